Context: an optimization exercise on an open-source flow, tuned for small area. The choices shown serve that exercise and are no tape-out recipe. RTL that was checked went through simulation tests only; none was proved equivalent to the original. Runs are listed by start time; runs that overlapped did not see each other's results, and the first one shown may already differ from the original design. Some runs may be left out. An edit can pass the tests and still lose a function that they never use. The RTL of run 12 was laid out without a check of its function. In runs 15 to 21 and 23 to 27 the design's own scripts or RTL, not TritonCTS, make the clock network. No driver is modelled on the clock port, so clock power and skew are understated where the tree is cut down; a real chip needs a root buffer or a tree.

**flow/design.v**
```verilog
`timescale 1ns / 1ps
module multiplicador(constante,multiplicador,salida);
input signed [8:0]constante,multiplicador;
output wire[17:0]salida;
assign salida=constante*multiplicador;
endmodule
`timescale 1ns / 1ps
module sumador16bits(entrada1,entrada2,salida);
input [17:0]entrada1,entrada2;
output wire [17:0]salida;
assign salida=entrada1+entrada2;
endmodule
`timescale 1ns / 1ps
module restador8bits(entrada1,entrada2,salida);
input[8:0]entrada1,entrada2;
output wire[8:0]salida;
assign salida=entrada1-entrada2;
endmodule
`timescale 1ns / 1ps
module restador16bits(entrada1,entrada2,salida);
input[17:0]entrada1,entrada2;
output wire[17:0]salida;
assign salida=entrada1-entrada2;
endmodule
`timescale 1ns / 1ps
module registro16bits(clk,rst,ena,dato,guardado);
input clk,ena,rst;
input [17:0]dato;
output reg [17:0]guardado;
always @(posedge clk)
	if(rst)
		guardado<=18'b0;
	else if(ena)
				guardado<=dato;
			else 
				guardado<=guardado;
endmodule
`timescale 1ns / 1ps
module registro8bits(clk,rst,ena,dato,guardado);
input clk,ena,rst;
input [8:0]dato;
output reg [8:0]guardado;
always @(posedge clk)
	if(rst)
		guardado<=8'b0;
	else if(ena)
				guardado<=dato;
			else 
				guardado<=guardado;
endmodule
`timescale 1ns / 1ps
module cuentatiempos(clk,rst1,ena1,salidaz1,salida2);
input clk,rst1,ena1;
output wire salidaz1;
output wire salida2;
reg [19:0] cuenta;
always @(posedge clk)
	if(rst1)
		cuenta<=20'b0;
	else if (ena1)
		cuenta<=cuenta+1'b1;
	else 
		cuenta<=cuenta;
assign salidaz1=(cuenta==20'd25000);
assign salida2=&cuenta[1:0];
endmodule
`timescale 1ns / 1ps
module controldelPID(clk,rst,tiempo,seg,ena1,ena2,ki,kd,kp,rst1,etapa2,etapa3,etapa4);
input clk,tiempo,rst,seg;
output reg ena1,ena2,rst1,etapa2,etapa3,etapa4;
output reg [8:0] ki,kp,kd;
reg [2:0] pres,futu;
	parameter 
	t0=3'b000,
	t1=3'b001,
	t2=3'b010,
	t3=3'b011,
	t4=3'b100,
	t5=3'b101,
	t6=3'b110,
	t7=3'b111;
always @(posedge clk)
	if (rst)
		pres<=0;
	else
		pres<=futu;
always @(pres or tiempo or seg)
	case(pres)
	t0: futu=t1;
	t1: if(seg)
			futu=t2;
		 else
			futu=t1;
	t2: if(seg)
			futu=t3;
		 else
			futu=t2;
	t3: if(seg)
			futu=t4;
		 else
			futu=t3;
	t4: if(seg)
			futu=t5;
		 else
			futu=t4;
	t5:futu=t6;
	t6: futu=t7;
	t7: if(tiempo)
			futu=t0;
		 else
			futu=t7;
	endcase
always @(pres)
	case(pres)
		t0:begin 
			ena1=0;
			ena2=0;
			rst1=1;
			ki=9'd504;
			kp=9'd493;
			kd=9'd436;
			etapa2=0;
			etapa3=0;
			etapa4=0;end
		t1:begin 
			ena1=1;
			ena2=0;
			rst1=0;
			ki=9'd7;
			kp=9'd18;
			kd=9'd150;
			etapa2=0;
			etapa3=0;
			etapa4=0;end
		t2:begin 
			ena1=1;
			ena2=0;
			rst1=0;
			ki=9'd7;
			kp=9'd18;
			kd=9'd150;
			etapa2=1;
			etapa3=0;
			etapa4=0;end
		t3:begin 
			ena1=1;
			ena2=0;
			rst1=0;
			ki=9'd7;
			kp=9'd18;
			kd=9'd150;
			etapa2=0;
			etapa3=1;
			etapa4=0;end
		t4:begin 
			ena1=1;
			ena2=0;
			rst1=0;
			ki=9'd7;
			kp=9'd18;
			kd=9'd150;
			etapa2=0;
			etapa3=0;
			etapa4=1;end
		t5:begin 
			ena1=1;
			ena2=0;
			rst1=0;
			ki=9'd7;
			kp=9'd18;
			kd=9'd150;
			etapa2=0;
			etapa3=0;
			etapa4=0;end
		t6:begin 
			ena1=1;
			ena2=0;
			rst1=0;
			ki=9'd7;
			kp=9'd18;
			kd=9'd150;
			etapa2=0;
			etapa3=0;
			etapa4=0;end
		t7:begin 
			ena1=1;
			ena2=1;
			rst1=0;
			ki=9'd7;
			kp=9'd18;
			kd=9'd150;
			etapa2=0;
			etapa3=0;
			etapa4=0;end
	endcase
endmodule
`timescale 1ns / 1ps
module P(clk,rst,etapa2,kp,yact,propo);
input clk,rst,etapa2;
input signed [8:0]yact,kp;
output wire [17:0]propo;
wire [17:0]salida,guardado;
multiplicador multipique(kp,yact,salida);
registro16bits guarde(clk,rst,etapa2,salida,guardado);
assign propo=guardado; 
endmodule
`timescale 1ns / 1ps
module I(clk,rst,etapa5,etapa2,yact,refe,ki,Isal);
input clk,rst,etapa5,etapa2;
input [8:0]yact,refe,ki;
output wire[17:0] Isal;
wire [8:0]dif;
wire [17:0]kiek,iant,salida,guardado;
restador8bits restador(refe,yact,dif);
multiplicador multip(ki,dif,kiek);
sumador16bits suma(iant,kiek,salida);
registro16bits ianterior(clk,rst,etapa5,guardado,iant);
registro16bits sigue(clk,rst,etapa2,salida,guardado);
assign Isal=guardado;
endmodule
`timescale 1ns / 1ps
module D(clk,rst,etapa5,etapa3,kd,yact,Dsal);
input clk,rst,etapa5,etapa3;
input [8:0]kd,yact;
output wire [17:0]Dsal;
wire [8:0]yant,ysub;
wire [17:0]kdysub,guardado;
registro16bits salidapd(clk,rst,etapa3,kdysub,guardado);
restador8bits ymenos(yact,yant,ysub);
multiplicador multi(kd,ysub,kdysub);
registro8bits anterior(clk,rst,etapa5,yact,yant);
assign Dsal=guardado;
endmodule
`timescale 1ns / 1ps
module PIDgeneral(clk,rst,etapa2,etapa3,etapa4,yactual,referencia,ki,kd,kp,PWMin);
input clk,rst,etapa2,etapa3,etapa4;
input[8:0] yactual,referencia,ki,kd,kp;
output wire [17:0]PWMin;
wire [17:0]Isal,propo,dato,Pids;
P proporcional(clk,rst,etapa2,kp,yactual,propo); 
I integral(clk,rst,etapa4,etapa2,yactual,referencia,ki,Isal); 
restador16bits restPI(Isal,propo,dato); 
registro16bits guardaresta(clk,rst,etapa3,dato,Pids); 
wire [17:0]Dsal,restatodo,fin;
D derivada(clk,rst,etapa4,etapa3,kd,yactual,Dsal); 
restador16bits restPID(Pids,Dsal,restatodo); 
registro16bits guardatodo(clk,rst,etapa4,restatodo,fin); 
assign PWMin=fin;
endmodule
`timescale 1ns / 1ps
module todoPID(clk,rst,yactual,referencia,ena2,PWMin);
input clk,rst;
input [8:0]yactual,referencia;
output wire ena2;
output wire [17:0]PWMin;
wire etapa2,etapa3,etapa4,ena1,seg,tiempo,rst1;
wire [8:0]ki,kp,kd;
PIDgeneral fisico(clk,rst,etapa2,etapa3,etapa4,yactual,referencia,ki,kd,kp,PWMin);
controldelPID FSM(clk,rst,tiempo,seg,ena1,ena2,ki,kd,kp,rst1,etapa2,etapa3,etapa4);
cuentatiempos periodo(clk,rst1,ena1,tiempo,seg); 
endmodule
```
**flow/run.sh**
```bash
#!/bin/bash
# synth_recipe.tcl (not shown) runs the flow's synth.tcl, then flattens the netlist and writes it again
# the make line also repeats each setting of config.mk as NAME=value (left out here)
make -C /OpenROAD-flow-scripts/flow DESIGN_CONFIG=/design/flow/config.mk WORK_HOME=/design/flow/orfs CLKGATE_MAP_FILE= SYNTH_SCRIPT=/design/flow/synth_recipe.tcl finish
```
**flow/config.mk**
```make
export PLATFORM = sky130hd
export DESIGN_NAME = todoPID
export DESIGN_NICKNAME = todoPID
export VERILOG_FILES = /design/flow/design.v
export SDC_FILE = /design/flow/constraint.sdc
export NUM_CORES = 4
export LEC_CHECK = 0
export CAP_MARGIN = 20
export CORE_MARGIN = 2
export CORE_UTILIZATION = 40
export SLEW_MARGIN = 20
```
**flow/constraint.sdc**
```tcl
create_clock -name core_clock -period 10.0 [get_ports {clk}]
set_input_delay 2.0000 -clock core_clock [delete_from_list [all_inputs] [get_ports {clk}]]
set_output_delay 2.0000 -clock core_clock [all_outputs]
set_load 0.01 [all_outputs]
```
==> flow_summary.yaml, run 1 <==
drt:
  drc: 0
  post_drt_wl_per_cell_um: 15.3
  num_vias: 10700
  viasPerCell: 5.02
  dr.first_iter.drc_count: 405
  first_pass_iters: 4
  ant_nets: 0
  drt_wl_total_um: 32800
synthesis:
  yosysMostFrequentCell: "inv_1"
  synth_area_sq_um: 14700
  yosys_warnings: 4
  synth_edf_count: 0
  synth_nets: 2000
  syn_area_per_cell_sq_um: 8.93
  seq_area_frac_synth: 0.198
  synthTopCellsByCount: "inv_1 (295), ha_1 (192), nor2_1 (151)"
  synth_top_flop_cell: "dfxtp_1"
  ys_seq_elements: 145
  syn_inst: 1640
  synth_area_leaders: "fa_1 (20%), dfxtp_1 (20%), ha_1 (16%), inv_1 (7.6%), mux2i_1 (5.2%)"
  synth.top_cell.area_share: 0.202
  async_flop_share: 0
  ys_types: 67
  synth_area_leader_cell: "fa_1"
timing:
  tns_ns: 0
  whs_ns: 0.460
  worstMarginPinSlew_ns: 0.919
  period_share: 0.847
  setup_violations: 0
  maxSlewViolCount: 0
  slew_headroom: 0.387
  finalHoldViolCount: 0
  max_freq_ghz: 0.118
  rsz0062_at_grt: "false"
  timing.final.crit_period_ns: 8.47
  worst_clock_skew_ns: 0.0142
global_route:
  grt_pass1_vias: 11000
  grt-ovfl-total: 0
  antenna_found_initial: 0
  grt_pass1_wl_um: 55100
  grt_usage: 0.180
  grt_max_degree: 82
min_path:
  min_path_type: "register to register"
floorplanning:
  io_pins: 39
  die_h_um: 195
  die_area_sq_um: 38200
  rows: 70
  coreArea_sq_um: 36300
  die_x_um: 195
  initial_utilization: 0.403
worst_setup_path:
  critPathMaxFanout: 5
  cp-start-kind: "input pin"
  crit_path_end_kind: "register"
  critPathKind: "input pin to register"
  arrival_ns: 8.85
  crit_required_ns: 10.38
clocking:
  cts.path.max_buffers: 2
  cts_buffers: 17
  h-tree-depth: 4
  cts_sinks: 145
  clk_latency_ns: 0.44
  cts_tree: "yes"
  clkTransAtPathRegs_ns: 0.07
  cts_setup_buffers: 0
  cts_root_buf: "clkbuf_16"
  cts_hold_buf: 0
  cts_resized: 0
final_layout:
  layout.nets: 2019
  area_growth_pct: 10.1
  drive_gt1_frac: 0.0353
  antenna_cells: 0
status:
  status: "complete, no violations"
placement:
  port_buffers: 38
  hpwl_um: 26700
  place_congestion: 0.828
run:
  drv_cap: 0
## sequential cells by signal (all words and copies together), names as in the netlist, 2 cells and up
register                             cells
fisico.proporcional.guarde.guardado     18
fisico.integral.sigue.guardado          18
fisico.integral.ianterior.guardado      18
fisico.derivada.salidapd.guardado       17
fisico.guardatodo.guardado              18
FSM.pres                                 3
periodo.cuenta                          20
fisico.guardaresta.guardado             18
fisico.derivada.multi.constante          2
fisico.derivada.anterior.guardado        9
## critical path: stages
cell and delay, ns:
clkdlybuf4s50_1 0.55, ha_1 0.30, fa_1 0.41, nor2b_1 0.13
o21ai_1 0.09, a21boi_1 0.21, o21ai_1 0.10, a21oi_1 0.16
xnor2_1 0.13, or2_1 0.26, fa_1 0.59, inv_1 0.07
fa_1 0.50, inv_1 0.09, fa_1 0.51, inv_1 0.06
fa_1 0.53, inv_1 0.06, fa_1 0.53, inv_1 0.04
ha_1 0.34, a21o_1 0.18, a21o_1 0.21, a31oi_2 0.18
nor2_1 0.09, or4_1 0.46, nand4_1 0.08
## cell type report
cell class | instances | area (sq um)
Clock buffer | 18 | 429
Sequential cell | 145 | 2910
Tap cell | 468 | 586
Clock inverter | 12 | 205
Multi-Input combinational cell | 1150 | 10400
Fill cell | 3500 | 20200
Timing Repair Buffer | 46 | 438
Inverter | 299 | 1120
## metal layers
metal | up-vias | track usage | share of wire | wire [um]
met4 | 0 | 0.0500 | 0.018 | 578
met2 | 102 | 0.314 | 0.48 | 15800
met5 | - | 0 | 0 | 0
met1 | 5182 | 0.234 | 0.48 | 15700
li1 | 5423 | - | - | -
met3 | 29 | 0.0238 | 0.019 | 626
## metrics by stage
stage / instance area [sq um] / util / instances / worst slack, ns
3_3_place_gp: 15500 / 0.426 / 2108 / 1.24
6_report: 16100 / 0.444 / 2138 / 1.53
4_1_cts: 16100 / 0.444 / 2138 / 1.55
3_5_place_dp: 15500 / 0.426 / 2108 / 1.09
2_1_floorplan: 14700 / - / 1640 / 2.08
5_1_grt: 16100 / 0.444 / 2138 / 1.18
## cell usage in the layout, fill, tap and decap left out, types with 9 or more instances in the layout
cell type / count
clkdlybuf4s50_1: 37
clkbuf_16: 17
xnor2_1: 58
or3_1: 10
nor3_1: 29
nand2b_1: 11
o21ai_1: 30
o21ai_0: 18
ha_1: 192
nor2b_1: 19
nor2_1: 151
a31oi_1: 11
dfxtp_1: 142
nand2_1: 76
a211oi_1: 17
buf_4: 9
nand4_1: 9
mux2i_1: 76
a21o_1: 21
and2_1: 30
nand3_1: 22
o21a_1: 13
fa_1: 148
xor2_1: 33
a21oi_1: 66
inv_1: 295
## cell families (layout without fill, tap and decap cells)
family,Yosys count,in the layout,share of synthesized area
muxes,76,76,0.0519
DFF,145,145,0.198
and+or+nand+nor,404,404,0.133
buffers and inverters,345,375,0.0886
adders and majority gates,340,340,0.366
AOI/OAI and AO/OA,239,239,0.107
xor gates and xnor gates,91,91,0.0544
## path summary, 6_finish.rpt
kind                                                                         from                                                  to  cells past startpoint  slack, ns
worst max-delay path                                                   yactual[0]     fisico.integral.sigue.guardado[15]$_SDFFE_PP0P_                     27       1.53
worst min-delay path                  fisico.guardatodo.guardado[15]$_SDFFE_PP0P_         fisico.guardatodo.guardado[15]$_SDFFE_PP0P_                      2       0.46
worst max register to register  fisico.derivada.anterior.guardado[0]$_SDFFE_PP0P_  fisico.derivada.salidapd.guardado[17]$_SDFFE_PP0P_                     22       3.74
worst min register to register        fisico.guardatodo.guardado[15]$_SDFFE_PP0P_         fisico.guardatodo.guardado[15]$_SDFFE_PP0P_                      2       0.46
Power of run 1 is not shown: the default activity estimate is doubtful for this run.
==> run 2, diff against run 1 <==
==> flow/design.v (replaced) <==
`timescale 1ns / 1ps
module rca #(parameter N = 8) (a, b, ci, s);
input [N-1:0] a, b;
input ci;
output [N-1:0] s;
wire [N:0] c;
assign c[0] = ci;
genvar i;
generate for (i = 0; i < N; i = i + 1) begin : fa
  assign s[i] = a[i] ^ b[i] ^ c[i];
  assign c[i+1] = (a[i] & b[i]) | (c[i] & (a[i] ^ b[i]));
end endgenerate
endmodule
`timescale 1ns / 1ps
module todoPID(clk,rst,yactual,referencia,ena2,PWMin);
input clk,rst;
input [8:0]yactual,referencia;
output wire ena2;
output reg [17:0]PWMin;
reg [14:0] k;       
reg [17:0] I;       
reg [8:0]  y8;      
reg [8:0]  yp;      
wire last = k[14] & k[13] & k[8] & k[7] & k[5] & k[3] & k[0];  
wire [14:0] kn;
rca #(15) inc(k, 15'd0, 1'b1, kn);
wire [8:0] e;
rca #(9) sub_e(referencia, ~yactual, 1'b1, e);
wire [11:0] e7;
rca #(12) mul7({e[8],e,3'b0}, ~{{3{e[8]}},e}, 1'b1, e7);
wire [17:0] ie;
rca #(18) add_i(I, {{6{e7[11]}},e7}, 1'b0, ie);
wire [8:0] d;
rca #(9) sub_d(yactual, ~yp, 1'b1, d);
wire [12:0] z;    
rca #(13) add_z({{4{y8[8]}},y8}, {yp[8],yp,3'b0}, 1'b0, z);
wire [16:0] z9;   
rca #(17) add_z9({{4{z[12]}},z}, {z[12],z,3'b0}, 1'b0, z9);
wire [10:0] d3;   
rca #(11) add_d3({{2{yp[8]}},yp}, {yp[8],yp,1'b0}, 1'b0, d3);
wire [16:0] s;
rca #(17) add_s(z9, {{6{d3[10]}},d3}, 1'b0, s);
wire [17:0] pw;
rca #(18) add_pw(I, ~{s,1'b0}, 1'b1, pw);
assign ena2 = (k >= 15'd19);
always @(posedge clk)
  if (rst) begin
    k <= 0; I <= 0; yp <= 0; PWMin <= 0;
  end else begin
    k <= last ? 15'd0 : kn;
    if (k == 15'd8) begin
      I <= ie;
      y8 <= yactual;
    end
    if (k == 15'd12) yp <= d;
    if (k == 15'd13) PWMin <= pw;
    if (k == 15'd16) yp <= yactual;
  end
endmodule
==> flow_summary.yaml, run 2 <==
final_layout:
  top_regs: "I: 18 flops, PWMin: 18 flops, k: 15 flops"
  fin_util: 0.482
  antenna_cells: 0
  layout.nets: 628
  area_growth_pct: 17.6
  fillers: 1195
  final_common_cell: "inv_1"
  drive_gt1_frac: 0.0850
  final_cell_mix: "inv_1 (92), fa_1 (90), dfxtp_1 (60)"
worst_setup_path:
  cp-start-kind: "input pin"
  crit_path_end_kind: "register"
  arrival_ns: 9.90
  crit_path_frequent_cell: "fa_1"
  path_buf_inv: 7
  crit_required_ns: 10.26
  cp_slowest_cell: "fa_1"
  critPathMaxFanout: 2
  critPathKind: "input pin to register"
  max_stage_delay_ns: 0.50
  path_delay_family: "adder cells"
clocking:
  cts_hold_buf: 0
  cts_setup_buffers: 0
  cts_sinks: 69
  cts.path.max_buffers: 2
  cts_root_buf: "clkbuf_16"
  clkTransAtPathRegs_ns: 0.06
  h-tree-depth: 3
  cts_tree: "yes"
  cts_buffers: 9
  clk_latency_ns: 0.34
synthesis:
  synth_area_leaders: "fa_1 (36%), dfxtp_1 (23%), inv_1 (6.7%), ha_1 (6.1%), edfxtp_1 (5.2%)"
  synth_top_flop_cell: "dfxtp_1"
  async_flop_share: 0
  yosys_warnings: 2
  yosysMostFrequentCell: "fa_1"
  syn_inst: 444
  ys_seq_elements: 69
  seq_area_frac_synth: 0.285
  synth_area_leader_cell: "fa_1"
  synth_area_sq_um: 5170
  synth_edf_count: 9
  synth.top_cell.area_share: 0.364
  synth_nets: 583
  ys_types: 42
  synthTopCellsByCount: "fa_1 (94), inv_1 (92), dfxtp_1 (60)"
  syn_area_per_cell_sq_um: 11.6
drt:
  wl_met2_um: 3840
  dr_wl_met3_um: 300
  routed.top_layer: "met4"
  post_drt_wl_per_cell_um: 13.1
  drc: 0
  ant_nets: 0
  drt_wl_total_um: 8690
  num_vias: 3059
  dr.first_iter.drc_count: 63
  drt-met1-wl_um: 4380
  first_pass_iters: 4
  viasPerCell: 4.59
floorplanning:
  initial_utilization: 0.409
  die_area_sq_um: 13800
  die_h_um: 118
  coreArea_sq_um: 12600
  die_x_um: 118
  io_pins: 39
  rows: 41
min_path:
  min_path_type: "register to register"
timing:
  max_freq_ghz: 0.104
  finalHoldViolCount: 0
  whs_ns: 0.457
  timing.final.crit_period_ns: 9.64
  tns_ns: 0
  period_share: 0.964
  setup_violations: 0
  rsz0062_at_grt: "false"
  setup_ws_ns: 0.357
  worstMarginPinSlew_ns: 0.998
  slew_headroom: 0.335
  maxSlewViolCount: 0
  worst_clock_skew_ns: 0.00716
placement:
  place_ws_ns: -0.155
  port_buffers: 38
  hpwl_um: 7130
  place_congestion: 0.761
global_route:
  grt_pass1_vias: 3390
  grt_usage: 0.144
  antenna_found_initial: 0
  grt_pass1_wl_um: 16000
  grt-ovfl-total: 0
  grt_max_degree: 52
run:
  drv_cap: 0
status:
  status: "complete, no violations"
[run 2: layout make-up]
type | instances | area [sq um] | area share
clock inverters | 4 | 51.3 | 0.00844
flip-flops and latches | 69 | 1470 | 0.242
repair buffers | 45 | 428 | 0.0704
multi-input cells | 272 | 3300 | 0.543
inverters | 92 | 345 | 0.0568
well taps | 172 | 215 | 0.0354
clock buffers | 12 | 268 | 0.0441
[run 2: worst paths after layout]
| path | startpoint | to | cells after the start | slack, ns |
|---|---|---|---|---|
| worst max register to register | yp[0]$_SDFFE_PP0P_ | PWMin[17]$_SDFFE_PP0N_ | 22 | 1.66 |
| worst max-delay path | yactual[0] | I[17]$_SDFFE_PP0N_ | 29 | 0.36 |
| worst min register to register | PWMin[1]$_SDFFE_PP0N_ | PWMin[1]$_SDFFE_PP0N_ | 2 | 0.46 |
| worst min-delay path | PWMin[1]$_SDFFE_PP0N_ | PWMin[1]$_SDFFE_PP0N_ | 2 | 0.46 |
[run 2: kinds of logic after synthesis]
group,Yosys count,synth area share
AOI/OAI and AO/OA,38,0.0538
adders and majority gates,119,0.425
buffers and inverters,103,0.0789
and+or+nand+nor,84,0.0969
DFF,69,0.285
muxes,24,0.0465
xor gates and xnor gates,7,0.0145
[run 2: through the flow]
step,std cells,area [sq um]
3_3_place_gp,650,5750
4_1_cts,666,6070
3_5_place_dp,650,5750
6_report,666,6080
5_1_grt,666,6080
2_1_floorplan,444,5170
[run 2: per-layer routing]
layer	global-route usage	vias up
li1	-	1490
met1	0.199	1508
met2	0.223	48
met3	0.0310	13
met4	0.0587	0
met5	0	-
[run 2: worst min-delay path, delay by kind of cell (launching register included)]
| family | cells | cell delay (ns) |
|---|---|---|
| DFF | 1 | 0.31 |
| and+or+nand+nor | 1 | 0.05 |
| AOI/OAI and AO/OA | 1 | 0.05 |
[run 2: what timing repair did]
item | CTS | global route
endpoints found under the setup margin | 0 | 1
endpoints found under the hold margin | 0 | 0
gates resized for setup | 0 | 4
Power of run 2 is not shown: the default activity estimate is doubtful for this run.
==> run 3, diff against run 2 <==
--- a/flow/config.mk
+++ b/flow/config.mk
@@ -9,3 +9,6 @@
 export CORE_MARGIN = 2
 export CORE_UTILIZATION = 40
+export CTS_BUF_LIST = sky130_fd_sc_hd__clkbuf_8
+export CTS_CLUSTER_DIAMETER = 500
+export CTS_CLUSTER_SIZE = 100
 export SLEW_MARGIN = 20
==> flow_summary.yaml, run 3 <==
synthesis:
  seq_area_frac_synth: 0.285
  ys_seq_elements: 69
  async_flop_share: 0
  yosys_warnings: 2
  syn_area_per_cell_sq_um: 11.6
  synth_area_sq_um: 5170
  synth_area_leader_cell: "fa_1"
  synth_top_flop_cell: "dfxtp_1"
  synthTopCellsByCount: "fa_1 (94), inv_1 (92), dfxtp_1 (60)"
  synth_area_leaders: "fa_1 (36%), dfxtp_1 (23%), inv_1 (6.7%), ha_1 (6.1%), edfxtp_1 (5.2%)"
  synth.top_cell.area_share: 0.364
  ys_types: 42
  synth_nets: 583
  yosysMostFrequentCell: "fa_1"
  synth_edf_count: 9
  syn_inst: 444
drt:
  first_pass_iters: 4
  num_vias: 3055
  drt_wl_total_um: 8640
  viasPerCell: 4.59
  drc: 0
  ant_nets: 0
  dr.first_iter.drc_count: 60
  post_drt_wl_per_cell_um: 13.0
timing:
  timing.final.crit_period_ns: 9.64
  rsz0062_at_grt: "false"
  max_freq_ghz: 0.104
  maxSlewViolCount: 0
  slew_headroom: 0.350
  worst_clock_skew_ns: 0.00919
  period_share: 0.964
  setup_violations: 0
  finalHoldViolCount: 0
  worstMarginPinSlew_ns: 0.975
  tns_ns: 0
final_layout:
  antenna_cells: 0
  final_common_cell: "inv_1"
  ff_latch_area_sq_um: 1470
  fin_area_sq_um: 5980
  final_cell_mix: "inv_1 (93), fa_1 (91), dfxtp_1 (60)"
  top_regs: "I: 18 flops, PWMin: 18 flops, k: 15 flops"
  multi_input_area_sq_um: 3300
  fin_util: 0.474
  drive_gt1_frac: 0.0830
  area_growth_pct: 15.7
  layout.nets: 628
  fillers: 1205
worst_setup_path:
  crit_path_end_kind: "register"
  critPathKind: "input pin to register"
  cp_slowest_cell: "fa_1"
  arrival_ns: 9.92
  cp-start-kind: "input pin"
  max_stage_delay_ns: 0.50
  critPathMaxFanout: 2
  crit_path_frequent_cell: "fa_1"
  cp-startpoint: "yactual[0]"
  crit_required_ns: 10.28
  timing.rr.start: "yp[1]$_SDFFE_PP0P_"
floorplanning:
  io_pins: 39
  die_area_sq_um: 13800
  die_x_um: 118
  rows: 41
  initial_utilization: 0.409
  die_h_um: 118
  coreArea_sq_um: 12600
run:
  drv_cap: 0
clocking:
  cts_tree: "yes"
  cts.path.max_buffers: 2
  cts_sinks: 69
  cts_hold_buf: 0
  h-tree-depth: 3
  clkTransAtPathRegs_ns: 0.08
  cts_buffers: 9
  cts_root_buf: "clkbuf_8"
  clk_latency_ns: 0.36
global_route:
  grt_pass1_vias: 3407
  grt_usage: 0.144
  grt_max_degree: 52
  grt_pass1_wl_um: 16000
  antenna_found_initial: 0
  grt-ovfl-total: 0
placement:
  post_dp_cell_area_sq_um: 5750
  port_buffers: 38
  hpwl_um: 7130
  place_congestion: 0.761
status:
  status: "complete, no violations"
min_path:
  hold_start: "I[1]$_SDFFE_PP0N_"
  min_path_type: "register to register"
## run 3: layout make-up
class / count / share of cell area
Clock inverter: 6 / 0.0142
Multi-Input combinational cell: 272 / 0.551
Clock buffer: 10 / 0.0230
Inverter: 92 / 0.0578
Timing Repair Buffer: 45 / 0.0716
Sequential cell: 69 / 0.246
Tap cell: 172 / 0.0360
## run 3: path summary, 6_finish.rpt
kind | depth (start not counted) | slack [ns] | end
worst max-delay path | 29 | 0.36 | I[17]$_SDFFE_PP0N_
worst min-delay path | 2 | 0.46 | I[1]$_SDFFE_PP0N_
worst max register to register | 22 | 1.67 | PWMin[17]$_SDFFE_PP0N_
worst min register to register | 2 | 0.46 | I[1]$_SDFFE_PP0N_
## run 3: critical path: cells and delay by family
family                   cells  cell delay (ns)
AO/OA/AOI/OAI                1             0.15
AND/OR/NAND/NOR              1             0.31
XOR/XNOR                     1             0.15
buffers and inverters        7             0.84
adder cells (fa/ha/maj)     19             6.46
## run 3: stage by stage
step	hold slack, ns	setup WS (ns)	cells
6_report	0.460	0.359	666
5_1_grt	0.494	0.0290	666
4_1_cts	0.463	0.236	666
3_5_place_dp	0.453	-0.155	650
3_3_place_gp	0.439	-0.0767	650
2_1_floorplan	0.432	0.587	444
## run 3: kinds of logic (layout without fill, tap and decap cells)
| group | Yosys count | after routing | share of synthesized area |
|---|---|---|---|
| AOI/OAI and AO/OA | 38 | 38 | 0.0538 |
| DFF | 69 | 69 | 0.285 |
| buffers and inverters | 103 | 153 | 0.0789 |
| adders and majority gates | 119 | 119 | 0.425 |
| and+or+nand+nor | 84 | 84 | 0.0969 |
| xor gates and xnor gates | 7 | 7 | 0.0145 |
| muxes | 24 | 24 | 0.0465 |
## run 3: layer usage
layer  GRT usage  vias to the layer above  wire length, um
met5           0                        -                0
met4      0.0565                        0              164
met3      0.0310                       15              289
met2       0.225                       43             3850
met1       0.198                     1507             4340
li1            -                     1490                -
## run 3: timing repair
item,4_1_cts,5_1_grt
setup endpoints to repair,0,1
buffers inserted,0,0
resized for setup,0,3
Power of run 3 is not shown: the default activity estimate is doubtful for this run.
==> run 4, diff against run 3 <==
--- a/flow/config.mk
+++ b/flow/config.mk
@@ -9,5 +9,5 @@
 export CORE_MARGIN = 2
 export CORE_UTILIZATION = 40
-export CTS_BUF_LIST = sky130_fd_sc_hd__clkbuf_8
+export CTS_BUF_LIST = sky130_fd_sc_hd__clkbuf_16
 export CTS_CLUSTER_DIAMETER = 500
 export CTS_CLUSTER_SIZE = 100
==> flow_summary.yaml, run 4 <==
clocking:
  clkTransAtPathRegs_ns: 0.06
  cts_hold_buf: 0
  cts_setup_buffers: 0
  cts.path.max_buffers: 2
  cts_resized: 0
  h-tree-depth: 3
  clk_latency_ns: 0.34
  cts_buffers: 9
  cts_tree: "yes"
  cts_sinks: 69
  cts_root_buf: "clkbuf_16"
timing:
  finalHoldViolCount: 0
  rsz0062_at_grt: "false"
  whs_ns: 0.457
  worstMarginPinSlew_ns: 0.993
  timing.final.crit_period_ns: 9.65
  worst_clock_skew_ns: 0.00789
  period_share: 0.965
  slew_headroom: 0.338
  setup_violations: 0
  maxSlewViolCount: 0
  max_freq_ghz: 0.104
worst_setup_path:
  crit_path_frequent_cell: "fa_1"
  crit_required_ns: 10.26
  critPathKind: "input pin to register"
  cp-start-kind: "input pin"
  crit_path_end_kind: "register"
  max_stage_delay_ns: 0.50
  critPathMaxFanout: 2
  arrival_ns: 9.91
  cp_slowest_cell: "fa_1"
final_layout:
  final_common_cell: "inv_1"
  area_growth_pct: 17.4
  final_cell_mix: "inv_1 (93), fa_1 (90), dfxtp_1 (60)"
  drive_gt1_frac: 0.0830
  fin_util: 0.481
  fillers: 1193
  top_regs: "I: 18 flops, PWMin: 18 flops, k: 15 flops"
  antenna_cells: 0
  layout.nets: 628
synthesis:
  async_flop_share: 0
  synth_nets: 583
  yosys_warnings: 2
  ys_types: 42
  yosysMostFrequentCell: "fa_1"
  synth_edf_count: 9
  synth_area_leader_cell: "fa_1"
  seq_area_frac_synth: 0.285
  syn_inst: 444
  syn_area_per_cell_sq_um: 11.6
  synth_area_sq_um: 5170
  ys_seq_elements: 69
  synthTopCellsByCount: "fa_1 (94), inv_1 (92), dfxtp_1 (60)"
  synth.top_cell.area_share: 0.364
  synth_top_flop_cell: "dfxtp_1"
  synth_area_leaders: "fa_1 (36%), dfxtp_1 (23%), inv_1 (6.7%), ha_1 (6.1%), edfxtp_1 (5.2%)"
drt:
  post_drt_wl_per_cell_um: 13.0
  ant_nets: 0
  viasPerCell: 4.57
  drt_wl_total_um: 8670
  num_vias: 3041
  dr.first_iter.drc_count: 53
  first_pass_iters: 4
  drc: 0
floorplanning:
  die_h_um: 118
  coreArea_sq_um: 12600
  die_area_sq_um: 13800
  die_x_um: 118
  io_pins: 39
  rows: 41
  initial_utilization: 0.409
global_route:
  grt_max_degree: 52
  grt_pass1_vias: 3408
  grt_usage: 0.145
  grt-ovfl-total: 0
  antenna_found_initial: 0
  grt_pass1_wl_um: 16000
placement:
  hpwl_um: 7130
  place_congestion: 0.761
  port_buffers: 38
run:
  drv_cap: 0
min_path:
  min_path_type: "register to register"
status:
  status: "complete, no violations"
==> run 4: metrics by stage <==
step                      area, sq um  std cells  setup WS (ns)  TNS, ns
after detailed placement         5750        650         -0.155   -0.155
final                            6070        666          0.353        0
after floorplan                  5170        444          0.587        0
after global placement           5750        650        -0.0767  -0.0767
after global routing             6070        666         0.0331        0
after CTS                        6060        666          0.202        0
==> run 4: area by class of cell <==
cell class	instances	area, sq um	share of cell area
repair buffers	45	428	0.0705
inverters	92	345	0.0569
clock inverters	6	58.8	0.00969
flip-flops and latches	69	1470	0.243
multi-input cells	272	3300	0.544
clock buffers	10	250	0.0412
well taps	172	215	0.0355
==> run 4: critical path, delay by kind of cell <==
kind	cells	cell delay [ns]
buf+inv	7	0.84
simple gates	1	0.31
compound gates	1	0.15
xor+xnor	1	0.15
fa+ha+maj	19	6.44
==> run 4: per-layer routing <==
layer,part of all wire,track usage
met4,0.019,0.0587
met1,0.51,0.198
met2,0.44,0.224
met5,0,0
met3,0.034,0.0325
==> run 4: cell families (layout without fill, tap and decap cells) <==
group	Yosys count	count (layout)	share of synthesized area
flops	69	69	0.285
fa+ha+maj	119	119	0.425
buf+inv	103	153	0.0789
mux	24	24	0.0465
simple gates	84	84	0.0969
compound gates	38	38	0.0538
xor+xnor	7	7	0.0145
==> run 4: final timing paths <==
path | from | endpoint | slack (ns) | cells past startpoint
setup / recovery | yactual[0] | I[17]$_SDFFE_PP0N_ | 0.35 | 29
hold / removal | I[1]$_SDFFE_PP0N_ | I[1]$_SDFFE_PP0N_ | 0.46 | 2
setup reg to reg | yp[1]$_SDFFE_PP0P_ | PWMin[17]$_SDFFE_PP0N_ | 1.67 | 22
hold reg to reg | I[1]$_SDFFE_PP0N_ | I[1]$_SDFFE_PP0N_ | 0.46 | 2
Power of run 4 is not shown: the default activity estimate is doubtful for this run.
==> run 5, diff against run 4 <==
==> flow/design.v (replaced) <==
`timescale 1ns / 1ps
module rca #(parameter N = 8) (a, b, ci, s);
input [N-1:0] a, b;
input ci;
output [N-1:0] s;
wire [N:0] c;
assign c[0] = ci;
genvar i;
generate for (i = 0; i < N; i = i + 1) begin : fa
  assign s[i] = a[i] ^ b[i] ^ c[i];
  assign c[i+1] = (a[i] & b[i]) | (c[i] & (a[i] ^ b[i]));
end endgenerate
endmodule
`timescale 1ns / 1ps
module todoPID(clk,rst,yactual,referencia,ena2,PWMin);
input clk,rst;
input [8:0]yactual,referencia;
output reg ena2;
output reg [17:0]PWMin;
reg [5:0]  L;
reg [8:0]  H;
reg [17:0] I;       
reg [8:0]  yp;      
wire w = ena2;
wire k8  = ~w & L[3] & ~L[2] & ~L[1] & ~L[0];
wire k12 = ~w & L[3] &  L[2] & ~L[1] & ~L[0];
wire k13 = ~w & L[3] &  L[2] & ~L[1] &  L[0];
wire k16 = ~w & L[4] & ~L[1] & ~L[0];
wire k18 = ~w & L[4] &  L[1];
wire last = w & H[8] & H[7] & H[2] & H[1] & L[5] & L[3] & L[0];  
wire [5:0] Ln;
rca #(6) incl(L, 6'd0, 1'b1, Ln);
wire [8:0] Hn;
rca #(9) inch(H, 9'd0, w & (&L), Hn);
wire [8:0] e;
rca #(9) sub_e(referencia, ~yactual, 1'b1, e);
wire [8:0] eg = e & {9{k8}};
wire [11:0] e7;
rca #(12) mul7({eg[8],eg,3'b0}, ~{{3{eg[8]}},eg}, 1'b1, e7);
wire [17:0] ie;
rca #(18) add_i(I, {{6{e7[11]}},e7}, 1'b0, ie);
wire [8:0] d;
rca #(9) sub_d(yactual, ~yp, 1'b1, d);
wire [12:0] z;    
rca #(13) add_z({{4{H[8]}},H}, {yp[8],yp,3'b0}, 1'b0, z);
wire [16:0] z9;   
rca #(17) add_z9({{4{z[12]}},z}, {z[12],z,3'b0}, 1'b0, z9);
wire [10:0] d3;   
rca #(11) add_d3({{2{yp[8]}},yp}, {yp[8],yp,1'b0}, 1'b0, d3);
wire [16:0] s;
rca #(17) add_s(z9, {{6{d3[10]}},d3}, 1'b0, s);
wire [17:0] pw;
rca #(18) add_pw(I, ~{s,1'b0}, 1'b1, pw);
always @(posedge clk) begin
  if (rst | last) begin
    L <= 0; ena2 <= 0;
  end else begin
    L <= Ln;
    if (k18) ena2 <= 1'b1;
  end
  if (k8) H <= yactual;
  else if (w) H <= Hn;
  else if (L[4]) H <= 0;
  if (rst) begin
    I <= 0; yp <= 0; PWMin <= 0;
  end else begin
    I <= ie;
    if (k12) yp <= d;
    if (k13) PWMin <= pw;
    if (k16) yp <= yactual;
  end
end
endmodule
--- a/flow/config.mk
+++ b/flow/config.mk
@@ -9,6 +9,3 @@
 export CORE_MARGIN = 2
 export CORE_UTILIZATION = 40
-export CTS_BUF_LIST = sky130_fd_sc_hd__clkbuf_16
-export CTS_CLUSTER_DIAMETER = 500
-export CTS_CLUSTER_SIZE = 100
 export SLEW_MARGIN = 20
==> flow_summary.yaml, run 5 <==
status:
  status: "complete, no violations"
synthesis:
  ys_types: 35
  synthTopCellsByCount: "fa_1 (94), inv_1 (84), nand2_1 (57)"
  synth_area_sq_um: 4770
  yosys_warnings: 2
  syn_inst: 444
  syn_area_per_cell_sq_um: 10.7
  yosysMostFrequentCell: "fa_1"
  synth_edf_count: 9
  synth_area_leader_cell: "fa_1"
  synth_top_flop_cell: "dfxtp_1"
  synth.top_cell.area_share: 0.395
  synth_area_leaders: "fa_1 (39%), dfxtp_1 (22%), inv_1 (6.6%), edfxtp_1 (5.7%), ha_1 (5.5%)"
  ys_seq_elements: 61
  async_flop_share: 0
  synth_nets: 579
  seq_area_frac_synth: 0.275
floorplanning:
  coreArea_sq_um: 11500
  initial_utilization: 0.414
  die_x_um: 113
  rows: 39
  die_area_sq_um: 12800
  io_pins: 39
  die_h_um: 113
timing:
  worstMarginPinSlew_ns: 0.945
  worst_clock_skew_ns: 0.00740
  timing.final.crit_period_ns: 9.65
  setup_ws_ns: 0.348
  setup_violations: 0
  slew_headroom: 0.370
  max_freq_ghz: 0.104
  finalHoldViolCount: 0
  period_share: 0.965
  maxSlewViolCount: 0
  rsz0062_at_grt: "false"
placement:
  place_ws_ns: -0.357
  dp.cells: 618
  post_dp_cell_area_sq_um: 5310
  place_congestion: 0.802
  port_buffers: 38
  hpwl_um: 7160
worst_setup_path:
  critPathMaxFanout: 2
  crit_path_frequent_cell: "fa_1"
  cp-startpoint: "yactual[0]"
  max_stage_delay_ns: 0.49
  r2r_cells: 22
  cp_slowest_cell: "clkdlybuf4s50_1"
  timing.rr.start: "yp[1]$_SDFFE_PP0P_"
  cp-start-kind: "input pin"
  arrival_ns: 9.84
  critPathKind: "input pin to register"
  crit_path_end_kind: "register"
  crit_required_ns: 10.19
clocking:
  cts_buffers: 9
  cts_tree: "yes"
  cts.path.max_buffers: 2
  clkTransAtPathRegs_ns: 0.05
  clk_latency_ns: 0.34
  cts_sinks: 61
  cts_root_buf: "clkbuf_16"
  h-tree-depth: 3
drt:
  drt_wl_total_um: 8930
  drc: 0
  ant_nets: 0
  post_drt_wl_per_cell_um: 14.1
  viasPerCell: 4.76
  num_vias: 3016
  dr.first_iter.drc_count: 131
  first_pass_iters: 15
global_route:
  grt_usage: 0.162
  grt_pass1_vias: 3392
  grt_pass1_wl_um: 15900
  grt_max_degree: 48
  antenna_found_initial: 0
  grt-ovfl-total: 0
final_layout:
  layout.nets: 621
  fin_area_sq_um: 5600
  fin_util: 0.486
  final_common_cell: "fa_1"
  area_growth_pct: 17.3
  antenna_cells: 0
  top_regs: "I: 18 flops, PWMin: 18 flops"
  instances_no_fill: 634
  drive_gt1_frac: 0.0733
  final_cell_mix: "fa_1 (88), inv_1 (84), nand2_1 (57)"
run:
  drv_cap: 0
min_path:
  hold_start: "PWMin[7]$_SDFFE_PP0P_"
  min_path_type: "register to register"
  holdPathStages: 2
==> run 5: cell types whose count changed after synthesis, moves of 5 or more <==
cell | previous run | this run
nand2_1 | 13 | 57
mux2i_1 | 24 | 0
a21oi_1 | 13 | 26
or2_0 | 11 | 0
nor2_1 | 28 | 19
nor2b_1 | 0 | 9
a22o_1 | 1 | 9
dfxtp_1 | 60 | 52
inv_1 | 92 | 84
o32ai_1 | 8 | 0
a31o_2 | 6 | 0
o211ai_1 | 0 | 6
and2_1 | 14 | 9
==> run 5: timing repair <==
| item | CTS | global route |
|---|---|---|
| hold buffers | 0 | 0 |
| setup buffers | 0 | 0 |
| resized for setup | 0 | 7 |
| endpoints found under the setup margin | 0 | 2 |
==> run 5: critical path, delay by kind of cell <==
| family | cells | cell delay (ns) |
|---|---|---|
| XOR/XNOR | 2 | 0.31 |
| adder cells (fa/ha/maj) | 19 | 6.63 |
| buffers and inverters | 6 | 0.78 |
| AND/OR/NAND/NOR | 2 | 0.13 |
==> run 5: cell families (layout without fill, tap and decap cells) <==
kind of cell	Yosys count	in the layout	share of synthesized area
AOI/OAI and AO/OA	50	50	0.0695
buffers and inverters	100	147	0.0824
xor gates and xnor gates	10	10	0.0212
and+or+nand+nor	108	108	0.102
adders and majority gates	115	115	0.450
DFF	61	61	0.275
==> run 5: through the flow <==
step           setup TNS (ns)  hold slack, ns
2_1_floorplan               0           0.436
6_report                    0           0.452
4_1_cts                     0           0.453
5_1_grt                     0           0.474
3_3_place_gp           -0.280           0.441
3_5_place_dp           -0.509           0.446
==> run 5: layer usage <==
| metal | part of all wire | GRT usage | vias up |
|---|---|---|---|
| met4 | 0.015 | 0.0626 | 0 |
| met2 | 0.49 | 0.269 | 46 |
| met5 | 0 | 0 | - |
| met1 | 0.45 | 0.207 | 1515 |
| li1 | - | - | 1446 |
| met3 | 0.046 | 0.0391 | 9 |
==> run 5: final cells by class <==
type	instances	area (sq um)
clock buffers	11	233
clock inverters	5	27.5
fillers	1047	5920
inverters	84	315
multi-input cells	283	3090
flip-flops and latches	61	1310
well taps	143	179
repair buffers	47	443
==> run 5: worst paths after layout <==
path / to / slack (ns)
worst max register to register: PWMin[17]$_SDFFE_PP0P_ / 1.97
worst min-delay path: PWMin[7]$_SDFFE_PP0P_ / 0.45
worst min register to register: PWMin[7]$_SDFFE_PP0P_ / 0.45
worst max-delay path: I[17]$_SDFF_PP0_ / 0.35
Power of run 5 is not shown: the default activity estimate is doubtful for this run.
==> run 6, diff against run 5 <==
==> flow/flow/run.sh (new file) <==
#!/bin/bash
# Own layout flow: the standard synthesis, then full adders used in the
# polarity that needs fewer inverters (flow/fixpol.py), then the standard
# layout steps with a smaller clock tree and smaller port buffers.
set -euo pipefail
R=orfs/results/$FLOW_PLATFORM/todoPID/base
export CTS_ARGS="-sink_clustering_enable -repair_clock_nets -dont_use_dummy_load -buf_list sky130_fd_sc_hd__clkbuf_8"
export BUFFER_PORTS_ARGS="-buffer_cell sky130_fd_sc_hd__buf_1"
bash standard.sh synth > synth.log 2>&1
cp $R/1_2_yosys.v yosys_before_fixpol.v
python3 flow/fixpol.py $R/1_2_yosys.v > fixpol.log 2>&1
rm -f $R/1_synth.odb
bash standard.sh finish > layout.log 2>&1
==> flow/flow/fixpol.py (new file) <==
#!/usr/bin/env python3
"""Push inverters through full-adder cells of a flat Yosys netlist.

A full adder is self-dual: FA(~a, ~b, ~c) = (~sum, ~cout). For each
sky130 fa cell, try using it in the other polarity (complementing its three
inputs and both outputs) and keep the change when the netlist ends up with
fewer inverter cells. The logic function of every net that existed before is
unchanged; only inverters are added or removed around the full adders.

usage: fixpol.py NETLIST.v  (rewrites the file in place)
"""
import copy, re, sys

INV = 'sky130_fd_sc_hd__inv_1'

def parse(text):
    cell_re = re.compile(r'^[ \t]*(sky130_fd_sc_hd__\w+)\s+(\S+)\s*\((.*?)\);[ \t]*\n', re.S | re.M)
    cells = {}
    order = []
    spans = []
    for m in cell_re.finditer(text):
        pins = {}
        for p, v in re.findall(r'\.(\w+)\(\s*(.*?)\s*\)', m.group(3), re.S):
            pins[p] = v.strip()
        cells[m.group(2)] = {'type': m.group(1), 'pins': pins}
        order.append(m.group(2))
        spans.append((m.start(), m.end()))
    return cells, order, spans

OUTS = ('X', 'Y', 'Q', 'Q_N', 'SUM', 'COUT', 'HI', 'LO')

def is_inv(c):
    return re.search(r'__(clk)?inv_\d+$', c['type']) is not None

class Net:
    def __init__(self, cells, fixed):
        self.cells = cells
        self.fixed = fixed
        self.n = 0
        self.rebuild()
    def rebuild(self):
        self.drv = {}
        self.lds = {}
        for name, c in self.cells.items():
            for p, v in c['pins'].items():
                if p in OUTS:
                    self.drv[v] = name
                else:
                    self.lds.setdefault(v, set()).add((name, p))
    def connect(self, cell, pin, net):
        old = self.cells[cell]['pins'].get(pin)
        if old is not None:
            if pin in OUTS:
                if self.drv.get(old) == cell:
                    del self.drv[old]
            else:
                self.lds.get(old, set()).discard((cell, pin))
        self.cells[cell]['pins'][pin] = net
        if pin in OUTS:
            self.drv[net] = cell
        else:
            self.lds.setdefault(net, set()).add((cell, pin))
    def remove(self, cell):
        for p, v in self.cells[cell]['pins'].items():
            if p in OUTS:
                if self.drv.get(v) == cell:
                    del self.drv[v]
            else:
                self.lds.get(v, set()).discard((cell, p))
        del self.cells[cell]
    def fresh(self, base):
        while True:
            self.n += 1
            name = '_fp%s%d_' % (base, self.n)
            if name not in self.drv and name not in self.lds:
                return name
    def new_inv(self, a):
        y = self.fresh('n')
        name = self.fresh('i')
        self.cells[name] = {'type': INV, 'pins': {}}
        self.connect(name, 'A', a)
        self.connect(name, 'Y', y)
        return y
    def inv_of(self, net):
        for (c, p) in self.lds.get(net, ()):
            if p == 'A' and is_inv(self.cells[c]):
                return self.cells[c]['pins']['Y']
        return None
    def move_loads(self, src, dst):
        for (c, p) in list(self.lds.get(src, ())):
            self.connect(c, p, dst)
    def flip(self, f):
        pins = self.cells[f]['pins']
        for p in ('A', 'B', 'CIN'):
            x = pins[p]
            d = self.drv.get(x)
            if d is not None and is_inv(self.cells[d]):
                self.connect(f, p, self.cells[d]['pins']['A'])
            else:
                y = self.inv_of(x) or self.new_inv(x)
                self.connect(f, p, y)
        for p in ('SUM', 'COUT'):
            o = pins[p]
            o2 = self.fresh('o')
            self.connect(f, p, o2)
            for (c, q) in list(self.lds.get(o, ())):
                if c in self.cells and q == 'A' and is_inv(self.cells[c]) \
                        and self.cells[c]['pins']['Y'] not in self.fixed:
                    t = self.cells[c]['pins']['Y']
                    self.remove(c)
                    self.move_loads(t, o2)
            if self.lds.get(o) or o in self.fixed:
                name = self.fresh('i')
                self.cells[name] = {'type': INV, 'pins': {}}
                self.connect(name, 'A', o2)
                self.connect(name, 'Y', o)
        self.cleanup()
    def cleanup(self):
        changed = True
        while changed:
            changed = False
            for name in list(self.cells):
                c = self.cells.get(name)
                if c is None or not is_inv(c):
                    continue
                y = c['pins']['Y']
                if not self.lds.get(y) and y not in self.fixed:
                    self.remove(name); changed = True; continue
                d = self.drv.get(c['pins']['A'])
                if d is not None and is_inv(self.cells[d]) and y not in self.fixed:
                    self.move_loads(y, self.cells[d]['pins']['A'])
                    self.remove(name); changed = True
    def ninv(self):
        return sum(1 for c in self.cells.values() if is_inv(c))

def main():
    path = sys.argv[1]
    text = open(path).read()
    cells, order, spans = parse(text)
    body = text[:spans[0][0]] + ''.join(
        text[spans[i][1]:spans[i + 1][0]] for i in range(len(spans) - 1)) + text[spans[-1][1]:]
    fixed = set()
    for m in re.finditer(r'^\s*(input|output|inout)\s+(\[[^\]]*\]\s*)?([^;]+);', body, re.M):
        for n in m.group(3).split(','):
            n = n.strip()
            if m.group(2):
                lo, hi = sorted(int(x) for x in re.findall(r'\d+', m.group(2)))
                fixed.update('%s[%d]' % (n, i) for i in range(lo, hi + 1))
            fixed.add(n)
    for m in re.finditer(r'^\s*assign\s+(.*?);', body, re.M | re.S):
        for tok in re.findall(r'\\\S+|[A-Za-z_][\w$]*(?:\s*\[\d+\])?', m.group(1)):
            fixed.add(re.sub(r'\s+', '', tok))
    net = Net(cells, fixed)
    before = net.ninv()
    fas = [n for n in order if re.search(r'__fa_\d+$', cells[n]['type'])]
    # carry chains: runs of full adders linked COUT -> CIN (through at most one inverter)
    def nxt(nt, f):
        o = nt.cells[f]['pins']['COUT']
        for (c, p) in nt.lds.get(o, ()):
            if p == 'CIN' and c in fas:
                return c
            if p == 'A' and is_inv(nt.cells[c]):
                for (c2, p2) in nt.lds.get(nt.cells[c]['pins']['Y'], ()):
                    if p2 == 'CIN' and c2 in fas:
                        return c2
        return None
    def chains(nt):
        succ = {f: nxt(nt, f) for f in fas}
        heads = set(fas) - set(v for v in succ.values() if v)
        out = []
        for h in heads:
            ch = [h]
            while succ[ch[-1]] and len(ch) < 64:
                ch.append(succ[ch[-1]])
            out.append(ch)
        return out
    for it in range(20):
        improved = False
        cands = [[f] for f in fas]
        for ch in chains(net):
            for i in range(len(ch)):
                for j in range(i + 2, len(ch) + 1):
                    cands.append(ch[i:j])
        for group in cands:
            if any(f not in net.cells for f in group):
                continue
            trial = copy.deepcopy(net)
            for f in group:
                trial.flip(f)
            if trial.ninv() < net.ninv():
                net = trial
                improved = True
        if not improved:
            break
    after = net.ninv()
    # write back: header/wires/assigns as they were, then every cell
    nets_new = sorted({v for c in net.cells.values() for v in c['pins'].values() if v.startswith('_fp')})
    head_end = body.index(';', body.index('module')) + 1
    decl = ''.join('  wire %s;\n' % n for n in nets_new)
    endm = body.rindex('endmodule')
    out = body[:head_end] + '\n' + decl + body[head_end:endm]
    for name, c in net.cells.items():
        pins = ',\n'.join('    .%s(%s )' % (p, v) for p, v in c['pins'].items())
        out += '  %s %s (\n%s\n  );\n' % (c['type'], name, pins)
    out += body[endm:]
    open(path, 'w').write(out)
    print('fixpol: %d full adders, inverters %d -> %d' % (len(fas), before, after))

main()
==> flow/standard.sh (new file) <==
#!/bin/bash
# synth_recipe.tcl (not shown) runs the flow's synth.tcl, then flattens the netlist and writes it again
# the make line also repeats each setting of config.mk as NAME=value (left out here)
make -C /OpenROAD-flow-scripts/flow DESIGN_CONFIG=/design/flow/config.mk WORK_HOME=/design/flow/orfs CLKGATE_MAP_FILE= SYNTH_SCRIPT=/design/flow/synth_recipe.tcl "${@:-finish}"
removed: flow/run.sh
==> flow_summary.yaml, run 6 <==
status:
  status: "complete, no violations"
final_layout:
  area_growth_pct: 9.36
  antenna_cells: 0
  final_cell_mix: "fa_1 (94), nand2_1 (57), inv_1 (56)"
  drive_gt1_frac: 0.0571
  top_regs: "I: 18 flops, PWMin: 18 flops"
  layout.nets: 592
  fin_util: 0.447
  final_common_cell: "fa_1"
  instances_no_fill: 598
timing:
  maxSlewViolCount: 0
  slew_headroom: 0.404
  rsz0062_at_grt: "false"
  period_share: 0.970
  worst_clock_skew_ns: 0.0181
  finalHoldViolCount: 0
  worstMarginPinSlew_ns: 0.892
  timing.final.crit_period_ns: 9.70
  setup_violations: 0
  max_freq_ghz: 0.103
clocking:
  h-tree-depth: 3
  cts_setup_buffers: 0
  cts_sinks: 61
  clk_latency_ns: 0.33
  cts_tree: "yes"
  cts.path.max_buffers: 2
  cts_root_buf: "clkbuf_8"
  clkTransAtPathRegs_ns: 0.06
  cts_buffers: 9
worst_setup_path:
  arrival_ns: 9.89
  max_stage_delay_ns: 0.51
  crit_required_ns: 10.19
  critPathMaxFanout: 2
  cp_slowest_cell: "fa_1"
  path_delay_family: "adder cells"
  cp-start-kind: "input pin"
  critPathKind: "input pin to register"
  path_buf_inv: 3
  crit_path_end_kind: "register"
  crit_path_frequent_cell: "fa_1"
run:
  drv_cap: 0
floorplanning:
  die_area_sq_um: 12500
  initial_utilization: 0.409
  die_h_um: 112
  rows: 39
  coreArea_sq_um: 11400
  io_pins: 39
  die_x_um: 112
placement:
  place_congestion: 0.769
  hpwl_um: 6770
  port_buffers: 38
  dp.cells: 589
drt:
  post_drt_wl_per_cell_um: 14.1
  drt_wl_total_um: 8410
  viasPerCell: 4.80
  first_pass_iters: 4
  ant_nets: 0
  dr.first_iter.drc_count: 117
  num_vias: 2872
  drc: 0
synthesis:
  synth_nets: 551
  synth_area_sq_um: 4660
  syn_inst: 416
  yosys_warnings: 2
  syn_area_per_cell_sq_um: 11.2
global_route:
  grt_max_degree: 48
  grt_usage: 0.151
  grt_pass1_vias: 3154
  antenna_found_initial: 0
  grt-ovfl-total: 0
  grt_pass1_wl_um: 14800
min_path:
  min_path_type: "register to register"
[run 6: repair_timing]
action	CTS	global route
setup endpoints to repair	0	1
resized for setup	0	1
hold buffers	0	0
[run 6: layout make-up]
cell class / count / area (sq um)
Tap cell: 143 / 179
Multi-Input combinational cell: 283 / 3070
Clock buffer: 9 / 124
Sequential cell: 61 / 1310
Timing Repair Buffer: 46 / 204
Fill cell: 1125 / 6320
Inverter: 56 / 210
[run 6: final timing paths]
check / from / to / cells past startpoint / slack [ns]
setup / recovery: yactual[0] / I[17]$_SDFF_PP0_ / 26 / 0.30
hold / removal: PWMin[8]$_SDFFE_PP0P_ / PWMin[8]$_SDFFE_PP0P_ / 2 / 0.45
setup reg to reg: yp[1]$_SDFFE_PP0P_ / PWMin[17]$_SDFFE_PP0P_ / 22 / 1.77
hold reg to reg: PWMin[8]$_SDFFE_PP0P_ / PWMin[8]$_SDFFE_PP0P_ / 2 / 0.45
[run 6: per-layer routing]
layer  vias up  wire (um)  GRT usage
li1       1375          -          -
met1      1452       3940      0.199
met2        38       4130      0.255
met3         7        237     0.0316
met4         0        105     0.0439
met5         -          0          0
[run 6: metrics by stage]
step	worst slack, ns	hold slack [ns]	cell area (sq um)	setup TNS (ns)
6_report	0.304	0.451	5100	0
5_1_grt	0.0218	0.470	5100	0
4_1_cts	0.260	0.455	5090	0
3_5_place_dp	-0.0844	0.447	4970	-0.0844
3_3_place_gp	-0.0296	0.441	4970	-0.0296
2_1_floorplan	0.327	0.436	4660	0
[run 6: worst min-delay path, cell delays in order, from the launching register on]
cell and delay [ns]:
dfxtp_1 0.30, nand2_1 0.05, a21oi_1 0.05
Power of run 6 is not shown: the default activity estimate is doubtful for this run.
==> run 7, diff against run 6 <==
==> flow/design.v (replaced) <==
`timescale 1ns / 1ps
module rca #(parameter N = 8) (a, b, ci, s);
input [N-1:0] a, b;
input ci;
output [N-1:0] s;
wire [N:0] c;
assign c[0] = ci;
genvar i;
generate for (i = 0; i < N; i = i + 1) begin : fa
  assign s[i] = a[i] ^ b[i] ^ c[i];
  assign c[i+1] = (a[i] & b[i]) | (c[i] & (a[i] ^ b[i]));
end endgenerate
endmodule
`timescale 1ns / 1ps
module todoPID(clk,rst,yactual,referencia,ena2,PWMin);
input clk,rst;
input [8:0]yactual,referencia;
output reg ena2;
output reg [17:0]PWMin;
reg [5:0]  L;
reg [8:0]  H;
reg [17:0] J;       
reg [8:0]  yp;      
wire w = ena2;
wire k8  = ~w & L[3] & ~L[2] & ~L[1] & ~L[0];
wire k12 = ~w & L[3] &  L[2] & ~L[1] & ~L[0];
wire k13 = ~w & L[3] &  L[2] & ~L[1] &  L[0];
wire k16 = ~w & L[4] & ~L[1] & ~L[0];
wire k18 = ~w & L[4] &  L[1];
wire last = w & H[8] & H[7] & H[2] & H[1] & L[5] & L[3] & L[0];  
wire [5:0] Ln;
rca #(6) incl(L, 6'd0, 1'b1, Ln);
wire [8:0] Hn;
rca #(9) inch(H, 9'd0, w & (&L), Hn);
wire [8:0] e;
rca #(9) sub_e(referencia & {9{k8}}, ~yactual & {9{k8}}, k8, e);
wire [11:0] e7;
rca #(12) mul7({e[8],e,3'b0}, ~{{3{e[8]}},e}, 1'b1, e7);
wire [17:0] je;
rca #(18) add_j(J, {{6{e7[11]}},e7}, 1'b0, je);
wire [8:0] nd;
rca #(9) sub_d(~yactual & {9{k12}}, yp, 1'b0, nd);
wire [16:0] Jh = J[17:1];
wire [16:0] pwh;
wire ts1 = Jh[6] ^ H[3];
wire tc2 = Jh[6] & H[3];
wire ts3 = Jh[7] ^ H[4] ^ H[7];
wire tc4 = (Jh[7] & H[4]) | (H[7] & (Jh[7] ^ H[4]));
wire ts5 = Jh[8] ^ H[5] ^ H[8];
wire tc6 = (Jh[8] & H[5]) | (H[8] & (Jh[8] ^ H[5]));
wire ts7 = Jh[3] ^ H[0] ^ H[3];
wire tc8 = (Jh[3] & H[0]) | (H[3] & (Jh[3] ^ H[0]));
wire ts9 = Jh[4] ^ H[1] ^ H[4];
wire tc10 = (Jh[4] & H[1]) | (H[4] & (Jh[4] ^ H[1]));
wire ts11 = yp[1] ^ yp[3];
wire tc12 = yp[1] & yp[3];
wire ts13 = Jh[5] ^ H[2] ^ H[5];
wire tc14 = (Jh[5] & H[2]) | (H[5] & (Jh[5] ^ H[2]));
wire ts15 = yp[2] ^ yp[4] ^ yp[5];
wire tc16 = (yp[2] & yp[4]) | (yp[5] & (yp[2] ^ yp[4]));
wire ts17 = ts1 ^ H[6] ^ yp[0];
wire tc18 = (ts1 & H[6]) | (yp[0] & (ts1 ^ H[6]));
wire ts19 = yp[3] ^ yp[5] ^ yp[6];
wire tc20 = (yp[3] & yp[5]) | (yp[6] & (yp[3] ^ yp[5]));
wire ts21 = ts3 ^ yp[1] ^ yp[4];
wire tc22 = (ts3 & yp[1]) | (yp[4] & (ts3 ^ yp[1]));
wire ts23 = yp[6] ^ yp[7] ^ tc2;
wire tc24 = (yp[6] & yp[7]) | (tc2 & (yp[6] ^ yp[7]));
wire ts25 = ts5 ^ yp[2] ^ yp[5];
wire tc26 = (ts5 & yp[2]) | (yp[5] & (ts5 ^ yp[2]));
wire ts27 = yp[7] ^ yp[8] ^ tc4;
wire tc28 = (yp[7] & yp[8]) | (tc4 & (yp[7] ^ yp[8]));
wire ts29 = Jh[9] ^ H[6] ^ yp[3];
wire tc30 = (Jh[9] & H[6]) | (yp[3] & (Jh[9] ^ H[6]));
wire ts31 = yp[6] ^ yp[8] ^ tc6;
wire tc32 = (yp[6] & yp[8]) | (tc6 & (yp[6] ^ yp[8]));
wire ts33 = Jh[10] ^ H[7] ^ yp[4];
wire tc34 = (Jh[10] & H[7]) | (yp[4] & (Jh[10] ^ H[7]));
wire ts35 = Jh[11] ^ H[8];
wire tc36 = Jh[11] & H[8];
wire ts37 = Jh[1] ^ H[1];
wire tc38 = Jh[1] & H[1];
wire ts39 = Jh[2] ^ H[2] ^ yp[1];
wire tc40 = (Jh[2] & H[2]) | (yp[1] & (Jh[2] ^ H[2]));
wire ts41 = ts7 ^ yp[0] ^ yp[2];
wire tc42 = (ts7 & yp[0]) | (yp[2] & (ts7 ^ yp[0]));
wire ts43 = ts9 ^ ts11 ^ yp[4];
wire tc44 = (ts9 & ts11) | (yp[4] & (ts9 ^ ts11));
wire ts45 = ts13 ^ ts15 ^ tc10;
wire tc46 = (ts13 & ts15) | (tc10 & (ts13 ^ ts15));
wire ts47 = ts17 ^ ts19 ^ tc14;
wire tc48 = (ts17 & ts19) | (tc14 & (ts17 ^ ts19));
wire ts49 = ts21 ^ ts23 ^ tc18;
wire tc50 = (ts21 & ts23) | (tc18 & (ts21 ^ ts23));
wire ts51 = ts25 ^ ts27 ^ tc22;
wire tc52 = (ts25 & ts27) | (tc22 & (ts25 ^ ts27));
wire ts53 = ts29 ^ ts31 ^ tc26;
wire tc54 = (ts29 & ts31) | (tc26 & (ts29 ^ ts31));
wire ts55 = ts33 ^ yp[7] ^ tc30;
wire tc56 = (ts33 & yp[7]) | (tc30 & (ts33 ^ yp[7]));
wire ts57 = ts35 ^ yp[5] ^ yp[8];
wire tc58 = (ts35 & yp[5]) | (yp[8] & (ts35 ^ yp[5]));
wire ts59 = Jh[12] ^ yp[6];
wire tc60 = Jh[12] & yp[6];
wire ts61 = Jh[0] ^ H[0];
wire tc62 = Jh[0] & H[0];
wire ts63 = ts37 ^ yp[0] ^ yp[1];
wire tc64 = (ts37 & yp[0]) | (yp[1] & (ts37 ^ yp[0]));
wire ts65 = ts39 ^ yp[2] ^ tc38;
wire tc66 = (ts39 & yp[2]) | (tc38 & (ts39 ^ yp[2]));
wire ts67 = ts41 ^ yp[3] ^ tc40;
wire tc68 = (ts41 & yp[3]) | (tc40 & (ts41 ^ yp[3]));
wire ts69 = ts43 ^ tc8 ^ tc42;
wire tc70 = (ts43 & tc8) | (tc42 & (ts43 ^ tc8));
wire ts71 = ts45 ^ tc12 ^ tc44;
wire tc72 = (ts45 & tc12) | (tc44 & (ts45 ^ tc12));
wire ts73 = ts47 ^ tc16 ^ tc46;
wire tc74 = (ts47 & tc16) | (tc46 & (ts47 ^ tc16));
wire ts75 = ts49 ^ tc20 ^ tc48;
wire tc76 = (ts49 & tc20) | (tc48 & (ts49 ^ tc20));
wire ts77 = ts51 ^ tc24 ^ tc50;
wire tc78 = (ts51 & tc24) | (tc50 & (ts51 ^ tc24));
wire ts79 = ts53 ^ tc28 ^ tc52;
wire tc80 = (ts53 & tc28) | (tc52 & (ts53 ^ tc28));
wire ts81 = ts55 ^ tc32 ^ tc54;
wire tc82 = (ts55 & tc32) | (tc54 & (ts55 ^ tc32));
wire ts83 = ts57 ^ tc34 ^ tc56;
wire tc84 = (ts57 & tc34) | (tc56 & (ts57 ^ tc34));
wire ts85 = ts59 ^ tc36 ^ tc58;
wire tc86 = (ts59 & tc36) | (tc58 & (ts59 ^ tc36));
wire ts87 = Jh[13] ^ yp[7] ^ tc60;
wire tc88 = (Jh[13] & yp[7]) | (tc60 & (Jh[13] ^ yp[7]));
wire ts89 = Jh[14] ^ yp[8];
wire tc90 = Jh[14] & yp[8];
wire ps0 = ts61 ^ yp[0];
wire pc0 = ts61 & yp[0];
wire ps1 = ts63 ^ tc62 ^ pc0;
wire pc1 = (ts63 & tc62) | (pc0 & (ts63 ^ tc62));
wire ps2 = ts65 ^ tc64 ^ pc1;
wire pc2 = (ts65 & tc64) | (pc1 & (ts65 ^ tc64));
wire ps3 = ts67 ^ tc66 ^ pc2;
wire pc3 = (ts67 & tc66) | (pc2 & (ts67 ^ tc66));
wire ps4 = ts69 ^ tc68 ^ pc3;
wire pc4 = (ts69 & tc68) | (pc3 & (ts69 ^ tc68));
wire ps5 = ts71 ^ tc70 ^ pc4;
wire pc5 = (ts71 & tc70) | (pc4 & (ts71 ^ tc70));
wire ps6 = ts73 ^ tc72 ^ pc5;
wire pc6 = (ts73 & tc72) | (pc5 & (ts73 ^ tc72));
wire ps7 = ts75 ^ tc74 ^ pc6;
wire pc7 = (ts75 & tc74) | (pc6 & (ts75 ^ tc74));
wire ps8 = ts77 ^ tc76 ^ pc7;
wire pc8 = (ts77 & tc76) | (pc7 & (ts77 ^ tc76));
wire ps9 = ts79 ^ tc78 ^ pc8;
wire pc9 = (ts79 & tc78) | (pc8 & (ts79 ^ tc78));
wire ps10 = ts81 ^ tc80 ^ pc9;
wire pc10 = (ts81 & tc80) | (pc9 & (ts81 ^ tc80));
wire ps11 = ts83 ^ tc82 ^ pc10;
wire pc11 = (ts83 & tc82) | (pc10 & (ts83 ^ tc82));
wire ps12 = ts85 ^ tc84 ^ pc11;
wire pc12 = (ts85 & tc84) | (pc11 & (ts85 ^ tc84));
wire ps13 = ts87 ^ tc86 ^ pc12;
wire pc13 = (ts87 & tc86) | (pc12 & (ts87 ^ tc86));
wire ps14 = ts89 ^ tc88 ^ pc13;
wire pc14 = (ts89 & tc88) | (pc13 & (ts89 ^ tc88));
wire ps15 = Jh[15] ^ tc90 ^ pc14;
wire pc15 = (Jh[15] & tc90) | (pc14 & (Jh[15] ^ tc90));
wire ps16 = Jh[16] ^ pc15;
wire pc16 = Jh[16] & pc15;
assign pwh = {ps16, ps15, ps14, ps13, ps12, ps11, ps10, ps9, ps8, ps7, ps6, ps5, ps4, ps3, ps2, ps1, ps0};
always @(posedge clk) begin
  if (rst | last) begin
    L <= 0; ena2 <= 0;
  end else begin
    L <= Ln;
    if (k18) ena2 <= 1'b1;
  end
  if (k8) H <= {yactual[8], ~yactual[7:0]};
  else if (w) H <= Hn;
  else if (L[4]) H <= 0;
  if (rst) begin
    J <= 18'd219304; yp <= 0; PWMin <= 0;
  end else begin
    J <= je;
    if (k12) yp <= {~nd[8], nd[7:0]};
    if (k13) PWMin <= {pwh, J[0]};
    if (k16) yp <= yactual;
  end
end
endmodule
--- a/flow/config.mk
+++ b/flow/config.mk
@@ -9,3 +9,4 @@
 export CORE_MARGIN = 2
 export CORE_UTILIZATION = 40
+export GPL_TIMING_DRIVEN = 0
 export SLEW_MARGIN = 20
==> flow_summary.yaml, run 7 <==
clocking:
  cts.path.max_buffers: 2
  cts_root_buf: "clkbuf_8"
  cts_sinks: 61
  cts_tree: "yes"
  cts_buffers: 9
  h-tree-depth: 3
  clk_latency_ns: 0.34
  clkTransAtPathRegs_ns: 0.06
placement:
  dp.cells: 590
  port_buffers: 38
  place_congestion: 0.836
  hpwl_um: 7760
floorplanning:
  coreArea_sq_um: 11300
  die_h_um: 111
  die_x_um: 111
  initial_utilization: 0.406
  rows: 39
  io_pins: 39
  die_area_sq_um: 12400
timing:
  setup_violations: 0
  max_freq_ghz: 0.104
  rsz0062_at_grt: "false"
  slew_headroom: 0.444
  worst_clock_skew_ns: 0.0142
  timing.final.crit_period_ns: 9.65
  tns_ns: 0
  worstMarginPinSlew_ns: 0.831
  period_share: 0.965
  finalHoldViolCount: 0
  maxSlewViolCount: 0
drt:
  drc: 0
  first_pass_iters: 4
  ant_nets: 0
  num_vias: 2998
  post_drt_wl_per_cell_um: 15.8
  drt_wl_total_um: 9460
  viasPerCell: 5.00
  dr.first_iter.drc_count: 110
worst_setup_path:
  critPathKind: "input pin to register"
  cp_slowest_cell: "fa_1"
  crit_path_frequent_cell: "fa_2"
  critPathMaxFanout: 3
  timing.rr.end: "J[17]$_SDFF_PP1_"
  r2r_cells: 34
  crit_path_end_kind: "register"
  arrival_ns: 9.85
  cp-start-kind: "input pin"
  max_stage_delay_ns: 0.59
  timing.rr.start: "L[0]$_SDFF_PP0_"
  rrSetupSlack_ns: 1.03
  crit_required_ns: 10.20
synthesis:
  syn_inst: 409
  synth_nets: 545
  syn_area_per_cell_sq_um: 11.2
  synth_area_sq_um: 4590
  yosys_warnings: 2
final_layout:
  drive_gt1_frac: 0.0832
  area_growth_pct: 10.6
  final_cell_mix: "fa_1 (77), nand2_1 (71), dfxtp_1 (52)"
  instances_no_fill: 600
  fillers: 1112
  layout.nets: 595
  antenna_cells: 0
  top_regs: "J: 18 flops, PWMin: 18 flops"
  final_common_cell: "fa_1"
global_route:
  grt_pass1_vias: 3259
  antenna_found_initial: 0
  grt-ovfl-total: 0
  grt_usage: 0.171
  grt_max_degree: 11
  grt_pass1_wl_um: 16300
run:
  drv_cap: 0
min_path:
  hold_start: "PWMin[9]$_SDFFE_PP0P_"
  min_path_type: "register to register"
  hold_end: "PWMin[9]$_SDFFE_PP0P_"
  holdPathStages: 2
status:
  status: "complete, no violations"
[run 7: worst max path at each step]
stage / from / end / slack [ns]
finish: yactual[0] / J[17]$_SDFF_PP1_ / 0.35
global route: yactual[0] / J[17]$_SDFF_PP1_ / 0.02
CTS: yactual[0] / J[17]$_SDFF_PP1_ / 0.02
detailed placement: yactual[0] / J[17]$_SDFF_PP1_ / -0.42
global placement: yactual[0] / J[17]$_SDFF_PP1_ / -0.37
floorplan: yactual[0] / J[17]$_SDFF_PP1_ / 0.11
[run 7: worst max-delay path: cells and delay by family]
| kind | cells | cell delay (ns) |
|---|---|---|
| AOI/OAI and AO/OA | 3 | 0.25 |
| xor gates and xnor gates | 3 | 0.46 |
| adders and majority gates | 19 | 6.37 |
| buffers and inverters | 4 | 0.30 |
| and+or+nand+nor | 2 | 0.46 |
[run 7: per-stage QoR]
| stage | hold slack, ns | cell area (sq um) | setup slack [ns] | utilization |
|---|---|---|---|---|
| final | 0.455 | 5080 | 0.349 | 0.449 |
| after global placement | 0.443 | 4910 | -0.374 | 0.434 |
| after global routing | 0.475 | 5080 | 0.0215 | 0.449 |
| after floorplan | 0.436 | 4590 | 0.112 | - |
| after detailed placement | 0.447 | 4910 | -0.417 | 0.434 |
| after CTS | 0.457 | 5060 | 0.0220 | 0.447 |
[run 7: what timing repair did]
action,CTS,global route
pin swaps,1,3
setup endpoints to repair,1,2
gates resized for setup,4,9
hold buffers,0,0
setup buffers,1,0
[run 7: layer usage]
layer,GRT usage,wire (um),up-vias
met4,0.0535,185,0
met1,0.210,4040,1525
met2,0.301,4820,51
li1,-,-,1406
met3,0.0372,414,16
met5,0,0,-
[run 7: area by class of cell]
class	count	area, sq um	area share
Clock buffer	9	124	0.0244
Timing Repair Buffer	39	150	0.0296
Tap cell	143	179	0.0352
Sequential cell	61	1310	0.258
Multi-Input combinational cell	303	3140	0.618
Buffer	16	66.3	0.0131
Inverter	29	109	0.0214
Power of run 7 is not shown: the default activity estimate is doubtful for this run.
==> run 8, diff against run 7 <==
--- a/flow/flow/run.sh
+++ b/flow/flow/run.sh
@@ -5,5 +5,5 @@
 set -euo pipefail
 R=orfs/results/$FLOW_PLATFORM/todoPID/base
-export CTS_ARGS="-sink_clustering_enable -repair_clock_nets -dont_use_dummy_load -buf_list sky130_fd_sc_hd__clkbuf_8"
+export CTS_ARGS="-sink_clustering_enable -repair_clock_nets -dont_use_dummy_load -root_buf sky130_fd_sc_hd__clkbuf_8 -buf_list sky130_fd_sc_hd__clkbuf_4"
 export BUFFER_PORTS_ARGS="-buffer_cell sky130_fd_sc_hd__buf_1"
 bash standard.sh synth > synth.log 2>&1
==> flow_summary.yaml, run 8 <==
status:
  status: "complete, no violations"
clocking:
  cts_hold_buf: 0
  cts_buffers: 9
  h-tree-depth: 3
  cts_sinks: 61
  cts.path.max_buffers: 2
  clkTransAtPathRegs_ns: 0.06
  cts_tree: "yes"
  cts_root_buf: "clkbuf_8"
  clk_latency_ns: 0.34
floorplanning:
  die_area_sq_um: 12400
  io_pins: 39
  coreArea_sq_um: 11300
  die_x_um: 111
  initial_utilization: 0.406
  rows: 39
  die_h_um: 111
timing:
  tns_ns: 0
  max_freq_ghz: 0.104
  whs_ns: 0.455
  worst_clock_skew_ns: 0.0142
  rsz0062_at_grt: "false"
  finalHoldViolCount: 0
  timing.final.crit_period_ns: 9.65
  period_share: 0.965
  maxSlewViolCount: 0
  setup_violations: 0
  slew_headroom: 0.444
  worstMarginPinSlew_ns: 0.831
drt:
  post_drt_wl_per_cell_um: 15.8
  num_vias: 2998
  first_pass_iters: 4
  viasPerCell: 5.00
  dr.first_iter.drc_count: 110
  drc: 0
  drt_wl_total_um: 9460
  ant_nets: 0
synthesis:
  yosys_warnings: 2
  syn_area_per_cell_sq_um: 11.2
  syn_inst: 409
  synth_nets: 545
  synth_area_sq_um: 4590
final_layout:
  layout.nets: 595
  fillers: 1112
  antenna_cells: 0
  instances_no_fill: 600
  area_growth_pct: 10.6
  top_regs: "J: 18 flops, PWMin: 18 flops"
  drive_gt1_frac: 0.0832
  fin_util: 0.449
  multi_input_area_sq_um: 3140
  final_cell_mix: "fa_1 (77), nand2_1 (71), dfxtp_1 (52)"
  ff_latch_area_sq_um: 1310
  final_common_cell: "fa_1"
placement:
  dp.cells: 590
  port_buffers: 38
  hpwl_um: 7760
  place_congestion: 0.836
worst_setup_path:
  crit_required_ns: 10.20
  arrival_ns: 9.85
  max_stage_delay_ns: 0.59
  cp_slowest_cell: "fa_1"
  crit_path_end_kind: "register"
  critPathKind: "input pin to register"
  crit_path_frequent_cell: "fa_2"
  critPathMaxFanout: 3
  cp-start-kind: "input pin"
  rrSetupSlack_ns: 1.03
global_route:
  grt_max_degree: 11
  grt_usage: 0.171
  antenna_found_initial: 0
  grt_pass1_wl_um: 16300
  grt_pass1_vias: 3259
  grt-ovfl-total: 0
min_path:
  min_path_type: "register to register"
run:
  drv_cap: 0
## run 8: cell counts in the layout (fill, tap and decap cells not counted)
Identical to the previous run, type by type.
## run 8: path summary, 6_finish.rpt
check / startpoint / to / depth (start not counted)
min: PWMin[9]$_SDFFE_PP0P_ / PWMin[9]$_SDFFE_PP0P_ / 2
max reg2reg: L[0]$_SDFF_PP0_ / J[17]$_SDFF_PP1_ / 34
min reg2reg: PWMin[9]$_SDFFE_PP0P_ / PWMin[9]$_SDFFE_PP0P_ / 2
max: yactual[0] / J[17]$_SDFF_PP1_ / 31
## run 8: stage by stage
step | setup WS (ns) | instance area, sq um
2_1_floorplan | 0.112 | 4590
3_3_place_gp | -0.374 | 4910
3_5_place_dp | -0.417 | 4910
4_1_cts | 0.0220 | 5060
5_1_grt | 0.0215 | 5080
6_report | 0.349 | 5080
## run 8: layer usage
layer,up-vias,track usage,share of wire
li1,1406,-,-
met4,0,0.0535,0.020
met5,-,0,0
met2,51,0.301,0.51
met3,16,0.0372,0.044
met1,1525,0.210,0.43
## run 8: critical path: cells and delay by family
kind            cells  cell delay [ns]
compound gates      3             0.25
xor+xnor            3             0.46
fa+ha+maj          19             6.37
buf+inv             4             0.30
simple gates        2             0.46
## run 8: final cells by class
type | instances | area share
clock buffer | 9 | 0.0244
sequential | 61 | 0.258
multi-input combinational | 303 | 0.618
tap | 143 | 0.0352
inverter | 29 | 0.0214
buffer | 16 | 0.0131
timing repair buffer | 39 | 0.0296
## run 8: timing repair
action,CTS,global route
pin swaps,1,3
buffers inserted,1,0
resized for setup,4,9
endpoints found under the setup margin,1,2
Power of run 8 is not shown: the default activity estimate is doubtful for this run.
==> run 9, diff against run 8 <==
--- a/flow/flow/run.sh
+++ b/flow/flow/run.sh
@@ -5,5 +5,5 @@
 set -euo pipefail
 R=orfs/results/$FLOW_PLATFORM/todoPID/base
-export CTS_ARGS="-sink_clustering_enable -repair_clock_nets -dont_use_dummy_load -root_buf sky130_fd_sc_hd__clkbuf_8 -buf_list sky130_fd_sc_hd__clkbuf_4"
+export CTS_ARGS="-sink_clustering_enable -repair_clock_nets -dont_use_dummy_load -buf_list sky130_fd_sc_hd__clkbuf_8"
 export BUFFER_PORTS_ARGS="-buffer_cell sky130_fd_sc_hd__buf_1"
 bash standard.sh synth > synth.log 2>&1
--- a/flow/config.mk
+++ b/flow/config.mk
@@ -9,4 +9,3 @@
 export CORE_MARGIN = 2
 export CORE_UTILIZATION = 40
-export GPL_TIMING_DRIVEN = 0
 export SLEW_MARGIN = 20
==> flow_summary.yaml, run 9 <==
worst_setup_path:
  crit_path_end_kind: "register"
  timing.rr.start: "L[0]$_SDFF_PP0_"
  crit_required_ns: 10.23
  r2r_cells: 32
  critPathMaxFanout: 2
  cp-startpoint: "yactual[0]"
  rrSetupSlack_ns: 0.69
  critPathKind: "input pin to register"
  endpoint: "J[17]$_SDFF_PP1_"
  max_stage_delay_ns: 0.58
  cp_slowest_cell: "fa_1"
  crit_path_frequent_cell: "fa_1"
  timing.rr.end: "J[17]$_SDFF_PP1_"
  cp-start-kind: "input pin"
  arrival_ns: 10.00
timing:
  setup_ws_ns: 0.233
  worstMarginPinSlew_ns: 0.595
  setup_violations: 0
  maxSlewViolCount: 0
  tns_ns: 0
  period_share: 0.977
  slew_headroom: 0.604
  finalHoldViolCount: 0
  worst_clock_skew_ns: 0.0263
  max_freq_ghz: 0.102
  whs_ns: 0.454
  timing.final.crit_period_ns: 9.77
final_layout:
  antenna_cells: 0
  final_cell_mix: "fa_1 (82), nand2_1 (71), dfxtp_1 (52)"
  drive_gt1_frac: 0.0822
  top_regs: "J: 18 flops, PWMin: 18 flops"
  fin_util: 0.448
  layout.nets: 588
  area_growth_pct: 10.4
  final_common_cell: "fa_1"
drt:
  wl_met2_um: 4900
  drc: 0
  num_vias: 2959
  drt-met1-wl_um: 3860
  ant_nets: 0
  routed.top_layer: "met4"
  dr_wl_met3_um: 363
  drt_wl_total_um: 9290
  viasPerCell: 4.99
  post_drt_wl_per_cell_um: 15.7
  first_pass_iters: 4
  dr.first_iter.drc_count: 121
global_route:
  antenna_found_initial: 0
  grt_max_degree: 39
  grt_pass1_vias: 3273
  grt_pass1_wl_um: 16300
  grt-ovfl-total: 0
  grt_usage: 0.169
synthesis:
  synth_area_sq_um: 4590
  synth_nets: 545
  syn_inst: 409
  syn_area_per_cell_sq_um: 11.2
  yosys_warnings: 2
clocking:
  clk_latency_ns: 0.35
  cts_hold_buf: 0
  cts_buffers: 9
  clkTransAtPathRegs_ns: 0.08
  cts_root_buf: "clkbuf_8"
  cts.path.max_buffers: 2
  h-tree-depth: 3
  cts_tree: "yes"
  cts_sinks: 61
floorplanning:
  die_x_um: 111
  coreArea_sq_um: 11300
  initial_utilization: 0.406
  io_pins: 39
  die_area_sq_um: 12400
  rows: 39
  die_h_um: 111
status:
  status: "complete, no violations"
placement:
  place_ws_ns: -0.312
  hpwl_um: 7550
  port_buffers: 38
  place_congestion: 0.820
min_path:
  min_path_type: "register to register"
run:
  drv_cap: 0
run 9: metal layers:
layer  GRT usage  up-vias
met5           0        -
met2       0.307       61
met4      0.0436        0
met3      0.0339       13
met1       0.205     1496
li1            -     1389
run 9: how the worst min path moves through the flow:
stage / startpoint / to / depth (start not counted)
after floorplan: J[0]$_SDFF_PP0_ / PWMin[0]$_SDFFE_PP0P_ / 2
after global placement: PWMin[3]$_SDFFE_PP0P_ / PWMin[3]$_SDFFE_PP0P_ / 2
after detailed placement: PWMin[3]$_SDFFE_PP0P_ / PWMin[3]$_SDFFE_PP0P_ / 2
after CTS: PWMin[3]$_SDFFE_PP0P_ / PWMin[3]$_SDFFE_PP0P_ / 2
after global routing: J[0]$_SDFF_PP0_ / PWMin[0]$_SDFFE_PP0P_ / 2
final: PWMin[3]$_SDFFE_PP0P_ / PWMin[3]$_SDFFE_PP0P_ / 2
run 9: repair_timing:
action,CTS,global route
setup buffers,0,0
gates resized for setup,0,8
setup endpoints to repair,0,2
run 9: worst max-delay path: cells and delay by family:
| family | cells | cell delay [ns] |
|---|---|---|
| simple gates | 2 | 0.44 |
| buf+inv | 5 | 0.36 |
| xor+xnor | 2 | 0.30 |
| fa+ha+maj | 19 | 6.66 |
| compound gates | 2 | 0.22 |
run 9: through the flow:
| step | area (sq um) | cells |
|---|---|---|
| 2_1_floorplan | 4590 | 409 |
| 3_3_place_gp | 4920 | 584 |
| 3_5_place_dp | 4920 | 584 |
| 4_1_cts | 5050 | 593 |
| 5_1_grt | 5070 | 593 |
| 6_report | 5070 | 593 |
run 9: area by class of cell:
cell class,instances,area [sq um]
Multi-Input combinational cell,303,3130
Tap cell,143,179
Timing Repair Buffer,48,218
Clock buffer,9,124
Inverter,29,109
Sequential cell,61,1310
Fill cell,1093,6250
Power of run 9 is not shown: the default activity estimate is doubtful for this run.
==> run 10, diff against run 9 <==
--- a/flow/config.mk
+++ b/flow/config.mk
@@ -8,4 +8,4 @@
 export CAP_MARGIN = 20
 export CORE_MARGIN = 2
-export CORE_UTILIZATION = 40
+export CORE_UTILIZATION = 75
 export SLEW_MARGIN = 20
==> flow_summary.yaml, run 10 <==
status:
  status: "complete, no violations"
timing:
  period_share: 0.983
  max_freq_ghz: 0.102
  worst_clock_skew_ns: 0.0155
  whs_ns: 0.451
  slew_headroom: 0.599
  worstMarginPinSlew_ns: 0.601
  finalHoldViolCount: 0
  timing.final.crit_period_ns: 9.83
  setup_violations: 0
  maxSlewViolCount: 0
drt:
  drt_wl_total_um: 9490
  drc: 0
  dr.first_iter.drc_count: 154
  ant_nets: 0
  viasPerCell: 5.87
  num_vias: 3075
  first_pass_iters: 5
  post_drt_wl_per_cell_um: 18.1
clocking:
  cts.path.max_buffers: 2
  cts_setup_buffers: 0
  clkTransAtPathRegs_ns: 0.06
  h-tree-depth: 3
  clk_latency_ns: 0.34
  cts_sinks: 61
  cts_tree: "yes"
  cts_root_buf: "clkbuf_8"
  cts_buffers: 9
  cts_hold_buf: 0
final_layout:
  top_regs: "J: 18 flops, PWMin: 18 flops"
  final_common_cell: "fa_1"
  final_cell_mix: "fa_1 (83), nand2_1 (71), dfxtp_1 (52)"
  area_growth_pct: 8.31
  antenna_cells: 0
  drive_gt1_frac: 0.0780
  layout.nets: 587
floorplanning:
  io_pins: 39
  initial_utilization: 0.776
  rows: 28
  die_area_sq_um: 6760
  die_x_um: 82.2
  coreArea_sq_um: 5920
  die_h_um: 82.2
worst_setup_path:
  cp_slowest_cell: "fa_1"
  crit_path_end_kind: "register"
  path_buf_inv: 5
  crit_path_frequent_cell: "fa_1"
  timing.rr.end: "J[17]$_SDFF_PP1_"
  timing.rr.start: "ena2$_SDFFE_PP0P_"
  cp-start-kind: "input pin"
  critPathMaxFanout: 2
  path_delay_family: "adder cells"
  rrSetupSlack_ns: 0.56
  arrival_ns: 10.04
  r2r_cells: 32
  cp-startpoint: "yactual[0]"
  worst-path-stages: 30
  max_stage_delay_ns: 0.51
  crit_required_ns: 10.21
  critPathKind: "input pin to register"
global_route:
  grt_pass1_wl_um: 15700
  antenna_found_initial: 0
  grt_util_met1: 0.398
  grt_max_degree: 39
  met3_usage: 0.0598
  grt-busiest-layer: "met2"
  grt_pass1_vias: 3316
  grt_usage: 0.328
  grt-ovfl-total: 0
  met2_usage: 0.568
synthesis:
  syn_area_per_cell_sq_um: 11.2
  synth_nets: 545
  syn_inst: 409
  yosys_warnings: 2
  synth_area_sq_um: 4590
placement:
  hpwl_um: 7470
  place_congestion: 0.915
  port_buffers: 38
min_path:
  min_path_type: "register to register"
  holdPathStages: 2
  hold_start: "PWMin[0]$_SDFFE_PP0P_"
  hold_end: "PWMin[0]$_SDFFE_PP0P_"
run:
  drv_cap: 0
[run 10: cell types whose count changed in the layout (fill, tap and decap cells not counted)]
| cell | previous run | this run |
|---|---|---|
| buf_4 | 10 | 9 |
| fa_1 | 82 | 83 |
| fa_2 | 7 | 6 |
[run 10: area by class of cell]
type | count | area (sq um)
flip-flops and latches | 61 | 1310
multi-input cells | 303 | 3130
fillers | 339 | 947
clock buffers | 9 | 124
inverters | 29 | 109
well taps | 75 | 93.8
repair buffers | 47 | 210
[run 10: stage by stage]
stage          utilization  TNS [ns]  instances  setup slack [ns]  area, sq um
2_1_floorplan            -         0        409             0.112         4590
3_3_place_gp         0.816    -0.136        515           -0.0994         4830
3_5_place_dp         0.816    -0.644        515            -0.369         4830
4_1_cts              0.837         0        524            0.0117         4960
5_1_grt              0.840   -0.0159        524           -0.0159         4970
6_report             0.840         0        524             0.173         4970
[run 10: per-layer routing]
layer,part of all wire,wire length [um]
met2,0.53,5070
met4,0.030,286
met1,0.39,3660
met3,0.049,466
met5,0,0
[run 10: worst max-delay path by stage]
| stage | endpoint | slack [ns] |
|---|---|---|
| 2_1_floorplan | J[17]$_SDFF_PP1_ | 0.11 |
| 3_3_place_gp | J[17]$_SDFF_PP1_ | -0.1 |
| 3_5_place_dp | J[17]$_SDFF_PP1_ | -0.37 |
| 4_1_cts | J[17]$_SDFF_PP1_ | 0.01 |
| 5_1_grt | J[17]$_SDFF_PP1_ | -0.02 |
| 6_report | J[17]$_SDFF_PP1_ | 0.17 |
[run 10: tightest hold or removal path, stage by stage (launching register included)]
cell	delay [ns]
dfxtp_1	0.30
nand2_1	0.05
a21oi_1	0.05
[run 10: repair_timing]
action / in CTS / in global routing
pin swaps: 0 / 2
resized for setup: 1 / 6
setup endpoints to repair: 1 / 2
Power of run 10 is not shown: the default activity estimate is doubtful for this run.
==> run 11, diff against run 10 <==
--- a/flow/config.mk
+++ b/flow/config.mk
@@ -8,4 +8,4 @@
 export CAP_MARGIN = 20
 export CORE_MARGIN = 2
-export CORE_UTILIZATION = 75
+export CORE_UTILIZATION = 60
 export SLEW_MARGIN = 20
==> flow_summary.yaml, run 11 <==
clocking:
  clkTransAtPathRegs_ns: 0.06
  cts_hold_buf: 0
  cts_buffers: 9
  h-tree-depth: 3
  cts_root_buf: "clkbuf_8"
  clk_latency_ns: 0.34
  cts.path.max_buffers: 2
  cts_tree: "yes"
  cts_sinks: 61
run:
  drv_cap: 0
timing:
  maxSlewViolCount: 0
  tns_ns: 0
  max_freq_ghz: 0.104
  finalHoldViolCount: 0
  setup_violations: 0
  slew_headroom: 0.616
  period_share: 0.964
  worst_clock_skew_ns: 0.0112
  timing.final.crit_period_ns: 9.64
  worstMarginPinSlew_ns: 0.576
  rsz0062_at_grt: "false"
placement:
  port_buffers: 38
  post_dp_cell_area_sq_um: 4870
  place_congestion: 0.856
  hpwl_um: 7060
floorplanning:
  die_area_sq_um: 8370
  io_pins: 39
  initial_utilization: 0.626
  die_x_um: 91.5
  die_h_um: 91.5
  rows: 31
  coreArea_sq_um: 7330
drt:
  first_pass_iters: 4
  drt_wl_total_um: 8790
  drc: 0
  dr.first_iter.drc_count: 74
  num_vias: 2922
  ant_nets: 0
  viasPerCell: 5.31
  post_drt_wl_per_cell_um: 16.0
synthesis:
  synth_area_sq_um: 4590
  syn_area_per_cell_sq_um: 11.2
  yosys_warnings: 2
  synth_nets: 545
  syn_inst: 409
final_layout:
  fin_area_sq_um: 5030
  fillers: 584
  top_regs: "J: 18 flops, PWMin: 18 flops"
  final_common_cell: "fa_1"
  layout.nets: 589
  drive_gt1_frac: 0.0843
  antenna_cells: 0
  final_cell_mix: "fa_1 (83), nand2_1 (71), dfxtp_1 (52)"
  area_growth_pct: 9.46
worst_setup_path:
  cp_slowest_cell: "fa_1"
  critPathKind: "input pin to register"
  rrSetupSlack_ns: 0.84
  cp-start-kind: "input pin"
  timing.rr.start: "L[0]$_SDFF_PP0_"
  max_stage_delay_ns: 0.55
  crit_path_frequent_cell: "fa_1"
  crit_required_ns: 10.21
  crit_path_end_kind: "register"
  arrival_ns: 9.85
  r2r_cells: 33
  critPathMaxFanout: 2
  path_buf_inv: 4
  timing.rr.end: "J[17]$_SDFF_PP1_"
  path_delay_family: "adder cells"
global_route:
  grt_usage: 0.244
  grt_max_degree: 39
  grt_pass1_wl_um: 15500
  grt_pass1_vias: 3156
  antenna_found_initial: 0
  grt-ovfl-total: 0
min_path:
  hold_end: "PWMin[14]$_SDFFE_PP0P_"
  holdPathStages: 2
  min_path_type: "register to register"
  hold_start: "PWMin[14]$_SDFFE_PP0P_"
status:
  status: "complete, no violations"
==> run 11: final cells by class <==
cell class,instances,area [sq um],area share
Tap cell,99,124,0.0246
Multi-Input combinational cell,303,3130,0.623
Timing Repair Buffer,49,225,0.0448
Clock buffer,9,124,0.0246
Inverter,29,109,0.0217
Sequential cell,61,1310,0.261
==> run 11: worst max path at each step <==
stage	from	to	slack [ns]	cells after the start
3_3_place_gp	yactual[0]	J[17]$_SDFF_PP1_	-0.12	30
4_1_cts	yactual[0]	J[17]$_SDFF_PP1_	0.04	31
5_1_grt	yactual[0]	J[17]$_SDFF_PP1_	0.03	30
6_report	yactual[0]	J[17]$_SDFF_PP1_	0.36	31
2_1_floorplan	yactual[0]	J[17]$_SDFF_PP1_	0.11	29
3_5_place_dp	yactual[0]	J[17]$_SDFF_PP1_	-0.27	31
==> run 11: routing by layer <==
layer	track usage	wire [um]	vias up
li1	-	-	1395
met1	0.309	3660	1449
met2	0.413	4520	63
met3	0.0456	404	15
met4	0.0972	198	0
met5	0	0	-
==> run 11: what timing repair did <==
action	CTS	global route
resized for setup	0	8
setup endpoints to repair	0	2
setup buffers	0	1
==> run 11: through the flow <==
step                      std cells  setup WS, ns  utilization  hold WS (ns)
after detailed placement        540        -0.272        0.664         0.446
final                           550         0.363        0.686         0.454
after CTS                       549        0.0366        0.681         0.456
after global placement          540        -0.124        0.664         0.442
after global routing            550        0.0305        0.686         0.468
after floorplan                 409         0.112            -         0.436
==> run 11: tightest hold or removal path, stage by stage, from the launching register on <==
cell and delay [ns]:
dfxtp_1 0.31, nand2_1 0.05, a21oi_1 0.05
Power of run 11 is not shown: the default activity estimate is doubtful for this run.
==> run 12, diff against run 11 <==
==> flow/design.v (replaced) <==
`timescale 1ns / 1ps
module rca #(parameter N = 8) (a, b, ci, s);
input [N-1:0] a, b;
input ci;
output [N-1:0] s;
wire [N:0] c;
assign c[0] = ci;
genvar i;
generate for (i = 0; i < N; i = i + 1) begin : fa
  assign s[i] = a[i] ^ b[i] ^ c[i];
  assign c[i+1] = (a[i] & b[i]) | (c[i] & (a[i] ^ b[i]));
end endgenerate
endmodule
`timescale 1ns / 1ps
module todoPID(clk,rst,yactual,referencia,ena2,PWMin);
input clk,rst;
input [8:0]yactual,referencia;
output reg ena2;
output reg [17:0]PWMin;
reg [5:0]  L;
reg [8:0]  H;
reg [17:0] J;       
reg [8:0]  yp;      
wire w = ena2;
wire k8  = ~w & L[3] & ~L[2] & ~L[1] & ~L[0];
wire k12 = ~w & L[3] &  L[2] & ~L[1] & ~L[0];
wire k13 = ~w & L[3] &  L[2] & ~L[1] &  L[0];
wire k16 = ~w & L[4] & ~L[1] & ~L[0];
wire k18 = ~w & L[4] &  L[1];
wire last = w & H[8] & H[7] & H[2] & H[1] & L[5] & L[3] & L[0];  
wire [5:0] Ln;
rca #(6) incl(L, 6'd0, 1'b1, Ln);
wire [8:0] Hn;
rca #(9) inch(H, 9'd0, w & (&L), Hn);
wire [8:0] e;
rca #(9) sub_e(referencia & {9{k8}}, ~yactual & {9{k8}}, k8, e);
wire [11:0] e7;
rca #(12) mul7({e[8],e,3'b0}, ~{{3{e[8]}},e}, 1'b1, e7);
wire [17:0] je;
rca #(18) add_j(J, {{6{e7[11]}},e7}, 1'b0, je);
wire [8:0] nd;
rca #(9) sub_d(~yactual & {9{k12}}, yp, 1'b0, nd);
wire [16:0] Jh = J[17:1];
wire [16:0] pwh;
wire rs1 = Jh[0] ^ H[0] ^ yp[0];
wire rc1 = (Jh[0] & H[0]) | (yp[0] & (Jh[0] ^ H[0]));
wire rs2 = Jh[1] ^ H[1] ^ yp[0];
wire rc2 = (Jh[1] & H[1]) | (yp[0] & (Jh[1] ^ H[1]));
wire rs3 = yp[1] ^ rc1 ^ rs2;
wire rc3 = (yp[1] & rc1) | (rs2 & (yp[1] ^ rc1));
wire rs4 = Jh[2] ^ H[2] ^ yp[1];
wire rc4 = (Jh[2] & H[2]) | (yp[1] & (Jh[2] ^ H[2]));
wire rs5 = yp[2] ^ rc2 ^ rc3;
wire rc5 = (yp[2] & rc2) | (rc3 & (yp[2] ^ rc2));
wire rs6 = rs4 ^ rs5;
wire rc6 = rs4 & rs5;
wire rs7 = Jh[3] ^ H[0] ^ H[3];
wire rc7 = (Jh[3] & H[0]) | (H[3] & (Jh[3] ^ H[0]));
wire rs8 = yp[0] ^ yp[2] ^ yp[3];
wire rc8 = (yp[0] & yp[2]) | (yp[3] & (yp[0] ^ yp[2]));
wire rs9 = rc4 ^ rc5 ^ rc6;
wire rc9 = (rc4 & rc5) | (rc6 & (rc4 ^ rc5));
wire rs10 = rs7 ^ rs8 ^ rs9;
wire rc10 = (rs7 & rs8) | (rs9 & (rs7 ^ rs8));
wire rs11 = Jh[4] ^ H[1] ^ H[4];
wire rc11 = (Jh[4] & H[1]) | (H[4] & (Jh[4] ^ H[1]));
wire rs12 = yp[1] ^ yp[3] ^ yp[4];
wire rc12 = (yp[1] & yp[3]) | (yp[4] & (yp[1] ^ yp[3]));
wire rs13 = rc7 ^ rc8 ^ rc9;
wire rc13 = (rc7 & rc8) | (rc9 & (rc7 ^ rc8));
wire rs14 = rc10 ^ rs11 ^ rs12;
wire rc14 = (rc10 & rs11) | (rs12 & (rc10 ^ rs11));
wire rs15 = rs13 ^ rs14;
wire rc15 = rs13 & rs14;
wire rs16 = Jh[5] ^ H[2] ^ H[5];
wire rc16 = (Jh[5] & H[2]) | (H[5] & (Jh[5] ^ H[2]));
wire rs17 = yp[2] ^ yp[4] ^ yp[5];
wire rc17 = (yp[2] & yp[4]) | (yp[5] & (yp[2] ^ yp[4]));
wire rs18 = rc11 ^ rc12 ^ rc13;
wire rc18 = (rc11 & rc12) | (rc13 & (rc11 ^ rc12));
wire rs19 = rc14 ^ rc15 ^ rs16;
wire rc19 = (rc14 & rc15) | (rs16 & (rc14 ^ rc15));
wire rs20 = rs17 ^ rs18 ^ rs19;
wire rc20 = (rs17 & rs18) | (rs19 & (rs17 ^ rs18));
wire rs21 = Jh[6] ^ H[3] ^ H[6];
wire rc21 = (Jh[6] & H[3]) | (H[6] & (Jh[6] ^ H[3]));
wire rs22 = yp[0] ^ yp[3] ^ yp[5];
wire rc22 = (yp[0] & yp[3]) | (yp[5] & (yp[0] ^ yp[3]));
wire rs23 = yp[6] ^ rc16 ^ rc17;
wire rc23 = (yp[6] & rc16) | (rc17 & (yp[6] ^ rc16));
wire rs24 = rc18 ^ rc19 ^ rc20;
wire rc24 = (rc18 & rc19) | (rc20 & (rc18 ^ rc19));
wire rs25 = rs21 ^ rs22 ^ rs23;
wire rc25 = (rs21 & rs22) | (rs23 & (rs21 ^ rs22));
wire rs26 = rs24 ^ rs25;
wire rc26 = rs24 & rs25;
wire rs27 = Jh[7] ^ H[4] ^ H[7];
wire rc27 = (Jh[7] & H[4]) | (H[7] & (Jh[7] ^ H[4]));
wire rs28 = yp[1] ^ yp[4] ^ yp[6];
wire rc28 = (yp[1] & yp[4]) | (yp[6] & (yp[1] ^ yp[4]));
wire rs29 = yp[7] ^ rc21 ^ rc22;
wire rc29 = (yp[7] & rc21) | (rc22 & (yp[7] ^ rc21));
wire rs30 = rc23 ^ rc24 ^ rc25;
wire rc30 = (rc23 & rc24) | (rc25 & (rc23 ^ rc24));
wire rs31 = rc26 ^ rs27 ^ rs28;
wire rc31 = (rc26 & rs27) | (rs28 & (rc26 ^ rs27));
wire rs32 = rs29 ^ rs30 ^ rs31;
wire rc32 = (rs29 & rs30) | (rs31 & (rs29 ^ rs30));
wire rs33 = Jh[8] ^ H[5] ^ H[8];
wire rc33 = (Jh[8] & H[5]) | (H[8] & (Jh[8] ^ H[5]));
wire rs34 = yp[2] ^ yp[5] ^ yp[7];
wire rc34 = (yp[2] & yp[5]) | (yp[7] & (yp[2] ^ yp[5]));
wire rs35 = yp[8] ^ rc27 ^ rc28;
wire rc35 = (yp[8] & rc27) | (rc28 & (yp[8] ^ rc27));
wire rs36 = rc29 ^ rc30 ^ rc31;
wire rc36 = (rc29 & rc30) | (rc31 & (rc29 ^ rc30));
wire rs37 = rc32 ^ rs33 ^ rs34;
wire rc37 = (rc32 & rs33) | (rs34 & (rc32 ^ rs33));
wire rs38 = rs35 ^ rs36 ^ rs37;
wire rc38 = (rs35 & rs36) | (rs37 & (rs35 ^ rs36));
wire rs39 = Jh[9] ^ H[6] ^ yp[3];
wire rc39 = (Jh[9] & H[6]) | (yp[3] & (Jh[9] ^ H[6]));
wire rs40 = yp[6] ^ yp[8] ^ rc33;
wire rc40 = (yp[6] & yp[8]) | (rc33 & (yp[6] ^ yp[8]));
wire rs41 = rc34 ^ rc35 ^ rc36;
wire rc41 = (rc34 & rc35) | (rc36 & (rc34 ^ rc35));
wire rs42 = rc37 ^ rc38 ^ rs39;
wire rc42 = (rc37 & rc38) | (rs39 & (rc37 ^ rc38));
wire rs43 = rs40 ^ rs41 ^ rs42;
wire rc43 = (rs40 & rs41) | (rs42 & (rs40 ^ rs41));
wire rs44 = Jh[10] ^ H[7] ^ yp[4];
wire rc44 = (Jh[10] & H[7]) | (yp[4] & (Jh[10] ^ H[7]));
wire rs45 = yp[7] ^ rc39 ^ rc40;
wire rc45 = (yp[7] & rc39) | (rc40 & (yp[7] ^ rc39));
wire rs46 = rc41 ^ rc42 ^ rc43;
wire rc46 = (rc41 & rc42) | (rc43 & (rc41 ^ rc42));
wire rs47 = rs44 ^ rs45 ^ rs46;
wire rc47 = (rs44 & rs45) | (rs46 & (rs44 ^ rs45));
wire rs48 = Jh[11] ^ H[8] ^ yp[5];
wire rc48 = (Jh[11] & H[8]) | (yp[5] & (Jh[11] ^ H[8]));
wire rs49 = yp[8] ^ rc44 ^ rc45;
wire rc49 = (yp[8] & rc44) | (rc45 & (yp[8] ^ rc44));
wire rs50 = rc46 ^ rc47 ^ rs48;
wire rc50 = (rc46 & rc47) | (rs48 & (rc46 ^ rc47));
wire rs51 = rs49 ^ rs50;
wire rc51 = rs49 & rs50;
wire rs52 = Jh[12] ^ yp[6] ^ rc48;
wire rc52 = (Jh[12] & yp[6]) | (rc48 & (Jh[12] ^ yp[6]));
wire rs53 = rc49 ^ rc50 ^ rc51;
wire rc53 = (rc49 & rc50) | (rc51 & (rc49 ^ rc50));
wire rs54 = rs52 ^ rs53;
wire rc54 = rs52 & rs53;
wire rs55 = Jh[13] ^ yp[7] ^ rc52;
wire rc55 = (Jh[13] & yp[7]) | (rc52 & (Jh[13] ^ yp[7]));
wire rs56 = rc53 ^ rc54 ^ rs55;
wire rc56 = (rc53 & rc54) | (rs55 & (rc53 ^ rc54));
wire rs57 = Jh[14] ^ yp[8] ^ rc55;
wire rc57 = (Jh[14] & yp[8]) | (rc55 & (Jh[14] ^ yp[8]));
wire rs58 = rc56 ^ rs57;
wire rc58 = rc56 & rs57;
wire rs59 = Jh[15] ^ rc57 ^ rc58;
wire rc59 = (Jh[15] & rc57) | (rc58 & (Jh[15] ^ rc57));
wire rs60 = Jh[16] ^ rc59;
wire rc60 = Jh[16] & rc59;
assign pwh = {rs60, rs59, rs58, rs56, rs54, rs51, rs47, rs43, rs38, rs32, rs26, rs20, rs15, rs10, rs6, rs3, rs1};
always @(posedge clk) begin
  if (rst | last) begin
    L <= 0; ena2 <= 0;
  end else begin
    L <= Ln;
    if (k18) ena2 <= 1'b1;
  end
  if (k8) H <= {yactual[8], ~yactual[7:0]};
  else if (w) H <= Hn;
  else if (L[4]) H <= 0;
  if (rst) begin
    J <= 18'd219304; yp <= 0; PWMin <= 0;
  end else begin
    J <= je;
    if (k12) yp <= {~nd[8], nd[7:0]};
    if (k13) PWMin <= {pwh, J[0]};
    if (k16) yp <= yactual;
  end
end
endmodule
==> flow/flow/run.sh (replaced) <==
#!/bin/bash
# Own layout flow: the standard synthesis; then the full adders are used in
# the polarity that needs fewer inverters (flow/fixpol.py) and the plain logic
# around them is re-mapped with ABC (flow/reabc.tcl), twice; then the standard flow's
# standard layout steps, with a clock tree without dummy loads and with buf_1
# port buffers.
set -euo pipefail
R=orfs/results/$FLOW_PLATFORM/todoPID/base
export CTS_ARGS="-sink_clustering_enable -repair_clock_nets -dont_use_dummy_load -buf_list sky130_fd_sc_hd__clkbuf_8"
export BUFFER_PORTS_ARGS="-buffer_cell sky130_fd_sc_hd__buf_1"
bash standard.sh synth > synth.log 2>&1
cp $R/1_2_yosys.v synth_standard.v
YOSYS=yosys
[ -x "$FLOW_HOME/../tools/install/yosys/bin/yosys" ] && YOSYS="$FLOW_HOME/../tools/install/yosys/bin/yosys"
export LIB="$FLOW_HOME/platforms/$FLOW_PLATFORM/lib/sky130_fd_sc_hd__tt_025C_1v80.lib"
export NETLIST="$PWD/$R/1_2_yosys.v"
export DELAY_PS=$(python3 -c "print(int(round(float('$FLOW_PERIOD_NS') * 1000)))")
export DONT_USE="$(make -s -C "$FLOW_HOME" DESIGN_CONFIG="$PWD/config.mk" WORK_HOME="$PWD/orfs" print-DONT_USE_CELLS 2>/dev/null | sed 's/^DONT_USE_CELLS[:=] *//' | tail -1)"
echo "DONT_USE: $DONT_USE" > reabc.log
for pass in 1 2; do
  python3 flow/fixpol.py "$NETLIST" >> fixpol.log 2>&1
  "$YOSYS" -c flow/reabc.tcl >> reabc.log 2>&1
done
cp $R/1_2_yosys.v synth_final.v
rm -f $R/1_synth.odb
bash standard.sh finish > layout.log 2>&1
==> flow/flow/reabc.tcl (new file) <==
# Re-map the plain logic of the synthesized netlist with ABC, keeping the
# full/half adders and the flip-flops (and so every register name) as they are.
yosys read_liberty -ignore_miss_func $::env(LIB)
yosys read_verilog $::env(NETLIST)
yosys hierarchy -top $::env(FLOW_TOP)
yosys setattr -mod -set blackbox 1 sky130_fd_sc_hd__fa_* sky130_fd_sc_hd__ha_* sky130_fd_sc_hd__df* sky130_fd_sc_hd__edf* sky130_fd_sc_hd__sdf* sky130_fd_sc_hd__conb_*
yosys flatten
yosys opt -purge
set du {}
foreach c $::env(DONT_USE) { lappend du -dont_use $c }
yosys abc -liberty $::env(LIB) {*}$du -D $::env(DELAY_PS)
yosys opt_clean -purge
yosys stat -liberty $::env(LIB)
yosys write_verilog -noattr -nohex -nodec $::env(NETLIST)
--- a/flow/config.mk
+++ b/flow/config.mk
@@ -8,4 +8,4 @@
 export CAP_MARGIN = 20
 export CORE_MARGIN = 2
-export CORE_UTILIZATION = 60
+export CORE_UTILIZATION = 40
 export SLEW_MARGIN = 20
==> flow_summary.yaml, run 12 <==
worst_setup_path:
  timing.rr.end: "PWMin[16]$_SDFFE_PP0P_"
  endpoint: "PWMin[16]$_SDFFE_PP0P_"
  cp-startpoint: "yp[0]$_SDFFE_PP0P_"
  cp-start-kind: "register"
  timing.rr.start: "yp[0]$_SDFFE_PP0P_"
  max_stage_delay_ns: 0.55
  crit_path_end_kind: "register"
  crit_path_frequent_cell: "fa_1"
  critPathMaxFanout: 2
  arrival_ns: 11.21
  crit_required_ns: 10.28
  r2r_cells: 35
  rrSetupSlack_ns: -0.93
  critPathKind: "register to register"
  cp_slowest_cell: "fa_1"
drt:
  drt_wl_total_um: 9060
  drc: 0
  ant_nets: 0
  post_drt_wl_per_cell_um: 14.9
  first_pass_iters: 4
  viasPerCell: 4.86
  num_vias: 2963
  dr.first_iter.drc_count: 85
final_layout:
  final_common_cell: "fa_1"
  area_growth_pct: 16.9
  drive_gt1_frac: 0.164
  final_cell_mix: "fa_1 (68), nand2_1 (58), dfxtp_1 (51)"
  layout.nets: 606
  fillers: 1025
  antenna_cells: 0
  top_regs: "J: 18 flops, PWMin: 18 flops"
timing:
  setup_violations: 4
  worstMarginPinSlew_ns: 0.833
  slew_headroom: 0.444
  worst_clock_skew_ns: 0.0248
  maxSlewViolCount: 0
  finalHoldViolCount: 0
  rsz0062_at_grt: "true"
  setup_ws_ns: -0.928
  period_share: 1.09
  whs_ns: 0.455
  timing.final.crit_period_ns: 10.93
  max_freq_ghz: 0.0915
global_route:
  grt_pass1_wl_um: 15900
  grt_max_degree: 42
  grt_pass1_vias: 3273
  antenna_found_initial: 0
  grt_usage: 0.181
  grt-ovfl-total: 0
status:
  status: "complete, but fails checks"
  so.violations: "negative setup slack"
synthesis:
  syn_area_per_cell_sq_um: 11.3
  synth_area_sq_um: 4480
  yosys_warnings: 2
  synth_nets: 531
  syn_inst: 397
clocking:
  clkTransAtPathRegs_ns: 0.07
  clk_latency_ns: 0.36
  cts_tree: "yes"
  cts_root_buf: "clkbuf_8"
  h-tree-depth: 3
  cts.path.max_buffers: 2
  cts_buffers: 9
  cts_sinks: 61
floorplanning:
  die_area_sq_um: 12100
  die_h_um: 110
  io_pins: 39
  coreArea_sq_um: 10900
  die_x_um: 110
  initial_utilization: 0.412
  rows: 38
placement:
  hpwl_um: 7550
  place_ws_ns: -1.14
  place_congestion: 0.813
  port_buffers: 38
min_path:
  min_path_type: "register to register"
  hold_start: "PWMin[8]$_SDFFE_PP0P_"
run:
  drv_cap: 0
-- run 12: changes by cell type in the layout (fill, tap and decap cells not counted), sizes merged, moves of 4 or more --
cell and delta:
buf +14, or3 -8, xnor2 -4, ha -5, or2 +7, o21ai +13, clkinv +42, a21oi -5
nand2 -13, inv -28, a31oi -7, nor2 +7
-- run 12: what timing repair did --
action / 4_1_cts / 5_1_grt
setup buffers: 1 / 0
gates resized for setup: 6 / 8
hold endpoints to repair: 0 / 0
hold buffers: 0 / 0
pin swaps: 10 / 10
setup endpoints to repair: 6 / 7
-- run 12: worst min path at each step --
stage	to	slack (ns)	cells after the start
finish	PWMin[8]$_SDFFE_PP0P_	0.45	2
global route	PWMin[3]$_SDFFE_PP0P_	0.48	2
CTS	PWMin[5]$_SDFFE_PP0P_	0.46	2
detailed placement	PWMin[8]$_SDFFE_PP0P_	0.45	2
global placement	PWMin[4]$_SDFFE_PP0P_	0.44	2
floorplan	PWMin[0]$_SDFFE_PP0P_	0.43	2
-- run 12: routing by layer --
metal,wire length (um),part of all wire,GRT usage
met1,3790,0.42,0.214
met2,4770,0.53,0.313
met3,351,0.039,0.0593
met4,153,0.017,0.0533
met5,0,0,0
-- run 12: critical path, delay by kind of cell (launching register included) --
family	cells	cell delay [ns]
buffers and inverters	6	0.33
adder cells (fa/ha/maj)	27	9.94
AO/OA/AOI/OAI	1	0.14
flip-flops	1	0.36
AND/OR/NAND/NOR	1	0.06
-- run 12: final cells by class --
cell class,instances,area [sq um],area share
Multi-Input combinational cell,293,3110,0.594
Sequential cell,61,1320,0.251
Timing Repair Buffer,64,339,0.0647
Tap cell,140,175,0.0334
Inverter,43,174,0.0332
Clock buffer,9,124,0.0236
-- run 12: through the flow --
step | setup TNS, ns | instance area (sq um) | instances | util
floorplan | -2.18 | 4560 | 397 | -
global placement | -3.30 | 5070 | 600 | 0.465
detailed placement | -4.36 | 5070 | 600 | 0.465
CTS | -3.37 | 5220 | 610 | 0.480
global route | -4.61 | 5240 | 610 | 0.481
finish | -2.69 | 5240 | 610 | 0.481
Power of run 12 is not shown: the default activity estimate is doubtful for this run.
==> run 13, diff against run 12 <==
==> flow/design.v: back to that of run 7 <==
==> flow_summary.yaml, run 13 <==
worst_setup_path:
  arrival_ns: 9.87
  r2r_cells: 29
  timing.rr.end: "J[16]$_SDFF_PP1_"
  max_stage_delay_ns: 0.57
  crit_required_ns: 10.23
  critPathMaxFanout: 3
  timing.rr.start: "ena2$_SDFFE_PP0P_"
  cp_slowest_cell: "fa_1"
  rrSetupSlack_ns: 0.79
  cp-start-kind: "input pin"
  crit_path_end_kind: "register"
  path_delay_family: "adder cells"
  path_buf_inv: 5
  crit_path_frequent_cell: "fa_1"
  critPathKind: "input pin to register"
final_layout:
  top_regs: "J: 18 flops, PWMin: 18 flops"
  final_cell_mix: "fa_1 (81), nand2_1 (63), dfxtp_1 (52)"
  drive_gt1_frac: 0.0626
  fillers: 1047
  area_growth_pct: 12.1
  fin_util: 0.460
  antenna_cells: 0
  layout.nets: 585
  final_common_cell: "fa_1"
global_route:
  grt-ovfl-total: 0
  grt_pass1_wl_um: 15800
  grt_max_degree: 42
  grt_pass1_vias: 3175
  antenna_found_initial: 0
  grt_usage: 0.179
timing:
  rsz0062_at_grt: "false"
  finalHoldViolCount: 0
  maxSlewViolCount: 0
  worstMarginPinSlew_ns: 0.675
  slew_headroom: 0.550
  setup_violations: 0
  timing.final.crit_period_ns: 9.64
  max_freq_ghz: 0.104
  worst_clock_skew_ns: 0.0164
  period_share: 0.964
floorplanning:
  die_x_um: 110
  initial_utilization: 0.411
  die_area_sq_um: 12000
  coreArea_sq_um: 10900
  die_h_um: 110
  io_pins: 39
  rows: 38
clocking:
  h-tree-depth: 3
  cts_tree: "yes"
  cts_root_buf: "clkbuf_8"
  cts_buffers: 9
  clk_latency_ns: 0.35
  cts_sinks: 61
  cts_hold_buf: 0
  cts.path.max_buffers: 2
  clkTransAtPathRegs_ns: 0.06
min_path:
  hold_start: "PWMin[9]$_SDFFE_PP0P_"
  min_path_type: "register to register"
  holdPathStages: 2
  hold_end: "PWMin[9]$_SDFFE_PP0P_"
drt:
  num_vias: 2934
  first_pass_iters: 4
  drt_wl_total_um: 9020
  dr.first_iter.drc_count: 121
  viasPerCell: 5.00
  drc: 0
  post_drt_wl_per_cell_um: 15.4
  ant_nets: 0
status:
  status: "complete, no violations"
placement:
  hpwl_um: 7310
  port_buffers: 38
  place_congestion: 0.847
run:
  drv_cap: 0
synthesis:
  synth_area_sq_um: 4470
  syn_area_per_cell_sq_um: 11.5
  syn_inst: 390
  synth_nets: 526
  yosys_warnings: 2
## run 13: area by class of cell
cell class	count	area, sq um	area share
multi-input combinational	303	3090	0.616
tap	140	175	0.0349
inverter	26	97.6	0.0195
clock buffer	9	124	0.0247
sequential	61	1310	0.262
timing repair buffer	48	218	0.0434
## run 13: timing repair
| action | CTS | global route |
|---|---|---|
| gates resized for setup | 0 | 9 |
| endpoints found under the setup margin | 0 | 2 |
| endpoints found under the hold margin | 0 | 0 |
| setup buffers | 0 | 1 |
## run 13: how the worst max path moves through the flow
stage / startpoint / endpoint / slack, ns / cells after the start
floorplan: yactual[0] / J[16]$_SDFF_PP1_ / 0.21 / 28
global placement: yactual[0] / J[16]$_SDFF_PP1_ / -0.03 / 28
detailed placement: yactual[0] / J[16]$_SDFF_PP1_ / -0.17 / 28
CTS: yactual[0] / J[16]$_SDFF_PP1_ / 0.19 / 28
global route: yactual[0] / J[16]$_SDFF_PP1_ / 0.04 / 28
finish: yactual[0] / J[16]$_SDFF_PP1_ / 0.36 / 28
## run 13: per-layer routing
metal  vias to the layer above  routed length [um]  global-route usage
met5                         -                   0                   0
met1                      1482                3800               0.215
met3                        20                 345              0.0421
met2                        54                4610               0.310
li1                       1378                   -                   -
met4                         0                 261              0.0714
## run 13: worst min-delay path: stages (launching register included)
cell	delay [ns]
dfxtp_1	0.30
nand2_1	0.05
a21oi_1	0.05
## run 13: stage by stage
step	hold WS [ns]	std cells	setup slack [ns]	TNS [ns]	area (sq um)
6_report	0.454	587	0.361	0	5010
5_1_grt	0.481	587	0.0358	0	5010
3_5_place_dp	0.448	577	-0.174	-0.315	4860
4_1_cts	0.458	586	0.192	0	4980
2_1_floorplan	0.429	390	0.205	0	4470
3_3_place_gp	0.442	577	-0.0273	-0.0385	4860
Power of run 13 is not shown: the default activity estimate is doubtful for this run.
==> run 14, diff against run 13 <==
--- a/flow/config.mk
+++ b/flow/config.mk
@@ -9,3 +9,4 @@
 export CORE_MARGIN = 2
 export CORE_UTILIZATION = 40
+export GPL_TIMING_DRIVEN = 0
 export SLEW_MARGIN = 20
==> flow_summary.yaml, run 14 <==
drt:
  drt_wl_total_um: 8950
  ant_nets: 0
  viasPerCell: 4.97
  dr.first_iter.drc_count: 96
  num_vias: 2876
  first_pass_iters: 4
  drc: 0
  post_drt_wl_per_cell_um: 15.5
floorplanning:
  die_x_um: 110
  initial_utilization: 0.411
  rows: 38
  die_area_sq_um: 12000
  io_pins: 39
  die_h_um: 110
  coreArea_sq_um: 10900
final_layout:
  fin_area_sq_um: 4960
  layout.nets: 577
  drive_gt1_frac: 0.0478
  fillers: 1045
  area_growth_pct: 10.9
  final_cell_mix: "fa_1 (83), nand2_1 (63), dfxtp_1 (52)"
  final_common_cell: "fa_1"
  top_regs: "J: 18 flops, PWMin: 18 flops"
  instances_no_fill: 579
  antenna_cells: 0
global_route:
  grt_max_degree: 42
  grt_pass1_wl_um: 15300
  grt_usage: 0.174
  met2_usage: 0.309
  met3_usage: 0.0516
  grt_util_met1: 0.204
  grt-busiest-layer: "met2"
  grt-ovfl-total: 0
  antenna_found_initial: 0
  grt_pass1_vias: 3085
worst_setup_path:
  timing.rr.start: "ena2$_SDFFE_PP0P_"
  critPathMaxFanout: 3
  crit_path_frequent_cell: "fa_1"
  cp-start-kind: "input pin"
  crit_path_end_kind: "register"
  cp_slowest_cell: "fa_1"
  worst-path-stages: 28
  max_stage_delay_ns: 0.51
  path_buf_inv: 5
  arrival_ns: 9.96
  critPathKind: "input pin to register"
  r2r_cells: 29
  path_delay_family: "adder cells"
  cp-startpoint: "yactual[0]"
  crit_required_ns: 10.25
clocking:
  cts_buffers: 9
  cts_sinks: 61
  cts.path.max_buffers: 2
  clkTransAtPathRegs_ns: 0.07
  cts_tree: "yes"
  clk_latency_ns: 0.36
  cts_hold_buf: 0
  cts_root_buf: "clkbuf_8"
  h-tree-depth: 3
timing:
  tns_ns: 0
  period_share: 0.971
  worstMarginPinSlew_ns: 0.832
  timing.final.crit_period_ns: 9.71
  slew_headroom: 0.445
  finalHoldViolCount: 0
  max_freq_ghz: 0.103
  setup_violations: 0
  setup_ws_ns: 0.287
  rsz0062_at_grt: "false"
  worst_clock_skew_ns: 0.0207
  maxSlewViolCount: 0
status:
  status: "complete, no violations"
placement:
  place_ws_ns: -0.318
  dp.cells: 568
  hpwl_um: 7180
  port_buffers: 38
  place_congestion: 0.835
  post_dp_cell_area_sq_um: 4790
run:
  drv_cap: 0
synthesis:
  synth_area_sq_um: 4470
  syn_area_per_cell_sq_um: 11.5
  synth_nets: 526
  syn_inst: 390
  yosys_warnings: 2
min_path:
  min_path_type: "register to register"
  hold_start: "PWMin[9]$_SDFFE_PP0P_"
  holdPathStages: 2
[run 14: area by class of cell]
type                    count  area [sq um]  area share
well taps                 140           175      0.0353
multi-input cells         303          3090       0.624
clock buffers               9           124      0.0250
inverters                  26          97.6      0.0197
repair buffers             40           159      0.0320
flip-flops and latches     61          1310       0.264
[run 14: routing by layer]
layer	routed length, um	part of all wire	vias up
li1	-	-	1360
met1	3730	0.42	1447
met2	4730	0.53	52
met3	339	0.038	17
met4	148	0.017	0
met5	0	0	-
[run 14: through the flow]
stage	utilization	hold slack [ns]
2_1_floorplan	-	0.429
3_3_place_gp	0.440	0.441
3_5_place_dp	0.440	0.447
4_1_cts	0.452	0.454
5_1_grt	0.456	0.473
6_report	0.456	0.452
[run 14: path summary, 6_finish.rpt]
| kind | slack, ns | endpoint |
|---|---|---|
| worst max register to register | 0.62 | J[16]$_SDFF_PP1_ |
| worst min register to register | 0.45 | PWMin[9]$_SDFFE_PP0P_ |
| worst min-delay path | 0.45 | PWMin[9]$_SDFFE_PP0P_ |
| worst max-delay path | 0.29 | J[16]$_SDFF_PP1_ |
[run 14: tightest hold or removal path: cells and delay by family (launching register included)]
family	cells	cell delay, ns
DFF	1	0.30
and+or+nand+nor	1	0.05
AOI/OAI and AO/OA	1	0.05
[run 14: timing repair]
action | 4_1_cts | 5_1_grt
setup buffers | 0 | 2
pin swaps | 0 | 3
endpoints found under the setup margin | 1 | 2
resized for setup | 1 | 8
Power of run 14 is not shown: the default activity estimate is doubtful for this run.
==> run 15, diff against run 14 <==
--- a/flow/flow/run.sh
+++ b/flow/flow/run.sh
@@ -3,9 +3,11 @@
 # the polarity that needs fewer inverters (flow/fixpol.py) and the plain logic
 # around them is re-mapped with ABC (flow/reabc.tcl), twice; then the standard flow's
-# standard layout steps, with a clock tree without dummy loads and with buf_1
-# port buffers.
+# standard layout steps, with buf_1 port buffers and a one-level clock tree
+# (flow/cts_manual.tcl: the flip-flops split into a few groups by location, one
+# clock buffer per group, driven from the clock port).
 set -euo pipefail
 R=orfs/results/$FLOW_PLATFORM/todoPID/base
-export CTS_ARGS="-sink_clustering_enable -repair_clock_nets -dont_use_dummy_load -buf_list sky130_fd_sc_hd__clkbuf_8"
+export PRE_CTS_TCL="$PWD/flow/cts_manual.tcl"
+export MANUAL_CTS_PORT=clk MANUAL_CTS_GROUPS=${MANUAL_CTS_GROUPS:-4} MANUAL_CTS_BUF=${MANUAL_CTS_BUF:-sky130_fd_sc_hd__clkbuf_8}
 export BUFFER_PORTS_ARGS="-buffer_cell sky130_fd_sc_hd__buf_1"
 bash standard.sh synth > synth.log 2>&1
==> flow/flow/cts_manual.tcl (new file) <==
# Sourced by ORFS's CTS step before it builds the clock tree (PRE_CTS_TCL).
# Replaces TritonCTS with a one-level tree: the clock sinks are split by
# location into MANUAL_CTS_GROUPS groups (k-means), and each group gets one
# clock buffer at its centre, driven straight from the clock port. The rest
# of the CTS step (legalization, timing repair) runs as usual.
rename clock_tree_synthesis _orfs_clock_tree_synthesis
proc clock_tree_synthesis {args} {
  set block [ord::get_db_block]
  set ngroups $::env(MANUAL_CTS_GROUPS)
  set master [[ord::get_db] findMaster $::env(MANUAL_CTS_BUF)]
  set port [$block findBTerm $::env(MANUAL_CTS_PORT)]
  set clknet [$port getNet]
  set sinks {}
  foreach it [$clknet getITerms] {
    set inst [$it getInst]
    set bb [$inst getBBox]
    set x [expr {([$bb xMin] + [$bb xMax]) / 2.0}]
    set y [expr {([$bb yMin] + [$bb yMax]) / 2.0}]
    lappend sinks [list $it $x $y]
  }
  set n [llength $sinks]
  puts "manual CTS: $n sinks on [$clknet getName], $ngroups groups of [$master getName]"
  # k-means, started from sinks spread along x
  set sorted [lsort -real -index 1 $sinks]
  set cx {}; set cy {}
  for {set g 0} {$g < $ngroups} {incr g} {
    set s [lindex $sorted [expr {int(($g + 0.5) * $n / $ngroups)}]]
    lappend cx [lindex $s 1]; lappend cy [lindex $s 2]
  }
  for {set iter 0} {$iter < 50} {incr iter} {
    set assign {}
    foreach s $sinks {
      set best 0; set bd 1e30
      for {set g 0} {$g < $ngroups} {incr g} {
        set d [expr {abs([lindex $s 1] - [lindex $cx $g]) + abs([lindex $s 2] - [lindex $cy $g])}]
        if {$d < $bd} { set bd $d; set best $g }
      }
      lappend assign $best
    }
    set nx {}; set ny {}
    for {set g 0} {$g < $ngroups} {incr g} {
      set sx 0; set sy 0; set c 0
      foreach s $sinks a $assign {
        if {$a == $g} { set sx [expr {$sx + [lindex $s 1]}]; set sy [expr {$sy + [lindex $s 2]}]; incr c }
      }
      if {$c > 0} { lappend nx [expr {$sx / $c}]; lappend ny [expr {$sy / $c}] } else { lappend nx [lindex $cx $g]; lappend ny [lindex $cy $g] }
    }
    set cx $nx; set cy $ny
  }
  for {set g 0} {$g < $ngroups} {incr g} {
    set net [odb::dbNet_create $block "clknet_m$g"]
    $net setSigType CLOCK
    set buf [odb::dbInst_create $block $master "clkbuf_m$g"]
    [$buf findITerm A] connect $clknet
    [$buf findITerm X] connect $net
    set c 0
    foreach s $sinks a $assign {
      if {$a == $g} { set it [lindex $s 0]; $it disconnect; $it connect $net; incr c }
    }
    set w [[$buf getMaster] getWidth]
    $buf setLocation [expr {int([lindex $cx $g] - $w / 2)}] [expr {int([lindex $cy $g])}]
    $buf setPlacementStatus PLACED
    puts "manual CTS: group $g: $c sinks, buffer at ([lindex $cx $g], [lindex $cy $g])"
  }
  set_propagated_clock [all_clocks]
}
--- a/flow/config.mk
+++ b/flow/config.mk
@@ -9,4 +9,3 @@
 export CORE_MARGIN = 2
 export CORE_UTILIZATION = 40
-export GPL_TIMING_DRIVEN = 0
 export SLEW_MARGIN = 20
==> flow_summary.yaml, run 15 <==
floorplanning:
  initial_utilization: 0.411
  io_pins: 39
  die_x_um: 110
  coreArea_sq_um: 10900
  rows: 38
  die_area_sq_um: 12000
  die_h_um: 110
run:
  drv_cap: 0
final_layout:
  final_cell_mix: "fa_1 (78), nand2_1 (63), dfxtp_1 (52)"
  antenna_cells: 0
  top_regs: "J: 18 flops, PWMin: 18 flops"
  multi_input_area_sq_um: 3100
  instances_no_fill: 582
  drive_gt1_frac: 0.0588
  ff_latch_area_sq_um: 1310
  fillers: 1049
  layout.nets: 580
  final_common_cell: "fa_1"
  area_growth_pct: 10.7
global_route:
  grt_usage: 0.167
  grt-ovfl-total: 0
  grt_max_degree: 42
  antenna_found_initial: 0
  grt_pass1_vias: 3120
  grt_pass1_wl_um: 15500
timing:
  finalHoldViolCount: 0
  max_freq_ghz: 0.103
  setup_violations: 0
  slew_headroom: 0.550
  worstMarginPinSlew_ns: 0.674
  period_share: 0.967
  maxSlewViolCount: 0
  rsz0062_at_grt: "false"
  timing.final.crit_period_ns: 9.67
  worst_clock_skew_ns: 0.0166
synthesis:
  synth_area_sq_um: 4470
  synth_nets: 526
  syn_inst: 390
  yosys_warnings: 2
  syn_area_per_cell_sq_um: 11.5
worst_setup_path:
  rrSetupSlack_ns: 0.95
  timing.rr.start: "ena2$_SDFFE_PP0P_"
  critPathKind: "input pin to register"
  crit_required_ns: 10.07
  timing.rr.end: "J[16]$_SDFF_PP1_"
  arrival_ns: 9.73
  critPathMaxFanout: 3
  cp-startpoint: "yactual[0]"
  crit_path_end_kind: "register"
  cp-start-kind: "input pin"
  r2r_cells: 29
placement:
  hpwl_um: 7310
  dp.cells: 577
  port_buffers: 38
  place_congestion: 0.847
drt:
  num_vias: 2913
  dr.first_iter.drc_count: 125
  first_pass_iters: 4
  drt_wl_total_um: 8920
  viasPerCell: 5.01
  drc: 0
  post_drt_wl_per_cell_um: 15.3
  ant_nets: 0
min_path:
  hold_end: "PWMin[0]$_SDFFE_PP0P_"
  min_path_type: "register to register"
  holdPathStages: 2
  hold_start: "PWMin[0]$_SDFFE_PP0P_"
status:
  status: "complete, no violations"
clocking:
  cts_hold_buf: 0
  clkTransAtPathRegs_ns: 0.11
  clk_latency_ns: 0.17
==> run 15: critical path: stages <==
cell      delay, ns
buf_1          0.11
or3_4          0.38
fa_2           0.36
fa_2           0.35
fa_2           0.34
fa_1           0.36
clkinv_1       0.07
fa_1           0.46
fa_2           0.41
fa_1           0.38
clkinv_1       0.06
ha_1           0.13
a21oi_1        0.05
fa_2           0.34
fa_1           0.37
clkinv_1       0.06
ha_1           0.12
o21ba_1        0.16
fa_1           0.57
fa_2           0.20
clkinv_1       0.07
fa_2           0.34
fa_2           0.35
fa_2           0.34
fa_2           0.34
fa_1           0.38
fa_1           0.42
or2_0          0.21
==> run 15: worst max path at each step <==
stage | to | slack [ns]
2_1_floorplan | J[16]$_SDFF_PP1_ | 0.21
3_3_place_gp | J[16]$_SDFF_PP1_ | -0.03
3_5_place_dp | J[16]$_SDFF_PP1_ | -0.17
4_1_cts | J[16]$_SDFF_PP1_ | 0.0005
5_1_grt | J[16]$_SDFF_PP1_ | 0.007
6_report | J[16]$_SDFF_PP1_ | 0.33
==> run 15: cell type report <==
class | count | share of cell area
inverter | 26 | 0.0197
buffer | 4 | 0.0111
sequential | 61 | 0.265
multi-input combinational | 303 | 0.625
tap | 140 | 0.0354
timing repair buffer | 48 | 0.0440
==> run 15: through the flow <==
stage	hold WS (ns)	util	cell area, sq um	setup slack (ns)	setup TNS [ns]
floorplan	0.429	-	4470	0.205	0
CTS	0.465	0.451	4910	0.000452	0
finish	0.459	0.455	4950	0.332	0
global placement	0.442	0.446	4860	-0.0273	-0.0385
global route	0.487	0.455	4950	0.00741	0
detailed placement	0.448	0.446	4860	-0.174	-0.315
==> run 15: repair_timing <==
| item | in CTS | in global routing |
|---|---|---|
| setup endpoints to repair | 0 | 2 |
| resized for setup | 0 | 12 |
| setup buffers | 0 | 1 |
==> run 15: layer usage <==
metal	global-route usage	up-vias	share of wire
met5	0	-	0
met4	0.0362	0	0.029
met3	0.0107	16	0.038
met2	0.305	59	0.51
met1	0.218	1472	0.42
li1	-	1366	-
Power of run 15 is not shown: the default activity estimate is doubtful for this run.
==> run 16, diff against run 15 <==
--- a/flow/config.mk
+++ b/flow/config.mk
@@ -8,4 +8,4 @@
 export CAP_MARGIN = 20
 export CORE_MARGIN = 2
-export CORE_UTILIZATION = 40
+export CORE_UTILIZATION = 70
 export SLEW_MARGIN = 20
==> flow_summary.yaml, run 16 <==
status:
  status: "complete, no violations"
timing:
  worst_clock_skew_ns: 0.0213
  finalHoldViolCount: 0
  max_freq_ghz: 0.104
  slew_headroom: 0.435
  period_share: 0.961
  rsz0062_at_grt: "false"
  timing.final.crit_period_ns: 9.61
  worstMarginPinSlew_ns: 0.848
  maxSlewViolCount: 0
  tns_ns: 0
  setup_ws_ns: 0.388
  setup_violations: 0
floorplanning:
  initial_utilization: 0.712
  rows: 29
  die_area_sq_um: 7040
  coreArea_sq_um: 6280
  die_h_um: 83.9
  die_x_um: 83.9
  io_pins: 39
synthesis:
  syn_area_per_cell_sq_um: 11.5
  syn_inst: 390
  yosys_warnings: 2
  synth_area_sq_um: 4470
  synth_nets: 526
drt:
  post_drt_wl_per_cell_um: 16.3
  ant_nets: 0
  num_vias: 2910
  drc: 0
  viasPerCell: 5.61
  drt_wl_total_um: 8480
  dr.first_iter.drc_count: 87
  first_pass_iters: 4
run:
  drv_cap: 0
global_route:
  grt_usage: 0.270
  antenna_found_initial: 0
  grt_pass1_wl_um: 15100
  grt_max_degree: 42
  grt-ovfl-total: 0
  grt_pass1_vias: 3149
worst_setup_path:
  cp-start-kind: "input pin"
  critPathMaxFanout: 2
  crit_path_end_kind: "register"
  path_buf_inv: 5
  max_stage_delay_ns: 0.50
  critPathKind: "input pin to register"
  crit_required_ns: 10.06
  path_delay_family: "adder cells"
  cp_slowest_cell: "fa_1"
  crit_path_frequent_cell: "fa_1"
  arrival_ns: 9.67
final_layout:
  layout.nets: 580
  area_growth_pct: 8.70
  antenna_cells: 0
  top_regs: "J: 18 flops, PWMin: 18 flops"
  fin_area_sq_um: 4860
  final_cell_mix: "fa_1 (83), nand2_1 (63), dfxtp_1 (52)"
  final_common_cell: "fa_1"
  drive_gt1_frac: 0.0475
  fillers: 441
clocking:
  cts_setup_buffers: 0
  cts_hold_buf: 0
  clkTransAtPathRegs_ns: 0.10
  clk_latency_ns: 0.16
placement:
  place_ws_ns: -0.0904
  place_congestion: 0.882
  post_dp_cell_area_sq_um: 4790
  port_buffers: 38
  hpwl_um: 6920
min_path:
  min_path_type: "register to register"
[run 16: per-layer routing]
layer,part of all wire,vias up,track usage
met5,0,-,0
met3,0.049,14,0.0208
li1,-,1368,-
met4,0.023,0,0.0528
met2,0.51,66,0.473
met1,0.42,1462,0.379
[run 16: path summary, 6_finish.rpt]
check                                             from                endpoint  slack, ns  depth (start not counted)
worst max-delay path                        yactual[0]        J[17]$_SDFF_PP1_       0.39                         29
worst min register to register  PWMin[12]$_SDFFE_PP0P_  PWMin[12]$_SDFFE_PP0P_       0.46                          2
worst max register to register       ena2$_SDFFE_PP0P_        J[17]$_SDFF_PP1_       0.97                         32
worst min-delay path            PWMin[12]$_SDFFE_PP0P_  PWMin[12]$_SDFFE_PP0P_       0.46                          2
[run 16: stage by stage]
stage / util / hold WS [ns] / cells
final: 0.774 / 0.458 / 519
after global routing: 0.774 / 0.480 / 519
after CTS: 0.771 / 0.459 / 519
after detailed placement: 0.762 / 0.445 / 515
after global placement: 0.762 / 0.441 / 515
after floorplan: - / 0.429 / 390
[run 16: layout make-up]
class | instances | area (sq um) | share of cell area
Buffer | 4 | 55.1 | 0.0113
Inverter | 26 | 97.6 | 0.0201
Sequential cell | 61 | 1310 | 0.270
Tap cell | 77 | 96.3 | 0.0198
Multi-Input combinational cell | 303 | 3080 | 0.634
Timing Repair Buffer | 48 | 218 | 0.0448
[run 16: worst min-delay path: stages (launching register included)]
cell and delay, ns:
dfxtp_1 0.32, nand2_1 0.05, a21oi_1 0.05
[run 16: repair_timing]
item,CTS,global route
gates resized for setup,0,7
endpoints found under the setup margin,0,2
hold endpoints to repair,0,0
Power of run 16 is not shown: the default activity estimate is doubtful for this run.
==> run 17, diff against run 16 <==
--- a/flow/config.mk
+++ b/flow/config.mk
@@ -9,3 +9,4 @@
 export CORE_MARGIN = 2
 export CORE_UTILIZATION = 70
+export GPL_TIMING_DRIVEN = 0
 export SLEW_MARGIN = 20
==> flow_summary.yaml, run 17 <==
status:
  status: "complete, no violations"
timing:
  rsz0062_at_grt: "false"
  worstMarginPinSlew_ns: 0.937
  max_freq_ghz: 0.104
  finalHoldViolCount: 0
  timing.final.crit_period_ns: 9.64
  maxSlewViolCount: 0
  period_share: 0.964
  setup_violations: 0
  tns_ns: 0
  slew_headroom: 0.374
  worst_clock_skew_ns: 0.0301
worst_setup_path:
  r2r_cells: 29
  cp_slowest_cell: "fa_2"
  max_stage_delay_ns: 0.56
  crit_path_frequent_cell: "fa_2"
  arrival_ns: 9.69
  cp-start-kind: "input pin"
  worst-path-stages: 28
  critPathKind: "input pin to register"
  critPathMaxFanout: 3
  path_delay_family: "adder cells"
  crit_path_end_kind: "register"
  path_buf_inv: 6
  crit_required_ns: 10.05
synthesis:
  synth_nets: 526
  syn_inst: 390
  yosys_warnings: 2
  synth_area_sq_um: 4470
  syn_area_per_cell_sq_um: 11.5
final_layout:
  layout.nets: 572
  drive_gt1_frac: 0.0484
  area_growth_pct: 7.78
  final_common_cell: "fa_1"
  fillers: 440
  top_regs: "J: 18 flops, PWMin: 18 flops"
  antenna_cells: 0
  final_cell_mix: "fa_1 (78), nand2_1 (63), dfxtp_1 (52)"
global_route:
  grt-ovfl-total: 0
  grt_pass1_wl_um: 15300
  grt_pass1_vias: 3185
  grt_max_degree: 42
  met2_usage: 0.493
  grt_util_met1: 0.368
  antenna_found_initial: 0
  grt_usage: 0.274
  met3_usage: 0.00890
  grt-busiest-layer: "met2"
floorplanning:
  die_area_sq_um: 7040
  die_h_um: 83.9
  io_pins: 39
  rows: 29
  coreArea_sq_um: 6280
  die_x_um: 83.9
  initial_utilization: 0.712
placement:
  place_congestion: 0.826
  hpwl_um: 6960
  port_buffers: 38
drt:
  num_vias: 2893
  post_drt_wl_per_cell_um: 16.8
  dr.first_iter.drc_count: 135
  drc: 0
  viasPerCell: 5.66
  drt_wl_total_um: 8570
  first_pass_iters: 4
  ant_nets: 0
min_path:
  holdPathStages: 2
  min_path_type: "register to register"
run:
  drv_cap: 0
clocking:
  clkTransAtPathRegs_ns: 0.10
  clk_latency_ns: 0.17
  cts_hold_buf: 0
## run 17: layout make-up
class | instances | area, sq um | area share
multi-input cells | 303 | 3100 | 0.643
flip-flops and latches | 61 | 1310 | 0.272
repair buffers | 40 | 159 | 0.0330
inverters | 26 | 97.6 | 0.0202
well taps | 77 | 96.3 | 0.0200
plain buffers | 4 | 55.1 | 0.0114
## run 17: metal layers
metal | routed length (um) | share of wire
met1 | 3470 | 0.40
met2 | 4520 | 0.53
met3 | 237 | 0.028
met4 | 336 | 0.039
met5 | 0 | 0
## run 17: path summary, 6_finish.rpt
| path | start | slack, ns | endpoint |
|---|---|---|---|
| setup / recovery | yactual[0] | 0.36 | J[16]$_SDFF_PP1_ |
| hold / removal | PWMin[4]$_SDFFE_PP0P_ | 0.45 | PWMin[4]$_SDFFE_PP0P_ |
| setup reg to reg | ena2$_SDFFE_PP0P_ | 0.74 | J[16]$_SDFF_PP1_ |
| hold reg to reg | PWMin[4]$_SDFFE_PP0P_ | 0.45 | PWMin[4]$_SDFFE_PP0P_ |
## run 17: repair_timing
action	CTS	global route
gates resized for setup	6	7
pin swaps	2	2
setup buffers	2	0
setup endpoints to repair	2	2
## run 17: stage by stage
step           cells  hold slack [ns]  cell area [sq um]  worst slack, ns  utilization
2_1_floorplan    390            0.429               4470            0.205            -
3_3_place_gp     505            0.441               4710           -0.165        0.750
3_5_place_dp     505            0.446               4710           -0.302        0.751
4_1_cts          511            0.456               4800           0.0418        0.765
5_1_grt          511            0.475               4820           0.0284        0.768
6_report         511            0.454               4820            0.357        0.768
## run 17: worst reg2reg max path, delay by kind of cell, from the launching register on
family	cells	cell delay, ns
AO/OA/AOI/OAI	1	0.15
buffers and inverters	6	0.62
flip-flops	1	0.49
AND/OR/NAND/NOR	3	1.34
adder cells (fa/ha/maj)	19	6.55
Power of run 17 is not shown: the default activity estimate is doubtful for this run.
==> run 18, diff against run 17 <==
--- a/flow/design.v
+++ b/flow/design.v
@@ -33,10 +33,13 @@
 wire [8:0] Hn;
 rca #(9) inch(H, 9'd0, w & (&L), Hn);
-wire [8:0] e;
-rca #(9) sub_e(referencia & {9{k8}}, ~yactual & {9{k8}}, k8, e);
-wire [11:0] e7;
-rca #(12) mul7({e[8],e,3'b0}, ~{{3{e[8]}},e}, 1'b1, e7);
+wire [8:0] e0;
+rca #(9) sub_e(referencia, ~yactual, 1'b1, e0);
+wire [8:0] e = e0 & {9{k8}};
+wire [17:0] ca = {{6{e[8]}},e,3'b0};
+wire [17:0] cb = ~{{9{e[8]}},e};
+wire [17:0] cs = J ^ ca ^ cb;
+wire [17:0] cc = (J & ca) | (cb & (J ^ ca));
 wire [17:0] je;
-rca #(18) add_j(J, {{6{e7[11]}},e7}, 1'b0, je);
+rca #(18) add_j(cs, {cc[16:0],1'b1}, 1'b0, je);
 wire [8:0] nd;
 rca #(9) sub_d(~yactual & {9{k12}}, yp, 1'b0, nd);
@@ -175,7 +178,5 @@
     if (k18) ena2 <= 1'b1;
   end
-  if (k8) H <= {yactual[8], ~yactual[7:0]};
-  else if (w) H <= Hn;
-  else if (L[4]) H <= 0;
+  H <= k8 ? {yactual[8], ~yactual[7:0]} : (Hn & {9{w | ~L[4]}});
   if (rst) begin
     J <= 18'd219304; yp <= 0; PWMin <= 0;
==> flow_summary.yaml, run 18 <==
timing:
  max_freq_ghz: 0.107
  tns_ns: 0
  period_share: 0.935
  slew_headroom: 0.484
  whs_ns: 0.453
  setup_violations: 0
  finalHoldViolCount: 0
  rsz0062_at_grt: "false"
  worstMarginPinSlew_ns: 0.772
  maxSlewViolCount: 0
  timing.final.crit_period_ns: 9.35
  worst_clock_skew_ns: 0.0451
clocking:
  clkTransAtPathRegs_ns: 0.09
  cts_resized: 0
  cts_hold_buf: 0
  clk_latency_ns: 0.17
  cts_setup_buffers: 0
drt:
  wl_met2_um: 4250
  drc: 0
  drt_wl_total_um: 8150
  post_drt_wl_per_cell_um: 16.8
  viasPerCell: 5.68
  dr_wl_met3_um: 333
  ant_nets: 0
  drt-met1-wl_um: 3410
  routed.top_layer: "met4"
  dr.first_iter.drc_count: 79
  num_vias: 2750
  first_pass_iters: 4
final_layout:
  top_regs: "J: 18 flops, PWMin: 18 flops"
  antenna_cells: 0
  area_growth_pct: 7.23
  layout.nets: 547
  drive_gt1_frac: 0.0147
  final_common_cell: "fa_1"
  final_cell_mix: "fa_1 (91), dfxtp_1 (61), nand2_1 (59)"
synthesis:
  synth_area_sq_um: 4330
  yosys_warnings: 1
  synth_nets: 502
  syn_area_per_cell_sq_um: 11.8
  syn_inst: 366
floorplanning:
  die_area_sq_um: 6830
  initial_utilization: 0.727
  rows: 28
  coreArea_sq_um: 5960
  die_x_um: 82.6
  io_pins: 39
  die_h_um: 82.6
run:
  drv_cap: 0
worst_setup_path:
  arrival_ns: 9.40
  cp-start-kind: "input pin"
  crit_required_ns: 10.05
  critPathKind: "input pin to register"
  critPathMaxFanout: 4
  crit_path_end_kind: "register"
global_route:
  grt_pass1_vias: 2919
  grt-ovfl-total: 0
  antenna_found_initial: 0
  grt_pass1_wl_um: 14000
  grt_usage: 0.274
  grt_max_degree: 35
placement:
  place_congestion: 0.851
  hpwl_um: 6600
  port_buffers: 38
status:
  status: "complete, no violations"
min_path:
  min_path_type: "register to register"
run 18: changes by cell type in the layout (fill, tap and decap cells not counted), moves of 8 or more:
cell / previous run / this run
dfxtp_1: 52 / 61
o21ai_0: 18 / 2
a22o_1: 0 / 8
a311oi_1: 0 / 8
edfxtp_1: 9 / 0
fa_1: 78 / 91
fa_2: 11 / 0
run 18: worst max-delay path, cell delays in order:
cell and delay, ns:
buf_1 0.18, ha_1 0.19, clkinv_1 0.08, fa_1 0.47, fa_1 0.45, fa_1 0.39, fa_1 0.38, fa_1 0.39
fa_1 0.40, fa_1 0.49, nand2_1 0.10, fa_1 0.55, fa_1 0.19, fa_1 0.18, fa_1 0.18, fa_1 0.21
fa_1 0.18, clkinv_1 0.07, fa_1 0.37, fa_1 0.39, fa_1 0.39, fa_1 0.39, fa_1 0.38, xor2_1 0.19
xnor2_1 0.13, nand2b_1 0.07
run 18: path summary, 6_finish.rpt:
kind	start	end	slack, ns	cells past startpoint
setup / recovery	yactual[0]	J[17]$_SDFF_PP1_	0.65	26
hold / removal	PWMin[3]$_SDFFE_PP0P_	PWMin[3]$_SDFFE_PP0P_	0.45	2
setup reg to reg	ena2$_SDFFE_PP0P_	J[17]$_SDFF_PP1_	2.16	24
hold reg to reg	PWMin[3]$_SDFFE_PP0P_	PWMin[3]$_SDFFE_PP0P_	0.45	2
run 18: area by class of cell:
cell class	count	area, sq um
timing repair buffer	39	164
fill	397	1310
multi-input combinational	282	3020
sequential	61	1220
buffer	4	55.1
inverter	23	86.3
tap	75	93.8
run 18: layer usage:
layer / vias up / global-route usage
met4: 0 / 0.0475
met3: 13 / 0.0217
met1: 1383 / 0.368
met2: 67 / 0.498
met5: - / 0
li1: 1287 / -
run 18: stage by stage:
step	util	std cells	area (sq um)	setup slack, ns
global route	0.779	484	4640	0.317
floorplan	-	366	4330	1.00
finish	0.779	484	4640	0.647
global placement	0.767	479	4570	0.529
CTS	0.779	484	4640	0.627
detailed placement	0.770	480	4590	0.467
Power of run 18 is not shown: the default activity estimate is doubtful for this run.
==> run 19, diff against run 18 <==
--- a/flow/design.v
+++ b/flow/design.v
@@ -33,7 +33,8 @@
 wire [8:0] Hn;
 rca #(9) inch(H, 9'd0, w & (&L), Hn);
-wire [8:0] e0;
-rca #(9) sub_e(referencia, ~yactual, 1'b1, e0);
-wire [8:0] e = e0 & {9{k8}};
+wire [8:0] dx;
+rca #(9) sub(k8 ? referencia : yp, ~yactual, k8, dx);
+wire [8:0] e = dx & {9{k8}};    
+wire [8:0] nd = dx;
 wire [17:0] ca = {{6{e[8]}},e,3'b0};
 wire [17:0] cb = ~{{9{e[8]}},e};
@@ -42,6 +43,4 @@
 wire [17:0] je;
 rca #(18) add_j(cs, {cc[16:0],1'b1}, 1'b0, je);
-wire [8:0] nd;
-rca #(9) sub_d(~yactual & {9{k12}}, yp, 1'b0, nd);
 wire [16:0] Jh = J[17:1];
 wire [16:0] pwh;
==> flow_summary.yaml, run 19 <==
drt:
  viasPerCell: 5.84
  drc: 0
  ant_nets: 0
  first_pass_iters: 5
  dr.first_iter.drc_count: 155
  num_vias: 2757
  post_drt_wl_per_cell_um: 17.5
  drt_wl_total_um: 8240
timing:
  worst_clock_skew_ns: 0.0139
  rsz0062_at_grt: "false"
  finalHoldViolCount: 0
  period_share: 0.972
  setup_violations: 0
  setup_ws_ns: 0.280
  slew_headroom: 0.436
  max_freq_ghz: 0.103
  timing.final.crit_period_ns: 9.72
  worstMarginPinSlew_ns: 0.846
  maxSlewViolCount: 0
final_layout:
  antenna_cells: 0
  final_cell_mix: "fa_1 (78), dfxtp_1 (61), nand2_1 (45)"
  layout.nets: 529
  final_common_cell: "fa_1"
  area_growth_pct: 8.23
  top_regs: "J: 18 flops, PWMin: 18 flops"
  fin_area_sq_um: 4560
  drive_gt1_frac: 0.0403
min_path:
  min_path_type: "register to register"
  holdPathStages: 2
synthesis:
  yosys_warnings: 1
  syn_area_per_cell_sq_um: 11.9
  synth_area_sq_um: 4210
  syn_inst: 354
  synth_nets: 484
floorplanning:
  coreArea_sq_um: 5850
  die_area_sq_um: 6650
  io_pins: 39
  initial_utilization: 0.720
  die_h_um: 81.6
  die_x_um: 81.6
  rows: 28
run:
  drv_cap: 0
clocking:
  cts_hold_buf: 0
  cts_setup_buffers: 0
  clkTransAtPathRegs_ns: 0.10
  clk_latency_ns: 0.16
global_route:
  grt_max_degree: 31
  grt_pass1_wl_um: 13600
  antenna_found_initial: 0
  grt_pass1_vias: 2814
  grt_usage: 0.274
  grt-ovfl-total: 0
placement:
  hpwl_um: 6620
  place_congestion: 0.846
  port_buffers: 38
  post_dp_cell_area_sq_um: 4480
  place_ws_ns: -0.464
worst_setup_path:
  crit_required_ns: 10.06
  cp_slowest_cell: "fa_1"
  cp-start-kind: "input pin"
  arrival_ns: 9.78
  path_buf_inv: 2
  critPathMaxFanout: 2
  critPathKind: "input pin to register"
  max_stage_delay_ns: 0.49
  r2r_cells: 29
  worst-path-stages: 27
  path_delay_family: "adder cells"
  crit_path_frequent_cell: "fa_1"
  crit_path_end_kind: "register"
status:
  status: "complete, no violations"
[run 19: final timing paths]
check	from	endpoint	slack, ns
setup / recovery	referencia[0]	J[17]$_SDFF_PP1_	0.28
hold / removal	PWMin[8]$_SDFFE_PP0P_	PWMin[8]$_SDFFE_PP0P_	0.46
setup reg to reg	ena2$_SDFFE_PP0P_	J[17]$_SDFF_PP1_	0.41
hold reg to reg	PWMin[8]$_SDFFE_PP0P_	PWMin[8]$_SDFFE_PP0P_	0.46
[run 19: layout make-up]
cell class | count | area, sq um
buffer | 4 | 55.1
tap | 75 | 93.8
timing repair buffer | 39 | 171
fill | 397 | 1290
multi-input combinational | 275 | 2950
inverter | 18 | 68.8
sequential | 61 | 1220
[run 19: through the flow]
step,hold slack [ns],util,std cells,setup TNS [ns]
global route,0.476,0.779,472,0
detailed placement,0.445,0.765,468,-0.878
finish,0.455,0.779,472,0
global placement,0.440,0.760,467,-0.301
floorplan,0.430,-,354,0
CTS,0.459,0.778,472,0
[run 19: layer usage]
layer  track usage  up-vias  part of all wire
met5             0        -                 0
met4        0.0542        0             0.023
met3        0.0242       19             0.060
met2         0.497       89              0.50
met1         0.364     1375              0.41
li1              -     1274                 -
[run 19: worst min-delay path, cell delays in order, from the launching register on]
cell	delay, ns
dfxtp_1	0.32
nand2_1	0.05
a21oi_1	0.05
[run 19: repair_timing]
item	in CTS	in global routing
endpoints found under the setup margin	3	2
gates resized for setup	9	4
pin swaps	0	5
Power of run 19 is not shown: the default activity estimate is doubtful for this run.
==> run 20, diff against run 19 <==
--- a/flow/flow/reabc.tcl
+++ b/flow/flow/reabc.tcl
@@ -9,5 +9,5 @@
 set du {}
 foreach c $::env(DONT_USE) { lappend du -dont_use $c }
-yosys abc -liberty $::env(LIB) {*}$du -D $::env(DELAY_PS)
+yosys abc -liberty $::env(LIB) {*}$du -script "+strash;dch,-f;amap;topo"
 yosys opt_clean -purge
 yosys stat -liberty $::env(LIB)
==> flow_summary.yaml, run 20 <==
synthesis:
  yosys_warnings: 1
  synth_nets: 476
  synth_area_sq_um: 4130
  syn_inst: 346
  syn_area_per_cell_sq_um: 11.9
floorplanning:
  die_x_um: 80.8
  initial_utilization: 0.736
  die_h_um: 80.8
  rows: 27
  coreArea_sq_um: 5610
  io_pins: 39
  die_area_sq_um: 6530
min_path:
  min_path_type: "register to register"
  hold_start: "PWMin[8]$_SDFFE_PP0P_"
worst_setup_path:
  cp-start-kind: "input pin"
  r2r_cells: 30
  crit_required_ns: 10.04
  critPathKind: "input pin to register"
  endpoint: "J[17]$_SDFF_PP1_"
  critPathMaxFanout: 2
  timing.rr.end: "J[17]$_SDFF_PP1_"
  cp-startpoint: "referencia[0]"
  timing.rr.start: "ena2$_SDFFE_PP0P_"
  rrSetupSlack_ns: 0.48
  arrival_ns: 9.77
  crit_path_end_kind: "register"
drt:
  first_pass_iters: 4
  post_drt_wl_per_cell_um: 18.1
  num_vias: 2737
  viasPerCell: 5.90
  drt_wl_total_um: 8400
  drc: 0
  ant_nets: 0
  dr.first_iter.drc_count: 191
final_layout:
  fin_area_sq_um: 4490
  fillers: 370
  drive_gt1_frac: 0.0357
  top_regs: "J: 18 flops, PWMin: 18 flops"
  fin_util: 0.801
  final_cell_mix: "fa_1 (85), dfxtp_1 (61), nor2_1 (49)"
  final_common_cell: "fa_1"
  layout.nets: 524
  area_growth_pct: 8.79
  antenna_cells: 0
timing:
  worstMarginPinSlew_ns: 0.765
  slew_headroom: 0.489
  tns_ns: 0
  max_freq_ghz: 0.103
  whs_ns: 0.504
  period_share: 0.972
  finalHoldViolCount: 0
  maxSlewViolCount: 0
  worst_clock_skew_ns: 0.0272
  setup_violations: 0
  timing.final.crit_period_ns: 9.72
placement:
  hpwl_um: 6670
  post_dp_cell_area_sq_um: 4390
  place_congestion: 0.826
  port_buffers: 38
status:
  status: "complete, no violations"
global_route:
  grt_usage: 0.282
  grt_pass1_wl_um: 13900
  grt_pass1_vias: 2881
  antenna_found_initial: 0
  grt-ovfl-total: 0
  grt_max_degree: 29
clocking:
  clk_latency_ns: 0.17
  cts_hold_buf: 0
  clkTransAtPathRegs_ns: 0.09
run:
  drv_cap: 0
==> run 20: timing repair <==
| action | CTS | global route |
|---|---|---|
| gates resized for setup | 0 | 8 |
| setup buffers | 0 | 3 |
| endpoints found under the setup margin | 0 | 4 |
==> run 20: layout make-up <==
cell class,count,area (sq um),share of cell area
multi-input cells,254,2810,0.626
flip-flops and latches,61,1220,0.272
repair buffers,42,194,0.0432
inverters,31,120,0.0267
well taps,72,90.1,0.0201
plain buffers,4,55.1,0.0123
==> run 20: per-layer routing <==
metal / track usage / part of all wire / up-vias
met5: 0 / 0 / -
met4: 0.0729 / 0.014 / 0
met3: 0.0244 / 0.042 / 13
met2: 0.504 / 0.54 / 68
met1: 0.376 / 0.41 / 1403
li1: - / - / 1253
==> run 20: how the worst min path moves through the flow <==
stage | depth (start not counted) | slack, ns | end
6_report | 2 | 0.50 | PWMin[8]$_SDFFE_PP0P_
5_1_grt | 1 | 0.53 | L[5]$_SDFF_PP0_
3_3_place_gp | 1 | 0.47 | L[0]$_SDFF_PP0_
4_1_cts | 1 | 0.51 | L[0]$_SDFF_PP0_
2_1_floorplan | 1 | 0.43 | L[0]$_SDFF_PP0_
3_5_place_dp | 1 | 0.48 | L[0]$_SDFF_PP0_
==> run 20: through the flow <==
step | cells | setup WS [ns]
after floorplan | 346 | 0.541
after global placement | 456 | 0.121
after detailed placement | 457 | 0.0125
after CTS | 461 | 0.0177
after global routing | 464 | -0.0197
final | 464 | 0.276
==> run 20: critical path, cell delays in order <==
cell and delay [ns]:
buf_1 0.07, o22ai_1 0.12, fa_1 0.48, fa_1 0.44, fa_1 0.44, fa_1 0.44
fa_1 0.46, fa_1 0.44, fa_1 0.42, fa_1 0.51, nor2_4 0.16, clkinv_1 0.12
fa_1 0.52, fa_1 0.19, fa_1 0.18, fa_1 0.18, fa_1 0.18, fa_1 0.17
clkinv_1 0.07, fa_1 0.37, fa_1 0.40, fa_1 0.40, fa_1 0.40, fa_1 0.39
o21ai_0 0.16, nand2_1 0.07
Power of run 20 is not shown: the default activity estimate is doubtful for this run.
==> run 21, diff against run 20 <==
--- a/flow/flow/run.sh
+++ b/flow/flow/run.sh
@@ -2,5 +2,5 @@
 # Own layout flow: the standard synthesis; then the full adders are used in
 # the polarity that needs fewer inverters (flow/fixpol.py) and the plain logic
-# around them is re-mapped with ABC (flow/reabc.tcl), twice; then the standard flow's
+# around them is re-mapped with ABC for area (flow/reabc.tcl), twice; then the standard flow's
 # standard layout steps, with buf_1 port buffers and a one-level clock tree
 # (flow/cts_manual.tcl: the flip-flops split into a few groups by location, one
==> flow_summary.yaml, run 21 <==
clocking:
  clkTransAtPathRegs_ns: 0.09
  cts_hold_buf: 0
  clk_latency_ns: 0.17
drt:
  viasPerCell: 5.90
  dr.first_iter.drc_count: 191
  drc: 0
  post_drt_wl_per_cell_um: 18.1
  num_vias: 2737
  ant_nets: 0
  drt_wl_total_um: 8400
  first_pass_iters: 4
worst_setup_path:
  cp-start-kind: "input pin"
  cp_slowest_cell: "fa_1"
  critPathMaxFanout: 2
  arrival_ns: 9.77
  max_stage_delay_ns: 0.52
  path_delay_family: "adder cells"
  crit_path_frequent_cell: "fa_1"
  crit_path_end_kind: "register"
  critPathKind: "input pin to register"
  path_buf_inv: 3
  crit_required_ns: 10.04
timing:
  timing.final.crit_period_ns: 9.72
  setup_violations: 0
  worstMarginPinSlew_ns: 0.765
  finalHoldViolCount: 0
  period_share: 0.972
  max_freq_ghz: 0.103
  slew_headroom: 0.489
  worst_clock_skew_ns: 0.0272
  setup_ws_ns: 0.276
  maxSlewViolCount: 0
placement:
  place_ws_ns: 0.0125
  post_dp_cell_area_sq_um: 4390
  port_buffers: 38
  hpwl_um: 6670
  dp.cells: 457
  place_congestion: 0.826
final_layout:
  top_regs: "J: 18 flops, PWMin: 18 flops"
  final_common_cell: "fa_1"
  final_cell_mix: "fa_1 (85), dfxtp_1 (61), nor2_1 (49)"
  fin_util: 0.801
  area_growth_pct: 8.79
  fin_area_sq_um: 4490
  instances_no_fill: 464
  antenna_cells: 0
  drive_gt1_frac: 0.0357
  layout.nets: 524
floorplanning:
  die_area_sq_um: 6530
  die_x_um: 80.8
  die_h_um: 80.8
  io_pins: 39
  rows: 27
  coreArea_sq_um: 5610
  initial_utilization: 0.736
global_route:
  grt_usage: 0.282
  grt_pass1_wl_um: 13900
  grt-ovfl-total: 0
  antenna_found_initial: 0
  grt_max_degree: 29
  grt_pass1_vias: 2881
status:
  status: "complete, no violations"
synthesis:
  synth_area_sq_um: 4130
  yosys_warnings: 1
  synth_nets: 476
  syn_inst: 346
  syn_area_per_cell_sq_um: 11.9
run:
  drv_cap: 0
min_path:
  min_path_type: "register to register"
[run 21: worst reg2reg max path: cells and delay by family, from the launching register on]
family,cells,cell delay (ns)
AOI/OAI and AO/OA,2,0.29
buffers and inverters,3,0.49
and+or+nand+nor,6,1.25
DFF,1,0.37
adders and majority gates,19,7.01
[run 21: metal layers]
metal / part of all wire / global-route usage / routed length [um]
met1: 0.41 / 0.376 / 3410
met2: 0.54 / 0.504 / 4520
met3: 0.042 / 0.0244 / 351
met4: 0.014 / 0.0729 / 119
met5: 0 / 0 / 0
[run 21: final timing paths]
check | to | start | cells past startpoint | slack [ns]
setup / recovery | J[17]$_SDFF_PP1_ | referencia[0] | 26 | 0.28
hold / removal | PWMin[8]$_SDFFE_PP0P_ | PWMin[8]$_SDFFE_PP0P_ | 2 | 0.50
setup reg to reg | J[17]$_SDFF_PP1_ | ena2$_SDFFE_PP0P_ | 30 | 0.48
hold reg to reg | PWMin[8]$_SDFFE_PP0P_ | PWMin[8]$_SDFFE_PP0P_ | 2 | 0.50
[run 21: area by class of cell]
type | instances | area (sq um)
multi-input combinational | 254 | 2810
sequential | 61 | 1220
fill | 370 | 1120
timing repair buffer | 42 | 194
inverter | 31 | 120
tap | 72 | 90.1
buffer | 4 | 55.1
[run 21: through the flow]
stage,setup TNS (ns),hold slack [ns]
floorplan,0,0.430
global placement,0,0.471
detailed placement,0,0.478
CTS,0,0.507
global route,-0.0366,0.532
finish,0,0.504
[run 21: timing repair]
item                       CTS  global route
gates resized for setup      0             8
setup buffers                0             3
setup endpoints to repair    0             4
Power of run 21 is not shown: the default activity estimate is doubtful for this run.
==> run 22, diff against run 21 <==
--- a/flow/config.mk
+++ b/flow/config.mk
@@ -8,5 +8,5 @@
 export CAP_MARGIN = 20
 export CORE_MARGIN = 2
-export CORE_UTILIZATION = 70
+export CORE_UTILIZATION = 85
 export GPL_TIMING_DRIVEN = 0
 export SLEW_MARGIN = 20
==> flow_summary.yaml, run 22 <==
floorplanning:
  die_x_um: 73.7
  die_h_um: 73.7
  initial_utilization: 0.880
  rows: 25
  io_pins: 39
timing:
  worst_path_end_type: "register data pin"
  grt-worst-endpoint: "J[16]$_SDFF_PP1_/D"
synthesis:
  syn_inst: 346
  synth_area_sq_um: 4130
  yosys_warnings: 1
  syn_area_per_cell_sq_um: 11.9
  synth_nets: 476
clocking:
  cts_hold_buf: 0
  cts_resized: 2
  cts_setup_buffers: 0
status:
  stop_stage: "5_1_grt"
  status: "aborted with a tool error"
  error: "[ERROR GRT-0232] Routing congestion too high. Check the congestion heatmap in the GUI."
global_route:
  grt_usage: 0.668
  grt_max_degree: 44
  grt-ovfl-total: 1
placement:
  hpwl_um: 8400
  port_buffers: 38
  place_congestion: 0.886
run 22: how the worst max path moves through the flow:
stage | endpoint | from | cells after the start | slack [ns]
3_5_place_dp | J[17]$_SDFF_PP1_ | referencia[0] | 25 | -0.18
2_1_floorplan | J[17]$_SDFF_PP1_ | referencia[0] | 24 | 0.54
3_3_place_gp | J[17]$_SDFF_PP1_ | referencia[0] | 25 | 0.14
4_1_cts | J[16]$_SDFF_PP1_ | referencia[0] | 25 | 0.04
run 22: stage by stage:
step                      instances  cell area (sq um)  worst slack [ns]
after detailed placement        438               4340            -0.183
after global placement          438               4340             0.143
after CTS                       442               4400            0.0382
after floorplan                 346               4130             0.541
run 22: per-layer routing:
layer | GRT overflow | track usage
met5 | 0 | 0.101
met4 | 0 | 0.632
met3 | 0 | 0.465
met2 | 1 | 0.863
met1 | 0 | 0.691
==> run 23, diff against run 22 <==
--- a/flow/flow/reabc.tcl
+++ b/flow/flow/reabc.tcl
@@ -9,5 +9,5 @@
 set du {}
 foreach c $::env(DONT_USE) { lappend du -dont_use $c }
-yosys abc -liberty $::env(LIB) {*}$du -script "+strash;dch,-f;amap;topo"
+yosys abc -liberty $::env(LIB) {*}$du -D $::env(DELAY_PS) -script "+strash;dch,-f;amap;topo;stime,-c;buffer,-c;upsize,-c;dnsize,-c"
 yosys opt_clean -purge
 yosys stat -liberty $::env(LIB)
--- a/flow/config.mk
+++ b/flow/config.mk
@@ -8,5 +8,5 @@
 export CAP_MARGIN = 20
 export CORE_MARGIN = 2
-export CORE_UTILIZATION = 85
+export CORE_UTILIZATION = 70
 export GPL_TIMING_DRIVEN = 0
 export SLEW_MARGIN = 20
==> flow_summary.yaml, run 23 <==
drt:
  ant_nets: 0
  post_drt_wl_per_cell_um: 16.9
  num_vias: 2733
  viasPerCell: 5.84
  first_pass_iters: 4
  drc: 0
  dr.first_iter.drc_count: 163
  drt_wl_total_um: 7900
synthesis:
  syn_inst: 351
  yosys_warnings: 1
  synth_area_sq_um: 4170
  synth_nets: 481
  syn_area_per_cell_sq_um: 11.9
min_path:
  hold_start: "L[0]$_SDFF_PP0_"
  holdPathStages: 1
  hold_end: "L[0]$_SDFF_PP0_"
  min_path_type: "register to register"
worst_setup_path:
  path_buf_inv: 3
  path_delay_family: "adder cells"
  critPathKind: "input pin to register"
  max_stage_delay_ns: 0.48
  arrival_ns: 9.72
  r2r_cells: 29
  rrSetupSlack_ns: 0.68
  cp_slowest_cell: "fa_1"
  timing.rr.start: "ena2$_SDFFE_PP0P_"
  cp-startpoint: "referencia[0]"
  crit_path_frequent_cell: "fa_1"
  crit_path_end_kind: "register"
  critPathMaxFanout: 2
  cp-start-kind: "input pin"
  timing.rr.end: "J[16]$_SDFF_PP1_"
  crit_required_ns: 10.09
final_layout:
  drive_gt1_frac: 0.0534
  instances_no_fill: 468
  final_common_cell: "fa_1"
  antenna_cells: 0
  fillers: 390
  top_regs: "J: 18 flops, PWMin: 18 flops"
  final_cell_mix: "fa_1 (85), dfxtp_1 (61), nor2_1 (49)"
  layout.nets: 525
  area_growth_pct: 7.23
timing:
  period_share: 0.962
  maxSlewViolCount: 0
  timing.final.crit_period_ns: 9.62
  worst_clock_skew_ns: 0.0118
  max_freq_ghz: 0.104
  rsz0062_at_grt: "false"
  slew_headroom: 0.313
  setup_violations: 0
  whs_ns: 0.486
  worstMarginPinSlew_ns: 1.02
  finalHoldViolCount: 0
  tns_ns: 0
status:
  status: "complete, no violations"
global_route:
  grt_usage: 0.258
  grt_pass1_wl_um: 13000
  grt_max_degree: 44
  antenna_found_initial: 0
  grt_pass1_vias: 2794
  grt-ovfl-total: 0
floorplanning:
  initial_utilization: 0.713
  io_pins: 39
  rows: 28
  coreArea_sq_um: 5850
  die_area_sq_um: 6590
  die_x_um: 81.2
  die_h_um: 81.2
clocking:
  clkTransAtPathRegs_ns: 0.10
  clk_latency_ns: 0.16
placement:
  port_buffers: 38
  dp.cells: 464
  hpwl_um: 6490
  place_congestion: 0.860
run:
  drv_cap: 0
run 23: worst max-delay path by stage:
stage / end / slack [ns] / depth (start not counted)
final: J[16]$_SDFF_PP1_ / 0.38 / 25
after global routing: J[16]$_SDFF_PP1_ / 0.0007 / 25
after CTS: J[17]$_SDFF_PP1_ / 0.21 / 25
after detailed placement: J[17]$_SDFF_PP1_ / 0.02 / 25
after global placement: J[17]$_SDFF_PP1_ / 0.20 / 25
after floorplan: J[17]$_SDFF_PP1_ / 0.59 / 24
run 23: worst register-to-register path, delay by kind of cell (launching register included):
kind                     cells  cell delay (ns)
flip-flops                   1             0.38
AND/OR/NAND/NOR              5             0.98
adder cells (fa/ha/maj)     19             7.09
AO/OA/AOI/OAI                1             0.19
buffers and inverters        4             0.63
run 23: timing repair:
| action | 4_1_cts | 5_1_grt |
|---|---|---|
| buffers inserted | 0 | 0 |
| endpoints found under the setup margin | 0 | 2 |
| hold buffers | 0 | 0 |
| resized for setup | 0 | 4 |
run 23: routing by layer:
| metal | GRT usage | vias to the layer above | share of wire |
|---|---|---|---|
| met1 | 0.357 | 1409 | 0.42 |
| li1 | - | 1252 | - |
| met4 | 0.0424 | 0 | 0.019 |
| met3 | 0.0167 | 14 | 0.038 |
| met5 | 0 | - | 0 |
| met2 | 0.461 | 58 | 0.53 |
run 23: stage by stage:
stage | util | area (sq um) | setup WS, ns
2_1_floorplan | - | 4170 | 0.588
3_3_place_gp | 0.754 | 4410 | 0.195
3_5_place_dp | 0.754 | 4410 | 0.0172
4_1_cts | 0.763 | 4470 | 0.206
5_1_grt | 0.765 | 4470 | 0.000674
6_report | 0.765 | 4470 | 0.376
run 23: cell type report:
class / instances / area, sq um / share of cell area
buffer: 9 / 75.1 / 0.0168
inverter: 32 / 120 / 0.0268
multi-input combinational: 253 / 2820 / 0.630
sequential: 61 / 1220 / 0.273
tap: 75 / 93.8 / 0.0210
timing repair buffer: 38 / 144 / 0.0322
Power of run 23 is not shown: the default activity estimate is doubtful for this run.
==> run 24, diff against run 23 <==
--- a/flow/flow/reabc.tcl
+++ b/flow/flow/reabc.tcl
@@ -9,5 +9,5 @@
 set du {}
 foreach c $::env(DONT_USE) { lappend du -dont_use $c }
-yosys abc -liberty $::env(LIB) {*}$du -D $::env(DELAY_PS) -script "+strash;dch,-f;amap;topo;stime,-c;buffer,-c;upsize,-c;dnsize,-c"
+yosys abc -liberty $::env(LIB) {*}$du -D $::env(DELAY_PS) -script "+strash;dch,-f;amap;topo;stime,-c;buffer,-c"
 yosys opt_clean -purge
 yosys stat -liberty $::env(LIB)
--- a/flow/config.mk
+++ b/flow/config.mk
@@ -6,7 +6,7 @@
 export NUM_CORES = 4
 export LEC_CHECK = 0
-export CAP_MARGIN = 20
+export CAP_MARGIN = 0
 export CORE_MARGIN = 2
 export CORE_UTILIZATION = 70
 export GPL_TIMING_DRIVEN = 0
-export SLEW_MARGIN = 20
+export SLEW_MARGIN = 0
==> flow_summary.yaml, run 24 <==
synthesis:
  syn_area_per_cell_sq_um: 12.1
  syn_inst: 351
  synth_nets: 481
  yosys_warnings: 1
  synth_area_sq_um: 4240
floorplanning:
  io_pins: 39
  rows: 28
  die_h_um: 81.8
  die_area_sq_um: 6690
  coreArea_sq_um: 5890
  initial_utilization: 0.720
  die_x_um: 81.8
global_route:
  grt_pass1_vias: 2839
  grt_max_degree: 44
  antenna_found_initial: 0
  grt_usage: 0.267
  grt-ovfl-total: 0
  grt_pass1_wl_um: 13500
drt:
  drt_wl_total_um: 8090
  first_pass_iters: 4
  ant_nets: 0
  dr.first_iter.drc_count: 163
  viasPerCell: 5.82
  drc: 0
  post_drt_wl_per_cell_um: 17.3
  num_vias: 2725
final_layout:
  area_growth_pct: 7.41
  layout.nets: 525
  top_regs: "J: 18 flops, PWMin: 18 flops"
  antenna_cells: 0
  final_common_cell: "fa_1"
  drive_gt1_frac: 0.0891
  final_cell_mix: "fa_1 (85), dfxtp_1 (61), nor2_1 (50)"
clocking:
  clk_latency_ns: 0.17
  clkTransAtPathRegs_ns: 0.08
  cts_setup_buffers: 0
  cts_hold_buf: 0
worst_setup_path:
  arrival_ns: 9.68
  crit_path_end_kind: "register"
  crit_required_ns: 10.08
  rrSetupSlack_ns: 0.75
  critPathMaxFanout: 2
  cp-start-kind: "input pin"
  critPathKind: "input pin to register"
timing:
  slew_headroom: 0.342
  worst_clock_skew_ns: 0.0360
  rsz0062_at_grt: "false"
  timing.final.crit_period_ns: 9.60
  setup_violations: 0
  finalHoldViolCount: 0
  maxSlewViolCount: 0
  period_share: 0.960
  worstMarginPinSlew_ns: 0.980
  max_freq_ghz: 0.104
  tns_ns: 0
placement:
  hpwl_um: 6730
  port_buffers: 38
  place_congestion: 0.834
status:
  status: "complete, no violations"
run:
  drv_cap: 0
min_path:
  min_path_type: "register to register"
-- run 24: worst max-delay path, stage by stage --
cell,delay [ns]
buf_1,0.06
o22ai_1,0.11
fa_1,0.44
fa_1,0.43
fa_1,0.43
fa_1,0.43
fa_1,0.43
fa_1,0.43
fa_1,0.51
nor2_4,0.18
inv_1,0.07
fa_1,0.47
fa_1,0.46
fa_1,0.39
fa_1,0.38
fa_1,0.39
fa_1,0.39
fa_1,0.36
inv_1,0.07
fa_1,0.18
fa_1,0.19
fa_1,0.19
fa_1,0.19
fa_1,0.41
nand2_1,0.06
-- run 24: area by class of cell --
type | count | area (sq um)
Sequential cell | 61 | 1220
Tap cell | 75 | 93.8
Fill cell | 405 | 1340
Inverter | 32 | 120
Multi-Input combinational cell | 253 | 2850
Timing Repair Buffer | 38 | 144
Buffer | 9 | 124
-- run 24: path summary, 6_finish.rpt --
| kind | startpoint | endpoint | cells past startpoint |
|---|---|---|---|
| hold / removal | PWMin[10]$_SDFFE_PP0P_ | PWMin[10]$_SDFFE_PP0P_ | 2 |
| hold reg to reg | PWMin[10]$_SDFFE_PP0P_ | PWMin[10]$_SDFFE_PP0P_ | 2 |
| setup / recovery | referencia[0] | J[16]$_SDFF_PP1_ | 25 |
| setup reg to reg | ena2$_SDFFE_PP0P_ | J[16]$_SDFF_PP1_ | 29 |
-- run 24: timing repair --
item	4_1_cts	5_1_grt
gates resized for setup	0	7
hold endpoints to repair	0	0
setup endpoints to repair	0	2
-- run 24: layer usage --
metal / part of all wire / vias to the layer above / global-route usage
li1: - / 1259 / -
met1: 0.39 / 1380 / 0.373
met2: 0.54 / 70 / 0.470
met3: 0.042 / 16 / 0.0121
met4: 0.029 / 0 / 0.0617
met5: 0 / - / 0
-- run 24: through the flow --
step           hold WS (ns)  worst slack, ns  cells   util  cell area (sq um)
2_1_floorplan         0.432            0.594    351      -               4240
3_3_place_gp          0.459            0.207    464  0.760               4470
3_5_place_dp          0.485           0.0455    464  0.760               4470
4_1_cts               0.507            0.212    468  0.770               4530
5_1_grt               0.532          0.00939    468  0.773               4550
6_report              0.502            0.401    468  0.773               4550
Power of run 24 is not shown: the default activity estimate is doubtful for this run.
==> run 25, diff against run 24 <==
--- a/flow/flow/reabc.tcl
+++ b/flow/flow/reabc.tcl
@@ -9,5 +9,5 @@
 set du {}
 foreach c $::env(DONT_USE) { lappend du -dont_use $c }
-yosys abc -liberty $::env(LIB) {*}$du -D $::env(DELAY_PS) -script "+strash;dch,-f;amap;topo;stime,-c;buffer,-c"
+yosys abc -liberty $::env(LIB) {*}$du -D $::env(DELAY_PS) -script "+strash;dch,-f;amap;topo;stime,-c;buffer,-c;upsize,-c;dnsize,-c"
 yosys opt_clean -purge
 yosys stat -liberty $::env(LIB)
==> flow_summary.yaml, run 25 <==
worst_setup_path:
  path_delay_family: "adder cells"
  rrSetupSlack_ns: 0.68
  cp-start-kind: "input pin"
  max_stage_delay_ns: 0.48
  critPathKind: "input pin to register"
  r2r_cells: 29
  crit_required_ns: 10.09
  crit_path_frequent_cell: "fa_1"
  crit_path_end_kind: "register"
  timing.rr.end: "J[16]$_SDFF_PP1_"
  timing.rr.start: "ena2$_SDFFE_PP0P_"
  path_buf_inv: 3
  cp_slowest_cell: "fa_1"
  arrival_ns: 9.72
  critPathMaxFanout: 2
min_path:
  min_path_type: "register to register"
  holdPathStages: 1
  hold_start: "L[0]$_SDFF_PP0_"
  hold_end: "L[0]$_SDFF_PP0_"
floorplanning:
  die_area_sq_um: 6590
  die_h_um: 81.2
  coreArea_sq_um: 5850
  initial_utilization: 0.713
  rows: 28
  die_x_um: 81.2
  io_pins: 39
timing:
  timing.final.crit_period_ns: 9.62
  finalHoldViolCount: 0
  worst_clock_skew_ns: 0.0118
  rsz0062_at_grt: "false"
  period_share: 0.962
  worstMarginPinSlew_ns: 1.02
  tns_ns: 0
  max_freq_ghz: 0.104
  slew_headroom: 0.313
  maxSlewViolCount: 0
  setup_violations: 0
final_layout:
  antenna_cells: 0
  top_regs: "J: 18 flops, PWMin: 18 flops"
  layout.nets: 525
  final_common_cell: "fa_1"
  fin_util: 0.765
  final_cell_mix: "fa_1 (85), dfxtp_1 (61), nor2_1 (49)"
  drive_gt1_frac: 0.0534
  area_growth_pct: 7.23
placement:
  place_congestion: 0.860
  port_buffers: 38
  hpwl_um: 6490
run:
  drv_cap: 0
synthesis:
  yosys_warnings: 1
  synth_nets: 481
  syn_inst: 351
  synth_area_sq_um: 4170
  syn_area_per_cell_sq_um: 11.9
global_route:
  grt_pass1_vias: 2794
  grt-ovfl-total: 0
  grt_max_degree: 44
  grt_pass1_wl_um: 13000
  grt_usage: 0.258
  antenna_found_initial: 0
clocking:
  clk_latency_ns: 0.16
  cts_resized: 0
  cts_hold_buf: 0
  cts_setup_buffers: 0
  clkTransAtPathRegs_ns: 0.10
status:
  status: "complete, no violations"
drt:
  first_pass_iters: 4
  dr.first_iter.drc_count: 163
  drt_wl_total_um: 7900
  ant_nets: 0
  post_drt_wl_per_cell_um: 16.9
  num_vias: 2733
  drc: 0
  viasPerCell: 5.84
## run 25: cell types whose count changed in the layout (fill, tap and decap cells not counted), moves of 2 or more
| cell | before | now |
|---|---|---|
| nand2_2 | 2 | 0 |
| inv_2 | 0 | 2 |
| and2b_2 | 11 | 0 |
| nor2b_1 | 0 | 11 |
| clkbuf_8 | 9 | 4 |
| clkbuf_1 | 0 | 4 |
| nor2_2 | 1 | 3 |
## run 25: through the flow
| step | hold slack [ns] | instance area [sq um] | setup WS [ns] | instances |
|---|---|---|---|---|
| finish | 0.486 | 4470 | 0.376 | 468 |
| global route | 0.505 | 4470 | 0.000674 | 468 |
| CTS | 0.487 | 4470 | 0.206 | 468 |
| detailed placement | 0.462 | 4410 | 0.0172 | 464 |
| global placement | 0.450 | 4410 | 0.195 | 464 |
| floorplan | 0.425 | 4170 | 0.588 | 351 |
## run 25: worst max-delay path by stage
| stage | start | to | slack [ns] | cells after the start |
|---|---|---|---|---|
| after detailed placement | referencia[0] | J[17]$_SDFF_PP1_ | 0.02 | 25 |
| after CTS | referencia[0] | J[17]$_SDFF_PP1_ | 0.21 | 25 |
| final | referencia[0] | J[16]$_SDFF_PP1_ | 0.38 | 25 |
| after floorplan | referencia[0] | J[17]$_SDFF_PP1_ | 0.59 | 24 |
| after global routing | referencia[0] | J[16]$_SDFF_PP1_ | 0.0007 | 25 |
| after global placement | referencia[0] | J[17]$_SDFF_PP1_ | 0.20 | 25 |
## run 25: final cells by class
type / count / area (sq um)
Multi-Input combinational cell: 253 / 2820
Fill cell: 390 / 1380
Sequential cell: 61 / 1220
Timing Repair Buffer: 38 / 144
Inverter: 32 / 120
Tap cell: 75 / 93.8
Buffer: 9 / 75.1
## run 25: worst reg2reg max path, delay by kind of cell, from the launching register on
family / cells / cell delay (ns)
AO/OA/AOI/OAI: 1 / 0.19
adder cells (fa/ha/maj): 19 / 7.09
buffers and inverters: 4 / 0.63
flip-flops: 1 / 0.38
AND/OR/NAND/NOR: 5 / 0.98
## run 25: routing by layer
metal  GRT usage  share of wire  vias to the layer above
li1            -              -                     1252
met3      0.0167          0.038                       14
met2       0.461           0.53                       58
met5           0              0                        -
met4      0.0424          0.019                        0
met1       0.357           0.42                     1409
Power of run 25 is not shown: the default activity estimate is doubtful for this run.
==> run 26, diff against run 25 <==
--- a/flow/flow/reabc.tcl
+++ b/flow/flow/reabc.tcl
@@ -9,5 +9,5 @@
 set du {}
 foreach c $::env(DONT_USE) { lappend du -dont_use $c }
-yosys abc -liberty $::env(LIB) {*}$du -D $::env(DELAY_PS) -script "+strash;dch,-f;amap;topo;stime,-c;buffer,-c;upsize,-c;dnsize,-c"
+yosys abc -liberty $::env(LIB) {*}$du -script "+strash;dch,-f;amap;topo"
 yosys opt_clean -purge
 yosys stat -liberty $::env(LIB)
==> flow_summary.yaml, run 26 <==
placement:
  place_ws_ns: 0.00232
  hpwl_um: 6450
  port_buffers: 38
  place_congestion: 0.826
worst_setup_path:
  path_delay_family: "adder cells"
  rrSetupSlack_ns: 0.54
  crit_path_frequent_cell: "fa_1"
  max_stage_delay_ns: 0.51
  path_buf_inv: 3
  arrival_ns: 9.77
  critPathMaxFanout: 2
  cp-start-kind: "input pin"
  cp-startpoint: "referencia[0]"
  timing.rr.end: "J[16]$_SDFF_PP1_"
  r2r_cells: 29
  critPathKind: "input pin to register"
  timing.rr.start: "ena2$_SDFFE_PP0P_"
  cp_slowest_cell: "fa_1"
  crit_required_ns: 10.09
  crit_path_end_kind: "register"
synthesis:
  syn_inst: 346
  synth_nets: 476
  syn_area_per_cell_sq_um: 11.9
  synth_area_sq_um: 4130
  yosys_warnings: 1
global_route:
  grt_max_degree: 44
  grt_pass1_vias: 2873
  grt_usage: 0.287
  antenna_found_initial: 0
  grt-ovfl-total: 0
  grt_pass1_wl_um: 14000
drt:
  drc: 0
  drt_wl_total_um: 8380
  num_vias: 2767
  first_pass_iters: 4
  post_drt_wl_per_cell_um: 18.1
  ant_nets: 0
  dr.first_iter.drc_count: 143
  viasPerCell: 5.99
final_layout:
  multi_input_area_sq_um: 2810
  final_common_cell: "fa_1"
  drive_gt1_frac: 0.0333
  area_growth_pct: 8.00
  top_regs: "J: 18 flops, PWMin: 18 flops"
  fillers: 367
  layout.nets: 522
  final_cell_mix: "fa_1 (84), dfxtp_1 (61), nor2_1 (49)"
  antenna_cells: 0
  ff_latch_area_sq_um: 1220
floorplanning:
  io_pins: 39
  die_area_sq_um: 6530
  initial_utilization: 0.736
  coreArea_sq_um: 5610
  die_h_um: 80.8
  die_x_um: 80.8
  rows: 27
timing:
  timing.final.crit_period_ns: 9.68
  worstMarginPinSlew_ns: 1.03
  period_share: 0.968
  max_freq_ghz: 0.103
  setup_ws_ns: 0.322
  slew_headroom: 0.308
  worst_clock_skew_ns: 0.0297
  finalHoldViolCount: 0
  maxSlewViolCount: 0
  tns_ns: 0
  setup_violations: 0
  rsz0062_at_grt: "false"
min_path:
  hold_end: "PWMin[12]$_SDFFE_PP0P_"
  holdPathStages: 2
  hold_start: "PWMin[12]$_SDFFE_PP0P_"
  min_path_type: "register to register"
clocking:
  clk_latency_ns: 0.17
  clkTransAtPathRegs_ns: 0.09
  cts_hold_buf: 0
status:
  status: "complete, no violations"
run:
  drv_cap: 0
run 26: worst max path at each step:
stage	cells past startpoint	endpoint	slack, ns
6_report	25	J[16]$_SDFF_PP1_	0.32
5_1_grt	25	J[16]$_SDFF_PP1_	0.02
4_1_cts	29	J[16]$_SDFF_PP1_	0.006
3_5_place_dp	25	J[16]$_SDFF_PP1_	0.002
3_3_place_gp	25	J[17]$_SDFF_PP1_	0.12
2_1_floorplan	24	J[17]$_SDFF_PP1_	0.54
run 26: final cells by class:
class | instances | share of cell area
Tap cell | 72 | 0.0202
Timing Repair Buffer | 40 | 0.0356
Inverter | 31 | 0.0269
Sequential cell | 61 | 0.274
Multi-Input combinational cell | 254 | 0.631
Buffer | 4 | 0.0123
run 26: per-layer routing:
| metal | vias to the layer above | wire length, um | track usage |
|---|---|---|---|
| li1 | 1249 | - | - |
| met1 | 1408 | 3400 | 0.389 |
| met2 | 85 | 4260 | 0.493 |
| met3 | 25 | 458 | 0.0367 |
| met4 | 0 | 258 | 0.0814 |
| met5 | - | 0 | 0 |
run 26: per-stage QoR:
stage | cell area, sq um | util | instances | hold slack, ns
floorplan | 4130 | - | 346 | 0.430
global placement | 4360 | 0.778 | 456 | 0.471
detailed placement | 4360 | 0.778 | 456 | 0.476
CTS | 4420 | 0.788 | 460 | 0.502
global route | 4460 | 0.795 | 462 | 0.532
finish | 4460 | 0.795 | 462 | 0.505
run 26: worst reg2reg max path: cells and delay by family, from the launching register on:
| kind | cells | cell delay, ns |
|---|---|---|
| buf+inv | 3 | 0.46 |
| fa+ha+maj | 19 | 7.17 |
| simple gates | 6 | 1.25 |
| flops | 1 | 0.37 |
| compound gates | 1 | 0.13 |
run 26: what timing repair did:
action / 4_1_cts / 5_1_grt
setup buffers: 0 / 2
gates resized for setup: 0 / 9
setup endpoints to repair: 0 / 4
Power of run 26 is not shown: the default activity estimate is doubtful for this run.
==> run 27, diff against run 26 <==
--- a/flow/flow/fixpol.py
+++ b/flow/flow/fixpol.py
@@ -73,5 +73,5 @@
             self.n += 1
             name = '_fp%s%d_' % (base, self.n)
-            if name not in self.drv and name not in self.lds:
+            if name not in self.drv and name not in self.lds and name not in self.cells:
                 return name
     def new_inv(self, a):
--- a/flow/config.mk
+++ b/flow/config.mk
@@ -8,5 +8,5 @@
 export CAP_MARGIN = 0
 export CORE_MARGIN = 2
-export CORE_UTILIZATION = 70
+export CORE_UTILIZATION = 65
 export GPL_TIMING_DRIVEN = 0
 export SLEW_MARGIN = 0
==> flow_summary.yaml, run 27 <==
final_layout:
  ff_latch_area_sq_um: 1220
  antenna_cells: 0
  layout.nets: 522
  fin_area_sq_um: 4470
  area_growth_pct: 8.24
  fillers: 488
  final_cell_mix: "fa_1 (84), dfxtp_1 (61), nor2_1 (49)"
  fin_util: 0.716
  top_regs: "J: 18 flops, PWMin: 18 flops"
  final_common_cell: "fa_1"
  multi_input_area_sq_um: 2820
  drive_gt1_frac: 0.0359
global_route:
  grt-busiest-layer: "met2"
  met2_usage: 0.400
  grt-ovfl-total: 0
  met3_usage: 0.0168
  grt_max_degree: 44
  grt_usage: 0.244
  grt_pass1_vias: 2817
  antenna_found_initial: 0
  grt_util_met1: 0.368
  grt_pass1_wl_um: 13700
floorplanning:
  die_x_um: 83.7
  coreArea_sq_um: 6240
  initial_utilization: 0.662
  die_area_sq_um: 7010
  die_h_um: 83.7
  io_pins: 39
  rows: 29
drt:
  ant_nets: 0
  viasPerCell: 5.86
  post_drt_wl_per_cell_um: 17.0
  drc: 0
  dr.first_iter.drc_count: 107
  num_vias: 2735
  drt_wl_total_um: 7960
  first_pass_iters: 4
synthesis:
  syn_area_per_cell_sq_um: 11.9
  syn_inst: 346
  synth_nets: 476
  yosys_warnings: 1
  synth_area_sq_um: 4130
timing:
  rsz0062_at_grt: "false"
  finalHoldViolCount: 0
  worstMarginPinSlew_ns: 1.17
  timing.final.crit_period_ns: 9.57
  setup_violations: 0
  maxSlewViolCount: 0
  worst_clock_skew_ns: 0.0182
  max_freq_ghz: 0.104
  period_share: 0.957
  slew_headroom: 0.210
worst_setup_path:
  critPathKind: "input pin to register"
  r2r_cells: 29
  arrival_ns: 9.68
  endpoint: "J[16]$_SDFF_PP1_"
  timing.rr.start: "ena2$_SDFFE_PP0P_"
  cp-startpoint: "referencia[0]"
  rrSetupSlack_ns: 0.66
  cp-start-kind: "input pin"
  timing.rr.end: "J[16]$_SDFF_PP1_"
  crit_path_end_kind: "register"
  critPathMaxFanout: 2
  crit_required_ns: 10.10
status:
  status: "complete, no violations"
run:
  drv_cap: 0
min_path:
  min_path_type: "register to register"
placement:
  hpwl_um: 6240
  port_buffers: 38
  post_dp_cell_area_sq_um: 4370
  place_congestion: 0.880
clocking:
  clk_latency_ns: 0.16
  clkTransAtPathRegs_ns: 0.11
-- run 27: cell type report --
type / count / area share
multi-input cells: 254 / 0.630
repair buffers: 40 / 0.0356
plain buffers: 4 / 0.0123
flip-flops and latches: 61 / 0.273
well taps: 77 / 0.0216
inverters: 31 / 0.0269
-- run 27: stage by stage --
stage | std cells | setup WS [ns] | TNS (ns) | hold slack, ns
final | 467 | 0.428 | 0 | 0.497
after global routing | 467 | 0.0339 | 0 | 0.522
after CTS | 465 | 0.127 | 0 | 0.504
after detailed placement | 461 | -0.0722 | -0.0722 | 0.480
after global placement | 461 | 0.0889 | 0 | 0.472
after floorplan | 346 | 0.541 | 0 | 0.430
-- run 27: what timing repair did --
item	4_1_cts	5_1_grt
buffers inserted	0	2
gates resized for setup	1	9
pin swaps	0	3
endpoints found under the setup margin	1	3
hold buffers	0	0
-- run 27: routing by layer --
metal | vias up | wire, um | share of wire
met5 | - | 0 | 0
met4 | 0 | 106 | 0.013
met1 | 1389 | 3500 | 0.44
met2 | 87 | 3940 | 0.50
li1 | 1251 | - | -
met3 | 8 | 405 | 0.051
-- run 27: critical path, stage by stage --
cell and delay, ns:
buf_1 0.07, o22ai_1 0.11, fa_2 0.39, fa_1 0.43
fa_1 0.44, fa_1 0.43, fa_1 0.42, fa_1 0.45
fa_1 0.52, nor2_2 0.20, clkinv_1 0.11, fa_1 0.47
fa_1 0.45, fa_1 0.38, fa_1 0.38, fa_1 0.39
fa_1 0.39, fa_1 0.39, clkinv_1 0.07, fa_1 0.17
fa_1 0.18, fa_1 0.18, fa_1 0.19, fa_1 0.41
nand2_1 0.07
-- run 27: worst min path at each step --
stage | cells after the start | slack, ns | end | start
finish | 2 | 0.50 | PWMin[0]$_SDFFE_PP0P_ | PWMin[0]$_SDFFE_PP0P_
global route | 2 | 0.52 | PWMin[0]$_SDFFE_PP0P_ | PWMin[0]$_SDFFE_PP0P_
CTS | 2 | 0.50 | PWMin[0]$_SDFFE_PP0P_ | PWMin[0]$_SDFFE_PP0P_
detailed placement | 2 | 0.48 | PWMin[0]$_SDFFE_PP0P_ | PWMin[0]$_SDFFE_PP0P_
global placement | 2 | 0.47 | PWMin[17]$_SDFFE_PP0P_ | PWMin[17]$_SDFFE_PP0P_
floorplan | 1 | 0.43 | L[0]$_SDFF_PP0_ | L[0]$_SDFF_PP0_
Power of run 27 is not shown: the default activity estimate is doubtful for this run.

-- static timing again, ports no longer ideal --
Ports are ideal in the flow. The routed layouts listed here were re-timed in OpenROAD.
Step 1 (the two cells are an assumption about what drives the block):
set clk [get_ports {clk}]
set_driving_cell -lib_cell sky130_fd_sc_hd__clkbuf_16 $clk
set_driving_cell -lib_cell sky130_fd_sc_hd__buf_2 [delete_from_list [all_inputs] $clk]
Step 2, shift: input delay + t, output delay - t, t = (earliest + latest rising clock arrival at the registers) / 2. This alone moves slack from input paths to output paths.
Slacks: ideal ports / drivers / drivers and shift; pairs: ideal ports / drivers.
| run | t, ns | setup slack, ns | worst setup path after step 2 |
|---|---|---|---|
| run 1 | 0.479 | 1.528 / 1.523 / 1.043 | input to register |
| run 2 | 0.372 | 0.357 / 0.370 / -0.002 | input to register |
| run 3 | 0.388 | 0.359 / 0.368 / -0.019 | input to register |
| run 4 | 0.372 | 0.353 / 0.366 / -0.006 | input to register |
| run 5 | 0.371 | 0.348 / 0.358 / -0.013 | input to register |
| run 6 | 0.356 | 0.304 / 0.316 / -0.040 | input to register |
| run 7 | 0.368 | 0.349 / 0.352 / -0.016 | input to register |
| run 8 | 0.368 | 0.349 / 0.352 / -0.016 | input to register |
| run 9 | 0.366 | 0.233 / 0.236 / -0.130 | input to register |
| run 10 | 0.365 | 0.173 / 0.180 / -0.185 | input to register |
| run 11 | 0.365 | 0.363 / 0.364 / -0.001 | input to register |
| run 12 | 0.380 | -0.928 / -0.928 / -0.928 | register to register |
| run 13 | 0.371 | 0.361 / 0.361 / -0.010 | input to register |
| run 14 | 0.382 | 0.287 / 0.298 / -0.083 | input to register |
| run 15 | 0.226 | 0.332 / 0.364 / 0.139 | input to register |
| run 16 | 0.211 | 0.388 / 0.430 / 0.220 | input to register |
| run 17 | 0.212 | 0.357 / 0.399 / 0.187 | input to register |
| run 18 | 0.213 | 0.647 / 0.681 / 0.467 | input to register |
| run 19 | 0.221 | 0.280 / 0.308 / 0.087 | input to register |
| run 20 | 0.217 | 0.276 / 0.313 / 0.096 | input to register |
| run 21 | 0.217 | 0.276 / 0.313 / 0.096 | input to register |
| run 23 | 0.214 | 0.376 / 0.412 / 0.197 | input to register |
| run 24 | 0.218 | 0.401 / 0.441 / 0.223 | input to register |
| run 25 | 0.214 | 0.376 / 0.412 / 0.197 | input to register |
| run 26 | 0.219 | 0.322 / 0.362 / 0.143 | input to register |
| run 27 | 0.213 | 0.428 / 0.467 / 0.254 | input to register |
Met with ideal ports but missed after step 2: setup timing in 12 of these runs. For run 1, which loses most, drivers alone change the setup slack by -0.005 ns; drivers and shift together by -0.485 ns.
